This design comes from an exercise in tuning for small area on the open sky130 flow, not from production work. Where RTL was checked, it was by simulation tests only, not by an equivalence proof against the original. Order is by start time. A run may have started before the one above it ended, and the first run may already hold edits. The series may have gaps, and a smaller design here may also do less where the tests do not look. Only the layout flow was run in runs 2, 4 and 5; the RTL was not checked for function there. In runs 5 to 24 the design's own scripts or RTL, not TritonCTS, make the clock network. The clock port is modelled as an ideal driver, which makes a skipped or thinned clock tree look cheaper than it is; a real chip needs a root buffer or a tree. No activity file was given, so power comes from the tool's default toggle rates.

==> design.v <==
`timescale 1ns / 1ps
module Vending_Machine_Controller(
input clk, input reset, input  conf_switch,input i_nickel, input i_dime, input i_quarter,
input sw0, input sw1, input sw2, input sw3,
output reg  oled_Soda, output reg  oled_Chips, output reg  oled_ProteinBar,
output reg  oled_Water,output reg oled_Error, 
 output reg [3:0] o_costMSB, output reg  [3:0] o_costLSB, 
 output reg [3:0] o_moneyMSB, output reg [3:0] o_moneyLSB,
 output reg [127:0] Page0, output reg [127:0] Page1, output reg [127:0] Page2, output reg [127:0] Page3
    );
    parameter init = 2'b00;
    parameter selection = 2'b01;
    parameter dispense = 2'b10;
    parameter change = 2'b11;
    reg [7:0] bit1;
    reg [7:0]bit2;
    reg [7:0]bit3;
    reg [7:0]bit4;
    reg [1:0] state;
    reg [1:0] next_state;
    integer money;
    integer cost;  
    localparam integer Water = 25;
    localparam integer Chips = 50;
    localparam integer ProteinBar = 65;
    localparam integer Soda= 80;
    localparam integer nickel= 5;
    localparam integer dime = 10;
    localparam integer quarter = 25;
    integer flag1;
    integer flag2;
    integer flag3;
    integer flag4;
    integer moneyCalculated;
    always @(posedge clk)
        begin 
        next_state = state;
        case (reset ? init : state)
            init: begin 
     Page0 <= {8'h45, 8'h4E, 8'h45, 8'h42, 8'h33, 8'h34, 8'h34, 8'h20, 8'h20, 8'h20, 8'h20, 8'h20, 8'h20, 8'h20, 8'h20, 8'h20};
     Page1 <= {8'h56, 8'h65, 8'h6E, 8'h64, 8'h69, 8'h6E, 8'h67, 8'h20, 8'h4D, 8'h61, 8'h63, 8'h68, 8'h69, 8'h6E, 8'h65, 8'h20};
     Page2 <= {8'h47, 8'h69, 8'h6F, 8'h76, 8'h61, 8'h6E, 8'h6E, 8'h69, 8'h20, 8'h41, 8'h72, 8'h67, 8'h75, 8'h65, 8'h74, 8'h61};
     Page3 <= {8'h20, 8'h20, 8'h20, 8'h20, 8'h20, 8'h20, 8'h20, 8'h20, 8'h20, 8'h20, 8'h20, 8'h20, 8'h20, 8'h20, 8'h20, 8'h20};
                oled_Soda =0;
                oled_Chips =0;
                oled_ProteinBar =0;
                oled_Water =0;
                oled_Error=0;
                cost = 0;
                o_costMSB = 4'b0000;
                o_costLSB= 4'b0000;
                o_moneyMSB= 4'b0000;
                o_moneyLSB= 4'b0000;
                money =0;
                flag1=0;
                flag2=0;
                flag3=0;
                flag4=0;
                moneyCalculated = 0;
                bit1=8'h30;
                bit2=8'h30;
                bit3=8'h30;
                bit4=8'h30;
      next_state= selection;
    end
        selection: begin
        oled_Error=0;
          if (sw0==1) begin
            if (flag1 ==0) begin
            cost = cost + Water;
            flag1 =1;
            bit1= 8'h31;
           end
           end
           else if (sw0 == 0) begin
           if (flag1 ==1) begin
           cost = cost - Water;
           flag1 = 0;
            bit1= 8'h30;
           end
           end
          if (sw1==1) begin
            if(flag2 ==0) begin
          cost = cost + Chips;
          flag2 = 1;
           bit2= 8'h31;
          end
          end
          else if(sw1 == 0) begin
          if (flag2 == 1) begin
          cost = cost- Chips;
          flag2 = 0;
           bit2= 8'h30;
          end 
          end
          if (sw2==1) begin
          if(flag3 ==0) begin
            cost = cost + ProteinBar;
            flag3= 1;
             bit3= 8'h31;
            end
            end
            else if (sw2 ==0) begin
            if(flag3 ==1) begin
            cost = cost - ProteinBar;
            flag3 =0;
             bit3= 8'h30;
            end 
            end
            if (sw3==1) begin
            if(flag4==0) begin
            cost = cost + Soda;
            flag4 =1;
             bit4= 8'h31;
            end
            end
            else if (sw3==0) begin
            if (flag4 ==1) begin
            cost = cost - Soda;
            flag4 =0;
             bit4= 8'h30;
            end
            end
      Page0 <= {8'h57, 8'h61, 8'h74, 8'h65, 8'h72, 8'h3A, 8'h53, 8'h57, 8'h33, 8'h3D, bit1, 8'h20, 8'h20, 8'h20, 8'h20, 8'h20};
    Page1 <= {8'h43, 8'h68, 8'h69, 8'h70, 8'h73, 8'h3A, 8'h53, 8'h57, 8'h32, 8'h3D, bit2, 8'h20, 8'h20, 8'h20, 8'h20, 8'h20};
     Page2 <= {8'h50, 8'h42, 8'h3A, 8'h53, 8'h57, 8'h31, 8'h3D, bit3, 8'h44, 8'h43, 8'h3A, 8'h53, 8'h57, 8'h30, 8'h3D, bit4};
     Page3 <= {8'h42, 8'h75, 8'h79, 8'h3A, 8'h20, 8'h53, 8'h57, 8'h34, 8'h3D, 8'h31, 8'h20, 8'h20, 8'h20, 8'h20, 8'h20, 8'h20};
    if( cost <= 96) begin
     case (cost / 10)
                    0: o_costMSB = 4'b0000;
                    1: o_costMSB = 4'b0001;
                    2: o_costMSB = 4'b0010;
                    3: o_costMSB = 4'b0011;
                    4: o_costMSB = 4'b0100;
                    5: o_costMSB = 4'b0101;
                    6: o_costMSB = 4'b0110;
                    7: o_costMSB = 4'b0111;
                    8: o_costMSB = 4'b1000;
                    9: o_costMSB = 4'b1001;
                    default: o_costMSB = 4'b0000;  
                endcase
             case (cost % 10)
                    0: o_costLSB = 4'b0000;
                    1: o_costLSB = 4'b0001;
                    2: o_costLSB = 4'b0010;
                    3: o_costLSB = 4'b0011;
                    4: o_costLSB = 4'b0100;
                    5: o_costLSB = 4'b0101;
                    6: o_costLSB = 4'b0110;
                    7: o_costLSB = 4'b0111;
                    8: o_costLSB = 4'b1000;
                    9: o_costLSB = 4'b1001;
                    default: o_costLSB = 4'b0000;  
                endcase
        end
          if (money <= 95) begin
          if (i_nickel ==1) begin money = money + nickel;
          end
          if (i_dime==1)begin money = money + dime;
         end
          if (i_quarter==1) begin money = money + quarter;
         end
         end
         if (money <=95) begin
          case (money / 10)
                    0: o_moneyMSB = 4'b0000;
                    1: o_moneyMSB = 4'b0001;
                    2: o_moneyMSB = 4'b0010;
                    3: o_moneyMSB = 4'b0011;
                    4: o_moneyMSB = 4'b0100;
                    5: o_moneyMSB = 4'b0101;
                    6: o_moneyMSB = 4'b0110;
                    7: o_moneyMSB = 4'b0111;
                    8: o_moneyMSB = 4'b1000;
                    9: o_moneyMSB = 4'b1001;
                    default: o_moneyMSB = 4'b0000;  
                endcase
        case (money % 10)
                    0: o_moneyLSB = 4'b0000;
                    1: o_moneyLSB = 4'b0001;
                    2: o_moneyLSB = 4'b0010;
                    3: o_moneyLSB = 4'b0011;
                    4: o_moneyLSB = 4'b0100;
                    5: o_moneyLSB = 4'b0101;
                    6: o_moneyLSB = 4'b0110;
                    7: o_moneyLSB = 4'b0111;
                    8: o_moneyLSB = 4'b1000;
                    9: o_moneyLSB = 4'b1001;
                    default: o_moneyLSB = 4'b0000; 
                endcase
         end
       if (money >=95)begin
        money = 95;
        end 
       if (conf_switch == 1) begin
            if((cost==0)) begin
                 next_state= selection;
                    oled_Error =1;
                     Page3 <= {8'h53, 8'h65, 8'h6c, 8'h65, 8'h63, 8'h74, 8'h20, 8'h61, 8'h20, 8'h70, 8'h72, 8'h6F, 8'h64, 8'h20, 8'h20, 8'h20};
                     end   
              if ( (money < cost) || (money==0)) begin
                    next_state = selection;
                     oled_Error = 1;
                    Page3 <= {8'h45, 8'h6E, 8'h74, 8'h65, 8'h72, 8'h20, 8'h6D, 8'h6F, 8'h72, 8'h65, 8'h20, 8'h6D, 8'h6F, 8'h6E, 8'h65, 8'h79};
                     end 
                  if( (money <cost) && (cost >95)) begin
                    next_state= selection;
                    oled_Error=1;
                    Page3 <= {8'h44, 8'h65, 8'h73, 8'h65, 8'h6C, 8'h65, 8'h63, 8'h74, 8'h20, 8'h70, 8'h72, 8'h6F, 8'h64, 8'h28, 8'h73, 8'h29};
                     end 
                      else if((money >=cost) && (money>0) &&  (cost >0) && (cost<=95))begin
                      next_state=dispense;
                    end
                   end
                    else next_state= selection;
                     end
          dispense: begin
     Page0 <= {8'h20, 8'h20, 8'h20, 8'h20, 8'h20, 8'h20, 8'h20, 8'h20, 8'h20, 8'h20, 8'h20, 8'h20, 8'h20, 8'h20, 8'h20, 8'h20};
     Page1 <= {8'h20, 8'h20, 8'h20, 8'h20, 8'h20, 8'h20, 8'h20, 8'h20, 8'h20, 8'h20, 8'h20, 8'h20, 8'h20, 8'h20, 8'h20, 8'h20};
     Page2 <= {8'h2E, 8'h2E, 8'h2E, 8'h2E, 8'h44, 8'h69, 8'h70, 8'h65, 8'h6E, 8'h73, 8'h69, 8'h6E, 8'h67, 8'h2E, 8'h2E, 8'h2E};
     Page3 <= {8'h20, 8'h20, 8'h20, 8'h20, 8'h20, 8'h20, 8'h20, 8'h20, 8'h20, 8'h20, 8'h20, 8'h20, 8'h20, 8'h20, 8'h20, 8'h20};
          oled_Error =0;
          if( sw0 && sw2) begin
          cost = cost - Water;
          cost = cost - ProteinBar;
          cost = cost + 80;
          Page3 <= {8'h44, 8'h69, 8'h73, 8'h63, 8'h6F, 8'h75, 8'h6E, 8'h74, 8'h21, 8'h32, 8'h30, 8'h63, 8'h20, 8'h6F, 8'h66, 8'h66};
          end
        if( cost<=96) begin
     case (cost / 10)
                    0: o_costMSB = 4'b0000;
                    1: o_costMSB = 4'b0001;
                    2: o_costMSB = 4'b0010;
                    3: o_costMSB = 4'b0011;
                    4: o_costMSB = 4'b0100;
                    5: o_costMSB = 4'b0101;
                    6: o_costMSB = 4'b0110;
                    7: o_costMSB = 4'b0111;
                    8: o_costMSB = 4'b1000;
                    9: o_costMSB = 4'b1001;
                    default: o_costMSB = 4'b0000;  
                endcase
             case (cost % 10)
                    0: o_costLSB = 4'b0000;
                    1: o_costLSB = 4'b0001;
                    2: o_costLSB = 4'b0010;
                    3: o_costLSB = 4'b0011;
                    4: o_costLSB = 4'b0100;
                    5: o_costLSB = 4'b0101;
                    6: o_costLSB = 4'b0110;
                    7: o_costLSB = 4'b0111;
                    8: o_costLSB = 4'b1000;
                    9: o_costLSB = 4'b1001;
                    default: o_costLSB = 4'b0000;  
                endcase
                end
            if(sw0) begin
            oled_Water = 1;
            end
            if (sw1) begin
            oled_Chips =1;
            end 
            if (sw2) begin
            oled_ProteinBar =1;
            end
            if (sw3) begin
            oled_Soda =1;
            end 
            if(money >= cost) begin
           next_state = change;
          end
          end
          change: begin
    Page0 <= {8'h48, 8'h65, 8'h72, 8'h65, 8'h27, 8'h73, 8'h20, 8'h79, 8'h6F, 8'h75, 8'h72, 8'h20, 8'h20, 8'h20, 8'h20, 8'h20};
     Page1 <= {8'h43, 8'h68, 8'h61, 8'h6E, 8'h67, 8'h65, 8'h20, 8'h20, 8'h20, 8'h20, 8'h20, 8'h20, 8'h20, 8'h20, 8'h20, 8'h20};
     Page2 <= {8'h54, 8'h75, 8'h72, 8'h6E, 8'h20, 8'h6F, 8'h66, 8'h66, 8'h20, 8'h61, 8'h6C, 8'h6C, 8'h20, 8'h73, 8'h77, 8'h73};
     Page3 <= {8'h74, 8'h6F, 8'h20, 8'h62, 8'h75, 8'h79, 8'h20, 8'h61, 8'h67, 8'h61, 8'h69, 8'h6E, 8'h20, 8'h20, 8'h20, 8'h20};
             if (!moneyCalculated && (money >= cost)) begin
            money = money - cost;
            moneyCalculated =1 ; 
        end  
        if(money <=95)begin
                case (money / 10)
                    0: o_moneyMSB = 4'b0000;
                    1: o_moneyMSB = 4'b0001;
                    2: o_moneyMSB = 4'b0010;
                    3: o_moneyMSB = 4'b0011;
                    4: o_moneyMSB = 4'b0100;
                    5: o_moneyMSB = 4'b0101;
                    6: o_moneyMSB = 4'b0110;
                    7: o_moneyMSB = 4'b0111;
                    8: o_moneyMSB = 4'b1000;
                    9: o_moneyMSB = 4'b1001;
                    default: o_moneyMSB = 4'b0000; 
                endcase
        case (money % 10)
                    0: o_moneyLSB = 4'b0000;
                    1: o_moneyLSB = 4'b0001;
                    2: o_moneyLSB = 4'b0010;
                    3: o_moneyLSB = 4'b0011;
                    4: o_moneyLSB = 4'b0100;
                    5: o_moneyLSB = 4'b0101;
                    6: o_moneyLSB = 4'b0110;
                    7: o_moneyLSB = 4'b0111;
                    8: o_moneyLSB = 4'b1000;
                    9: o_moneyLSB = 4'b1001;
                    default: o_moneyLSB = 4'b0000; 
                endcase
                end
               if ((sw0 == 0) && (sw1 == 0) && (sw2 ==0) && (sw3 ==0))
               next_state = init;
        end
       endcase
        if (reset == 1) state <= init;
        else state <= next_state;
       end
endmodule
==> run.sh <==
#!/bin/bash
# synth_recipe.tcl (not shown) runs the flow's synth.tcl, then flattens the netlist and writes it again
# the make line also repeats each setting of config.mk as NAME=value (left out here)
make -C /OpenROAD-flow-scripts/flow DESIGN_CONFIG=/design/flow/config.mk WORK_HOME=/design/flow/orfs CLKGATE_MAP_FILE= SYNTH_SCRIPT=/design/flow/synth_recipe.tcl finish
==> config.mk <==
export PLATFORM = sky130hd
export DESIGN_NAME = Vending_Machine_Controller
export DESIGN_NICKNAME = Vending_Machine_Controller
export VERILOG_FILES = /design/flow/design.v
export SDC_FILE = /design/flow/constraint.sdc
export NUM_CORES = 8
export LEC_CHECK = 0
export CAP_MARGIN = 20
export CORE_AREA = 5 5 355 355
export DIE_AREA = 0 0 360 360
export SLEW_MARGIN = 20
==> constraint.sdc <==
create_clock -name core_clock -period 30.0 [get_ports {clk}]
set_input_delay 6.0000 -clock core_clock [delete_from_list [all_inputs] [get_ports {clk}]]
set_output_delay 6.0000 -clock core_clock [all_outputs]
set_load 0.01 [all_outputs]
==> run notes, run 1 <==
outcome timing/DRC/antenna clean; total CTS buffers 25; CP Capture Type register; die area 130000 um2; count of flip-flops with a built-in enable after synthesis 122; Die Span Y 360 um; Hold WC Path Type reg2reg; vias in the first global route between 50000 and 60000; Port Buf Inserts 361; aggregate global-route resource usage 28.6%; Worst path max stage delay about 1.2 ns; worst clock skew on the final layout approximately 0.038 ns; cell with the largest stage delay on the worst path sky130_fd_sc_hd__clkdlybuf4s50_1; terminus of the critical flop-to-flop path o_moneyMSB[1]; number of clock sinks 212; slew margin rel. 17.3%; First-pass DRT Iterations 8; Synth top area share 7.25%; area of the mapped netlist 50600 um2; most common cell in the synthesized netlist sky130_fd_sc_hd__nor2_1; worst slew pin tran 1.24 ns; number of placed I/O pins 543; critical-path maximum fanout 39; TritonCTS clock tree built; most instantiated cells after synthesis 668 x sky130_fd_sc_hd__nor2_1, 608 x sky130_fd_sc_hd__nand2_1, 453 x sky130_fd_sc_hd__buf_4, 409 x sky130_fd_sc_hd__xnor2_1, 373 x sky130_fd_sc_hd__a21oi_1; Post-Syn Area per Cell 7.08 um2; initial core utilization 41.5%; worst hold start bit3[7]; Placement Rows 128; final net count 7234; cells after synthesis 7144; core area 122000 um2; first-pass GRT wire length 306000 um; endpoint arrival time on the critical path 29.10 ns; cell types occupying the most area after synthesis sky130_fd_sc_hd__edfxtp_1 7.2%, sky130_fd_sc_hd__xnor2_1 7.1%, sky130_fd_sc_hd__buf_4 6.7%; clock latency reported for the late side of the worst-skew pair 0.62 ns; number of endpoints failing setup at the final stage 0; setup repair after global routing missed its margin no; Max-cap violations 0; warning count from the yosys run 1; count of cells along the worst hold path 1; Post-synth ARST share 0%; shortest period the worst path allows 28.63 ns; Sum Neg Setup Slack 0 ns; placed wire-length estimate 157000 um; total number of vias around 57000; GR Overflow Total 0; layout overhead on the synthesized area 6.88%; maximum level of the CTS H-tree 1; reg2reg start money[0]; FF-to-FF setup slack a little over 6 ns; hold endpoint Page2[71]; clock-pin slew on the worst setup and hold paths about 0.06 ns; depth of the worst register-to-register path between 70 and 80; final wirelength 201000 um; final-layout fill cell count 12700; number of distinct library cells after synthesis 171; Final Cycle Share 95.4%; drt via density 6.52; Final Slew Violations 0; required time of the critical path 30.47 ns; Max Clk Rate 34.9 MHz; flip-flop and latch count after synthesis 212; Final ANT Viol Nets 0; Seq/Total Area, Yosys 10.8%; storage element area 5470 um2; primary flip-flop cell chosen by synthesis mapping sky130_fd_sc_hd__edfxtp_1; Die W 360 um; proportion of layout cells with a drive suffix above 1 7.42%; multi-input gate area in the final layout about 40000 um2; Avg WL per Cell between 20 and 25 um; total DRC errors in the routed layout 0; kind of start point of the critical path input port; Final Hold Fails 0; number of buffers on the longest clock path 3; RePlAce Congestion 0.986; critical path type in2reg; root buffer selected by CTS sky130_fd_sc_hd__clkbuf_16; maximum number of pins on one net before global-route repair 53; most area-hungry cell type in the Yosys netlist sky130_fd_sc_hd__edfxtp_1; Iter 0 DRT Violations 6480; antenna violations before repair 11; post-CTS setup buffer count 0
-- placed cells by master, fill, tap and decap left out, drive strengths merged, types with 78 or more instances in the layout --
cell,synthesis,routed
inv,195,199
o211ai,119,119
o31ai,89,89
dfxtp,90,90
clkdlybuf4s50,0,361
xor2,152,152
ha,136,136
and3,102,102
nand4,143,143
nor4,150,150
mux2i,78,78
or3,103,103
a21oi,379,379
xnor2,436,436
nor3,324,324
and2,111,111
nand3,268,268
o21ai,420,420
edfxtp,122,122
a31oi,112,112
nor2,681,681
buf,548,152
nand2,609,609
conb,2,181
a21o,84,84
a211oi,100,100
-- logic make-up (layout without fill, tap and decap cells) --
kind of cell    Yosys count  after routing  synth area share (%)
xor+xnor                589            589                  10.7
compound gates         2224           2224                  32.0
flops                   212            212                  10.8
mux                     104            104                  2.15
simple gates           2882           2882                  29.4
fa+ha+maj               152            152                  3.70
other cells               2            185                0.0149
buf+inv                 979            762                  11.2
-- metrics by stage --
| stage | cell area (um2) | hold slack, ns | cells | util [%] | worst slack (ns) |
|---|---|---|---|---|---|
| finish | 54000 | 0.492 | 8735 | 44.4 | 1.37 |
| global route | 54000 | 0.504 | 8731 | 44.4 | 0.0222 |
| CTS | 54000 | 0.491 | 8731 | 44.3 | 1.79 |
| detailed placement | 53200 | 0.473 | 8685 | 43.7 | 1.23 |
| global placement | 53100 | 0.470 | 8684 | 43.7 | 1.02 |
| floorplan | 51200 | 0.443 | 7323 | - | 7.26 |
-- flip-flops by register name, indices dropped and copies added, names as in the netlist, 2 cells and up --
| signal | cells |
|---|---|
| Page2 | 20 |
| o_costMSB | 4 |
| cost | 32 |
| o_moneyLSB | 4 |
| bit2 | 8 |
| bit4 | 8 |
| o_moneyMSB | 4 |
| money | 32 |
| o_costLSB | 4 |
| bit3 | 8 |
| bit1 | 8 |
| Page3 | 42 |
| state | 2 |
| Page0 | 18 |
| Page1 | 8 |
-- critical path, delay by kind of cell --
kind	cells	cell delay, ns
AO/OA/AOI/OAI	27	9.70
AND/OR/NAND/NOR	28	9.05
buffers and inverters	4	2.03
multiplexers	3	1.05
XOR/XNOR	2	0.69
adder cells (fa/ha/maj)	2	0.53
-- final cells by class --
class,count,share of cell area (%)
Inverter,203,1.41
Antenna cell,4,0.0185
Sequential cell,212,10.1
Clock inverter,6,0.0996
Timing Repair Buffer,513,8.79
Tap cell,1625,3.76
Clock buffer,40,1.42
Multi-Input combinational cell,6132,74.4
-- routing by layer --
| metal | GRT usage, % | vias to the layer above | wire length (um) |
|---|---|---|---|
| li1 | - | 26600 | - |
| met1 | 39.2 | 27300 | 86500 |
| met2 | 45.5 | 2744 | 88500 |
| met3 | 3.92 | 364 | 16700 |
| met4 | 11.1 | 0 | 9150 |
| met5 | 0 | - | 0 |
-- how the worst max path moves through the flow --
| stage | startpoint | cells past startpoint | end |
|---|---|---|---|
| detailed placement | sw0 | 66 | o_costMSB[1] |
| finish | sw0 | 66 | o_costMSB[1] |
| CTS | sw0 | 66 | o_costMSB[1] |
| global placement | sw0 | 65 | o_costMSB[1] |
| global route | sw0 | 67 | o_costMSB[1] |
| floorplan | i_nickel | 74 | o_moneyMSB[1] |
-- timing repair --
item                                    in CTS  in global routing
endpoints found under the setup margin       0                  3
hold buffers                                 0                  0
gates resized for setup                      0                  1
Power of run 1 is left out: the tool's default activity adds up to more than one toggle a clock period on the data nets, which glitch-free logic cannot reach.
==> inputs of run 2 (changes only) <==
==> design.v (replaced) <==
module Vending_Machine_Controller(
input clk, input reset, input  conf_switch,input i_nickel, input i_dime, input i_quarter,
input sw0, input sw1, input sw2, input sw3,
output reg  oled_Soda, output reg  oled_Chips, output reg  oled_ProteinBar,
output reg  oled_Water,output reg oled_Error,
 output [3:0] o_costMSB, output [3:0] o_costLSB,
 output [3:0] o_moneyMSB, output [3:0] o_moneyLSB,
 output reg [127:0] Page0, output reg [127:0] Page1, output reg [127:0] Page2, output reg [127:0] Page3
    );
    localparam [3:0] I0 = 4'd0,   
                     I1 = 4'd1,   
                     SB = 4'd2,   
                     SD = 4'd3,   
                     SS = 4'd4,   
                     SE = 4'd5,   
                     SX = 4'd6,   
                     DN = 4'd7,   
                     DD = 4'd8,   
                     C1 = 4'd9,   
                     C0 = 4'd10;  
    reg [3:0] f;
    reg [3:0] r;     
    reg [4:0] md;    
    reg ovf;         
    reg [4:0] cd;    
    assign o_costMSB = cd[4:1];
    assign o_costLSB = {1'b0, cd[0], 1'b0, cd[0]};
    assign o_moneyMSB = md[4:1];
    assign o_moneyLSB = {1'b0, md[0], 1'b0, md[0]};
    wire [5:0] c = (sw0 ? 6'd5 : 6'd0) + (sw1 ? 6'd10 : 6'd0) + (sw2 ? 6'd13 : 6'd0) + (sw3 ? 6'd16 : 6'd0);
    wire [4:0] base = ovf ? 5'd19 : md;
    wire [5:0] s = base + i_nickel + (i_dime ? 6'd2 : 6'd0) + (i_quarter ? 6'd5 : 6'd0);
    wire [5:0] m = (s > 6'd19) ? 6'd19 : s;
    wire [4:0] cr = (r[0] ? 5'd5 : 5'd0) + (r[1] ? 5'd10 : 5'd0) + (r[2] ? 5'd13 : 5'd0) + (r[3] ? 5'd16 : 5'd0)
                    - ((sw0 & sw2) ? 5'd2 : 5'd0);
    wire in_init = (f == I0) || (f == C0);
    wire in_sel = (f == I1) || (f == SB) || (f == SS) || (f == SE) || (f == SX);
    wire in_disp = (f == SD);
    always @(posedge clk) begin
        if (reset || in_init) begin
            f <= reset ? I0 : I1;
            r <= 4'd0;
            md <= 5'd0;
            ovf <= 1'b0;
            cd <= 5'd0;
        end else if (in_sel) begin
            r <= {sw3, sw2, sw1, sw0};
            if (c <= 6'd19) cd <= c[4:0];
            if (s <= 6'd19) begin
                md <= s[4:0];
                ovf <= 1'b0;
            end else
                ovf <= 1'b1;
            if (!conf_switch) f <= SB;
            else if (c > 6'd19) f <= SX;
            else if (m < c || m == 6'd0) f <= SE;
            else if (c == 6'd0) f <= SS;
            else f <= SD;
        end else if (in_disp) begin
            r <= {sw3, sw2, sw1, sw0};
            cd <= cr;
            f <= (sw0 & sw2) ? DD : DN;
        end else begin
            if (f != C1 && f != C0) begin
                md <= base - cd;
                ovf <= 1'b0;
            end
            f <= (sw0 | sw1 | sw2 | sw3) ? C1 : C0;
        end
    end
    localparam [127:0] T0 = "ENEB344         ",
                       T1 = "Vending Machine ",
                       T2 = "Giovanni Argueta",
                       BL = "                ",
                       M0 = "Water:SW3=0     ",
                       M1 = "Chips:SW2=0     ",
                       M2 = "PB:SW1=0DC:SW0=0",
                       BUY = "Buy: SW4=1      ",
                       SEL = "Select a prod   ",
                       ENT = "Enter more money",
                       DES = "Deselect prod(s)",
                       DSP = "....Dipensing...",
                       DIS = "Discount!20c off",
                       H0 = "Here's your     ",
                       H1 = "Change          ",
                       H2 = "Turn off all sws",
                       H3 = "to buy again    ";
    always @* begin
        oled_Water = 1'b0; oled_Chips = 1'b0; oled_ProteinBar = 1'b0; oled_Soda = 1'b0;
        oled_Error = 1'b0;
        case (f)
            I0, I1: begin
                Page0 = T0; Page1 = T1; Page2 = T2; Page3 = BL;
            end
            DN, DD: begin
                Page0 = BL; Page1 = BL; Page2 = DSP; Page3 = (f == DD) ? DIS : BL;
                {oled_Soda, oled_ProteinBar, oled_Chips, oled_Water} = r;
            end
            C1, C0: begin
                Page0 = H0; Page1 = H1; Page2 = H2; Page3 = H3;
                {oled_Soda, oled_ProteinBar, oled_Chips, oled_Water} = r;
            end
            default: begin
                Page0 = M0 | {80'd0, 7'd0, r[0], 40'd0};
                Page1 = M1 | {80'd0, 7'd0, r[1], 40'd0};
                Page2 = M2 | {56'd0, 7'd0, r[2], 56'd0, 7'd0, r[3]};
                case (f)
                    SS: Page3 = SEL;
                    SE: Page3 = ENT;
                    SX: Page3 = DES;
                    default: Page3 = BUY;
                endcase
                oled_Error = (f == SS) || (f == SE) || (f == SX);
            end
        endcase
    end
endmodule
==> flow/run.sh (new file) <==
#!/bin/bash
# Standard ORFS layout, with minimum-size port buffers.
set -euo pipefail
bash standard.sh finish "BUFFER_PORTS_ARGS=-buffer_cell sky130_fd_sc_hd__buf_1" > make_finish.log 2>&1
==> standard.sh (new file) <==
#!/bin/bash
# synth_recipe.tcl (not shown) runs the flow's synth.tcl, then flattens the netlist and writes it again
# the make line also repeats each setting of config.mk as NAME=value (left out here)
make -C /OpenROAD-flow-scripts/flow DESIGN_CONFIG=/design/flow/config.mk WORK_HOME=/design/flow/orfs CLKGATE_MAP_FILE= SYNTH_SCRIPT=/design/flow/synth_recipe.tcl "${@:-finish}"
--- a/config.mk
+++ b/config.mk
@@ -6,6 +6,6 @@
 export NUM_CORES = 8
 export LEC_CHECK = 0
 export CAP_MARGIN = 20
-export CORE_AREA = 5 5 355 355
-export DIE_AREA = 0 0 360 360
+export CORE_AREA = 5 5 105 105
+export DIE_AREA = 0 0 110 110
 export SLEW_MARGIN = 20
removed: run.sh
==> run 2 against run 1 <==
  * The flow now stops in I/O pin placement
  * Synthesized cell count decreased by 89%
  * Area after synthesis shrank 88%
==> run notes, run 2 <==
Placement Rows 36; cells after synthesis 811; area of the mapped netlist 5860 um2; count of flip-flops with a built-in enable after synthesis 0; number of distinct library cells after synthesis 52; warning count from the yosys run 1; outcome did not finish; Post-synth ARST share 0%; flip-flop and latch count after synthesis 19; Synth top area share 58.7%; most instantiated cells after synthesis 458 x sky130_fd_sc_hd__buf_4, 42 x sky130_fd_sc_hd__nand2_1, 41 x sky130_fd_sc_hd__nor2_1, 33 x sky130_fd_sc_hd__inv_1, 29 x sky130_fd_sc_hd__a21oi_1; primary flip-flop cell chosen by synthesis mapping sky130_fd_sc_hd__dfxtp_1; Post-Syn Area per Cell 7.22 um2; Stop Error [ERROR PPL-0024] Number of IO pins (543) exceeds maximum number of available positions (390). Increase the die perimeter from 440.00um to 738.48um.; Exit stage I/O pin placement; initial core utilization 59.9%; cell types occupying the most area after synthesis sky130_fd_sc_hd__buf_4 59%, sky130_fd_sc_hd__dfxtp_1 6.5%, sky130_fd_sc_hd__ha_1 4.7%; Die Span Y roughly 110 um; most common cell in the synthesized netlist sky130_fd_sc_hd__buf_4; Seq/Total Area, Yosys 6.49%; Die W approximately 110 um; most area-hungry cell type in the Yosys netlist sky130_fd_sc_hd__buf_4
[run 2: changes by cell type after synthesis, sizes merged, moves of 162 or more]
cell and delta:
o21ai -394, clkbuf -206, inv -162, a21oi -350, nor3 -312, nand2 -567
nor2 -640, xnor2 -427, nand3 -260
[run 2: logic make-up after synthesis]
group / share of synthesized area [%]
AND/OR/NAND/NOR: 10.8
other: 0.128
AO/OA/AOI/OAI: 10.9
multiplexers: 1.47
flip-flops: 6.49
buffers and inverters: 62.2
XOR/XNOR: 2.22
adder cells (fa/ha/maj): 5.73
==> inputs of run 3 (changes only) <==
==> design.v (replaced) <==
module Vending_Machine_Controller(
input clk, input reset, input  conf_switch,input i_nickel, input i_dime, input i_quarter,
input sw0, input sw1, input sw2, input sw3,
output reg  oled_Soda, output reg  oled_Chips, output reg  oled_ProteinBar,
output reg  oled_Water,output reg oled_Error,
 output [3:0] o_costMSB, output [3:0] o_costLSB,
 output [3:0] o_moneyMSB, output [3:0] o_moneyLSB,
 output reg [127:0] Page0, output reg [127:0] Page1, output reg [127:0] Page2, output reg [127:0] Page3
    );
    localparam [2:0] ZI = 3'd1,   
                     ZB = 3'd6,   
                     ZS = 3'd7,   
                     ZE = 3'd2,   
                     ZX = 3'd3,   
                     ZD = 3'd5,   
                     ZK = 3'd4,   
                     ZC = 3'd0;   
    reg [2:0] z;
    reg nx;
    reg [3:0] r;     
    reg [4:0] md;    
    reg ovf;         
    reg [4:0] cd;    
    assign o_costMSB = cd[4:1];
    assign o_costLSB = {1'b0, cd[0], 1'b0, cd[0]};
    assign o_moneyMSB = md[4:1];
    assign o_moneyLSB = {1'b0, md[0], 1'b0, md[0]};
    wire [3:0] sw = {sw3, sw2, sw1, sw0};
    wire too_much = (sw3 & (sw0 | sw1 | sw2)) | (sw1 & sw2);
    reg [4:0] c;
    always @* begin
        case (sw)
            4'b0001: c = 5'd5;
            4'b0010: c = 5'd10;
            4'b0100: c = 5'd13;
            4'b1000: c = 5'd16;
            4'b0011: c = 5'd15;
            4'b0101: c = 5'd18;
            default: c = 5'd0;
        endcase
    end
    wire [4:0] base = ovf ? 5'd19 : md;
    wire init_br = reset || ((z == ZI || z == ZC) && !nx);
    wire sel_br = (z == ZI && nx) || (z == ZB && !nx) || z == ZS || z == ZE || z == ZX;
    wire disp_br = z == ZB && nx;
    wire first_chg = z == ZD || z == ZK;
    wire [4:0] coin = {3'b000, i_dime, i_nickel} + (i_quarter ? 5'd5 : 5'd0);
    wire [4:0] opnd = sel_br ? coin : ~cd;
    wire [5:0] sum = {1'b0, base} + {1'b0, opnd} + {5'd0, !sel_br};
    wire s_ok = sum <= 6'd19;
    wire short = (sum == 6'd0) || (sum < {1'b0, c});
    wire disc = sw0 & sw2;
    always @(posedge clk) begin
        if (init_br) begin
            z <= ZI;
            nx <= !reset;
            r <= 4'd0;
            md <= 5'd0;
            ovf <= 1'b0;
            cd <= 5'd0;
        end else if (sel_br) begin
            r <= sw;
            if (!too_much) cd <= c;
            if (s_ok) begin
                md <= sum[4:0];
                ovf <= 1'b0;
            end else
                ovf <= 1'b1;
            nx <= 1'b0;
            if (!conf_switch) z <= ZB;
            else if (too_much) z <= ZX;
            else if (short) z <= ZE;
            else if (sw == 4'd0) z <= ZS;
            else begin
                z <= ZB;
                nx <= 1'b1;
            end
        end else if (disp_br) begin
            r <= sw;
            if (disc) cd <= cd - 5'd2;
            z <= disc ? ZK : ZD;
        end else begin
            if (first_chg) begin
                md <= sum[4:0];
                ovf <= 1'b0;
            end
            z <= ZC;
            nx <= |sw;
        end
    end
    localparam [127:0] T0 = "ENEB344         ",
                       T1 = "Vending Machine ",
                       T2 = "Giovanni Argueta",
                       BL = "                ",
                       M0 = "Water:SW3=0     ",
                       M1 = "Chips:SW2=0     ",
                       M2 = "PB:SW1=0DC:SW0=0",
                       BUY = "Buy: SW4=1      ",
                       SEL = "Select a prod   ",
                       ENT = "Enter more money",
                       DES = "Deselect prod(s)",
                       DSP = "....Dipensing...",
                       DIS = "Discount!20c off",
                       H0 = "Here's your     ",
                       H1 = "Change          ",
                       H2 = "Turn off all sws",
                       H3 = "to buy again    ";
    always @* begin
        oled_Water = 1'b0; oled_Chips = 1'b0; oled_ProteinBar = 1'b0; oled_Soda = 1'b0;
        oled_Error = 1'b0;
        case (z)
            ZI: begin
                Page0 = T0; Page1 = T1; Page2 = T2; Page3 = BL;
            end
            ZD, ZK: begin
                Page0 = BL; Page1 = BL; Page2 = DSP; Page3 = (z == ZK) ? DIS : BL;
                {oled_Soda, oled_ProteinBar, oled_Chips, oled_Water} = r;
            end
            ZC: begin
                Page0 = H0; Page1 = H1; Page2 = H2; Page3 = H3;
                {oled_Soda, oled_ProteinBar, oled_Chips, oled_Water} = r;
            end
            default: begin
                Page0 = M0 | {80'd0, 7'd0, r[0], 40'd0};
                Page1 = M1 | {80'd0, 7'd0, r[1], 40'd0};
                Page2 = M2 | {56'd0, 7'd0, r[2], 56'd0, 7'd0, r[3]};
                case (z)
                    ZS: Page3 = SEL;
                    ZE: Page3 = ENT;
                    ZX: Page3 = DES;
                    default: Page3 = BUY;
                endcase
                oled_Error = z != ZB;
            end
        endcase
    end
endmodule
==> flow/run.sh (replaced) <==
#!/bin/bash
# Layout flow: the standard flow (standard.sh) with these changes:
#  - after the standard synthesis, the combinational logic between the
#    registers is re-mapped for area (flow/resynth.tcl); registers untouched;
#  - minimum-size port buffers;
#  - the tie cells of constant outputs are paired so that no tie pin is left
#    unused (flow/ties_pair.tcl after floorplan, flow/ties_inv.tcl after
#    global placement).
# Each tool's output goes to a log file of its own in this folder.
set -euo pipefail
F=$(pwd)/flow
R=$(pwd)/orfs/results/$FLOW_PLATFORM/Vending_Machine_Controller/base
LIB=$FLOW_HOME/platforms/$FLOW_PLATFORM/lib/sky130_fd_sc_hd__tt_025C_1v80.lib

bash standard.sh synth > make_synth.log 2>&1
cp $R/1_2_yosys.v std_synth.v
python3 $F/cellmodels.py $LIB cells.v > cellmodels.log 2>&1
RS_LIB=$LIB RS_CELLS=cells.v RS_IN=std_synth.v RS_TOP=$FLOW_TOP \
RS_DONT_USE="sky130_fd_sc_hd__probe_p_8 sky130_fd_sc_hd__probec_p_8 sky130_fd_sc_hd__lpflow_*" \
RS_ABC=$F/area.abc RS_STAT=resynth_stat.txt RS_OUT=resynth.v \
  yosys -c $F/resynth.tcl > resynth.log 2>&1
cp resynth.v $R/1_2_yosys.v
bash standard.sh finish \
  "BUFFER_PORTS_ARGS=-buffer_cell sky130_fd_sc_hd__buf_1" \
  "CTS_ARGS=-sink_clustering_enable -repair_clock_nets -buf_list sky130_fd_sc_hd__clkbuf_4 -sink_clustering_size 50 -sink_clustering_max_diameter 400 -dont_use_dummy_load" \
  "POST_FLOORPLAN_TCL=$F/ties_pair.tcl" \
  "POST_GLOBAL_PLACE_TCL=$F/ties_inv.tcl" > make_finish.log 2>&1
==> flow/area.abc (new file) <==
strash
&get -n
&deepsyn -I 1 -J 50
&put
dch -f
amap
==> flow/cellmodels.py (new file) <==
#!/usr/bin/env python3
"""Write Verilog models of the liberty's cells: combinational cells as assigns
of their liberty functions, every other cell (flip-flops, ties, ...) as a
blackbox with its pins.  Usage: cellmodels.py LIB OUT.v"""
import re, sys

def cells(text):
    i = 0
    for m in re.finditer(r'\n\s*cell\s*\(\s*"?([A-Za-z0-9_]+)"?\s*\)\s*\{', text):
        start = m.end()
        depth = 1
        j = start
        while depth:
            c = text[j]
            if c == '{':
                depth += 1
            elif c == '}':
                depth -= 1
            j += 1
        yield m.group(1), text[start:j - 1]

def pins(body):
    for m in re.finditer(r'\n\s*pin\s*\(\s*"?([A-Za-z0-9_]+)"?\s*\)\s*\{', body):
        start = m.end()
        depth = 1
        j = start
        while depth:
            c = body[j]
            if c == '{':
                depth += 1
            elif c == '}':
                depth -= 1
            j += 1
        pb = body[start:j - 1]
        # only this pin's own attributes, not nested groups
        flat = re.sub(r'\{[^{}]*\}', '', pb)
        while re.search(r'\{[^{}]*\}', flat):
            flat = re.sub(r'\{[^{}]*\}', '', flat)
        d = re.search(r'direction\s*:\s*"?(\w+)"?', flat)
        f = re.search(r'function\s*:\s*"([^"]*)"', flat)
        yield m.group(1), d.group(1) if d else None, f.group(1) if f else None

def main():
    text = open(sys.argv[1]).read()
    out = []
    for name, body in cells(text):
        ps = list(pins(body))
        seq = re.search(r'\n\s*(ff|latch|statetable)\s*\(', body) is not None
        ins = [p for p, d, f in ps if d == 'input']
        outs = [(p, f) for p, d, f in ps if d == 'output']
        others = [p for p, d, f in ps if d not in ('input', 'output')]
        comb = (not seq and outs and not others and all(f for p, f in outs)
                and all(re.fullmatch(r'[A-Za-z0-9_!&|^() ]+', f) for p, f in outs)
                and all(set(re.findall(r'[A-Za-z_][A-Za-z0-9_]*', f)) <= set(ins) for p, f in outs))
        decl = ', '.join([f'input {p}' for p in ins] + [f'output {p}' for p, f in outs]
                         + [f'inout {p}' for p in others])
        if comb:
            out.append(f'module {name}({decl});')
            for p, f in outs:
                out.append(f'  assign {p} = {f.replace("!", "~")};')
            out.append('endmodule')
        else:
            out.append(f'(* blackbox *) module {name}({decl});')
            out.append('endmodule')
    open(sys.argv[2], 'w').write('\n'.join(out) + '\n')

main()
==> flow/resynth.tcl (new file) <==
# Re-map the combinational logic of the standard synthesis's netlist for area.
# The flip-flops are blackboxes here, so every register keeps its instance,
# name and cell type; only the logic between them is re-synthesised.
yosys -import
set lib $::env(RS_LIB)
read_verilog $::env(RS_CELLS)
read_verilog $::env(RS_IN)
hierarchy -top $::env(RS_TOP)
flatten
opt_clean -purge
hierarchy -top $::env(RS_TOP)
read_liberty -lib -ignore_redef $lib
techmap
opt -fast
set du {}
foreach c $::env(RS_DONT_USE) { lappend du -dont_use $c }
abc -liberty $lib {*}$du -script $::env(RS_ABC)
opt_clean -purge
setundef -zero
splitnets
opt_clean -purge
hilomap -singleton -hicell sky130_fd_sc_hd__conb_1 HI -locell sky130_fd_sc_hd__conb_1 LO
insbuf -buf sky130_fd_sc_hd__buf_4 A X
opt_clean -purge
check -assert -mapped
tee -o $::env(RS_STAT) stat -liberty $lib
write_verilog -noattr -nohex -nodec $::env(RS_OUT)
==> flow/ties_inv.tcl (new file) <==
# Ties left using only their LO pin: for each pair of them, keep one and drive
# the other's port from an inverter fed by the kept cell's HI pin, so no tie
# pin is left unconnected.  Runs after port buffering and global placement.
set block [ord::get_db_block]
set lo_only {}
foreach inst [$block getInsts] {
  if {[[$inst getMaster] getName] ne "sky130_fd_sc_hd__conb_1"} { continue }
  set hn [[$inst findITerm HI] getNet]
  set ln [[$inst findITerm LO] getNet]
  if {$ln ne "NULL" && $hn eq "NULL"} { lappend lo_only $inst }
}
# pair nearest neighbours greedily
set inv_master [[ord::get_db] findMaster sky130_fd_sc_hd__inv_1]
set left $lo_only
set k 0
while {[llength $left] >= 2} {
  set a [lindex $left 0]
  set left [lrange $left 1 end]
  lassign [$a getLocation] ax ay
  set best -1; set bd 1e18
  for {set j 0} {$j < [llength $left]} {incr j} {
    lassign [[lindex $left $j] getLocation] bx by
    set d [expr {abs($bx-$ax)+abs($by-$ay)}]
    if {$d < $bd} { set bd $d; set best $j }
  }
  set b [lindex $left $best]
  set left [lreplace $left $best $best]
  lassign [$b getLocation] bx by
  set bt [$b findITerm LO]
  set pnet [$bt getNet]
  $bt disconnect
  odb::dbInst_destroy $b
  set inv [odb::dbInst_create $block $inv_master "tie_inv_$k"]
  set hnet [odb::dbNet_create $block "tie_inv_net_$k"]
  [$a findITerm HI] connect $hnet
  [$inv findITerm A] connect $hnet
  [$inv findITerm Y] connect $pnet
  $inv setLocation $bx $by
  $inv setPlacementStatus PLACED
  incr k
}
puts "ties_inv: made $k inverters"
==> flow/ties_pair.tcl (new file) <==
# Pair tie cells: after repair_tie_fanout each constant output port has a
# conb_1 of its own, using only one of its two pins.  Give a port tied low the
# LO pin of a cell that already drives a port tied high, and delete its own
# cell, so both pins of the kept cell are used.
set block [ord::get_db_block]
set hi_only {}
set lo_only {}
foreach inst [$block getInsts] {
  if {[[$inst getMaster] getName] ne "sky130_fd_sc_hd__conb_1"} { continue }
  set hn [[$inst findITerm HI] getNet]
  set ln [[$inst findITerm LO] getNet]
  if {$hn ne "NULL" && $ln eq "NULL"} { lappend hi_only $inst }
  if {$ln ne "NULL" && $hn eq "NULL"} { lappend lo_only $inst }
}
set n [expr {min([llength $hi_only], [llength $lo_only])}]
puts "ties_pair: [llength $hi_only] high-only, [llength $lo_only] low-only ties; pairing $n"
for {set i 0} {$i < $n} {incr i} {
  set h [lindex $hi_only $i]
  set l [lindex $lo_only $i]
  set lt [$l findITerm LO]
  set net [$lt getNet]
  $lt disconnect
  [$h findITerm LO] connect $net
  odb::dbInst_destroy $l
}
--- a/config.mk
+++ b/config.mk
@@ -6,6 +6,6 @@
 export NUM_CORES = 8
 export LEC_CHECK = 0
 export CAP_MARGIN = 20
-export CORE_AREA = 5 5 105 105
-export DIE_AREA = 0 0 110 110
+export CORE_AREA = 5 5 151 151
+export DIE_AREA = 0 0 156 156
 export SLEW_MARGIN = 20
==> run 3 against run 2 <==
  * The run now finishes clean
  * Area after synthesis decreased by 9.5%
  * Synthesized cell count decreased by 6.4%
==> run notes, run 3 <==
aggregate global-route resource usage 9.72%; drt via density 3.59; TritonCTS clock tree built; depth of the worst register-to-register path 33; First-pass DRT Iterations 4; endpoint arrival time on the critical path 9.80 ns; M1 WL 5770 um; Max Clk Rate a little over 100 MHz; first-pass GRT wire length 18700 um; required time of the critical path 30.08 ns; worst setup path endpoint nx; clock-pin slew on the worst setup and hold paths about 0.12 ns; Port Buf Inserts 345; Hold WC Path Type reg2reg; number of endpoints failing setup at the final stage 0; terminus of the critical flop-to-flop path nx; total number of vias 3626; number of placed I/O pins between 500 and 600; Final ANT Viol Nets 0; # resized after CTS 0; maximum number of pins on one net before global-route repair 39; Final Slew Violations 0; Iter 0 DRT Violations 109; Max-cap violations 0; final-layout fill cell count ~2500; post-CTS setup buffer count 0; proportion of layout cells with a drive suffix above 1 1.77%; cells after synthesis 759; slew margin rel. 28.3%; worst slew pin tran 1.07 ns; largest registers ranked by flip-flop count cd x5, md x5, r x4; number of cells after detailed placement 1006; worst hold start md[2]; critical-path maximum fanout 5; shortest period the worst path allows roughly 9.7 ns; final wirelength 14400 um; warning count from the yosys run 1; root buffer selected by CTS sky130_fd_sc_hd__clkbuf_4; setup repair after global routing missed its margin no; core area around 21000 um2; die area between 20000 and 25000 um2; Final Cycle Share 32.4%; vias in the first global route 3025; length of routed met2 wiring 7380 um; Avg WL per Cell 14.3 um; kind of start point of the critical path input port; worst clock skew on the final layout 0.0188 ns; crit path buf inv count 2; Post-Syn Area per Cell between 6 and 7 um2; CTS Hold Bufs 0; maximum level of the CTS H-tree 1; Crit path top cell by count sky130_fd_sc_hd__nor2_1; clock latency reported for the late side of the worst-skew pair ~0.31 ns; antenna violations before repair 0; commonest non-fill, non-tap cell in the layout sky130_fd_sc_hd__buf_1; number of standard cells in the layout, taps in and fillers out 1010; Sum Neg Setup Slack 0 ns; Die W 156 um; number of buffers on the longest clock path 2; initial core utilization 25.2%; kind of cell adding the most delay to the critical path compound AO/OA/AOI/OAI gates; total CTS buffers 3; total DRC errors in the routed layout 0; most frequent cells in the layout 345 x sky130_fd_sc_hd__buf_1, 99 x sky130_fd_sc_hd__conb_1, 85 x sky130_fd_sc_hd__nor2_1; Placement Rows 53; placed wire-length estimate 12700 um; GR Overflow Total 0; Die Span Y 156 um; area of the mapped netlist 5300 um2; cell with the largest stage delay on the worst path sky130_fd_sc_hd__o31ai_1; WL met3 1230 um; uppermost signal routing layer after detailed routing met4; critical path type in2reg; reg2reg start z[1]; Crit. path cell count 26; Worst path max stage delay between 0.5 and 0.6 ns; FF-to-FF setup slack 22.81 ns; outcome timing/DRC/antenna clean; CP Capture Type register; final net count 844; layout overhead on the synthesized area -31.7%; worst setup path startpoint i_quarter; Final Hold Fails 0; number of clock sinks 19
==> run 3: worst min-delay path by stage <==
stage	slack [ns]	depth (start not counted)	endpoint
floorplan	0.45	2	md[2]
global placement	0.48	2	md[2]
detailed placement	0.48	2	md[2]
CTS	0.50	2	md[2]
global route	0.53	2	md[2]
finish	0.49	2	md[2]
==> run 3: through the flow <==
step / cell area [um2] / hold slack, ns / setup WS [ns] / util, %
final: 3620 / 0.494 / 20.28 / 17.2
after floorplan: 6030 / 0.449 / 20.44 / -
after CTS: 3610 / 0.501 / 20.33 / 17.2
after global placement: 3590 / 0.475 / 20.18 / 17.1
after detailed placement: 3590 / 0.477 / 20.00 / 17.1
after global routing: 3610 / 0.526 / 19.62 / 17.2
==> run 3: cell type report <==
cell class / instances / area, um2 / share of cell area [%]
inverters: 88 / 330 / 9.13
repair buffers: 354 / 1360 / 37.7
flip-flops and latches: 19 / 390 / 10.8
diodes: 1 / 2.50 / 0.0692
well taps: 275 / 344 / 9.52
clock buffers: 3 / 22.5 / 0.623
multi-input cells: 270 / 1160 / 32.2
==> run 3: per-layer routing <==
layer  vias up  GRT usage (%)
met1      1602           13.0
met5         -              0
met4         0          0.750
met3         6           1.22
met2       247           17.4
li1       1771              -
==> run 3: tightest hold or removal path: cells and delay by family, from the launching register on <==
kind	cells	cell delay, ns
AO/OA/AOI/OAI	1	0.06
buffers and inverters	1	0.05
flip-flops	1	0.34
Power of run 3 is not shown: the default activity estimate is doubtful for this run.
==> inputs of run 4 (changes only) <==
--- a/design.v
+++ b/design.v
@@ -9,12 +9,12 @@
     );
     localparam [2:0] ZI = 3'd1,   
                      ZB = 3'd6,   
-                     ZS = 3'd7,   
-                     ZE = 3'd2,   
-                     ZX = 3'd3,   
-                     ZD = 3'd5,   
-                     ZK = 3'd4,   
-                     ZC = 3'd0;   
+                     ZS = 3'd2,   
+                     ZE = 3'd0,   
+                     ZX = 3'd4,   
+                     ZD = 3'd7,   
+                     ZK = 3'd5,   
+                     ZC = 3'd3;   
     reg [2:0] z;
     reg nx;
     reg [3:0] r;     
--- a/flow/run.sh
+++ b/flow/run.sh
@@ -3,6 +3,8 @@
 #  - after the standard synthesis, the combinational logic between the
 #    registers is re-mapped for area (flow/resynth.tcl); registers untouched;
 #  - minimum-size port buffers;
+#  - global placement not timing-driven (flow/pre_gpl.tcl removes the
+#    synthesis buffers, as timing-driven placement would);
 #  - the tie cells of constant outputs are paired so that no tie pin is left
 #    unused (flow/ties_pair.tcl after floorplan, flow/ties_inv.tcl after
 #    global placement).
@@ -23,5 +25,6 @@
 bash standard.sh finish \
   "BUFFER_PORTS_ARGS=-buffer_cell sky130_fd_sc_hd__buf_1" \
   "CTS_ARGS=-sink_clustering_enable -repair_clock_nets -buf_list sky130_fd_sc_hd__clkbuf_4 -sink_clustering_size 50 -sink_clustering_max_diameter 400 -dont_use_dummy_load" \
+  "PRE_GLOBAL_PLACE_TCL=$F/pre_gpl.tcl" \
   "POST_FLOORPLAN_TCL=$F/ties_pair.tcl" \
   "POST_GLOBAL_PLACE_TCL=$F/ties_inv.tcl" > make_finish.log 2>&1
==> flow/pre_gpl.tcl (new file) <==
# Global placement runs without timing-driven mode (no buffering of
# high-fanout nets while placing); remove synthesis buffers here instead, as
# timing-driven mode would.
remove_buffers
--- a/config.mk
+++ b/config.mk
@@ -8,4 +8,5 @@
 export CAP_MARGIN = 20
 export CORE_AREA = 5 5 151 151
 export DIE_AREA = 0 0 156 156
+export GPL_TIMING_DRIVEN = 0
 export SLEW_MARGIN = 20
==> run 4 against run 3 <==
  * First-iteration DRC count is 16% higher
  * Worst hold slack lost 0.0010 ns
  * Global-route usage is 1.5 points higher
  * Synthesized cell count is 1.3% lower
  * Area after synthesis fell by 1.0%
  * Count of clock-buffer cells in the layout is the same
  * Wire length grew 13%
  * Non-clock buffer count is 6 lower
  * Critical path type is now reg2out
  * Largest cell class unchanged
  * Highest routed layer unchanged
==> run notes, run 4 <==
depth of the worst register-to-register path 25; internal power 186 uW; crit path cell chain clkinv_1 -> buf_16 -> nor2_2 -> clkinv_1 -> nor2_2 -> buf_8 -> clkinv_1 -> o21ai_0 -> buf_1; cell with the largest stage delay on the worst path sky130_fd_sc_hd__dfxtp_2; layout overhead on the synthesized area -32.2%; number of clock sinks 19; net switching power 426 uW; crit path buf inv count 6; GR Overflow Total 0; final wirelength 16300 um; Die W 156 um; maximum number of pins on one net before global-route repair 34; Die Span Y approximately 160 um; warning count from the yosys run 1; Iter 0 DRT Violations approximately 130; share of power burned in combinational logic 89.9%; Max-cap violations 0; antenna diode count 0; Final Hold Fails 0; core area 21000 um2; clock network fraction of design power about 2.1%; shortest period the worst path allows roughly 10 ns; total CTS buffers 3; Final Slew Violations 0; slew margin rel. 46.6%; clock-pin slew on the worst setup and hold paths 0.12 ns; number of placed I/O pins 543; Worst path max stage delay 0.76 ns; root buffer selected by CTS sky130_fd_sc_hd__clkbuf_4; clock latency reported for the late side of the worst-skew pair roughly 0.31 ns; kind of start point of the critical path register; endpoint arrival time on the critical path about 4.5 ns; terminus of the critical flop-to-flop path md[3]; aggregate global-route resource usage between 10 and 15%; number of buffers on the longest clock path 2; Final ANT Viol Nets 0; outcome timing/DRC/antenna clean; antenna violations before repair 0; cells after synthesis 749; kind of cell adding the most delay to the critical path buffers and inverters; critical-path maximum fanout 33; commonest non-fill, non-tap cell in the layout sky130_fd_sc_hd__buf_1; # resized after CTS 0; Post-Syn Area per Cell 7.00 um2; required time of the critical path 24.00 ns; Sum Neg Setup Slack 0 ns; worst clock skew on the final layout between 0.015 and 0.02 ns; power density normalized to cell area 172 nW/um2; leakage component of the power between 1.5 and 2 nW; largest registers ranked by flip-flop count cd x5, md x5, r x4; Port Buf Inserts about 350; critical path type reg2out; first-pass GRT wire length 20200 um; area of the mapped netlist 5240 um2; count of cells along the worst hold path 2; CP Capture Type output pin; worst slew pin tran 0.797 ns; number of standard cells in the layout, taps in and fillers out just under 1000; hold endpoint md[2]; TritonCTS clock tree built; part of the power in registers 8.0%; number of cells after detailed placement 990; drt via density about 3.6; switching part of the total 69.6%; Max Clk Rate 95.6 MHz; final net count 828; vias in the first global route between 2000 and 3000; die area 24300 um2; proportion of layout cells with a drive suffix above 1 under 10%; maximum vdd ir drop 0.0000455 V; Avg WL per Cell around 16 um; placed wire-length estimate ~15000 um; Placement Rows 53; First-pass DRT Iterations 4; total number of vias 3529; Final Cycle Share about a third; CTS Hold Bufs 0; number of endpoints failing setup at the final stage 0; FF-to-FF setup slack 23.06 ns; setup repair after global routing missed its margin no; Crit. path cell count 9; post-CTS setup buffer count 0; Crit path top cell by count sky130_fd_sc_hd__clkinv_1; reg2reg start z[2]; initial core utilization 24.9%; Hold WC Path Type reg2reg; total DRC errors in the routed layout 0; worst hold start md[2]; maximum level of the CTS H-tree 1; most frequent cells in the layout 345 x sky130_fd_sc_hd__buf_1, 99 x sky130_fd_sc_hd__conb_1, 62 x sky130_fd_sc_hd__nor2_1
-- run 4: cell count changes in the layout (fill, tap and decap cells not counted), sizes merged, moves of 2 or more --
cell | before | now
nand3 | 3 | 1
buf | 354 | 348
nor2 | 86 | 66
nor3 | 5 | 3
nand2 | 13 | 28
and2 | 2 | 0
o21ai | 19 | 22
-- run 4: power groups by stage --
| stage | clock, mW | sequential [mW] | combinational, mW |
|---|---|---|---|
| floorplan | 0 | 0.0440 | 0.661 |
| global placement | 0 | 0.0499 | 0.558 |
| detailed placement | 0 | 0.0505 | 0.565 |
| CTS | 0.0133 | 0.0499 | 0.566 |
| global route | 0.0146 | 0.0515 | 0.608 |
| finish | 0.0129 | 0.0491 | 0.550 |
-- run 4: per-stage QoR --
stage                     cell area (um2)  util, %  hold slack, ns  setup WS, ns  power (mW)
after detailed placement             3530     16.8           0.480         19.30       0.615
final                                3550     16.9           0.493         19.54       0.612
after global routing                 3550     16.9           0.518         19.03       0.674
after global placement               3470     16.5           0.480         17.29       0.608
after CTS                            3550     16.9           0.497         18.95       0.630
after floorplan                      5970        -           0.441         19.02       0.705
-- run 4: worst max path at each step --
stage	start	end	slack, ns
floorplan	z[0]	Page1[40]	19.02
detailed placement	z[0]	Page1[40]	19.30
global route	z[0]	Page1[40]	19.03
global placement	z[0]	Page1[40]	17.29
finish	z[0]	Page1[40]	19.54
CTS	z[0]	Page1[40]	18.95
-- run 4: final cells by class --
class / count / area (um2)
fill: 2456 / 17500
timing repair buffer: 348 / 1350
multi-input combinational: 260 / 1120
sequential: 19 / 392
tap: 275 / 344
inverter: 88 / 330
clock buffer: 3 / 22.5
-- run 4: worst register-to-register path: stages (launching register included) --
cell	delay (ns)
sky130_fd_sc_hd__dfxtp_1	0.65
sky130_fd_sc_hd__nor2_1	0.23
sky130_fd_sc_hd__nand2_1	0.35
sky130_fd_sc_hd__clkinv_1	0.68
sky130_fd_sc_hd__nor2_2	0.60
sky130_fd_sc_hd__buf_6	0.25
sky130_fd_sc_hd__clkinv_1	0.33
sky130_fd_sc_hd__nor2_1	0.63
sky130_fd_sc_hd__clkinv_1	0.35
sky130_fd_sc_hd__o22ai_1	0.28
sky130_fd_sc_hd__nand2_1	0.10
sky130_fd_sc_hd__o31ai_1	0.09
sky130_fd_sc_hd__nor2_1	0.11
sky130_fd_sc_hd__a21oi_1	0.20
sky130_fd_sc_hd__a21oi_1	0.11
sky130_fd_sc_hd__o21ai_0	0.28
sky130_fd_sc_hd__o21ai_0	0.16
sky130_fd_sc_hd__o21ai_0	0.28
sky130_fd_sc_hd__clkinv_1	0.17
sky130_fd_sc_hd__o211ai_1	0.19
sky130_fd_sc_hd__nand2_1	0.09
sky130_fd_sc_hd__nand2_1	0.07
sky130_fd_sc_hd__nand2_1	0.06
sky130_fd_sc_hd__nor2_1	0.24
sky130_fd_sc_hd__clkinv_1	0.18
sky130_fd_sc_hd__o22ai_1	0.18
-- run 4: per-layer routing --
metal | GRT usage, % | wire length, um
met1 | 13.8 | 6110
met2 | 22.3 | 9050
met3 | 0.610 | 1100
met4 | 0.667 | 34
met5 | 0 | 0
==> inputs of run 5 (changes only) <==
==> flow/run.sh (replaced) <==
#!/bin/bash
# Layout flow: the standard flow (standard.sh) with these changes:
#  - after the standard synthesis, the combinational logic between the
#    registers is re-mapped for area (flow/resynth.tcl, trying the ABC
#    scripts in flow/abc/ and keeping the smallest); registers untouched;
#  - minimum-size port buffers;
#  - global placement not timing-driven (flow/pre_gpl.tcl removes the
#    synthesis buffers, as timing-driven placement would);
#  - the tie cells of constant outputs are paired so that no tie pin is left
#    unused (flow/ties_pair.tcl after floorplan, flow/ties_inv.tcl after
#    global placement);
#  - after CTS the clock tree is replaced by two buffers on the clock port,
#    each driving the registers near it (flow/clock_groups.tcl).
# Each tool's output goes to a log file of its own in this folder.
set -euo pipefail
F=$(pwd)/flow
R=$(pwd)/orfs/results/$FLOW_PLATFORM/Vending_Machine_Controller/base
LIB=$FLOW_HOME/platforms/$FLOW_PLATFORM/lib/sky130_fd_sc_hd__tt_025C_1v80.lib

bash standard.sh synth > make_synth.log 2>&1
cp $R/1_2_yosys.v std_synth.v
python3 $F/cellmodels.py $LIB cells.v > cellmodels.log 2>&1
RS_LIB=$LIB RS_CELLS=cells.v RS_IN=std_synth.v RS_TOP=$FLOW_TOP \
RS_DONT_USE="sky130_fd_sc_hd__probe_p_8 sky130_fd_sc_hd__probec_p_8 sky130_fd_sc_hd__lpflow_*" \
RS_ABC="$(ls $F/abc/*.abc | tr '\n' ' ')" RS_STAT=resynth_stat.txt RS_OUT=resynth.v \
  yosys -c $F/resynth.tcl > resynth.log 2>&1
cp resynth.v $R/1_2_yosys.v
CLOCK_GROUPS=2 CLOCK_GROUP_BUF=sky130_fd_sc_hd__clkbuf_4 bash standard.sh finish \
  "BUFFER_PORTS_ARGS=-buffer_cell sky130_fd_sc_hd__buf_1" \
  "CTS_ARGS=-sink_clustering_enable -repair_clock_nets -buf_list sky130_fd_sc_hd__clkbuf_4 -sink_clustering_size 50 -sink_clustering_max_diameter 400 -dont_use_dummy_load" \
  "PRE_GLOBAL_PLACE_TCL=$F/pre_gpl.tcl" \
  "POST_FLOORPLAN_TCL=$F/ties_pair.tcl" \
  "POST_GLOBAL_PLACE_TCL=$F/ties_inv.tcl" \
  "POST_CTS_TCL=$F/clock_groups.tcl" > make_finish.log 2>&1
==> flow/abc/ds0.abc (new file) <==
strash
&get -n
&deepsyn -I 1 -J 50 -S 0
&put
dch -f
amap
==> flow/abc/ds1.abc (new file) <==
strash
&get -n
&deepsyn -I 1 -J 50 -S 1
&put
dch -f
amap
==> flow/abc/ds2.abc (new file) <==
strash
&get -n
&deepsyn -I 1 -J 50 -S 2
&put
dch -f
amap
==> flow/abc/ds3.abc (new file) <==
strash
&get -n
&deepsyn -I 1 -J 50 -S 3
&put
dch -f
amap
==> flow/abc/ds4.abc (new file) <==
strash
&get -n
&deepsyn -I 1 -J 50 -S 4
&put
dch -f
amap
==> flow/abc/ds5.abc (new file) <==
strash
&get -n
&deepsyn -I 1 -J 50 -S 5
&put
dch -f
amap
==> flow/abc/ds6.abc (new file) <==
strash
&get -n
&deepsyn -I 1 -J 50 -S 6
&put
dch -f
amap
==> flow/abc/ds7.abc (new file) <==
strash
&get -n
&deepsyn -I 1 -J 50 -S 7
&put
dch -f
amap
==> flow/clock_groups.tcl (new file) <==
# After CTS: replace the clock tree by CLOCK_GROUPS buffers (cell
# CLOCK_GROUP_BUF) fed by the clock port, each driving the flip-flops of one
# group; the flip-flops are grouped by position (k-means) and each buffer is
# placed at its group's centre.  The placement is legalised again.
set block [ord::get_db_block]
set k $::env(CLOCK_GROUPS)
set master [[ord::get_db] findMaster $::env(CLOCK_GROUP_BUF)]
set clk_net [[$block findBTerm clk] getNet]
# every clock buffer below the port, and every other clock pin (the sinks)
set bufs {}
set sinks {}
set todo [list $clk_net]
while {[llength $todo]} {
  set n [lindex $todo 0]
  set todo [lrange $todo 1 end]
  foreach it [$n getITerms] {
    if {![$it isInputSignal]} { continue }
    set inst [$it getInst]
    if {[string match "sky130_fd_sc_hd__clkbuf_*" [[$inst getMaster] getName]]} {
      lappend bufs $inst
      lappend todo [[$inst findITerm X] getNet]
    } else {
      lappend sinks $it
    }
  }
}
foreach b $bufs {
  set o [[$b findITerm X] getNet]
  foreach it [$o getITerms] { if {[$it getInst] ne $b} { $it disconnect } }
  odb::dbInst_destroy $b
  odb::dbNet_destroy $o
}
foreach it $sinks { $it disconnect }
# k-means on the sinks' positions, started from the sinks sorted along x
set pts {}
foreach it $sinks {
  set b [[$it getInst] getBBox]
  lappend pts [list [expr {([$b xMin] + [$b xMax]) / 2}] [expr {([$b yMin] + [$b yMax]) / 2}]]
}
set n [llength $pts]
set order [lsort -integer -indices -index 0 [lmap p $pts {lindex $p 0}]]
set cent {}
for {set g 0} {$g < $k} {incr g} {
  lappend cent [lindex $pts [lindex $order [expr {int(($g + 0.5) * $n / $k)}]]]
}
for {set iter 0} {$iter < 50} {incr iter} {
  set assign {}
  foreach p $pts {
    set best 0; set bd 1e30
    for {set g 0} {$g < $k} {incr g} {
      lassign [lindex $cent $g] cx cy
      set d [expr {abs([lindex $p 0] - $cx) + abs([lindex $p 1] - $cy)}]
      if {$d < $bd} { set bd $d; set best $g }
    }
    lappend assign $best
  }
  set new {}
  for {set g 0} {$g < $k} {incr g} {
    set sx 0; set sy 0; set c 0
    foreach p $pts a $assign { if {$a == $g} { set sx [expr {$sx + [lindex $p 0]}]; set sy [expr {$sy + [lindex $p 1]}]; incr c } }
    if {$c} { lappend new [list [expr {$sx / $c}] [expr {$sy / $c}]] } else { lappend new [lindex $cent $g] }
  }
  set cent $new
}
for {set g 0} {$g < $k} {incr g} {
  set buf [odb::dbInst_create $block $master "clkbuf_group_$g"]
  set net [odb::dbNet_create $block "clknet_group_$g"]
  $net setSigType CLOCK
  [$buf findITerm A] connect $clk_net
  [$buf findITerm X] connect $net
  set c 0
  foreach it $sinks a $assign { if {$a == $g} { $it connect $net; incr c } }
  lassign [lindex $cent $g] cx cy
  $buf setLocation [expr {int($cx)}] [expr {int($cy)}]
  $buf setPlacementStatus PLACED
  puts "clock_groups: $buf drives $c clock pins"
}
puts "clock_groups: [llength $bufs] tree buffers replaced by $k"
detailed_placement
check_placement -verbose
--- a/flow/resynth.tcl
+++ b/flow/resynth.tcl
@@ -1,6 +1,7 @@
 # Re-map the combinational logic of the standard synthesis's netlist for area.
 # The flip-flops are blackboxes here, so every register keeps its instance,
-# name and cell type; only the logic between them is re-synthesised.
+# name and cell type; only the logic between them is re-synthesised.  Each
+# ABC script in RS_ABC is tried in turn and the smallest result is kept.
 yosys -import
 set lib $::env(RS_LIB)
 read_verilog $::env(RS_CELLS)
@@ -12,10 +13,27 @@
 read_liberty -lib -ignore_redef $lib
 techmap
 opt -fast
+design -save base
 set du {}
 foreach c $::env(RS_DONT_USE) { lappend du -dont_use $c }
-abc -liberty $lib {*}$du -script $::env(RS_ABC)
-opt_clean -purge
+set best_area 1e30
+set best_script ""
+foreach script $::env(RS_ABC) {
+  design -load base
+  abc -liberty $lib {*}$du -script $script
+  opt_clean -purge
+  tee -q -o rs_try.txt stat -liberty $lib
+  set f [open rs_try.txt r]; set txt [read $f]; close $f
+  if {![regexp {Chip area for module [^:]*: ([0-9.]+)} $txt -> area]} { continue }
+  puts "RESYNTH $script area $area"
+  if {$area < $best_area} {
+    set best_area $area
+    set best_script $script
+    design -save best
+  }
+}
+puts "RESYNTH best $best_script area $best_area"
+design -load best
 setundef -zero
 splitnets
 opt_clean -purge
--- a/config.mk
+++ b/config.mk
@@ -5,8 +5,8 @@
 export SDC_FILE = /design/flow/constraint.sdc
 export NUM_CORES = 8
 export LEC_CHECK = 0
-export CAP_MARGIN = 20
+export CAP_MARGIN = 0
 export CORE_AREA = 5 5 151 151
 export DIE_AREA = 0 0 156 156
 export GPL_TIMING_DRIVEN = 0
-export SLEW_MARGIN = 20
+export SLEW_MARGIN = 0
removed: flow/area.abc
==> run 5 against run 4 <==
  * Still clean
  * Register-to-register slack worse by 0.56 ns
  * Synthesized cell count unchanged
  * Clock power down 21%
  * Cell count down 0.20%
  * Area after synthesis unchanged
  * Worst hold slack better by 0.0079 ns
  * Power down 0.99%
  * Flip-flop and latch count unchanged
  * First-iteration DRC count up 8.7%
  * Largest cell class unchanged
==> run notes, run 5 <==
outcome timing/DRC/antenna clean; power density normalized to cell area roughly 170 nW/um2; die area around 24000 um2; final net count 826; maximum vdd ir drop ~0.000036 V; Iter 0 DRT Violations roughly 140; share of power burned in combinational logic 90.2%; required time of the critical path approximately 24 ns; cells after synthesis roughly 750; setup repair after global routing missed its margin no; crit path buf inv count 5; antenna diode count 0; Max Clk Rate 85.4 MHz; part of the power in registers roughly 8%; CP Capture Type output pin; endpoint arrival time on the critical path 5.71 ns; core area between 20000 and 25000 um2; clock network fraction of design power 1.7%; first-pass GRT wire length 20100 um; Worst Hold Margin 0.501 ns; GR Overflow Total 0; worst clock skew on the final layout 0.00980 ns; kind of start point of the critical path register; vias in the first global route about 3000; leakage component of the power 1.78 nW; Die W 156 um; Sum Neg Setup Slack 0 ns; Placement Rows 53; internal power 184 uW; clock latency reported for the late side of the worst-skew pair 0.17 ns; kind of cell adding the most delay to the critical path buffers and inverters; slew margin rel. 18.8%; net switching power about 420 uW; number of placed I/O pins 543; clock-pin slew on the worst setup and hold paths around 0.11 ns; warning count from the yosys run 1; Hold WC Path Type reg2reg; cell with the largest stage delay on the worst path sky130_fd_sc_hd__clkinv_1; total DRC errors in the routed layout 0; initial core utilization 24.9%; final wirelength 16200 um; number of standard cells in the layout, taps in and fillers out 991; First-pass DRT Iterations 4; Max-cap violations 0; largest registers ranked by flip-flop count cd x5, md x5, r x4; Final Slew Violations 0; Post-Syn Area per Cell about 7 um2; Avg WL per Cell 16.3 um; shortest period the worst path allows 11.71 ns; layout overhead on the synthesized area -32.9%; switching part of the total between 60 and 70%; number of clock sinks 19; critical path type reg2out; Final ANT Viol Nets 0; aggregate global-route resource usage 11.3%; number of endpoints failing setup at the final stage 0; commonest non-fill, non-tap cell in the layout sky130_fd_sc_hd__buf_1; total number of vias 3547; drt via density around 3.6; worst slew pin tran 1.22 ns; post-placement cell area about 3500 um2; maximum number of pins on one net before global-route repair 43; Die Span Y 156 um; critical-path maximum fanout 42; storage element area 390 um2; area of the mapped netlist 5240 um2; multi-input gate area in the final layout between 1000 and 1500 um2; Crit path top cell by count sky130_fd_sc_hd__clkinv_1; placed wire-length estimate 14500 um; post-route cell area 3520 um2; Final Cycle Share 39.0%; most frequent cells in the layout 345 x sky130_fd_sc_hd__buf_1, 99 x sky130_fd_sc_hd__conb_1, 64 x sky130_fd_sc_hd__nor2_1; Final Hold Fails 0; antenna violations before repair 0; Port Buf Inserts 345; number of cells after detailed placement just under 1000; proportion of layout cells with a drive suffix above 1 less than 1%; crit path cell chain clkinv_1 -> nor2_1 -> clkinv_1 -> nor2_2 -> buf_8 -> clkinv_1 -> o21ai_0 -> buf_1; final-layout fill cell count 2465; Worst path max stage delay 1.26 ns
==> run 5: power groups by stage <==
stage | clock (mW) | sequential, mW | combinational (mW)
6_report | 0.0102 | 0.0492 | 0.547
3_5_place_dp | 0 | 0.0504 | 0.562
3_3_place_gp | 0 | 0.0499 | 0.558
5_1_grt | 0.0114 | 0.0513 | 0.607
2_1_floorplan | 0 | 0.0440 | 0.661
==> run 5: final timing paths <==
path	start	slack [ns]	cells past startpoint	to
worst max-delay path	z[0]	18.29	8	Page1[40]
worst min-delay path	md[2]	0.50	2	md[2]
worst max register to register	z[0]	22.50	24	nx
worst min register to register	md[2]	0.50	2	md[2]
==> run 5: metrics by stage <==
| stage | util, % | power, mW | worst slack, ns |
|---|---|---|---|
| 2_1_floorplan | - | 0.705 | 19.02 |
| 3_3_place_gp | 16.5 | 0.608 | 17.29 |
| 3_5_place_dp | 16.7 | 0.613 | 18.21 |
| 5_1_grt | 16.7 | 0.669 | 17.47 |
| 6_report | 16.7 | 0.606 | 18.29 |
==> run 5: cell type report <==
type                    instances  share of cell area, %
plain buffers                   2                  0.427
inverters                      88                   9.40
multi-input cells             260                   31.6
flip-flops and latches         19                   11.1
well taps                     275                   9.79
repair buffers                347                   37.7
==> run 5: tightest hold or removal path: stages, from the launching register on <==
cell and delay [ns]:
sky130_fd_sc_hd__dfxtp_1 0.34, sky130_fd_sc_hd__clkinv_1 0.06, sky130_fd_sc_hd__o22ai_1 0.07
==> run 5: routing by layer <==
layer	part of all wire [%]	vias to the layer above	track usage, %
met3	7.6	5	0.888
met4	0.70	0	1.29
met5	0	-	0
met2	56	256	22.4
met1	36	1566	13.3
li1	-	1720	-
==> inputs of run 6 (changes only) <==
--- a/design.v
+++ b/design.v
@@ -79,6 +79,7 @@
             r <= sw;
             if (disc) cd <= cd - 5'd2;
             z <= disc ? ZK : ZD;
+            nx <= 1'b0;
         end else begin
             if (first_chg) begin
                 md <= sum[4:0];
==> run 6 against run 5 <==
  * Still clean on timing, DRC and antenna
  * Global-route usage is 1.6 points lower
  * Maximum frequency increased by 9.3%
  * Worst hold slack worse by 0.0036 ns
  * Utilization rose by 0.10 points
  * Critical path depth stayed put
  * Die area is the same
  * Wire length down 11%
  * Clock skew shrank 0.0080 ns
  * Design area grew 0.60%
  * Critical path type unchanged
==> run notes, run 6 <==
crit path buf inv count 5; final net count 823; CP Capture Type output pin; cells after synthesis 745; First-pass DRT Iterations 4; multi-input gate area in the final layout 1120 um2; vias in the first global route between 2000 and 3000; slew margin rel. about 40%; die area ~24000 um2; initial core utilization around a quarter; total number of vias roughly 3500; aggregate global-route resource usage roughly 9.7%; warning count from the yosys run 1; number of clock sinks 19; required time of the critical path 24.00 ns; Final Slew Violations 0; number of placed I/O pins 543; Placement Rows 53; setup repair after global routing missed its margin no; crit path cell chain buf_16 -> clkinv_1 -> nor2_2 -> clkinv_1 -> nor2_2 -> clkinv_1 -> o21ai_0 -> buf_1; Hold WC Path Type reg2reg; Final Hold Fails 0; layout overhead on the synthesized area -32.4%; antenna violations before repair 1; drt via density 3.58; Max Clk Rate just over 90 MHz; shortest period the worst path allows 10.71 ns; Worst path max stage delay 0.96 ns; GR Overflow Total 0; Final ANT Viol Nets 0; outcome timing/DRC/antenna clean; proportion of layout cells with a drive suffix above 1 1.26%; antenna diode count 0; clock latency reported for the late side of the worst-skew pair ~0.17 ns; Die Span Y 156 um; Die W 156 um; commonest non-fill, non-tap cell in the layout sky130_fd_sc_hd__buf_1; kind of start point of the critical path register; Final Cycle Share 35.7%; Max-cap violations 0; Avg WL per Cell 14.6 um; final wirelength about 14000 um; core area around 21000 um2; Crit path top cell by count sky130_fd_sc_hd__clkinv_1; storage element area 380 um2; largest registers ranked by flip-flop count cd x5, md x5, r x4; Iter 0 DRT Violations 126; critical path type reg2out; most frequent cells in the layout 345 x sky130_fd_sc_hd__buf_1, 99 x sky130_fd_sc_hd__conb_1, 62 x sky130_fd_sc_hd__nor2_1; cell with the largest stage delay on the worst path sky130_fd_sc_hd__nor2_2; critical-path maximum fanout 38; final-layout fill cell count 2488; first-pass GRT wire length 18200 um; placed wire-length estimate 12700 um; worst slew pin tran 0.889 ns; endpoint arrival time on the critical path around 4.7 ns; Sum Neg Setup Slack 0 ns; clock-pin slew on the worst setup and hold paths between 0.1 and 0.15 ns; total DRC errors in the routed layout 0; Port Buf Inserts between 300 and 400; Post-Syn Area per Cell about 7.0 um2; number of endpoints failing setup at the final stage 0; kind of cell adding the most delay to the critical path buffers and inverters; worst clock skew on the final layout 0.00182 ns; area of the mapped netlist ~5200 um2; maximum number of pins on one net before global-route repair 39
==> run 6: final timing paths <==
| kind | from | endpoint | slack, ns | depth (start not counted) |
|---|---|---|---|---|
| worst min-delay path | md[4] | md[4] | 0.50 | 2 |
| worst min register to register | md[4] | md[4] | 0.50 | 2 |
| worst max register to register | z[0] | md[2] | 22.95 | 26 |
| worst max-delay path | z[0] | Page1[40] | 19.29 | 8 |
==> run 6: stage by stage <==
stage	cell area (um2)	instances	hold WS, ns	utilization, %	setup slack (ns)
after global placement	3450	983	0.472	16.4	17.06
after detailed placement	3520	986	0.477	16.7	18.78
after floorplan	5960	940	0.449	-	19.02
after global routing	3540	988	0.543	16.8	18.53
final	3540	988	0.498	16.8	19.29
==> run 6: cell type report <==
| class | instances | share of cell area, % |
|---|---|---|
| flip-flops and latches | 19 | 10.8 |
| repair buffers | 348 | 38.2 |
| plain buffers | 2 | 0.424 |
| inverters | 86 | 9.13 |
| well taps | 275 | 9.73 |
| multi-input cells | 258 | 31.7 |
==> run 6: worst reg2reg max path: stages (launching register included) <==
cell and delay [ns]:
sky130_fd_sc_hd__dfxtp_1 0.75, sky130_fd_sc_hd__buf_16 0.24, sky130_fd_sc_hd__clkinv_1 0.69, sky130_fd_sc_hd__nor2_2 0.99
sky130_fd_sc_hd__nor2_2 0.20, sky130_fd_sc_hd__buf_8 0.23, sky130_fd_sc_hd__clkinv_1 0.26, sky130_fd_sc_hd__nor2_1 0.27
sky130_fd_sc_hd__o21ai_0 0.21, sky130_fd_sc_hd__o21a_1 0.19, sky130_fd_sc_hd__nand2_1 0.06, sky130_fd_sc_hd__and2_0 0.19
sky130_fd_sc_hd__o21ai_0 0.23, sky130_fd_sc_hd__nor2_1 0.09, sky130_fd_sc_hd__a21oi_1 0.16, sky130_fd_sc_hd__o21a_1 0.14
sky130_fd_sc_hd__o21ai_0 0.11, sky130_fd_sc_hd__o21ai_0 0.26, sky130_fd_sc_hd__nand2_1 0.10, sky130_fd_sc_hd__o21ai_0 0.13
sky130_fd_sc_hd__o21ai_0 0.15, sky130_fd_sc_hd__o21ai_0 0.27, sky130_fd_sc_hd__nand3b_1 0.17, sky130_fd_sc_hd__a21oi_1 0.09
sky130_fd_sc_hd__nor3_1 0.43, sky130_fd_sc_hd__clkinv_1 0.21, sky130_fd_sc_hd__o22ai_1 0.17
==> run 6: per-layer routing <==
layer / wire (um) / track usage [%] / part of all wire [%] / vias to the layer above
met4: 163 / 1.92 / 1.1 / 0
met3: 1380 / 1.58 / 9.6 / 9
met5: 0 / 0 / 0 / -
met2: 7440 / 17.4 / 52 / 248
met1: 5440 / 12.2 / 38 / 1562
li1: - / - / - / 1714
Power of run 6 is not shown: the default activity estimate is doubtful for this run.
==> inputs of run 7 (changes only) <==
--- a/flow/run.sh
+++ b/flow/run.sh
@@ -9,6 +9,8 @@
 #  - the tie cells of constant outputs are paired so that no tie pin is left
 #    unused (flow/ties_pair.tcl after floorplan, flow/ties_inv.tcl after
 #    global placement);
+#  - after global placement, the driver of a net with more than SPLIT_FANOUT
+#    loads is duplicated per group of loads (flow/split_fanout.tcl);
 #  - after CTS the clock tree is replaced by two buffers on the clock port,
 #    each driving the registers near it (flow/clock_groups.tcl).
 # Each tool's output goes to a log file of its own in this folder.
@@ -25,10 +27,10 @@
 RS_ABC="$(ls $F/abc/*.abc | tr '\n' ' ')" RS_STAT=resynth_stat.txt RS_OUT=resynth.v \
   yosys -c $F/resynth.tcl > resynth.log 2>&1
 cp resynth.v $R/1_2_yosys.v
-CLOCK_GROUPS=2 CLOCK_GROUP_BUF=sky130_fd_sc_hd__clkbuf_4 bash standard.sh finish \
+SPLIT_FANOUT=16 CLOCK_GROUPS=2 CLOCK_GROUP_BUF=sky130_fd_sc_hd__clkbuf_4 bash standard.sh finish \
   "BUFFER_PORTS_ARGS=-buffer_cell sky130_fd_sc_hd__buf_1" \
   "CTS_ARGS=-sink_clustering_enable -repair_clock_nets -buf_list sky130_fd_sc_hd__clkbuf_4 -sink_clustering_size 50 -sink_clustering_max_diameter 400 -dont_use_dummy_load" \
   "PRE_GLOBAL_PLACE_TCL=$F/pre_gpl.tcl" \
   "POST_FLOORPLAN_TCL=$F/ties_pair.tcl" \
-  "POST_GLOBAL_PLACE_TCL=$F/ties_inv.tcl" \
+  "POST_GLOBAL_PLACE_TCL=$F/post_gpl.tcl" \
   "POST_CTS_TCL=$F/clock_groups.tcl" > make_finish.log 2>&1
==> flow/post_gpl.tcl (new file) <==
# After global placement: tie pins (ties_inv.tcl), then high-fanout nets
# (split_fanout.tcl).
set here [file dirname [info script]]
source $here/ties_inv.tcl
source $here/split_fanout.tcl
==> flow/split_fanout.tcl (new file) <==
# Nets of more than SPLIT_FANOUT loads (the decoded screen text drives up to
# 37 port buffers around the die): the loads are grouped by position and the
# driving gate is duplicated for each further group, each copy placed at its
# group's centre, instead of leaving the resizer to add large buffers.
set block [ord::get_db_block]
set maxfo $::env(SPLIT_FANOUT)
proc kmeans {pts k} {
  set n [llength $pts]
  set order [lsort -integer -indices [lmap p $pts {expr {[lindex $p 0] + [lindex $p 1]}}]]
  set cent {}
  for {set g 0} {$g < $k} {incr g} {
    lappend cent [lindex $pts [lindex $order [expr {int(($g + 0.5) * $n / $k)}]]]
  }
  set assign {}
  for {set iter 0} {$iter < 50} {incr iter} {
    set assign {}
    foreach p $pts {
      set best 0; set bd 1e30
      for {set g 0} {$g < $k} {incr g} {
        lassign [lindex $cent $g] cx cy
        set d [expr {abs([lindex $p 0] - $cx) + abs([lindex $p 1] - $cy)}]
        if {$d < $bd} { set bd $d; set best $g }
      }
      lappend assign $best
    }
    set new {}
    for {set g 0} {$g < $k} {incr g} {
      set sx 0; set sy 0; set c 0
      foreach p $pts a $assign { if {$a == $g} { set sx [expr {$sx + [lindex $p 0]}]; set sy [expr {$sy + [lindex $p 1]}]; incr c } }
      if {$c} { lappend new [list [expr {$sx / $c}] [expr {$sy / $c}]] } else { lappend new [lindex $cent $g] }
    }
    set cent $new
  }
  return [list $assign $cent]
}
set count 0
foreach net [$block getNets] {
  if {[$net getSigType] ne "SIGNAL"} { continue }
  if {[llength [$net getBTerms]]} { continue }
  set drv ""; set loads {}
  foreach it [$net getITerms] {
    if {[$it isOutputSignal]} { set drv $it } elseif {[$it isInputSignal]} { lappend loads $it }
  }
  set n [llength $loads]
  if {$drv eq "" || $n <= $maxfo} { continue }
  set inst [$drv getInst]
  set master [$inst getMaster]
  if {[llength [$inst getITerms]] > 8} { continue }
  set mname [$master getName]
  if {[string match "*conb*" $mname] || [string match "*df*" $mname]} { continue }
  set k [expr {int(ceil(double($n) / $maxfo))}]
  set pts {}
  foreach it $loads {
    set b [[$it getInst] getBBox]
    lappend pts [list [expr {([$b xMin] + [$b xMax]) / 2}] [expr {([$b yMin] + [$b yMax]) / 2}]]
  }
  lassign [kmeans $pts $k] assign cent
  for {set g 0} {$g < $k} {incr g} {
    lassign [lindex $cent $g] cx cy
    if {$g == 0} {
      set gi $inst
    } else {
      set gi [odb::dbInst_create $block $master "split_${count}_$g"]
      set gnet [odb::dbNet_create $block "split_net_${count}_$g"]
      foreach it [$inst getITerms] {
        if {[$it isInputSignal] && [$it getNet] ne "NULL"} {
          [$gi findITerm [[$it getMTerm] getName]] connect [$it getNet]
        }
      }
      [$gi findITerm [[$drv getMTerm] getName]] connect $gnet
      foreach it $loads a $assign {
        if {$a == $g} { $it disconnect; $it connect $gnet }
      }
    }
    $gi setLocation [expr {int($cx)}] [expr {int($cy)}]
    $gi setPlacementStatus PLACED
  }
  puts "split_fanout: [$net getName] ($n loads, [$master getName]) split in $k"
  incr count
}
puts "split_fanout: $count nets split"
==> run 7 against run 6 <==
  * Via count grew 0.34%
  * Sequential share of layout area grew 0.12 points
  * Wire length is 2.3% higher
  * Clock skew increased by 0.013 ns
  * Utilization decreased by 0.14 points
  * Largest cell class unchanged
  * Critical path type unchanged
  * First-iteration DRC count up 30%
  * Register-to-register slack lost 0.86 ns
  * Critical path depth fell by 1
  * Global-route usage rose by 0.28 points
  * Flip-flop and latch count unchanged
==> run notes, run 7 <==
commonest non-fill, non-tap cell in the layout sky130_fd_sc_hd__buf_1; worst slew pin tran 1.11 ns; area of the mapped netlist 5230 um2; crit path cell chain clkinv_1 -> nor2_1 -> nand2_1 -> clkinv_1 -> nor2_1 -> clkinv_1 -> buf_1; drt via density 3.56; warning count from the yosys run 1; final net count 830; aggregate global-route resource usage 9.95%; maximum number of pins on one net before global-route repair 36; Final Hold Fails 0; depth of the worst register-to-register path 27; Final Cycle Share 33.5%; cells after synthesis roughly 750; Worst path max stage delay 1.01 ns; required time of the critical path between 20 and 25 ns; number of endpoints failing setup at the final stage 0; endpoint arrival time on the critical path ~4.0 ns; smallest setup slack after layout ~20 ns; kind of cell adding the most delay to the critical path buffers and inverters; number of placed I/O pins between 500 and 600; CP Capture Type output pin; proportion of layout cells with a drive suffix above 1 0.417%; First-pass DRT Iterations 4; Hold WC Path Type reg2reg; Final Slew Violations 0; Max-cap violations 0; critical path type reg2out; final wirelength roughly 15000 um; clock-pin slew on the worst setup and hold paths 0.11 ns; largest registers ranked by flip-flop count cd x5, md x5, r x4; Final ANT Viol Nets 0; total number of vias roughly 3500; first-pass GRT wire length ~19000 um; Iter 0 DRT Violations ~160; total DRC errors in the routed layout 0; core area 21000 um2; count of cells along the worst hold path 2; cell with the largest stage delay on the worst path sky130_fd_sc_hd__nor2_1; setup repair after global routing missed its margin no; critical-path maximum fanout 23; layout overhead on the synthesized area -32.9%; Port Buf Inserts 345; Placement Rows 53; initial core utilization approximately 25%; vias in the first global route a little under 3000; kind of start point of the critical path register; outcome timing/DRC/antenna clean; most frequent cells in the layout 345 x sky130_fd_sc_hd__buf_1, 99 x sky130_fd_sc_hd__conb_1, 71 x sky130_fd_sc_hd__nor2_1; die area 24300 um2; placed wire-length estimate 13000 um; clock latency reported for the late side of the worst-skew pair 0.18 ns; antenna diode count 0; Sum Neg Setup Slack 0 ns; shortest period the worst path allows 10.04 ns; Die Span Y approximately 160 um; Max Clk Rate 99.6 MHz; slew margin rel. roughly a quarter; Post-Syn Area per Cell about 7.0 um2; crit path buf inv count 4; antenna violations before repair 0; Die W between 150 and 200 um; GR Overflow Total 0; Crit path top cell by count sky130_fd_sc_hd__clkinv_1; Avg WL per Cell between 10 and 15 um; pre-CTS setup slack 20.15 ns; Crit. path cell count 7; number of clock sinks 19; worst clock skew on the final layout approximately 0.015 ns
==> run 7: final cells by class <==
class | count | area, um2
fillers | 2481 | 17500
repair buffers | 345 | 1290
multi-input cells | 263 | 1130
flip-flops and latches | 19 | 382
well taps | 275 | 344
inverters | 91 | 342
plain buffers | 2 | 15.0
==> run 7: path summary, 6_finish.rpt <==
kind	start	end	slack, ns
hold / removal	md[3]	md[3]	0.49
setup / recovery	z[1]	Page2[35]	19.96
hold reg to reg	md[3]	md[3]	0.49
setup reg to reg	z[1]	md[3]	22.09
==> run 7: routing by layer <==
layer	vias to the layer above	GRT usage (%)	part of all wire (%)
met5	-	0	0
met4	0	1.46	0.67
met3	5	1.64	9.1
met2	225	17.8	52
met1	1581	12.8	38
li1	1734	-	-
==> run 7: worst reg2reg max path: cells and delay by family (launching register included) <==
kind                   cells  cell delay [ns]
AOI/OAI and AO/OA         12             1.97
buffers and inverters      4             1.67
DFF                        1             0.54
and+or+nand+nor           11             3.66
==> run 7: metrics by stage <==
step | hold slack [ns] | util, % | area, um2 | instances
2_1_floorplan | 0.449 | - | 5960 | 940
3_3_place_gp | 0.472 | 16.4 | 3450 | 983
3_5_place_dp | 0.477 | 16.6 | 3490 | 993
5_1_grt | 0.527 | 16.7 | 3510 | 995
6_report | 0.492 | 16.7 | 3510 | 995
Power of run 7 is not shown: the default activity estimate is doubtful for this run.
==> inputs of run 8 (changes only) <==
--- a/flow/run.sh
+++ b/flow/run.sh
@@ -27,7 +27,7 @@
 RS_ABC="$(ls $F/abc/*.abc | tr '\n' ' ')" RS_STAT=resynth_stat.txt RS_OUT=resynth.v \
   yosys -c $F/resynth.tcl > resynth.log 2>&1
 cp resynth.v $R/1_2_yosys.v
-SPLIT_FANOUT=16 CLOCK_GROUPS=2 CLOCK_GROUP_BUF=sky130_fd_sc_hd__clkbuf_4 bash standard.sh finish \
+SPLIT_FANOUT=25 CLOCK_GROUPS=2 CLOCK_GROUP_BUF=sky130_fd_sc_hd__clkbuf_4 bash standard.sh finish \
   "BUFFER_PORTS_ARGS=-buffer_cell sky130_fd_sc_hd__buf_1" \
   "CTS_ARGS=-sink_clustering_enable -repair_clock_nets -buf_list sky130_fd_sc_hd__clkbuf_4 -sink_clustering_size 50 -sink_clustering_max_diameter 400 -dont_use_dummy_load" \
   "PRE_GLOBAL_PLACE_TCL=$F/pre_gpl.tcl" \
==> run 8 against run 7 <==
  * Worst hold slack got worse by 0.0027 ns
  * Sequential share of layout area up 0.055 points
  * Die area is the same
  * Still clean
  * Global-route usage decreased by 0.40 points
  * Highest routed layer unchanged
  * First-iteration DRC count down 13%
==> run notes, run 8 <==
antenna diode count 0; antenna violations before repair 0; placed wire-length estimate 12700 um; core area 21000 um2; final net count approximately 820; final-layout fill cell count 2466; Sum Neg Setup Slack 0 ns; CP Capture Type output pin; Final ANT Viol Nets 0; Post-Syn Area per Cell 7.02 um2; Worst path max stage delay 0.88 ns; Hold WC Path Type reg2reg; Placement Rows 53; number of placed I/O pins 543; clock latency reported for the late side of the worst-skew pair 0.18 ns; worst slew pin tran 1.05 ns; vias in the first global route ~2900; kind of start point of the critical path register; total number of vias 3537; cells after synthesis 745; worst clock skew on the final layout 0.0200 ns; most frequent cells in the layout 345 x sky130_fd_sc_hd__buf_1, 99 x sky130_fd_sc_hd__conb_1, 66 x sky130_fd_sc_hd__nor2_1; final wirelength 14400 um; outcome timing/DRC/antenna clean; maximum number of pins on one net before global-route repair 35; number of endpoints failing setup at the final stage 0; largest registers ranked by flip-flop count cd x5, md x5, r x4; clock-pin slew on the worst setup and hold paths ~0.13 ns; crit path buf inv count 4; GR Overflow Total 0; reg2reg start z[1]; initial core utilization between 20% and 30%; number of standard cells in the layout, taps in and fillers out 989; area of the mapped netlist 5230 um2; slew margin rel. 29.9%; Die W 156 um; Iter 0 DRT Violations roughly 140; Final Cycle Share 35.8%; Final Hold Fails 0; required time of the critical path 24.00 ns; Crit path top cell by count sky130_fd_sc_hd__clkinv_1; Max Clk Rate slightly above 90 MHz; Avg WL per Cell between 10 and 15 um; die area 24300 um2; crit path cell chain clkinv_1 -> nor2_2 -> clkinv_1 -> nor2_1 -> clkinv_1 -> o21ai_0 -> buf_1; drt via density roughly 3.6; First-pass DRT Iterations 6; layout overhead on the synthesized area -33.3%; shortest period the worst path allows 10.74 ns; Die Span Y 156 um; Final Slew Violations 0; critical-path maximum fanout 34; setup repair after global routing missed its margin no; Port Buf Inserts 345; number of clock sinks 19; critical path type reg2out; worst setup path startpoint z[0]; commonest non-fill, non-tap cell in the layout sky130_fd_sc_hd__buf_1; aggregate global-route resource usage 9.55%; number of cells after detailed placement about 990; endpoint arrival time on the critical path 4.74 ns; total DRC errors in the routed layout 0; warning count from the yosys run 1; worst hold start md[3]; first-pass GRT wire length 17900 um; kind of cell adding the most delay to the critical path buffers and inverters; proportion of layout cells with a drive suffix above 1 0.700%; Max-cap violations 0; cell with the largest stage delay on the worst path sky130_fd_sc_hd__nor2_2
-- run 8: area by class of cell --
class	count	area (um2)	share of cell area (%)
Inverter	88	330	9.46
Tap cell	275	344	9.86
Timing Repair Buffer	345	1290	37.1
Sequential cell	19	382	10.9
Multi-Input combinational cell	260	1120	32.2
Buffer	2	15.0	0.430
-- run 8: final timing paths --
path / depth (start not counted) / endpoint / slack [ns]
worst max-delay path: 7 / Page1[40] / 19.26
worst min-delay path: 2 / md[3] / 0.49
worst min register to register: 2 / md[3] / 0.49
worst max register to register: 27 / md[2] / 22.24
-- run 8: metal layers --
layer	part of all wire, %	vias up	wire length, um	track usage [%]
li1	-	1728	-	-
met1	38	1555	5470	12.0
met2	51	244	7320	16.8
met3	9.5	10	1370	1.72
met4	1.7	0	240	2.42
met5	0	-	0	0
-- run 8: worst reg2reg max path: stages, from the launching register on --
cell and delay, ns:
sky130_fd_sc_hd__dfxtp_1 0.50, sky130_fd_sc_hd__clkinv_1 0.18, sky130_fd_sc_hd__nor2_1 0.17, sky130_fd_sc_hd__nand2_1 0.29, sky130_fd_sc_hd__clkinv_1 0.57, sky130_fd_sc_hd__nor2_1 1.01
sky130_fd_sc_hd__clkinv_1 0.68, sky130_fd_sc_hd__nor2_1 0.82, sky130_fd_sc_hd__o21ai_0 0.31, sky130_fd_sc_hd__o21a_1 0.19, sky130_fd_sc_hd__nand2_1 0.07, sky130_fd_sc_hd__and2_0 0.18
sky130_fd_sc_hd__o21ai_0 0.14, sky130_fd_sc_hd__nor2_1 0.14, sky130_fd_sc_hd__a21oi_1 0.07, sky130_fd_sc_hd__o21a_1 0.11, sky130_fd_sc_hd__o21ai_0 0.25, sky130_fd_sc_hd__o21ai_0 0.16
sky130_fd_sc_hd__nand2_1 0.10, sky130_fd_sc_hd__o21ai_0 0.12, sky130_fd_sc_hd__o21ai_0 0.22, sky130_fd_sc_hd__nand2_1 0.12, sky130_fd_sc_hd__o21ai_0 0.14, sky130_fd_sc_hd__nand3b_1 0.17
sky130_fd_sc_hd__a21oi_1 0.09, sky130_fd_sc_hd__nor3_1 0.48, sky130_fd_sc_hd__clkinv_1 0.23, sky130_fd_sc_hd__o22ai_1 0.16
-- run 8: through the flow --
| step | hold slack [ns] | utilization (%) | worst slack [ns] | instance area (um2) |
|---|---|---|---|---|
| detailed placement | 0.472 | 16.5 | 18.80 | 3470 |
| floorplan | 0.449 | - | 19.02 | 5960 |
| global route | 0.547 | 16.6 | 18.52 | 3490 |
| finish | 0.490 | 16.6 | 19.26 | 3490 |
| global placement | 0.472 | 16.4 | 17.06 | 3450 |
Power of run 8 is not shown: the default activity estimate is doubtful for this run.
==> inputs of run 9 (changes only) <==
--- a/flow/run.sh
+++ b/flow/run.sh
@@ -27,7 +27,7 @@
 RS_ABC="$(ls $F/abc/*.abc | tr '\n' ' ')" RS_STAT=resynth_stat.txt RS_OUT=resynth.v \
   yosys -c $F/resynth.tcl > resynth.log 2>&1
 cp resynth.v $R/1_2_yosys.v
-SPLIT_FANOUT=25 CLOCK_GROUPS=2 CLOCK_GROUP_BUF=sky130_fd_sc_hd__clkbuf_4 bash standard.sh finish \
+SPLIT_FANOUT=25 CLOCK_GROUPS=3 CLOCK_GROUP_BUF=sky130_fd_sc_hd__clkbuf_4 bash standard.sh finish \
   "BUFFER_PORTS_ARGS=-buffer_cell sky130_fd_sc_hd__buf_1" \
   "CTS_ARGS=-sink_clustering_enable -repair_clock_nets -buf_list sky130_fd_sc_hd__clkbuf_4 -sink_clustering_size 50 -sink_clustering_max_diameter 400 -dont_use_dummy_load" \
   "PRE_GLOBAL_PLACE_TCL=$F/pre_gpl.tcl" \
==> flow/abc/ds10.abc (new file) <==
strash
&get -n
&deepsyn -I 1 -J 50 -S 10
&put
dch -f
amap
==> flow/abc/ds11.abc (new file) <==
strash
&get -n
&deepsyn -I 1 -J 50 -S 11
&put
dch -f
amap
==> flow/abc/ds12.abc (new file) <==
strash
&get -n
&deepsyn -I 1 -J 50 -S 12
&put
dch -f
amap
==> flow/abc/ds13.abc (new file) <==
strash
&get -n
&deepsyn -I 1 -J 50 -S 13
&put
dch -f
amap
==> flow/abc/ds14.abc (new file) <==
strash
&get -n
&deepsyn -I 1 -J 50 -S 14
&put
dch -f
amap
==> flow/abc/ds15.abc (new file) <==
strash
&get -n
&deepsyn -I 1 -J 50 -S 15
&put
dch -f
amap
==> flow/abc/ds8.abc (new file) <==
strash
&get -n
&deepsyn -I 1 -J 50 -S 8
&put
dch -f
amap
==> flow/abc/ds9.abc (new file) <==
strash
&get -n
&deepsyn -I 1 -J 50 -S 9
&put
dch -f
amap
==> run 9 against run 8 <==
  * Maximum frequency is essentially flat
  * Worst setup slack gained 0.0067 ns
  * Global-route usage grew 0.052 points
  * First-iteration DRC count grew 30%
  * Critical path depth is the same
  * Die area is the same
  * Via count grew 0.17%
==> run notes, run 9 <==
proportion of layout cells with a drive suffix above 1 0.839%; clock-pin slew on the worst setup and hold paths around 0.08 ns; die area between 20000 and 25000 um2; total DRC errors in the routed layout 0; slew margin rel. 27.8%; Post-Syn Area per Cell approximately 7 um2; Avg WL per Cell 14.5 um; Hold WC Path Type reg2reg; endpoint arrival time on the critical path 4.74 ns; most frequent cells in the layout 345 x sky130_fd_sc_hd__buf_1, 99 x sky130_fd_sc_hd__conb_1, 66 x sky130_fd_sc_hd__nor2_1; critical path type reg2out; aggregate global-route resource usage 9.60%; storage element area 382 um2; CP Capture Type output pin; setup repair after global routing missed its margin no; commonest non-fill, non-tap cell in the layout sky130_fd_sc_hd__buf_1; final net count 825; length of routed met2 wiring between 7000 and 8000 um; Final ANT Viol Nets 0; Sum Neg Setup Slack 0 ns; Die W 156 um; post-placement cell area 3470 um2; drt via density 3.58; clock latency reported for the late side of the worst-skew pair 0.15 ns; final wirelength 14400 um; number of endpoints failing setup at the final stage 0; placed wire-length estimate 12700 um; shortest period the worst path allows between 10 and 15 ns; cells after synthesis between 700 and 800; kind of start point of the critical path register; maximum number of pins on one net before global-route repair 35; Iter 0 DRT Violations 185; total number of vias 3543; required time of the critical path about 24 ns; Worst Hold Margin about 0.48 ns; Final Hold Fails 0; Die Span Y 156 um; critical-path maximum fanout 34; Final Slew Violations 0; Placement Rows 53; final design utilization 16.6%; number of placed I/O pins 543; uppermost signal routing layer after detailed routing met4; warning count from the yosys run 1; outcome timing/DRC/antenna clean; final-layout fill cell count 2463; antenna diode count 0; multi-input gate area in the final layout around 1100 um2; antenna violations before repair 0; number of clock sinks 19; Max-cap violations 0; First-pass DRT Iterations 4; largest registers ranked by flip-flop count cd x5, md x5, r x4; vias in the first global route 2855; post-route cell area 3500 um2; GR Overflow Total 0; M1 WL 5430 um; Max Clk Rate slightly above 90 MHz; core area 21000 um2; area of the mapped netlist ~5200 um2; first-pass GRT wire length ~18000 um; worst clock skew on the final layout 0.00984 ns; initial core utilization 24.9%; Final Cycle Share 35.8%; Port Buf Inserts 345; worst slew pin tran approximately 1.1 ns; layout overhead on the synthesized area -33.1%; WL met3 1420 um
==> run 9: path summary, 6_finish.rpt <==
check	from	endpoint	slack (ns)	depth (start not counted)
max	z[0]	Page1[40]	19.26	7
min	md[3]	md[3]	0.48	2
max reg2reg	z[1]	md[2]	22.33	27
min reg2reg	md[3]	md[3]	0.48	2
==> run 9: worst max-delay path: stages (launching register included) <==
cell and delay (ns):
sky130_fd_sc_hd__dfxtp_2 0.84, sky130_fd_sc_hd__clkinv_1 0.72, sky130_fd_sc_hd__nor2_2 0.90, sky130_fd_sc_hd__clkinv_1 0.61, sky130_fd_sc_hd__nor2_1 0.81, sky130_fd_sc_hd__clkinv_1 0.36, sky130_fd_sc_hd__o21ai_0 0.15, sky130_fd_sc_hd__buf_1 0.18
==> run 9: final cells by class <==
class	count	area share [%]
timing repair buffer	345	37.0
inverter	88	9.44
sequential	19	10.9
buffer	3	0.644
multi-input combinational	260	32.2
tap	275	9.84
==> run 9: layer usage <==
metal  vias to the layer above  track usage, %
li1                       1734               -
met1                      1560            12.0
met2                       239            16.8
met3                        10            1.97
met4                         0            2.58
met5                         -               0
==> run 9: metrics by stage <==
stage	std cells	setup WS, ns
2_1_floorplan	940	19.02
5_1_grt	990	18.58
3_5_place_dp	987	18.80
6_report	990	19.26
3_3_place_gp	983	17.06
Power of run 9 is not shown: the default activity estimate is doubtful for this run.
==> inputs of run 10 (changes only) <==
--- a/flow/run.sh
+++ b/flow/run.sh
@@ -27,7 +27,7 @@
 RS_ABC="$(ls $F/abc/*.abc | tr '\n' ' ')" RS_STAT=resynth_stat.txt RS_OUT=resynth.v \
   yosys -c $F/resynth.tcl > resynth.log 2>&1
 cp resynth.v $R/1_2_yosys.v
-SPLIT_FANOUT=25 CLOCK_GROUPS=3 CLOCK_GROUP_BUF=sky130_fd_sc_hd__clkbuf_4 bash standard.sh finish \
+SPLIT_FANOUT=25 CLOCK_GROUPS=2 CLOCK_PULL=0.5 CLOCK_GROUP_BUF=sky130_fd_sc_hd__clkbuf_4 bash standard.sh finish \
   "BUFFER_PORTS_ARGS=-buffer_cell sky130_fd_sc_hd__buf_1" \
   "CTS_ARGS=-sink_clustering_enable -repair_clock_nets -buf_list sky130_fd_sc_hd__clkbuf_4 -sink_clustering_size 50 -sink_clustering_max_diameter 400 -dont_use_dummy_load" \
   "PRE_GLOBAL_PLACE_TCL=$F/pre_gpl.tcl" \
--- a/flow/clock_groups.tcl
+++ b/flow/clock_groups.tcl
@@ -1,7 +1,8 @@
 # After CTS: replace the clock tree by CLOCK_GROUPS buffers (cell
 # CLOCK_GROUP_BUF) fed by the clock port, each driving the flip-flops of one
 # group; the flip-flops are grouped by position (k-means) and each buffer is
-# placed at its group's centre.  The placement is legalised again.
+# placed at its group's centre; the group's flip-flops are moved towards it
+# by the fraction CLOCK_PULL.  The placement is legalised again.
 set block [ord::get_db_block]
 set k $::env(CLOCK_GROUPS)
 set master [[ord::get_db] findMaster $::env(CLOCK_GROUP_BUF)]
@@ -71,6 +72,14 @@
   set c 0
   foreach it $sinks a $assign { if {$a == $g} { $it connect $net; incr c } }
   lassign [lindex $cent $g] cx cy
+  # pull the group's flip-flops towards its buffer by CLOCK_PULL (0..1)
+  foreach it $sinks a $assign {
+    if {$a != $g} { continue }
+    set inst [$it getInst]
+    lassign [$inst getLocation] ix iy
+    set f $::env(CLOCK_PULL)
+    $inst setLocation [expr {int($ix + $f * ($cx - $ix))}] [expr {int($iy + $f * ($cy - $iy))}]
+  }
   $buf setLocation [expr {int($cx)}] [expr {int($cy)}]
   $buf setPlacementStatus PLACED
   puts "clock_groups: $buf drives $c clock pins"
==> run 10 against run 9 <==
  * Global-route usage grew 0.078 points
  * Critical path depth unchanged
  * Wire length grew 1.2%
  * Utilization hardly changed
  * Via count barely moved
  * Cell count fell by 0.10%
  * Die area unchanged
  * Worst hold slack better by 0.011 ns
  * Critical path type unchanged
  * Still clean on timing, DRC and antenna
==> run notes, run 10 <==
Final ANT Viol Nets 0; Port Buf Inserts 345; Final Hold Fails 0; Avg WL per Cell between 10 and 15 um; layout overhead on the synthesized area -33.3%; clock latency reported for the late side of the worst-skew pair 0.17 ns; critical path type reg2out; antenna diode count 0; total DRC errors in the routed layout 0; total number of vias 3546; clock-pin slew on the worst setup and hold paths between 0.1 and 0.15 ns; outcome timing/DRC/antenna clean; final wirelength 14500 um; Post-Syn Area per Cell approximately 7.0 um2; crit path cell chain clkinv_1 -> nor2_2 -> clkinv_1 -> nor2_1 -> clkinv_1 -> o21ai_0 -> buf_1; First-pass DRT Iterations 4; cell with the largest stage delay on the worst path sky130_fd_sc_hd__nor2_2; required time of the critical path 24.00 ns; number of placed I/O pins 543; placed wire-length estimate between 10000 and 15000 um; Die Span Y 156 um; initial core utilization 24.9%; slew margin rel. 27.2%; most frequent cells in the layout 345 x sky130_fd_sc_hd__buf_1, 99 x sky130_fd_sc_hd__conb_1, 66 x sky130_fd_sc_hd__nor2_1; setup repair after global routing missed its margin no; Placement Rows 53; Die W 156 um; endpoint arrival time on the critical path 4.80 ns; final-layout fill cell count around 2500; Hold WC Path Type reg2reg; critical-path maximum fanout 34; vias in the first global route 2885; number of clock sinks 19; Final Cycle Share a little over a third; die area around 24000 um2; antenna violations before repair 0; proportion of layout cells with a drive suffix above 1 0.700%; final net count ~820; cells after synthesis 745; GR Overflow Total 0; drt via density 3.59; Final Slew Violations 0; Max-cap violations 0; worst clock skew on the final layout 0.0181 ns; number of endpoints failing setup at the final stage 0; largest registers ranked by flip-flop count cd x5, md x5, r x4; aggregate global-route resource usage 9.68%; first-pass GRT wire length 18100 um; Max Clk Rate 92.6 MHz; worst slew pin tran 1.09 ns; area of the mapped netlist 5230 um2; maximum number of pins on one net before global-route repair 35; commonest non-fill, non-tap cell in the layout sky130_fd_sc_hd__buf_1; warning count from the yosys run 1; Sum Neg Setup Slack 0 ns; core area ~21000 um2; shortest period the worst path allows about 11 ns; Worst path max stage delay between 0.8 and 0.9 ns; Iter 0 DRT Violations 165; CP Capture Type output pin; kind of start point of the critical path register; Crit path top cell by count sky130_fd_sc_hd__clkinv_1
==> run 10: cell type report <==
class                           instances  area, um2  share of cell area [%]
Buffer                                  2       15.0                   0.430
Inverter                               88        330                    9.46
Multi-Input combinational cell        260       1120                    32.2
Tap cell                              275        344                    9.86
Timing Repair Buffer                  345       1290                    37.1
Sequential cell                        19        382                    10.9
==> run 10: worst paths after layout <==
| check | startpoint | to | slack [ns] | depth (start not counted) |
|---|---|---|---|---|
| worst max-delay path | z[0] | Page1[40] | 19.20 | 7 |
| worst min-delay path | md[3] | md[3] | 0.49 | 2 |
| worst max register to register | z[1] | md[2] | 22.22 | 27 |
| worst min register to register | md[3] | md[3] | 0.49 | 2 |
==> run 10: per-stage QoR <==
| stage | util [%] | hold slack (ns) | std cells | worst slack (ns) | area, um2 |
|---|---|---|---|---|---|
| 6_report | 16.6 | 0.495 | 989 | 19.20 | 3490 |
| 3_5_place_dp | 16.5 | 0.472 | 987 | 18.80 | 3470 |
| 2_1_floorplan | - | 0.449 | 940 | 19.02 | 5960 |
| 5_1_grt | 16.6 | 0.546 | 989 | 18.50 | 3490 |
| 3_3_place_gp | 16.4 | 0.472 | 983 | 17.06 | 3450 |
==> run 10: routing by layer <==
layer  track usage (%)  part of all wire, %
met1              12.1                   38
met2              17.0                   51
met3              1.72                  9.4
met5                 0                    0
met4              2.63                  1.7
==> run 10: critical path, delay by kind of cell (launching register included) <==
| kind | cells | cell delay, ns |
|---|---|---|
| and+or+nand+nor | 2 | 1.70 |
| buffers and inverters | 4 | 1.87 |
| DFF | 1 | 0.88 |
| AOI/OAI and AO/OA | 1 | 0.15 |
Power of run 10 is not shown: the default activity estimate is doubtful for this run.
==> inputs of run 11 (changes only) <==
--- a/design.v
+++ b/design.v
@@ -7,25 +7,25 @@
  output [3:0] o_moneyMSB, output [3:0] o_moneyLSB,
  output reg [127:0] Page0, output reg [127:0] Page1, output reg [127:0] Page2, output reg [127:0] Page3
     );
-    localparam [2:0] ZI = 3'd1,   
-                     ZB = 3'd6,   
-                     ZS = 3'd2,   
-                     ZE = 3'd0,   
-                     ZX = 3'd4,   
-                     ZD = 3'd7,   
-                     ZK = 3'd5,   
-                     ZC = 3'd3;   
+    localparam [2:0] ZI = 3'd3,   
+                     ZB = 3'd5,   
+                     ZP = 3'd4,   
+                     ZS = 3'd7,   
+                     ZE = 3'd6,   
+                     ZX = 3'd2,   
+                     ZD = 3'd1,   
+                     ZC = 3'd0;   
     reg [2:0] z;
-    reg nx;
     reg [3:0] r;     
     reg [4:0] md;    
-    reg ovf;         
+    reg ovf;
     reg [4:0] cd;    
     assign o_costMSB = cd[4:1];
     assign o_costLSB = {1'b0, cd[0], 1'b0, cd[0]};
     assign o_moneyMSB = md[4:1];
     assign o_moneyLSB = {1'b0, md[0], 1'b0, md[0]};
     wire [3:0] sw = {sw3, sw2, sw1, sw0};
+    wire disc = sw0 & sw2;
     wire too_much = (sw3 & (sw0 | sw1 | sw2)) | (sw1 & sw2);
     reg [4:0] c;
     always @* begin
@@ -40,23 +40,27 @@
         endcase
     end
     wire [4:0] base = ovf ? 5'd19 : md;
-    wire init_br = reset || ((z == ZI || z == ZC) && !nx);
-    wire sel_br = (z == ZI && nx) || (z == ZB && !nx) || z == ZS || z == ZE || z == ZX;
-    wire disp_br = z == ZB && nx;
-    wire first_chg = z == ZD || z == ZK;
+    wire init_br = (z == ZI && ovf) || (z == ZC && !ovf);
+    wire sel_br = (z == ZI && !ovf) || z == ZB || z == ZS || z == ZE || z == ZX;
+    wire disp_br = z == ZP;
+    wire first_chg = z == ZD;
     wire [4:0] coin = {3'b000, i_dime, i_nickel} + (i_quarter ? 5'd5 : 5'd0);
     wire [4:0] opnd = sel_br ? coin : ~cd;
     wire [5:0] sum = {1'b0, base} + {1'b0, opnd} + {5'd0, !sel_br};
     wire s_ok = sum <= 6'd19;
     wire short = (sum == 6'd0) || (sum < {1'b0, c});
-    wire disc = sw0 & sw2;
     always @(posedge clk) begin
-        if (init_br) begin
+        if (reset) begin
             z <= ZI;
-            nx <= !reset;
+            ovf <= 1'b1;
             r <= 4'd0;
             md <= 5'd0;
+            cd <= 5'd0;
+        end else if (init_br) begin
+            z <= ZI;
             ovf <= 1'b0;
+            r <= 4'd0;
+            md <= 5'd0;
             cd <= 5'd0;
         end else if (sel_br) begin
             r <= sw;
@@ -66,27 +70,19 @@
                 ovf <= 1'b0;
             end else
                 ovf <= 1'b1;
-            nx <= 1'b0;
             if (!conf_switch) z <= ZB;
             else if (too_much) z <= ZX;
             else if (short) z <= ZE;
             else if (sw == 4'd0) z <= ZS;
-            else begin
-                z <= ZB;
-                nx <= 1'b1;
-            end
+            else z <= ZP;
         end else if (disp_br) begin
             r <= sw;
             if (disc) cd <= cd - 5'd2;
-            z <= disc ? ZK : ZD;
-            nx <= 1'b0;
+            z <= ZD;
         end else begin
-            if (first_chg) begin
-                md <= sum[4:0];
-                ovf <= 1'b0;
-            end
+            if (first_chg) md <= sum[4:0];
             z <= ZC;
-            nx <= |sw;
+            ovf <= |sw;
         end
     end
     localparam [127:0] T0 = "ENEB344         ",
@@ -113,8 +109,8 @@
             ZI: begin
                 Page0 = T0; Page1 = T1; Page2 = T2; Page3 = BL;
             end
-            ZD, ZK: begin
-                Page0 = BL; Page1 = BL; Page2 = DSP; Page3 = (z == ZK) ? DIS : BL;
+            ZD: begin
+                Page0 = BL; Page1 = BL; Page2 = DSP; Page3 = (r[0] & r[2]) ? DIS : BL;
                 {oled_Soda, oled_ProteinBar, oled_Chips, oled_Water} = r;
             end
             ZC: begin
@@ -131,7 +127,7 @@
                     ZX: Page3 = DES;
                     default: Page3 = BUY;
                 endcase
-                oled_Error = z != ZB;
+                oled_Error = z == ZS || z == ZE || z == ZX;
             end
         endcase
     end
==> run 11 against run 10 <==
  * Design area fell by 0.25%
  * Area after synthesis down 0.29%
  * Die area stayed put
  * Largest cell class unchanged
  * Critical path type unchanged
  * Worst setup slack better by 0.41 ns
  * Register-to-register slack gained 2.7 ns
==> run notes, run 11 <==
outcome timing/DRC/antenna clean; depth of the worst register-to-register path 18; most frequent cells in the layout 345 x sky130_fd_sc_hd__buf_1, 99 x sky130_fd_sc_hd__conb_1, 70 x sky130_fd_sc_hd__nor2_1; first-pass GRT wire length 19100 um; Final Cycle Share 34.6%; count of cells along the worst hold path 2; Tot Pwr 573 uW; Final Hold Fails 0; GR Overflow Total 0; Iter 0 DRT Violations approximately 230; warning count from the yosys run 1; leakage component of the power 1.75 nW; largest registers ranked by flip-flop count cd x5, md x5, r x4; setup repair after global routing missed its margin no; kind of start point of the critical path register; Final Slew Violations 0; internal power 171 uW; area of the mapped netlist 5220 um2; drt via density 3.56; aggregate global-route resource usage 10.2%; proportion of layout cells with a drive suffix above 1 0.849%; shortest period the worst path allows about 10 ns; maximum vdd ir drop 0.000108 V; number of endpoints failing setup at the final stage 0; maximum number of pins on one net before global-route repair 30; clock-pin slew on the worst setup and hold paths 0.10 ns; switching part of the total 70.2%; number of placed I/O pins between 500 and 600; Placement Rows 53; final design utilization 16.6%; endpoint arrival time on the critical path 4.39 ns; part of the power in registers ~7.7%; cells after synthesis 738; initial core utilization 24.8%; number of clock sinks 18; net switching power 402 uW; worst slew pin tran 1.24 ns; Final ANT Viol Nets 0; power density normalized to cell area roughly 160 nW/um2; Post-Syn Area per Cell 7.07 um2; antenna violations before repair 0; slew margin rel. 17.2%; antenna diode count 0; worst clock skew on the final layout about 0.016 ns; Die Span Y 156 um; share of power burned in combinational logic 90.8%; CP Capture Type output pin; required time of the critical path 24.00 ns; critical path type reg2out; Max Clk Rate around 96 MHz; clock latency reported for the late side of the worst-skew pair 0.16 ns; First-pass DRT Iterations 4; core area between 20000 and 25000 um2; Avg WL per Cell 15.4 um; final net count 817; layout overhead on the synthesized area -33.2%; clock network fraction of design power 1.5%; total DRC errors in the routed layout 0; commonest non-fill, non-tap cell in the layout sky130_fd_sc_hd__buf_1; die area 24300 um2; Port Buf Inserts 345; final wirelength 15100 um; Die W roughly 160 um; critical-path maximum fanout 19; total number of vias about 3500; Max-cap violations 0; Hold WC Path Type reg2reg; vias in the first global route 2847; placed wire-length estimate 13400 um; Sum Neg Setup Slack 0 ns
run 11: path summary, 6_finish.rpt:
kind	startpoint	endpoint	slack, ns
worst max-delay path	z[2]	Page3[73]	19.61
worst min-delay path	md[3]	md[3]	0.49
worst max register to register	z[2]	md[4]	24.87
worst min register to register	md[3]	md[3]	0.49
run 11: layout make-up:
cell class,count,area [um2]
Inverter,80,300
Buffer,2,15.0
Tap cell,275,344
Multi-Input combinational cell,262,1170
Timing Repair Buffer,345,1290
Sequential cell,18,360
Fill cell,2468,17500
run 11: power groups by stage:
stage	clock [mW]	sequential [mW]	combinational (mW)
2_1_floorplan	0	0.0383	0.646
6_report	0.00888	0.0440	0.520
3_3_place_gp	0	0.0433	0.527
5_1_grt	0.0104	0.0457	0.578
3_5_place_dp	0	0.0445	0.529
run 11: metrics by stage:
stage          instance area (um2)  cells  worst slack [ns]  hold slack (ns)
2_1_floorplan                 5950    933             20.14            0.450
3_5_place_dp                  3450    980             19.07            0.472
6_report                      3480    982             19.61            0.493
5_1_grt                       3480    982             19.03            0.522
3_3_place_gp                  3440    976             18.66            0.480
run 11: critical path: stages (launching register included):
cell,delay (ns)
sky130_fd_sc_hd__dfxtp_1,0.48
sky130_fd_sc_hd__clkinv_1,0.28
sky130_fd_sc_hd__nand2_1,0.28
sky130_fd_sc_hd__nor2_1,0.85
sky130_fd_sc_hd__clkinv_1,0.71
sky130_fd_sc_hd__nor3_2,0.76
sky130_fd_sc_hd__or2_0,0.28
sky130_fd_sc_hd__nor2_1,0.11
sky130_fd_sc_hd__nor2_1,0.20
sky130_fd_sc_hd__buf_1,0.25
run 11: layer usage:
layer | global-route usage (%) | wire (um)
met1 | 12.8 | 5690
met2 | 17.5 | 7560
met3 | 3.41 | 1780
met4 | 1.17 | 80
met5 | 0 | 0
==> inputs of run 12 (changes only) <==
--- a/design.v
+++ b/design.v
@@ -46,9 +46,9 @@
     wire first_chg = z == ZD;
     wire [4:0] coin = {3'b000, i_dime, i_nickel} + (i_quarter ? 5'd5 : 5'd0);
     wire [4:0] opnd = sel_br ? coin : ~cd;
-    wire [5:0] sum = {1'b0, base} + {1'b0, opnd} + {5'd0, !sel_br};
-    wire s_ok = sum <= 6'd19;
-    wire short = (sum == 6'd0) || (sum < {1'b0, c});
+    wire [4:0] sum = base + opnd + {4'd0, !sel_br};
+    wire s_ok = !(sum[4] & (sum[3] | sum[2]));
+    wire short = (sum == 5'd0) || (sum < c);
     always @(posedge clk) begin
         if (reset) begin
             z <= ZI;
@@ -59,7 +59,7 @@
         end else if (init_br) begin
             z <= ZI;
             ovf <= 1'b0;
-            r <= 4'd0;
+            r <= sw;
             md <= 5'd0;
             cd <= 5'd0;
         end else if (sel_br) begin
@@ -77,7 +77,7 @@
             else z <= ZP;
         end else if (disp_br) begin
             r <= sw;
-            if (disc) cd <= cd - 5'd2;
+            if (disc) cd[4:1] <= {cd[4] & cd[1], cd[3] | (cd[4] & ~cd[1]), (cd[3] & cd[2] & cd[1]) | (cd[4] & ~cd[1]), ~cd[1]};
             z <= ZD;
         end else begin
             if (first_chg) md <= sum[4:0];
==> run 12 against run 11 <==
  * Design area down 0.90%
  * Flip-flop and latch count is the same
  * First-iteration DRC count shrank 12%
  * Critical path depth did not move
  * Worst setup slack lost 1.1 ns
  * Worst hold slack lost 0.0026 ns
  * Largest power group unchanged
  * Critical path type unchanged
  * Wire length decreased by 1.5%
  * Power grew 3.9%
  * Utilization is 0.15 points lower
  * Clock skew decreased by 0.015 ns
==> run notes, run 12 <==
clock network fraction of design power 1.6%; endpoint arrival time on the critical path 5.49 ns; layout overhead on the synthesized area -33.6%; aggregate global-route resource usage 10.0%; Sum Neg Setup Slack 0 ns; worst clock skew on the final layout about 0.0012 ns; most frequent cells in the layout 345 x sky130_fd_sc_hd__buf_1, 99 x sky130_fd_sc_hd__conb_1, 59 x sky130_fd_sc_hd__nor2_1; clock latency reported for the late side of the worst-skew pair 0.16 ns; proportion of layout cells with a drive suffix above 1 less than 1%; share of power burned in combinational logic between 90% and 100%; cells after synthesis 743; leakage component of the power around 1.8 nW; largest registers ranked by flip-flop count cd x5, md x5, r x4; Placement Rows 53; Worst path max stage delay 0.93 ns; power density normalized to cell area 173 nW/um2; initial core utilization 24.7%; final-layout fill cell count between 2000 and 2500; shortest period the worst path allows roughly 11 ns; maximum vdd ir drop 0.0000985 V; number of placed I/O pins between 500 and 600; die area roughly 24000 um2; number of endpoints failing setup at the final stage 0; commonest non-fill, non-tap cell in the layout sky130_fd_sc_hd__buf_1; number of clock sinks 18; antenna diode count 0; setup repair after global routing missed its margin no; Avg WL per Cell 15.1 um; First-pass DRT Iterations 5; first-pass GRT wire length around 19000 um; final wirelength 14900 um; placed wire-length estimate approximately 13000 um; critical-path maximum fanout 25; internal power 175 uW; clock-pin slew on the worst setup and hold paths 0.10 ns; part of the power in registers under 10%; cell with the largest stage delay on the worst path sky130_fd_sc_hd__nor2_1; warning count from the yosys run 1; Port Buf Inserts between 300 and 400; antenna violations before repair 0; Die Span Y around 160 um; Final Slew Violations 0; kind of start point of the critical path register; Die W 156 um; required time of the critical path 24.00 ns; final net count 822; post-placement cell area around 3400 um2; Post-Syn Area per Cell between 6 and 7 um2; GR Overflow Total 0; worst slew pin tran 1.19 ns; total number of vias 3595; Final Hold Fails 0; Iter 0 DRT Violations just under 200; area of the mapped netlist 5190 um2; critical path type reg2out; total DRC errors in the routed layout 0; CP Capture Type output pin; Max Clk Rate between 80 and 90 MHz; post-route cell area between 3000 and 4000 um2; crit path cell chain nor2_1 -> clkinv_1 -> nor2_2 -> clkinv_1 -> nand3_1 -> clkinv_1 -> nor2_1 -> nor2_1 -> buf_1; Final Cycle Share 38.3%; Max-cap violations 0; core area roughly 21000 um2; slew margin rel. 20.6%; switching part of the total 70.6%; vias in the first global route 2802; net switching power 420 uW; Final ANT Viol Nets 0; Hold WC Path Type reg2reg; maximum number of pins on one net before global-route repair 26; drt via density 3.64; outcome timing/DRC/antenna clean
[run 12: routing by layer]
layer | share of wire, % | vias up | track usage [%]
met5 | 0 | - | 0
met4 | 0.80 | 0 | 1.00
met3 | 8.8 | 2 | 1.36
met2 | 52 | 252 | 18.4
met1 | 39 | 1619 | 12.9
li1 | - | 1722 | -
[run 12: worst paths after layout]
kind | cells past startpoint | slack (ns) | end | start
worst max-delay path | 9 | 18.51 | Page3[70] | z[1]
worst min-delay path | 2 | 0.49 | md[3] | md[3]
worst max register to register | 17 | 24.00 | md[4] | z[2]
worst min register to register | 2 | 0.49 | md[3] | md[3]
[run 12: power groups by stage]
| stage | Sequential, mW | Combinational, mW | Clock (mW) |
|---|---|---|---|
| final | 0.0425 | 0.544 | 0.00935 |
| after global routing | 0.0445 | 0.597 | 0.0100 |
| after detailed placement | 0.0431 | 0.551 | 0 |
| after global placement | 0.0419 | 0.550 | 0 |
| after floorplan | 0.0381 | 0.690 | 0 |
[run 12: stage by stage]
| stage | util [%] | instances | worst slack [ns] | hold WS, ns | total power [mW] |
|---|---|---|---|---|---|
| 6_report | 16.4 | 987 | 18.51 | 0.491 | 0.595 |
| 3_5_place_dp | 16.3 | 985 | 18.45 | 0.474 | 0.594 |
| 2_1_floorplan | - | 938 | 19.95 | 0.452 | 0.728 |
| 5_1_grt | 16.4 | 987 | 17.82 | 0.530 | 0.652 |
| 3_3_place_gp | 16.3 | 981 | 17.92 | 0.473 | 0.592 |
[run 12: critical path: cells and delay by family, from the launching register on]
family,cells,cell delay (ns)
buffers and inverters,4,1.66
flip-flops,1,0.42
AND/OR/NAND/NOR,5,3.22
[run 12: final cells by class]
cell class | instances | area, um2 | share of cell area, %
inverter | 90 | 338 | 9.79
buffer | 2 | 15.0 | 0.435
timing repair buffer | 345 | 1290 | 37.5
sequential | 18 | 360 | 10.4
multi-input combinational | 257 | 1100 | 31.8
tap | 275 | 344 | 9.97
==> inputs of run 13 (changes only) <==
--- a/flow/run.sh
+++ b/flow/run.sh
@@ -29,6 +29,7 @@
 cp resynth.v $R/1_2_yosys.v
 SPLIT_FANOUT=25 CLOCK_GROUPS=2 CLOCK_PULL=0.5 CLOCK_GROUP_BUF=sky130_fd_sc_hd__clkbuf_4 bash standard.sh finish \
   "BUFFER_PORTS_ARGS=-buffer_cell sky130_fd_sc_hd__buf_1" \
+  "IO_PLACER_V=met2 met4" \
   "CTS_ARGS=-sink_clustering_enable -repair_clock_nets -buf_list sky130_fd_sc_hd__clkbuf_4 -sink_clustering_size 50 -sink_clustering_max_diameter 400 -dont_use_dummy_load" \
   "PRE_GLOBAL_PLACE_TCL=$F/pre_gpl.tcl" \
   "POST_FLOORPLAN_TCL=$F/ties_pair.tcl" \
--- a/flow/resynth.tcl
+++ b/flow/resynth.tcl
@@ -25,6 +25,9 @@
   tee -q -o rs_try.txt stat -liberty $lib
   set f [open rs_try.txt r]; set txt [read $f]; close $f
   if {![regexp {Chip area for module [^:]*: ([0-9.]+)} $txt -> area]} { continue }
+  # keep only a fully mapped result
+  set unmapped [string trim [tee -q -s result.string select -list t:\$*]]
+  if {$unmapped ne ""} { puts "RESYNTH $script not fully mapped"; continue }
   puts "RESYNTH $script area $area"
   if {$area < $best_area} {
     set best_area $area
--- a/config.mk
+++ b/config.mk
@@ -6,7 +6,7 @@
 export NUM_CORES = 8
 export LEC_CHECK = 0
 export CAP_MARGIN = 0
-export CORE_AREA = 5 5 151 151
-export DIE_AREA = 0 0 156 156
+export CORE_AREA = 5 5 115 115
+export DIE_AREA = 0 0 120 120
 export GPL_TIMING_DRIVEN = 0
 export SLEW_MARGIN = 0
==> run 13 against run 12 <==
  * Register-to-register slack gained 0.11 ns
  * Critical endpoint is now Page3[94]
  * Maximum frequency grew 8.3%
  * Via count grew 7.0%
  * Die area fell by 41%
  * Clock skew is essentially flat
  * Flip-flop and latch count stayed put
  * Area after synthesis stayed put
  * Utilization rose by 11 points
  * Worst hold slack gained 0.011 ns
  * First-iteration DRC count grew 22%
  * Cell count decreased by 13%
==> run notes, run 13 <==
Final Slew Violations 0; Final ANT Viol Nets 0; proportion of layout cells with a drive suffix above 1 0.980%; vias in the first global route 3146; Port Buf Inserts 345; total DRC errors in the routed layout 0; core area 12000 um2; Max-cap violations 0; largest registers ranked by flip-flop count cd x5, md x5, r x4; clock latency reported for the late side of the worst-skew pair roughly 0.16 ns; clock-pin slew on the worst setup and hold paths approximately 0.1 ns; multi-input gate area in the final layout approximately 1100 um2; initial core utilization 43.4%; drt via density 4.47; number of clock sinks 18; shortest period the worst path allows around 11 ns; GR Overflow Total 0; final-layout fill cell count 1391; antenna diode count 0; Worst Hold Margin between 0.5 and 0.6 ns; Final Cycle Share 35.4%; First-pass DRT Iterations 4; endpoint arrival time on the critical path 4.61 ns; most frequent cells in the layout 345 x sky130_fd_sc_hd__buf_1, 99 x sky130_fd_sc_hd__conb_1, 57 x sky130_fd_sc_hd__nor2_1; placed wire-length estimate 12700 um; setup repair after global routing missed its margin no; slew margin rel. approximately 30%; cells after synthesis 743; warning count from the yosys run 1; number of placed I/O pins between 500 and 600; layout overhead on the synthesized area -36.1%; Avg WL per Cell 17.0 um; number of endpoints failing setup at the final stage 0; Hold WC Path Type reg2reg; aggregate global-route resource usage between 15 and 20%; final net count 824; Placement Rows 40; antenna violations before repair 0; first-pass GRT wire length 19300 um; critical-path maximum fanout 22; required time of the critical path approximately 24 ns; kind of start point of the critical path register; Iter 0 DRT Violations 242; Final Hold Fails 0; Post-Syn Area per Cell 6.99 um2; maximum number of pins on one net before global-route repair 29; area of the mapped netlist roughly 5200 um2; Die W 120 um; worst slew pin tran around 1.0 ns; Die Span Y 120 um; storage element area around 360 um2; Sum Neg Setup Slack 0 ns; commonest non-fill, non-tap cell in the layout sky130_fd_sc_hd__buf_1; final wirelength 14600 um; worst clock skew on the final layout between 0.001 and 0.0015 ns; Max Clk Rate ~94 MHz; CP Capture Type output pin; outcome timing/DRC/antenna clean; total number of vias 3846; critical path type reg2out; die area 14400 um2
## run 13: cell count changes in the layout (fill, tap and decap cells not counted)
cell                     delta
sky130_fd_sc_hd__buf_8      +1
sky130_fd_sc_hd__buf_6      +1
sky130_fd_sc_hd__nor2_2     +2
sky130_fd_sc_hd__nor2_1     -2
## run 13: area by class of cell
class | instances | area share, %
timing repair buffer | 347 | 39.8
inverter | 90 | 10.2
sequential | 18 | 10.8
multi-input combinational | 257 | 33.2
buffer | 2 | 0.452
tap | 147 | 5.54
## run 13: path summary, 6_finish.rpt
path	startpoint	endpoint	slack [ns]	cells past startpoint
setup reg to reg	z[2]	md[1]	24.11	17
hold / removal	r[1]	r[1]	0.50	2
hold reg to reg	r[1]	r[1]	0.50	2
setup / recovery	z[1]	Page3[94]	19.39	10
## run 13: metal layers
metal	vias to the layer above	part of all wire [%]	global-route usage [%]	wire length, um
met3	134	9.3	3.82	1360
met4	0	3.8	4.58	558
met1	1630	37	20.9	5460
li1	1722	-	-	-
met2	360	50	29.6	7260
met5	-	0	0	0
## run 13: critical path, stage by stage, from the launching register on
cell	delay, ns
sky130_fd_sc_hd__dfxtp_1	0.39
sky130_fd_sc_hd__nor2_1	0.57
sky130_fd_sc_hd__clkinv_1	0.42
sky130_fd_sc_hd__nor2_2	0.33
sky130_fd_sc_hd__buf_8	0.22
sky130_fd_sc_hd__clkinv_1	0.33
sky130_fd_sc_hd__nand3_1	0.50
sky130_fd_sc_hd__clkinv_1	0.30
sky130_fd_sc_hd__nor2_1	0.84
sky130_fd_sc_hd__nor2_1	0.30
sky130_fd_sc_hd__buf_1	0.22
## run 13: metrics by stage
step / utilization [%] / instances / area [um2] / setup slack (ns)
3_5_place_dp: 27.5 / 858 / 3290 / 18.82
5_1_grt: 27.8 / 861 / 3320 / 18.76
3_3_place_gp: 27.2 / 853 / 3260 / 17.26
6_report: 27.8 / 861 / 3320 / 19.39
2_1_floorplan: - / 938 / 5930 / 19.95
Power of run 13 is not shown: the default activity estimate is doubtful for this run.
==> inputs of run 14 (changes only) <==
--- a/design.v
+++ b/design.v
@@ -16,7 +16,8 @@
                      ZD = 3'd1,   
                      ZC = 3'd0;   
     reg [2:0] z;
-    reg [3:0] r;     
+    reg [3:0] nr;
+    wire [3:0] r = ~nr;
     reg [4:0] md;    
     reg ovf;
     reg [4:0] cd;    
@@ -27,43 +28,32 @@
     wire [3:0] sw = {sw3, sw2, sw1, sw0};
     wire disc = sw0 & sw2;
     wire too_much = (sw3 & (sw0 | sw1 | sw2)) | (sw1 & sw2);
-    reg [4:0] c;
-    always @* begin
-        case (sw)
-            4'b0001: c = 5'd5;
-            4'b0010: c = 5'd10;
-            4'b0100: c = 5'd13;
-            4'b1000: c = 5'd16;
-            4'b0011: c = 5'd15;
-            4'b0101: c = 5'd18;
-            default: c = 5'd0;
-        endcase
-    end
+    wire [4:0] c = {sw3 | disc, sw1 | (sw2 & ~sw0), sw0 ^ sw2, sw1 | disc, sw0 ^ sw2};
     wire [4:0] base = ovf ? 5'd19 : md;
     wire init_br = (z == ZI && ovf) || (z == ZC && !ovf);
     wire sel_br = (z == ZI && !ovf) || z == ZB || z == ZS || z == ZE || z == ZX;
     wire disp_br = z == ZP;
     wire first_chg = z == ZD;
-    wire [4:0] coin = {3'b000, i_dime, i_nickel} + (i_quarter ? 5'd5 : 5'd0);
+    wire [4:0] coin = {1'b0, i_quarter & i_dime & i_nickel, i_quarter & ~(i_dime & i_nickel), i_dime ^ (i_nickel & i_quarter), i_nickel ^ i_quarter};
     wire [4:0] opnd = sel_br ? coin : ~cd;
     wire [4:0] sum = base + opnd + {4'd0, !sel_br};
     wire s_ok = !(sum[4] & (sum[3] | sum[2]));
-    wire short = (sum == 5'd0) || (sum < c);
+    wire short = sum < {c[4:1], c[0] | (sw == 4'd0)};
     always @(posedge clk) begin
         if (reset) begin
             z <= ZI;
             ovf <= 1'b1;
-            r <= 4'd0;
+            nr <= 4'b1111;
             md <= 5'd0;
             cd <= 5'd0;
         end else if (init_br) begin
             z <= ZI;
             ovf <= 1'b0;
-            r <= sw;
+            nr <= 4'b1111;
             md <= 5'd0;
             cd <= 5'd0;
         end else if (sel_br) begin
-            r <= sw;
+            nr <= ~sw;
             if (!too_much) cd <= c;
             if (s_ok) begin
                 md <= sum[4:0];
@@ -76,7 +66,7 @@
             else if (sw == 4'd0) z <= ZS;
             else z <= ZP;
         end else if (disp_br) begin
-            r <= sw;
+            nr <= ~sw;
             if (disc) cd[4:1] <= {cd[4] & cd[1], cd[3] | (cd[4] & ~cd[1]), (cd[3] & cd[2] & cd[1]) | (cd[4] & ~cd[1]), ~cd[1]};
             z <= ZD;
         end else begin
--- a/flow/run.sh
+++ b/flow/run.sh
@@ -29,7 +29,6 @@
 cp resynth.v $R/1_2_yosys.v
 SPLIT_FANOUT=25 CLOCK_GROUPS=2 CLOCK_PULL=0.5 CLOCK_GROUP_BUF=sky130_fd_sc_hd__clkbuf_4 bash standard.sh finish \
   "BUFFER_PORTS_ARGS=-buffer_cell sky130_fd_sc_hd__buf_1" \
-  "IO_PLACER_V=met2 met4" \
   "CTS_ARGS=-sink_clustering_enable -repair_clock_nets -buf_list sky130_fd_sc_hd__clkbuf_4 -sink_clustering_size 50 -sink_clustering_max_diameter 400 -dont_use_dummy_load" \
   "PRE_GLOBAL_PLACE_TCL=$F/pre_gpl.tcl" \
   "POST_FLOORPLAN_TCL=$F/ties_pair.tcl" \
--- a/config.mk
+++ b/config.mk
@@ -6,7 +6,7 @@
 export NUM_CORES = 8
 export LEC_CHECK = 0
 export CAP_MARGIN = 0
-export CORE_AREA = 5 5 115 115
-export DIE_AREA = 0 0 120 120
+export CORE_AREA = 5 5 151 151
+export DIE_AREA = 0 0 156 156
 export GPL_TIMING_DRIVEN = 0
 export SLEW_MARGIN = 0
==> run 14 against run 13 <==
  * Critical path type unchanged
  * Cell count up 14%
  * Wire length up 12%
  * Design area up 4.1%
  * Via count down 7.2%
  * Register-to-register slack better by 1.0 ns
  * Clock skew up 0.019 ns
  * Sequential share of layout area down 0.43 points
  * Worst hold slack worse by 0.0064 ns
  * Critical path depth unchanged
  * Global-route usage down 5.7 points
  * Largest cell class unchanged
  * Synthesized cell count down 1.3%
==> run notes, run 14 <==
endpoint arrival time on the critical path 4.67 ns; final net count between 800 and 900; power density normalized to cell area 175 nW/um2; clock latency reported for the late side of the worst-skew pair around 0.16 ns; maximum vdd ir drop 0.0000608 V; Final Cycle Share between 30% and 40%; placed wire-length estimate 14600 um; maximum number of pins on one net before global-route repair 25; area of the mapped netlist between 5000 and 6000 um2; commonest non-fill, non-tap cell in the layout sky130_fd_sc_hd__buf_1; Worst path max stage delay 0.77 ns; crit path cell chain clkinv_1 -> nand2_1 -> nor2_1 -> buf_6 -> clkinv_1 -> nor3_2 -> buf_8 -> clkinv_1 -> o21ai_0 -> buf_1; kind of cell adding the most delay to the critical path simple AND/OR/NAND/NOR gates; FF-to-FF setup slack approximately 25 ns; pre-CTS setup slack 18.45 ns; worst clock skew on the final layout 0.0203 ns; Final ANT Viol Nets 0; Worst Hold Margin 0.495 ns; total DRC errors in the routed layout 0; number of placed I/O pins 543; Final Hold Fails 0; Avg WL per Cell about 17 um; final wirelength 16500 um; Crit path top cell by count sky130_fd_sc_hd__clkinv_1; aggregate global-route resource usage 11.2%; First-pass DRT Iterations 4; Final Slew Violations 0; antenna diode count 0; proportion of layout cells with a drive suffix above 1 0.711%; critical path type reg2out; total number of vias 3570; kind of start point of the critical path register; warning count from the yosys run 1; required time of the critical path 24.00 ns; shortest period the worst path allows 10.67 ns; number of clock sinks 18; initial core utilization between 20% and 30%; Sum Neg Setup Slack 0 ns; CP Capture Type output pin; crit path buf inv count 6; number of endpoints failing setup at the final stage 0; GR Overflow Total 0; first-pass GRT wire length 20500 um; outcome timing/DRC/antenna clean; Hold WC Path Type reg2reg; worst slew pin tran 1.40 ns; Port Buf Inserts between 300 and 400; post-route cell area 3460 um2; Die Span Y around 160 um; Placement Rows 53; Max Clk Rate 93.7 MHz; die area 24300 um2; layout overhead on the synthesized area -33.2%; cells after synthesis 733; largest registers ranked by flip-flop count cd x5, md x5, nr x4; slew margin rel. 6.56%; most frequent cells in the layout 345 x sky130_fd_sc_hd__buf_1, 99 x sky130_fd_sc_hd__conb_1, 62 x sky130_fd_sc_hd__nor2_1; core area 21000 um2; vias in the first global route slightly below 3000; clock-pin slew on the worst setup and hold paths 0.10 ns; smallest setup slack after layout approximately 19 ns; number of standard cells in the layout, taps in and fillers out 978; leakage component of the power 1.76 nW; Die W 156 um; setup repair after global routing missed its margin no; Iter 0 DRT Violations 144; Max-cap violations 0; number of cells after detailed placement around 980; cell with the largest stage delay on the worst path sky130_fd_sc_hd__nor2_1; critical-path maximum fanout 24; Post-Syn Area per Cell 7.07 um2; post-placement cell area between 3000 and 4000 um2; drt via density 3.65; antenna violations before repair 0
-- run 14: per-layer routing --
| metal | global-route usage (%) | vias up | routed length (um) |
|---|---|---|---|
| li1 | - | 1690 | - |
| met1 | 14.0 | 1598 | 6210 |
| met2 | 19.4 | 268 | 8140 |
| met3 | 3.33 | 14 | 1880 |
| met4 | 2.04 | 0 | 226 |
| met5 | 0 | - | 0 |
-- run 14: worst register-to-register path, delay by kind of cell, from the launching register on --
| kind | cells | cell delay [ns] |
|---|---|---|
| buffers and inverters | 1 | 0.26 |
| AOI/OAI and AO/OA | 9 | 2.08 |
| DFF | 1 | 0.48 |
| and+or+nand+nor | 6 | 1.91 |
-- run 14: worst paths after layout --
kind,depth (start not counted),end,startpoint
worst max register to register,16,md[0],z[2]
worst min register to register,2,md[1],md[1]
worst min-delay path,2,md[1],md[1]
worst max-delay path,10,Page3[96],z[2]
-- run 14: per-stage QoR --
stage                     total power [mW]  utilization, %
after global routing                 0.668            16.5
after floorplan                      0.718               -
final                                0.607            16.5
after detailed placement             0.608            16.3
after global placement               0.603            16.2
-- run 14: report_power, final --
part,internal (mW),total (mW),switching [mW]
sequential,0.0322,0.0457,0.0134
clock,0.00319,0.00862,0.00543
combinational,0.141,0.553,0.411
-- run 14: area by class of cell --
type                    count  area (um2)
plain buffers               2        15.0
fillers                  2464       17600
inverters                  80         300
multi-input cells         256        1120
flip-flops and latches     18         360
well taps                 275         344
repair buffers            347        1320
==> inputs of run 15 (changes only) <==
--- a/flow/run.sh
+++ b/flow/run.sh
@@ -10,7 +10,8 @@
 #    unused (flow/ties_pair.tcl after floorplan, flow/ties_inv.tcl after
 #    global placement);
 #  - after global placement, the driver of a net with more than SPLIT_FANOUT
-#    loads is duplicated per group of loads (flow/split_fanout.tcl);
+#    loads, or whose slowest load sees a slew above SPLIT_SLEW_NS, is
+#    duplicated per group of loads (flow/split_fanout.tcl, split_slew.tcl);
 #  - after CTS the clock tree is replaced by two buffers on the clock port,
 #    each driving the registers near it (flow/clock_groups.tcl).
 # Each tool's output goes to a log file of its own in this folder.
@@ -27,7 +28,7 @@
 RS_ABC="$(ls $F/abc/*.abc | tr '\n' ' ')" RS_STAT=resynth_stat.txt RS_OUT=resynth.v \
   yosys -c $F/resynth.tcl > resynth.log 2>&1
 cp resynth.v $R/1_2_yosys.v
-SPLIT_FANOUT=25 CLOCK_GROUPS=2 CLOCK_PULL=0.5 CLOCK_GROUP_BUF=sky130_fd_sc_hd__clkbuf_4 bash standard.sh finish \
+SPLIT_FANOUT=25 SPLIT_SLEW_NS=1.2 CLOCK_GROUPS=2 CLOCK_PULL=0.5 CLOCK_GROUP_BUF=sky130_fd_sc_hd__clkbuf_4 bash standard.sh finish \
   "BUFFER_PORTS_ARGS=-buffer_cell sky130_fd_sc_hd__buf_1" \
   "CTS_ARGS=-sink_clustering_enable -repair_clock_nets -buf_list sky130_fd_sc_hd__clkbuf_4 -sink_clustering_size 50 -sink_clustering_max_diameter 400 -dont_use_dummy_load" \
   "PRE_GLOBAL_PLACE_TCL=$F/pre_gpl.tcl" \
==> flow/post_gpl.tcl (replaced) <==
# After global placement: tie pins (ties_inv.tcl), then high-fanout nets
# (split_fanout.tcl) and nets with slow slews (split_slew.tcl).
set here [file dirname [info script]]
source $here/ties_inv.tcl
source $here/split_fanout.tcl
source $here/split_slew.tcl
--- a/flow/split_fanout.tcl
+++ b/flow/split_fanout.tcl
@@ -33,6 +33,37 @@
   }
   return [list $assign $cent]
 }
+proc split_net {net drv loads k tag} {
+  set block [ord::get_db_block]
+  set inst [$drv getInst]
+  set master [$inst getMaster]
+  set pts {}
+  foreach it $loads {
+    set b [[$it getInst] getBBox]
+    lappend pts [list [expr {([$b xMin] + [$b xMax]) / 2}] [expr {([$b yMin] + [$b yMax]) / 2}]]
+  }
+  lassign [kmeans $pts $k] assign cent
+  for {set g 0} {$g < $k} {incr g} {
+    lassign [lindex $cent $g] cx cy
+    if {$g == 0} {
+      set gi $inst
+    } else {
+      set gi [odb::dbInst_create $block $master "split_${tag}_$g"]
+      set gnet [odb::dbNet_create $block "split_net_${tag}_$g"]
+      foreach it [$inst getITerms] {
+        if {[$it isInputSignal] && [$it getNet] ne "NULL"} {
+          [$gi findITerm [[$it getMTerm] getName]] connect [$it getNet]
+        }
+      }
+      [$gi findITerm [[$drv getMTerm] getName]] connect $gnet
+      foreach it $loads a $assign {
+        if {$a == $g} { $it disconnect; $it connect $gnet }
+      }
+    }
+    $gi setLocation [expr {int($cx)}] [expr {int($cy)}]
+    $gi setPlacementStatus PLACED
+  }
+}
 set count 0
 foreach net [$block getNets] {
   if {[$net getSigType] ne "SIGNAL"} { continue }
@@ -49,33 +80,8 @@
   set mname [$master getName]
   if {[string match "*conb*" $mname] || [string match "*df*" $mname]} { continue }
   set k [expr {int(ceil(double($n) / $maxfo))}]
-  set pts {}
-  foreach it $loads {
-    set b [[$it getInst] getBBox]
-    lappend pts [list [expr {([$b xMin] + [$b xMax]) / 2}] [expr {([$b yMin] + [$b yMax]) / 2}]]
-  }
-  lassign [kmeans $pts $k] assign cent
-  for {set g 0} {$g < $k} {incr g} {
-    lassign [lindex $cent $g] cx cy
-    if {$g == 0} {
-      set gi $inst
-    } else {
-      set gi [odb::dbInst_create $block $master "split_${count}_$g"]
-      set gnet [odb::dbNet_create $block "split_net_${count}_$g"]
-      foreach it [$inst getITerms] {
-        if {[$it isInputSignal] && [$it getNet] ne "NULL"} {
-          [$gi findITerm [[$it getMTerm] getName]] connect [$it getNet]
-        }
-      }
-      [$gi findITerm [[$drv getMTerm] getName]] connect $gnet
-      foreach it $loads a $assign {
-        if {$a == $g} { $it disconnect; $it connect $gnet }
-      }
-    }
-    $gi setLocation [expr {int($cx)}] [expr {int($cy)}]
-    $gi setPlacementStatus PLACED
-  }
-  puts "split_fanout: [$net getName] ($n loads, [$master getName]) split in $k"
+  split_net $net $drv $loads $k $count
+  puts "split_fanout: [$net getName] ($n loads, $mname) split in $k"
   incr count
 }
 puts "split_fanout: $count nets split"
==> flow/split_slew.tcl (new file) <==
# After splitting by fanout: estimate the wires and split again, in two, any
# net whose slowest load sees a slew above SPLIT_SLEW_NS (the library limit is
# 1.5 ns), so the resizer has no reason to add large buffers.
estimate_parasitics -placement
set block [ord::get_db_block]
set limit $::env(SPLIT_SLEW_NS)
proc net_worst_slew {net} {
  set worst 0.0
  foreach it [$net getITerms] {
    if {![$it isInputSignal]} { continue }
    set pn "[[$it getInst] getName]/[[$it getMTerm] getName]"
    foreach e {rise fall} {
      set s [get_property [get_pins $pn] slew_max_$e]
      if {[string is double -strict $s]} {
        set s [sta::time_sta_ui $s]
        if {$s > $worst} { set worst $s }
      }
    }
  }
  return $worst
}
set done 0
foreach net [$block getNets] {
  if {[$net getSigType] ne "SIGNAL" || [llength [$net getBTerms]]} { continue }
  set drv ""; set loads {}
  foreach it [$net getITerms] {
    if {[$it isOutputSignal]} { set drv $it } elseif {[$it isInputSignal]} { lappend loads $it }
  }
  if {$drv eq "" || [llength $loads] < 4} { continue }
  set inst [$drv getInst]
  set mname [[$inst getMaster] getName]
  if {[string match "*conb*" $mname] || [string match "*df*" $mname] || [string match "*clkbuf*" $mname]} { continue }
  set w [net_worst_slew $net]
  if {$w <= $limit} { continue }
  puts "split_slew: [$net getName] ([llength $loads] loads, $mname) worst slew $w ns"
  split_net $net $drv $loads 2 "slew$done"
  incr done
}
puts "split_slew: $done nets split"
==> run 15 against run 14 <==
  * Still clean
  * Global-route usage up 0.63 points
  * Via count rose by 5.8%
  * Combinational power is 2% higher
  * Clock skew is 0.010 ns higher
  * Clock power up 4.1%
  * Die area stayed put
  * Register-to-register slack better by 0.63 ns
  * Worst hold slack got worse by 0.010 ns
==> run notes, run 15 <==
setup repair after global routing missed its margin no; number of endpoints failing setup at the final stage 0; Final ANT Viol Nets 0; number of clock sinks 18; Die W 156 um; Avg WL per Cell ~17 um; vias in the first global route between 3000 and 4000; Worst Hold Margin about 0.48 ns; FF-to-FF setup slack 25.74 ns; Crit path top cell by count sky130_fd_sc_hd__clkinv_1; kind of cell adding the most delay to the critical path simple AND/OR/NAND/NOR gates; Die Span Y approximately 160 um; Max Clk Rate 92.6 MHz; Sum Neg Setup Slack 0 ns; worst slew pin tran about 1.1 ns; clock latency reported for the late side of the worst-skew pair between 0.15 and 0.2 ns; proportion of layout cells with a drive suffix above 1 less than 1%; layout overhead on the synthesized area -30.1%; leakage component of the power 1.82 nW; Worst path max stage delay 1.00 ns; placed wire-length estimate roughly 15000 um; hold endpoint md[1]; part of the power in registers a little over 8%; Final Cycle Share 36.0%; crit path buf inv count 3; critical path type reg2out; shortest period the worst path allows roughly 11 ns; clock-pin slew on the worst setup and hold paths ~0.11 ns; area of the mapped netlist between 5000 and 6000 um2; power density normalized to cell area 173 nW/um2; cell with the largest stage delay on the worst path sky130_fd_sc_hd__nor3_1; final wirelength ~17000 um; cells after synthesis 733; final design utilization between 15 and 20%; Post-Syn Area per Cell 7.07 um2; worst clock skew on the final layout 0.0305 ns; core area around 21000 um2; depth of the worst register-to-register path 16; endpoint arrival time on the critical path between 4 and 5 ns; largest registers ranked by flip-flop count cd x5, md x5, nr x4; outcome timing/DRC/antenna clean; total DRC errors in the routed layout 0; Final Slew Violations 0; count of cells along the worst hold path 2; number of placed I/O pins around 540; antenna violations before repair 0; maximum number of pins on one net before global-route repair 19; final-layout fill cell count 2470; slew margin rel. about 28%; maximum vdd ir drop 0.0000706 V; most frequent cells in the layout 348 x sky130_fd_sc_hd__buf_1, 99 x sky130_fd_sc_hd__conb_1, 78 x sky130_fd_sc_hd__nor2_1; commonest non-fill, non-tap cell in the layout sky130_fd_sc_hd__buf_1; required time of the critical path 24.00 ns; first-pass GRT wire length 21800 um; Port Buf Inserts ~350; terminus of the critical flop-to-flop path md[0]; internal power between 150 and 200 uW; GR Overflow Total 0; warning count from the yosys run 1; switching part of the total 71.3%; Placement Rows 53; drt via density 3.69; Iter 0 DRT Violations approximately 130; die area 24300 um2; clock network fraction of design power 1.4%; antenna diode count 0; initial core utilization between 20 and 25%; kind of start point of the critical path register; worst hold start md[1]; CP Capture Type output pin; First-pass DRT Iterations 4; Final Hold Fails 0; total number of vias 3777; crit path cell chain nand2_1 -> nor2_1 -> clkinv_1 -> nor3_1 -> clkinv_1 -> o21ai_0 -> buf_1; final net count 858; aggregate global-route resource usage between 10% and 20%; worst setup path startpoint z[0]; Max-cap violations 0; net switching power 446 uW; reg2reg start z[2]; critical-path maximum fanout 18; Hold WC Path Type reg2reg; share of power burned in combinational logic 90.2%
## run 15: how the worst max path moves through the flow
stage	slack, ns	endpoint	cells after the start
final	19.20	Page3[96]	7
after floorplan	20.52	Page3[10]	8
after global routing	18.51	Page3[78]	7
after detailed placement	19.14	Page3[56]	7
after global placement	16.65	Page3[94]	8
## run 15: tightest hold or removal path, delay by kind of cell, from the launching register on
| family | cells | cell delay [ns] |
|---|---|---|
| AO/OA/AOI/OAI | 1 | 0.06 |
| buffers and inverters | 1 | 0.05 |
| flip-flops | 1 | 0.33 |
## run 15: layer usage
layer | share of wire (%) | track usage [%] | vias up
li1 | - | - | 1821
met1 | 39 | 14.8 | 1675
met2 | 50 | 20.9 | 270
met3 | 10 | 3.22 | 11
met4 | 0.97 | 1.67 | 0
met5 | 0 | 0 | -
## run 15: layout make-up
| type | instances | area, um2 | share of cell area [%] |
|---|---|---|---|
| buffer | 5 | 26.3 | 0.726 |
| inverter | 97 | 364 | 10.1 |
| multi-input combinational | 283 | 1230 | 34.0 |
| sequential | 18 | 360 | 9.96 |
| tap | 275 | 344 | 9.51 |
| timing repair buffer | 345 | 1290 | 35.8 |
## run 15: metrics by stage
stage / cell area [um2] / std cells / worst slack, ns / power (mW)
after floorplan: 5910 / 928 / 20.52 / 0.718
after global placement: 3400 / 971 / 16.65 / 0.603
after detailed placement: 3600 / 1021 / 19.14 / 0.627
after global routing: 3620 / 1023 / 18.51 / 0.688
final: 3620 / 1023 / 19.20 / 0.625
## run 15: power by group through the flow
stage	clock network (mW)	logic, mW	registers [mW]
2_1_floorplan	0	0.679	0.0390
3_5_place_dp	0	0.572	0.0551
5_1_grt	0.0102	0.623	0.0552
3_3_place_gp	0	0.559	0.0445
6_report	0.00897	0.564	0.0520
==> inputs of run 16 (changes only) <==
--- a/flow/split_slew.tcl
+++ b/flow/split_slew.tcl
@@ -12,7 +12,6 @@
     foreach e {rise fall} {
       set s [get_property [get_pins $pn] slew_max_$e]
       if {[string is double -strict $s]} {
-        set s [sta::time_sta_ui $s]
         if {$s > $worst} { set worst $s }
       }
     }
==> run 16 against run 15 <==
  * Register-to-register slack worse by 0.51 ns
  * Area after synthesis unchanged
  * Power is 2.7% lower
  * Worst hold slack gained 0.0024 ns
  * Synthesized cell count did not move
  * Utilization down 0.85 points
  * Design area is 4.9% lower
  * Wire length shrank 2.7%
  * Critical path depth increased by 1
  * Largest cell class unchanged
==> run notes, run 16 <==
kind of start point of the critical path register; Max-cap violations 0; pre-CTS setup slack 18.91 ns; number of clock sinks 18; crit path cell chain clkinv_1 -> nand2_1 -> nor2_1 -> clkinv_1 -> nor3_1 -> clkinv_1 -> o21ai_0 -> buf_1; Die W approximately 160 um; required time of the critical path 24.00 ns; placed wire-length estimate 14900 um; Placement Rows 53; Die Span Y 156 um; Sum Neg Setup Slack 0 ns; total DRC errors in the routed layout 0; First-pass DRT Iterations 4; core area about 21000 um2; cell with the largest stage delay on the worst path sky130_fd_sc_hd__nor3_1; Final Slew Violations 0; layout overhead on the synthesized area -33.6%; setup repair after global routing missed its margin no; outcome timing/DRC/antenna clean; Post-Syn Area per Cell about 7 um2; largest registers ranked by flip-flop count cd x5, md x5, nr x4; aggregate global-route resource usage 11.6%; endpoint arrival time on the critical path 4.95 ns; warning count from the yosys run 1; commonest non-fill, non-tap cell in the layout sky130_fd_sc_hd__buf_1; Worst path max stage delay 0.86 ns; maximum vdd ir drop approximately 0.000066 V; initial core utilization about a quarter; antenna diode count 0; number of endpoints failing setup at the final stage 0; Port Buf Inserts 345; die area 24300 um2; number of placed I/O pins between 500 and 600; final design utilization 16.4%; cells after synthesis 733; clock-pin slew on the worst setup and hold paths 0.11 ns; Max Clk Rate around 91 MHz; smallest setup slack after layout between 15 and 20 ns; power density normalized to cell area roughly 180 nW/um2; antenna violations before repair 0; critical-path maximum fanout 25; area of the mapped netlist 5180 um2; GR Overflow Total 0; CP Capture Type output pin; worst clock skew on the final layout 0.0302 ns; Hold WC Path Type reg2reg; shortest period the worst path allows 10.95 ns; leakage component of the power approximately 1.7 nW; Final Cycle Share 36.5%; Avg WL per Cell 17.0 um; final wirelength 16600 um; Iter 0 DRT Violations 149; final net count 814; clock latency reported for the late side of the worst-skew pair 0.17 ns; most frequent cells in the layout 345 x sky130_fd_sc_hd__buf_1, 99 x sky130_fd_sc_hd__conb_1, 64 x sky130_fd_sc_hd__nor2_1; drt via density 3.63; critical path type reg2out; Final ANT Viol Nets 0; proportion of layout cells with a drive suffix above 1 0.284%; Final Hold Fails 0; vias in the first global route 2989; total number of vias about 3600; first-pass GRT wire length 21000 um; maximum number of pins on one net before global-route repair 26; Crit path top cell by count sky130_fd_sc_hd__clkinv_1; worst slew pin tran 1.21 ns; slew margin rel. 19.2%
run 16: where the power goes:
part	switching [mW]	total (mW)	internal, mW
clock	0.00553	0.00872	0.00319
combinational	0.411	0.551	0.140
sequential	0.0159	0.0481	0.0322
total	0.432	0.608	0.176
run 16: worst max-delay path: cells and delay by family, from the launching register on:
family	cells	cell delay [ns]
buf+inv	4	1.82
simple gates	3	2.17
compound gates	1	0.27
flops	1	0.49
run 16: routing by layer:
metal  vias to the layer above  track usage (%)  part of all wire, %  wire length, um
met5                         -                0                    0                0
met4                         0             1.42                 0.73              121
met3                         8             3.58                   11             1890
met2                       261             19.9                   50             8240
met1                      1579             14.6                   38             6400
li1                       1702                -                    -                -
run 16: stage by stage:
step                area (um2)  power [mW]  std cells  hold WS [ns]
floorplan                 5910       0.718        928         0.449
detailed placement        3430       0.612        977         0.474
global placement          3400       0.603        971         0.472
finish                    3440       0.608        979         0.487
global route              3440       0.669        979         0.508
run 16: final timing paths:
check	startpoint	to	slack [ns]	cells past startpoint
max	z[2]	Page3[96]	19.05	8
min	md[1]	md[1]	0.49	2
max reg2reg	z[1]	md[0]	25.23	9
min reg2reg	md[1]	md[1]	0.49	2
run 16: cell type report:
type,count,area [um2]
multi-input cells,259,1130
plain buffers,2,15.0
inverters,80,300
repair buffers,345,1290
flip-flops and latches,18,360
well taps,275,344
fillers,2513,17600
==> inputs of run 17 (changes only) <==
--- a/flow/run.sh
+++ b/flow/run.sh
@@ -28,7 +28,7 @@
 RS_ABC="$(ls $F/abc/*.abc | tr '\n' ' ')" RS_STAT=resynth_stat.txt RS_OUT=resynth.v \
   yosys -c $F/resynth.tcl > resynth.log 2>&1
 cp resynth.v $R/1_2_yosys.v
-SPLIT_FANOUT=25 SPLIT_SLEW_NS=1.2 CLOCK_GROUPS=2 CLOCK_PULL=0.5 CLOCK_GROUP_BUF=sky130_fd_sc_hd__clkbuf_4 bash standard.sh finish \
+SPLIT_FANOUT=1000 SPLIT_SLEW_NS=1.2 CLOCK_GROUPS=2 CLOCK_PULL=0.5 CLOCK_GROUP_BUF=sky130_fd_sc_hd__clkbuf_4 bash standard.sh finish \
   "BUFFER_PORTS_ARGS=-buffer_cell sky130_fd_sc_hd__buf_1" \
   "CTS_ARGS=-sink_clustering_enable -repair_clock_nets -buf_list sky130_fd_sc_hd__clkbuf_4 -sink_clustering_size 50 -sink_clustering_max_diameter 400 -dont_use_dummy_load" \
   "PRE_GLOBAL_PLACE_TCL=$F/pre_gpl.tcl" \
==> run 17 against run 16 <==
  * Register-to-register slack lost 0.02 ns
  * Sequential power barely moved
  * Highest routed layer unchanged
  * Critical path type unchanged
  * Via count is 0.23% lower
  * Sequential share of layout area is essentially flat
  * Flip-flop and latch count is the same
==> run notes, run 17 <==
final net count 813; number of endpoints failing setup at the final stage 0; worst hold start md[4]; required time of the critical path approximately 24 ns; maximum vdd ir drop 0.0000649 V; placed wire-length estimate 14900 um; Hold WC Path Type reg2reg; number of clock sinks 18; kind of start point of the critical path register; GR Overflow Total 0; Die Span Y 156 um; Final Hold Fails 0; crit path buf inv count 3; Max-cap violations 0; die area 24300 um2; first-pass GRT wire length ~21000 um; cells after synthesis 733; total DRC errors in the routed layout 0; largest registers ranked by flip-flop count cd x5, md x5, nr x4; shortest period the worst path allows 11.09 ns; kind of cell adding the most delay to the critical path simple AND/OR/NAND/NOR gates; total number of vias 3542; antenna diode count 0; Iter 0 DRT Violations 118; endpoint arrival time on the critical path approximately 5.1 ns; Port Buf Inserts around 350; Post-Syn Area per Cell roughly 7.1 um2; power density normalized to cell area 176 nW/um2; clock-pin slew on the worst setup and hold paths 0.11 ns; antenna violations before repair 0; leakage component of the power 1.75 nW; drt via density 3.62; worst setup path startpoint z[2]; Sum Neg Setup Slack 0 ns; CP Capture Type output pin; proportion of layout cells with a drive suffix above 1 0.284%; Avg WL per Cell 17.1 um; maximum number of pins on one net before global-route repair 35; clock latency reported for the late side of the worst-skew pair 0.16 ns; aggregate global-route resource usage 11.5%; cell with the largest stage delay on the worst path sky130_fd_sc_hd__nor3_1; First-pass DRT Iterations 4; Crit path top cell by count sky130_fd_sc_hd__nor2_1; Final Cycle Share 37.0%; reg2reg start z[1]; number of placed I/O pins 543; pre-CTS setup slack 18.93 ns; commonest non-fill, non-tap cell in the layout sky130_fd_sc_hd__buf_1; slew margin rel. 24.9%; core area 21000 um2; worst clock skew on the final layout 0.0289 ns; Worst path max stage delay 0.90 ns; Tot Pwr 606 uW; worst slew pin tran 1.11 ns; Max Clk Rate ~90 MHz; critical path type reg2out; vias in the first global route ~3000; area of the mapped netlist 5180 um2; Placement Rows 53; Final ANT Viol Nets 0; Final Slew Violations 0; crit path cell chain clkinv_1 -> nand2_1 -> nor2_1 -> clkinv_1 -> nor3_1 -> nor2_1 -> nor2_1 -> buf_1; Die W between 150 and 200 um; initial core utilization 24.6%; layout overhead on the synthesized area -33.6%; warning count from the yosys run 1; final wirelength approximately 17000 um; critical-path maximum fanout 25; setup repair after global routing missed its margin no; smallest setup slack after layout 18.91 ns; most frequent cells in the layout 345 x sky130_fd_sc_hd__buf_1, 99 x sky130_fd_sc_hd__conb_1, 64 x sky130_fd_sc_hd__nor2_1; outcome timing/DRC/antenna clean
run 17: final timing paths:
kind	to	slack, ns	cells after the start
setup reg to reg	md[0]	25.21	9
setup / recovery	Page3[38]	18.91	8
hold reg to reg	md[4]	0.49	2
hold / removal	md[4]	0.49	2
run 17: where the power goes:
part           internal, mW  switching [mW]
clock network       0.00319         0.00546
logic                 0.140           0.408
registers            0.0322          0.0161
run 17: final cells by class:
| class | instances | area, um2 |
|---|---|---|
| Inverter | 79 | 297 |
| Buffer | 2 | 15.0 |
| Sequential cell | 18 | 360 |
| Tap cell | 275 | 344 |
| Timing Repair Buffer | 345 | 1290 |
| Multi-Input combinational cell | 259 | 1130 |
| Fill cell | 2494 | 17600 |
run 17: worst register-to-register path, cell delays in order, from the launching register on:
cell	delay [ns]
sky130_fd_sc_hd__dfxtp_1	0.69
sky130_fd_sc_hd__clkinv_1	0.46
sky130_fd_sc_hd__nor2_1	0.79
sky130_fd_sc_hd__clkinv_1	0.56
sky130_fd_sc_hd__nand2_1	0.18
sky130_fd_sc_hd__o21ai_0	0.11
sky130_fd_sc_hd__o21ai_0	0.89
sky130_fd_sc_hd__clkinv_1	0.43
sky130_fd_sc_hd__o21ai_0	0.33
sky130_fd_sc_hd__o22ai_1	0.18
run 17: routing by layer:
metal	track usage, %	vias to the layer above	wire [um]	share of wire [%]
met2	20.4	238	8370	50
met4	1.04	0	64	0.38
li1	-	1697	-	-
met3	3.41	5	1760	11
met5	0	-	0	0
met1	14.2	1602	6500	39
run 17: stage by stage:
step,hold WS (ns),util (%),area [um2],cells
floorplan,0.449,-,5910,928
global placement,0.472,16.2,3400,971
detailed placement,0.475,16.3,3420,976
global route,0.521,16.4,3440,978
finish,0.490,16.4,3440,978
==> inputs of run 18 (changes only) <==
--- a/flow/run.sh
+++ b/flow/run.sh
@@ -28,7 +28,7 @@
 RS_ABC="$(ls $F/abc/*.abc | tr '\n' ' ')" RS_STAT=resynth_stat.txt RS_OUT=resynth.v \
   yosys -c $F/resynth.tcl > resynth.log 2>&1
 cp resynth.v $R/1_2_yosys.v
-SPLIT_FANOUT=1000 SPLIT_SLEW_NS=1.2 CLOCK_GROUPS=2 CLOCK_PULL=0.5 CLOCK_GROUP_BUF=sky130_fd_sc_hd__clkbuf_4 bash standard.sh finish \
+SPLIT_FANOUT=25 SPLIT_SLEW_NS=1.35 CLOCK_GROUPS=2 CLOCK_PULL=0.5 CLOCK_GROUP_BUF=sky130_fd_sc_hd__clkbuf_4 bash standard.sh finish \
   "BUFFER_PORTS_ARGS=-buffer_cell sky130_fd_sc_hd__buf_1" \
   "CTS_ARGS=-sink_clustering_enable -repair_clock_nets -buf_list sky130_fd_sc_hd__clkbuf_4 -sink_clustering_size 50 -sink_clustering_max_diameter 400 -dont_use_dummy_load" \
   "PRE_GLOBAL_PLACE_TCL=$F/pre_gpl.tcl" \
==> run 18 against run 17 <==
  * Worst hold slack got worse by 0.0028 ns
  * Maximum frequency grew 1.3%
  * Global-route usage up 0.082 points
  * First-iteration DRC count increased by 26%
  * Flip-flop and latch count unchanged
  * Design area increased by 0.11%
  * Via count increased by 0.23%
  * Die area unchanged
==> run notes, run 18 <==
outcome timing/DRC/antenna clean; worst hold start md[1]; total number of vias 3550; layout overhead on the synthesized area -33.6%; most frequent cells in the layout 345 x sky130_fd_sc_hd__buf_1, 99 x sky130_fd_sc_hd__conb_1, 64 x sky130_fd_sc_hd__nor2_1; number of standard cells in the layout, taps in and fillers out 979; die area 24300 um2; clock latency reported for the late side of the worst-skew pair 0.17 ns; total DRC errors in the routed layout 0; crit path cell chain clkinv_1 -> nand2_1 -> nor2_1 -> clkinv_1 -> nor3_1 -> clkinv_1 -> o21ai_0 -> buf_1; final wirelength 16600 um; largest registers ranked by flip-flop count cd x5, md x5, nr x4; post-placement cell area 3430 um2; Final Cycle Share about 36%; required time of the critical path 24.00 ns; Sum Neg Setup Slack 0 ns; count of cells along the worst hold path 2; shortest period the worst path allows approximately 11 ns; power density normalized to cell area 177 nW/um2; antenna diode count 0; commonest non-fill, non-tap cell in the layout sky130_fd_sc_hd__buf_1; Final Slew Violations 0; number of endpoints failing setup at the final stage 0; post-route cell area between 3000 and 4000 um2; first-pass GRT wire length 21000 um; maximum vdd ir drop roughly 0.000066 V; worst slew pin tran between 1 and 1.5 ns; final-layout fill cell count 2513; reg2reg start z[1]; drt via density 3.63; final net count between 800 and 900; CP Capture Type output pin; worst clock skew on the final layout 0.0302 ns; crit path buf inv count 4; warning count from the yosys run 1; hold endpoint md[1]; Crit path top cell by count sky130_fd_sc_hd__clkinv_1; multi-input gate area in the final layout 1130 um2; initial core utilization 24.6%; Post-Syn Area per Cell 7.07 um2; Placement Rows 53; setup repair after global routing missed its margin no; Max Clk Rate between 90 and 100 MHz; core area 21000 um2; leakage component of the power between 1.5 and 2 nW; proportion of layout cells with a drive suffix above 1 less than 1%; aggregate global-route resource usage 11.6%; final design utilization 16.4%; Port Buf Inserts approximately 350; Worst path max stage delay 0.86 ns; Max-cap violations 0; slew margin rel. 19.2%; Hold WC Path Type reg2reg; terminus of the critical flop-to-flop path md[0]; clock-pin slew on the worst setup and hold paths 0.11 ns; endpoint arrival time on the critical path 4.95 ns; Avg WL per Cell 17.0 um; Die W 156 um; antenna violations before repair 0; First-pass DRT Iterations 4; depth of the worst register-to-register path 9; cells after synthesis 733; number of placed I/O pins 543; Final Hold Fails 0; critical-path maximum fanout 25; Die Span Y 156 um; number of clock sinks 18; Final ANT Viol Nets 0; placed wire-length estimate between 10000 and 15000 um; maximum number of pins on one net before global-route repair 26; FF-to-FF setup slack 25.23 ns; number of cells after detailed placement about 1000; kind of start point of the critical path register; Iter 0 DRT Violations 149; cell with the largest stage delay on the worst path sky130_fd_sc_hd__nor3_1; critical path type reg2out; storage element area between 300 and 400 um2; GR Overflow Total 0; kind of cell adding the most delay to the critical path simple AND/OR/NAND/NOR gates; area of the mapped netlist slightly above 5000 um2; vias in the first global route approximately 3000
## run 18: how the worst max path moves through the flow
stage | startpoint | slack [ns] | depth (start not counted) | end
2_1_floorplan | z[2] | 20.52 | 8 | Page3[10]
3_3_place_gp | z[2] | 16.65 | 8 | Page3[94]
3_5_place_dp | z[2] | 18.91 | 8 | Page3[94]
5_1_grt | z[2] | 18.27 | 8 | Page3[70]
6_report | z[2] | 19.05 | 8 | Page3[96]
## run 18: through the flow
stage / power (mW) / setup WS, ns / hold WS, ns
finish: 0.608 / 19.05 / 0.487
floorplan: 0.718 / 20.52 / 0.449
global placement: 0.603 / 16.65 / 0.472
detailed placement: 0.612 / 18.91 / 0.474
global route: 0.669 / 18.27 / 0.508
## run 18: layout make-up
class / count / area share, %
Buffer: 2 / 0.436
Inverter: 80 / 8.73
Tap cell: 275 / 10.0
Timing Repair Buffer: 345 / 37.6
Sequential cell: 18 / 10.5
Multi-Input combinational cell: 259 / 32.7
## run 18: where the power goes
part           total, mW  internal (mW)  switching, mW
clock network    0.00872        0.00319        0.00553
registers         0.0481         0.0322         0.0159
logic              0.551          0.140          0.411
total              0.608          0.176          0.432
## run 18: metal layers
layer	GRT usage, %	vias to the layer above	wire [um]
met5	0	-	0
met4	1.42	0	121
met3	3.58	8	1890
met2	19.9	261	8240
met1	14.6	1579	6400
li1	-	1702	-
## run 18: tightest hold or removal path: stages, from the launching register on
cell and delay (ns):
sky130_fd_sc_hd__dfxtp_1 0.33, sky130_fd_sc_hd__clkinv_1 0.05, sky130_fd_sc_hd__o22ai_1 0.06
==> inputs of run 19 (changes only) <==
--- a/flow/run.sh
+++ b/flow/run.sh
@@ -28,7 +28,7 @@
 RS_ABC="$(ls $F/abc/*.abc | tr '\n' ' ')" RS_STAT=resynth_stat.txt RS_OUT=resynth.v \
   yosys -c $F/resynth.tcl > resynth.log 2>&1
 cp resynth.v $R/1_2_yosys.v
-SPLIT_FANOUT=25 SPLIT_SLEW_NS=1.35 CLOCK_GROUPS=2 CLOCK_PULL=0.5 CLOCK_GROUP_BUF=sky130_fd_sc_hd__clkbuf_4 bash standard.sh finish \
+SPLIT_FANOUT=1000 SPLIT_SLEW_NS=1.2 CLOCK_GROUPS=2 CLOCK_PULL=0.5 CLOCK_GROUP_BUF=sky130_fd_sc_hd__clkbuf_4 bash standard.sh finish \
   "BUFFER_PORTS_ARGS=-buffer_cell sky130_fd_sc_hd__buf_1" \
   "CTS_ARGS=-sink_clustering_enable -repair_clock_nets -buf_list sky130_fd_sc_hd__clkbuf_4 -sink_clustering_size 50 -sink_clustering_max_diameter 400 -dont_use_dummy_load" \
   "PRE_GLOBAL_PLACE_TCL=$F/pre_gpl.tcl" \
--- a/config.mk
+++ b/config.mk
@@ -9,4 +9,5 @@
 export CORE_AREA = 5 5 151 151
 export DIE_AREA = 0 0 156 156
 export GPL_TIMING_DRIVEN = 0
+export PLACE_DENSITY = 0.35
 export SLEW_MARGIN = 0
==> run 19 against run 18 <==
  * Still clean on timing, DRC and antenna
  * Die area unchanged
  * Clock skew shrank 0.029 ns
  * Design area down 0.33%
  * Maximum frequency is 0.63% higher
  * Global-route usage down 0.81 points
  * Register-to-register slack worse by 0.44 ns
==> run notes, run 19 <==
number of cells after detailed placement 974; critical path type reg2out; commonest non-fill, non-tap cell in the layout sky130_fd_sc_hd__buf_1; layout overhead on the synthesized area -33.8%; aggregate global-route resource usage approximately 11%; number of clock sinks 18; number of standard cells in the layout, taps in and fillers out just under 1000; clock network fraction of design power 1.6%; Avg WL per Cell 15.9 um; vias in the first global route 3012; Port Buf Inserts 345; final design utilization 16.3%; required time of the critical path 24.00 ns; maximum number of pins on one net before global-route repair 35; initial core utilization 24.6%; maximum vdd ir drop a little under 0.00006 V; cell with the largest stage delay on the worst path sky130_fd_sc_hd__nor2_1; antenna diode count 0; First-pass DRT Iterations 4; die area between 20000 and 25000 um2; number of placed I/O pins 543; total DRC errors in the routed layout 0; post-route cell area 3430 um2; GR Overflow Total 0; multi-input gate area in the final layout 1120 um2; final wirelength approximately 16000 um; clock latency reported for the late side of the worst-skew pair 0.16 ns; Iter 0 DRT Violations between 100 and 150; endpoint arrival time on the critical path 4.88 ns; switching part of the total 70.5%; Max-cap violations 0; Placement Rows 53; net switching power around 420 uW; critical-path maximum fanout 32; CP Capture Type output pin; shortest period the worst path allows ~11 ns; part of the power in registers 7.6%; kind of start point of the critical path register; Crit path top cell by count sky130_fd_sc_hd__nor2_1; worst clock skew on the final layout 0.000838 ns; core area approximately 21000 um2; Hold WC Path Type reg2reg; Tot Pwr ~600 uW; area of the mapped netlist between 5000 and 6000 um2; storage element area 360 um2; proportion of layout cells with a drive suffix above 1 less than 1%; crit path cell chain clkinv_1 -> nand2_1 -> nor2_1 -> clkinv_1 -> nor3_1 -> nor2_1 -> nor2_1 -> buf_1; pre-CTS setup slack ~19 ns; Die W 156 um; number of endpoints failing setup at the final stage 0; warning count from the yosys run 1; share of power burned in combinational logic 90.9%; antenna violations before repair 0; setup repair after global routing missed its margin no; largest registers ranked by flip-flop count cd x5, md x5, nr x4; Die Span Y ~160 um; slew margin rel. 21.2%; Final Hold Fails 0; first-pass GRT wire length 20100 um; Post-Syn Area per Cell slightly above 7 um2; placed wire-length estimate 13700 um; Max Clk Rate slightly above 90 MHz; most frequent cells in the layout 345 x sky130_fd_sc_hd__buf_1, 99 x sky130_fd_sc_hd__conb_1, 63 x sky130_fd_sc_hd__nor2_1; Final Slew Violations 0; Worst Hold Margin about 0.5 ns; internal power 177 uW; kind of cell adding the most delay to the critical path simple AND/OR/NAND/NOR gates; leakage component of the power 1.74 nW; post-placement cell area 3410 um2; cells after synthesis around 730; Final ANT Viol Nets 0; Final Cycle Share between 30% and 40%; drt via density about 3.5; outcome timing/DRC/antenna clean; Sum Neg Setup Slack 0 ns; smallest setup slack after layout 19.12 ns; Worst path max stage delay 0.83 ns; crit path buf inv count 3; final net count 811; worst slew pin tran 1.18 ns; final-layout fill cell count 2508; total number of vias 3421; power density normalized to cell area 175 nW/um2; clock-pin slew on the worst setup and hold paths 0.10 ns
-- run 19: cell count changes in the layout (fill, tap and decap cells not counted), sizes merged --
cell / change
clkinv: -1
nand2: -1
nor2: -1
-- run 19: path summary, 6_finish.rpt --
path	startpoint	to	slack, ns	depth (start not counted)
setup / recovery	z[2]	Page3[94]	19.12	8
hold reg to reg	md[2]	md[2]	0.51	2
hold / removal	md[2]	md[2]	0.51	2
setup reg to reg	z[2]	md[1]	24.79	10
-- run 19: per-layer routing --
layer | part of all wire (%) | global-route usage [%] | wire [um] | vias to the layer above
li1 | - | - | - | 1684
met1 | 38 | 13.6 | 5940 | 1510
met2 | 50 | 18.2 | 7720 | 224
met3 | 12 | 4.30 | 1860 | 3
met4 | 0.19 | 0.625 | 29 | 0
met5 | 0 | 0 | 0 | -
-- run 19: cell type report --
cell class / count / share of cell area (%)
repair buffers: 345 / 37.8
multi-input cells: 257 / 32.6
flip-flops and latches: 18 / 10.5
well taps: 275 / 10.0
inverters: 79 / 8.65
plain buffers: 2 / 0.438
-- run 19: worst reg2reg max path, cell delays in order, from the launching register on --
cell	delay [ns]
sky130_fd_sc_hd__dfxtp_1	0.46
sky130_fd_sc_hd__clkinv_1	0.28
sky130_fd_sc_hd__nand2_1	0.74
sky130_fd_sc_hd__nor2_1	1.09
sky130_fd_sc_hd__clkinv_1	0.51
sky130_fd_sc_hd__nand2_1	0.16
sky130_fd_sc_hd__o21ai_0	0.11
sky130_fd_sc_hd__o21ai_0	0.77
sky130_fd_sc_hd__clkinv_1	0.41
sky130_fd_sc_hd__o21ai_0	0.34
sky130_fd_sc_hd__o22ai_1	0.19
-- run 19: power by group through the flow --
stage	logic (mW)	registers [mW]	clock network [mW]
after floorplan	0.679	0.0390	0
after detailed placement	0.563	0.0470	0
final	0.546	0.0456	0.00934
after global placement	0.568	0.0452	0
after global routing	0.609	0.0481	0.0100
==> inputs of run 20 (changes only) <==
--- a/config.mk
+++ b/config.mk
@@ -9,5 +9,5 @@
 export CORE_AREA = 5 5 151 151
 export DIE_AREA = 0 0 156 156
 export GPL_TIMING_DRIVEN = 0
-export PLACE_DENSITY = 0.35
+export PLACE_DENSITY = 0.9
 export SLEW_MARGIN = 0
==> run 20 against run 19 <==
  * Via count up 5.1%
  * Maximum frequency down 5.5%
  * Flip-flop and latch count unchanged
  * Largest cell class unchanged
  * Sequential share of layout area unchanged
  * First-iteration DRC count up 28%
  * Utilization unchanged
  * Clock power down 1%
  * Worst setup slack worse by 0.63 ns
  * Area after synthesis unchanged
  * Global-route usage down 0.070 points
  * Power about the same
  * Critical path depth unchanged
==> run notes, run 20 <==
outcome timing/DRC/antenna clean; Iter 0 DRT Violations 151; number of placed I/O pins 543; Final Cycle Share 38.4%; Die Span Y 156 um; part of the power in registers a little under 8%; worst hold start md[1]; final net count 811; Final Slew Violations 0; layout overhead on the synthesized area -33.8%; maximum number of pins on one net before global-route repair 35; Max Clk Rate ~87 MHz; worst slew pin tran 1.22 ns; vias in the first global route 3040; Final ANT Viol Nets 0; placed wire-length estimate 13800 um; cells after synthesis 733; final wirelength approximately 16000 um; setup repair after global routing missed its margin no; Max-cap violations 0; antenna diode count 0; critical path type reg2out; total DRC errors in the routed layout 0; critical-path maximum fanout 31; final design utilization 16.3%; core area 21000 um2; post-placement cell area 3410 um2; Post-Syn Area per Cell about 7.1 um2; endpoint arrival time on the critical path 5.51 ns; depth of the worst register-to-register path 10; post-route cell area 3430 um2; internal power 177 uW; clock network fraction of design power around 1.5%; proportion of layout cells with a drive suffix above 1 0.285%; most frequent cells in the layout 345 x sky130_fd_sc_hd__buf_1, 99 x sky130_fd_sc_hd__conb_1, 63 x sky130_fd_sc_hd__nor2_1; Final Hold Fails 0; area of the mapped netlist 5180 um2; commonest non-fill, non-tap cell in the layout sky130_fd_sc_hd__buf_1; CP Capture Type output pin; number of standard cells in the layout, taps in and fillers out 976; reg2reg start z[2]; terminus of the critical flop-to-flop path md[0]; leakage component of the power 1.74 nW; switching part of the total 70.6%; Hold WC Path Type reg2reg; worst clock skew on the final layout 0.0147 ns; slew margin rel. 18.7%; maximum vdd ir drop 0.0000870 V; Avg WL per Cell approximately 16 um; FF-to-FF setup slack 24.43 ns; clock-pin slew on the worst setup and hold paths 0.10 ns; hold endpoint md[1]; count of cells along the worst hold path 2; die area 24300 um2; aggregate global-route resource usage 10.7%; Die W 156 um; power density normalized to cell area 176 nW/um2; shortest period the worst path allows 11.51 ns; total number of vias 3596; number of endpoints failing setup at the final stage 0; first-pass GRT wire length 19900 um; initial core utilization 24.6%; antenna violations before repair 0; required time of the critical path 24.00 ns; number of cells after detailed placement ~970; drt via density 3.68; warning count from the yosys run 1; clock latency reported for the late side of the worst-skew pair 0.16 ns; First-pass DRT Iterations 4; Sum Neg Setup Slack 0 ns; Port Buf Inserts 345; net switching power 425 uW; GR Overflow Total 0; number of clock sinks 18; kind of start point of the critical path register; largest registers ranked by flip-flop count cd x5, md x5, nr x4; share of power burned in combinational logic 90.6%; Placement Rows 53
run 20: routing by layer:
metal	global-route usage [%]	wire [um]
met5	0	0
met4	1.13	142
met3	3.19	1750
met2	19.4	8020
met1	12.8	5710
run 20: how the worst max path moves through the flow:
stage | from | to | slack (ns) | cells after the start
after floorplan | z[2] | Page3[10] | 20.52 | 8
after global placement | z[2] | Page3[94] | 17.86 | 8
after detailed placement | z[2] | Page3[94] | 18.38 | 8
after global routing | z[2] | Page3[94] | 17.48 | 8
final | z[2] | Page3[94] | 18.49 | 8
run 20: worst max-delay path: stages (launching register included):
cell and delay (ns):
sky130_fd_sc_hd__dfxtp_1 0.53, sky130_fd_sc_hd__clkinv_1 0.33, sky130_fd_sc_hd__nand2_1 0.72, sky130_fd_sc_hd__nor2_1 1.02
sky130_fd_sc_hd__clkinv_1 0.82, sky130_fd_sc_hd__nor3_1 0.77, sky130_fd_sc_hd__nor2_1 0.39, sky130_fd_sc_hd__nor2_1 0.41
sky130_fd_sc_hd__buf_1 0.31
run 20: per-stage QoR:
step           setup WS (ns)  hold slack [ns]  power [mW]
6_report               18.49            0.497       0.602
5_1_grt                17.48            0.526       0.666
3_5_place_dp           18.38            0.482       0.603
3_3_place_gp           17.86            0.466       0.592
2_1_floorplan          20.52            0.449       0.718
run 20: final cells by class:
type / instances / area, um2
Fill cell: 2464 / 17600
Multi-Input combinational cell: 257 / 1120
Tap cell: 275 / 344
Buffer: 2 / 15.0
Sequential cell: 18 / 360
Timing Repair Buffer: 345 / 1290
Inverter: 79 / 297
run 20: power groups by stage:
stage | clock [mW] | combinational (mW) | sequential [mW]
after floorplan | 0 | 0.679 | 0.0390
after global placement | 0 | 0.547 | 0.0450
after detailed placement | 0 | 0.555 | 0.0484
after global routing | 0.0102 | 0.606 | 0.0497
final | 0.00924 | 0.545 | 0.0476
==> inputs of run 21 (changes only) <==
--- a/flow/run.sh
+++ b/flow/run.sh
@@ -28,7 +28,7 @@
 RS_ABC="$(ls $F/abc/*.abc | tr '\n' ' ')" RS_STAT=resynth_stat.txt RS_OUT=resynth.v \
   yosys -c $F/resynth.tcl > resynth.log 2>&1
 cp resynth.v $R/1_2_yosys.v
-SPLIT_FANOUT=1000 SPLIT_SLEW_NS=1.2 CLOCK_GROUPS=2 CLOCK_PULL=0.5 CLOCK_GROUP_BUF=sky130_fd_sc_hd__clkbuf_4 bash standard.sh finish \
+SPLIT_FANOUT=1000 SPLIT_SLEW_NS=1.2 CLOCK_GROUPS=1 CLOCK_PULL=0.5 CLOCK_GROUP_BUF=sky130_fd_sc_hd__clkbuf_8 bash standard.sh finish \
   "BUFFER_PORTS_ARGS=-buffer_cell sky130_fd_sc_hd__buf_1" \
   "CTS_ARGS=-sink_clustering_enable -repair_clock_nets -buf_list sky130_fd_sc_hd__clkbuf_4 -sink_clustering_size 50 -sink_clustering_max_diameter 400 -dont_use_dummy_load" \
   "PRE_GLOBAL_PLACE_TCL=$F/pre_gpl.tcl" \
==> run 21 against run 20 <==
  * Worst setup slack got worse by 0.059 ns
  * Synthesized cell count did not move
  * Design area barely moved
  * Sequential power barely moved
  * Register-to-register slack got worse by 0.18 ns
  * Die area did not move
  * Combinational power rose by 0.7%
  * Worst hold slack got worse by 0.0015 ns
  * Global-route usage rose by 0.29 points
  * Wire length rose by 2.1%
  * Sequential share of layout area barely moved
==> run notes, run 21 <==
drt via density 3.74; total number of vias 3651; critical-path maximum fanout 31; Post-Syn Area per Cell 7.07 um2; CP Capture Type output pin; storage element area 360 um2; share of power burned in combinational logic between 90% and 100%; Placement Rows between 50 and 60; Sum Neg Setup Slack 0 ns; placed wire-length estimate 13800 um; die area around 24000 um2; number of standard cells in the layout, taps in and fillers out 975; First-pass DRT Iterations 5; endpoint arrival time on the critical path 5.57 ns; Final ANT Viol Nets 0; final-layout fill cell count 2457; internal power approximately 180 uW; critical path type reg2out; area of the mapped netlist 5180 um2; number of placed I/O pins 543; maximum vdd ir drop 0.0000871 V; number of endpoints failing setup at the final stage 0; multi-input gate area in the final layout 1120 um2; warning count from the yosys run 1; Die W 156 um; largest registers ranked by flip-flop count cd x5, md x5, nr x4; cells after synthesis approximately 730; Avg WL per Cell approximately 16 um; antenna diode count 0; outcome timing/DRC/antenna clean; kind of start point of the critical path register; worst clock skew on the final layout 0.00308 ns; Final Hold Fails 0; Max Clk Rate 86.5 MHz; initial core utilization 24.6%; depth of the worst register-to-register path 10; count of cells along the worst hold path 2; slew margin rel. between 10% and 20%; Iter 0 DRT Violations 233; aggregate global-route resource usage around 11%; Final Slew Violations 0; shortest period the worst path allows 11.57 ns; Die Span Y 156 um; setup repair after global routing missed its margin no; final wirelength about 16000 um; clock network fraction of design power 1.6%; leakage component of the power approximately 1.7 nW; switching part of the total 70.8%; antenna violations before repair 0; net switching power between 400 and 500 uW; required time of the critical path 24.00 ns; proportion of layout cells with a drive suffix above 1 0.143%; number of clock sinks 18; Max-cap violations 0; vias in the first global route 3089; first-pass GRT wire length slightly above 20000 um; number of cells after detailed placement 974; power density normalized to cell area 177 nW/um2; part of the power in registers 7.9%; GR Overflow Total 0; Hold WC Path Type reg2reg; worst slew pin tran 1.21 ns; layout overhead on the synthesized area -33.8%; clock latency reported for the late side of the worst-skew pair 0.17 ns; final net count 810; core area 21000 um2; Port Buf Inserts 345; pre-CTS setup slack between 15 and 20 ns; total DRC errors in the routed layout 0; most frequent cells in the layout 345 x sky130_fd_sc_hd__buf_1, 99 x sky130_fd_sc_hd__conb_1, 63 x sky130_fd_sc_hd__nor2_1; Final Cycle Share about 39%; commonest non-fill, non-tap cell in the layout sky130_fd_sc_hd__buf_1; clock-pin slew on the worst setup and hold paths 0.11 ns; smallest setup slack after layout 18.44 ns; maximum number of pins on one net before global-route repair 35
## run 21: area by class of cell
| type | instances | area share [%] |
|---|---|---|
| Timing Repair Buffer | 345 | 37.8 |
| Sequential cell | 18 | 10.5 |
| Multi-Input combinational cell | 257 | 32.6 |
| Buffer | 1 | 0.401 |
| Inverter | 79 | 8.65 |
| Tap cell | 275 | 10.0 |
## run 21: final timing paths
check        start   endpoint  slack (ns)
min reg2reg  md[3]      md[3]        0.50
max           z[2]  Page3[94]       18.44
max reg2reg   z[2]      md[1]       24.25
min          md[3]      md[3]        0.50
## run 21: critical path, cell delays in order, from the launching register on
cell and delay, ns:
sky130_fd_sc_hd__dfxtp_1 0.53, sky130_fd_sc_hd__clkinv_1 0.32, sky130_fd_sc_hd__nand2_1 0.74, sky130_fd_sc_hd__nor2_1 1.06, sky130_fd_sc_hd__clkinv_1 0.82, sky130_fd_sc_hd__nor3_1 0.77
sky130_fd_sc_hd__nor2_1 0.39, sky130_fd_sc_hd__nor2_1 0.41, sky130_fd_sc_hd__buf_1 0.31
## run 21: layer usage
| metal | routed length [um] | track usage (%) | vias up |
|---|---|---|---|
| met4 | 214 | 1.58 | 0 |
| met1 | 5710 | 13.2 | 1617 |
| met2 | 8170 | 19.7 | 323 |
| met5 | 0 | 0 | - |
| met3 | 1850 | 3.19 | 24 |
| li1 | - | - | 1687 |
## run 21: per-stage QoR
step	util (%)	area, um2	hold slack [ns]	power (mW)
after floorplan	-	5910	0.449	0.718
after global placement	16.2	3400	0.466	0.592
after detailed placement	16.2	3410	0.482	0.603
after global routing	16.3	3430	0.518	0.667
final	16.3	3430	0.495	0.606
## run 21: power groups by stage
stage	sequential, mW	clock, mW	combinational (mW)
5_1_grt	0.0499	0.00955	0.608
2_1_floorplan	0.0390	0	0.679
6_report	0.0477	0.00943	0.549
3_5_place_dp	0.0484	0	0.555
3_3_place_gp	0.0450	0	0.547
==> inputs of run 22 (changes only) <==
--- a/flow/run.sh
+++ b/flow/run.sh
@@ -28,7 +28,7 @@
 RS_ABC="$(ls $F/abc/*.abc | tr '\n' ' ')" RS_STAT=resynth_stat.txt RS_OUT=resynth.v \
   yosys -c $F/resynth.tcl > resynth.log 2>&1
 cp resynth.v $R/1_2_yosys.v
-SPLIT_FANOUT=1000 SPLIT_SLEW_NS=1.2 CLOCK_GROUPS=1 CLOCK_PULL=0.5 CLOCK_GROUP_BUF=sky130_fd_sc_hd__clkbuf_8 bash standard.sh finish \
+SPLIT_FANOUT=1000 SPLIT_SLEW_NS=1.2 CLOCK_GROUPS=2 CLOCK_PULL=0.5 CLOCK_GROUP_BUF=sky130_fd_sc_hd__clkbuf_4 bash standard.sh finish \
   "BUFFER_PORTS_ARGS=-buffer_cell sky130_fd_sc_hd__buf_1" \
   "CTS_ARGS=-sink_clustering_enable -repair_clock_nets -buf_list sky130_fd_sc_hd__clkbuf_4 -sink_clustering_size 50 -sink_clustering_max_diameter 400 -dont_use_dummy_load" \
   "PRE_GLOBAL_PLACE_TCL=$F/pre_gpl.tcl" \
--- a/flow/split_slew.tcl
+++ b/flow/split_slew.tcl
@@ -1,6 +1,7 @@
 # After splitting by fanout: estimate the wires and split again, in two, any
 # net whose slowest load sees a slew above SPLIT_SLEW_NS (the library limit is
-# 1.5 ns), so the resizer has no reason to add large buffers.
+# 1.5 ns): its driver is sized up one step if that is enough, otherwise
+# duplicated, so the resizer has no reason to add large buffers.
 estimate_parasitics -placement
 set block [ord::get_db_block]
 set limit $::env(SPLIT_SLEW_NS)
@@ -18,6 +19,10 @@
   }
   return $worst
 }
+proc dont_use_master {m} {
+  foreach pat $::env(DONT_USE_CELLS) { if {[string match $pat [$m getName]]} { return 1 } }
+  return 0
+}
 set done 0
 foreach net [$block getNets] {
   if {[$net getSigType] ne "SIGNAL" || [llength [$net getBTerms]]} { continue }
@@ -31,8 +36,27 @@
   if {[string match "*conb*" $mname] || [string match "*df*" $mname] || [string match "*clkbuf*" $mname]} { continue }
   set w [net_worst_slew $net]
   if {$w <= $limit} { continue }
-  puts "split_slew: [$net getName] ([llength $loads] loads, $mname) worst slew $w ns"
-  split_net $net $drv $loads 2 "slew$done"
+  # first try the next drive strength of the same cell, if it is enough
+  set fixed 0
+  if {[regexp {^(.*_)([0-9]+)$} $mname -> stem size] && $size == 1} {
+    set up [[ord::get_db] findMaster "${stem}2"]
+    if {$up ne "NULL" && ![dont_use_master $up]} {
+      $inst swapMaster $up
+      estimate_parasitics -placement
+      set w2 [net_worst_slew $net]
+      if {$w2 <= $limit} {
+        puts "split_slew: [$net getName] ([llength $loads] loads) $mname sized up, slew $w ns -> $w2 ns"
+        set fixed 1
+      } else {
+        $inst swapMaster [[ord::get_db] findMaster $mname]
+        estimate_parasitics -placement
+      }
+    }
+  }
+  if {!$fixed} {
+    puts "split_slew: [$net getName] ([llength $loads] loads, $mname) worst slew $w ns, split"
+    split_net $net $drv $loads 2 "slew$done"
+  }
   incr done
 }
 puts "split_slew: $done nets split"
==> run 22 against run 21 <==
  * Power shrank 1.0%
  * Global-route usage decreased by 0.58 points
  * Wire length down 3.5%
  * First-iteration DRC count shrank 4.3%
  * Register-to-register slack improved by 0.17 ns
  * Area after synthesis unchanged
  * Clock skew increased by 0.033 ns
  * Clock power shrank 1%
  * Sequential power decreased by 4.6%
  * Largest power group unchanged
==> run notes, run 22 <==
most frequent cells in the layout 345 x sky130_fd_sc_hd__buf_1, 99 x sky130_fd_sc_hd__conb_1, 59 x sky130_fd_sc_hd__nor2_1; number of clock sinks 18; maximum number of pins on one net before global-route repair 39; clock-pin slew on the worst setup and hold paths 0.12 ns; shortest period the worst path allows 11.62 ns; GR Layer Usage met3 2.77%; Max Clk Rate 86.0 MHz; layer with the highest usage after global routing met2; Worst path max stage delay 1.07 ns; part of the power in registers roughly 7.6%; pre-CTS setup slack 18.28 ns; Final ANT Viol Nets 0; Sum Neg Setup Slack 0 ns; drt via density 3.64; cell with the largest stage delay on the worst path sky130_fd_sc_hd__nor2_1; Die Span Y 156 um; final wirelength 15400 um; antenna violations before repair 0; final-layout fill cell count ~2400; crit path cell chain clkinv_1 -> nand2_1 -> nor2_1 -> clkinv_1 -> nor3_2 -> nor2_1 -> nor2_1 -> buf_1; aggregate global-route resource usage 10.4%; Placement Rows 53; largest registers ranked by flip-flop count cd x5, md x5, nr x4; maximum vdd ir drop 0.0000951 V; Post-Syn Area per Cell between 7 and 8 um2; number of placed I/O pins between 500 and 600; power density normalized to cell area approximately 180 nW/um2; final net count 808; Final Cycle Share just under 40%; clock latency reported for the late side of the worst-skew pair 0.18 ns; warning count from the yosys run 1; GR Util met2 18.8%; crit path buf inv count 3; cells after synthesis 733; Worst Hold Margin 0.497 ns; worst slew pin tran 1.17 ns; smallest setup slack after layout roughly 18 ns; vias in the first global route 2981; share of power burned in combinational logic 90.9%; Port Buf Inserts 345; CP Capture Type output pin; Final Hold Fails 0; kind of start point of the critical path register; switching part of the total 70.4%; initial core utilization 24.6%; outcome timing/DRC/antenna clean; Final Slew Violations 0; net switching power 423 uW; First-pass DRT Iterations 4; setup repair after global routing missed its margin no; placed wire-length estimate 13500 um; number of endpoints failing setup at the final stage 0; required time of the critical path roughly 24 ns; Hold WC Path Type reg2reg; endpoint arrival time on the critical path 5.62 ns; first-pass GRT wire length 19400 um; Iter 0 DRT Violations 223; total number of vias 3540; die area between 20000 and 25000 um2; internal power 177 uW; worst clock skew on the final layout 0.0361 ns; kind of cell adding the most delay to the critical path simple AND/OR/NAND/NOR gates; Max-cap violations 0; area of the mapped netlist around 5200 um2; total DRC errors in the routed layout 0; proportion of layout cells with a drive suffix above 1 less than 1%; critical-path maximum fanout 30; layout overhead on the synthesized area -33.8%; commonest non-fill, non-tap cell in the layout sky130_fd_sc_hd__buf_1; clock network fraction of design power 1.6%; Crit path top cell by count sky130_fd_sc_hd__nor2_1; slew margin rel. 22.1%; leakage component of the power 1.74 nW; Avg WL per Cell 15.8 um; critical path type reg2out; antenna diode count 0; Die W roughly 160 um; GR Overflow Total 0; Global Route met1 Usage 12.7%; core area 21000 um2
==> run 22: cell types whose count changed in the layout (fill, tap and decap cells not counted), sizes merged <==
cell	previous run	this run
nor3	4	3
nor2	63	61
clkbuf	1	2
==> run 22: worst register-to-register path, stage by stage, from the launching register on <==
cell and delay (ns):
sky130_fd_sc_hd__dfxtp_1 0.51, sky130_fd_sc_hd__clkinv_1 0.31, sky130_fd_sc_hd__nand2_1 0.72, sky130_fd_sc_hd__nor2_2 1.20, sky130_fd_sc_hd__clkinv_1 0.62, sky130_fd_sc_hd__nand2_1 0.18, sky130_fd_sc_hd__o21ai_0 0.12, sky130_fd_sc_hd__o21ai_0 0.79
sky130_fd_sc_hd__clkinv_1 0.40, sky130_fd_sc_hd__o21ai_0 0.35, sky130_fd_sc_hd__o22ai_1 0.19
==> run 22: power groups by stage <==
| stage | Clock (mW) | Combinational (mW) | Sequential [mW] |
|---|---|---|---|
| floorplan | 0 | 0.679 | 0.0390 |
| global placement | 0 | 0.547 | 0.0450 |
| detailed placement | 0 | 0.555 | 0.0458 |
| global route | 0.00971 | 0.603 | 0.0469 |
| finish | 0.00934 | 0.545 | 0.0455 |
==> run 22: cell type report <==
class | count | area [um2] | share of cell area, %
Buffer | 2 | 15.0 | 0.438
Inverter | 79 | 297 | 8.65
Multi-Input combinational cell | 254 | 1120 | 32.6
Sequential cell | 18 | 360 | 10.5
Tap cell | 275 | 344 | 10.0
Timing Repair Buffer | 345 | 1290 | 37.8
==> run 22: path summary, 6_finish.rpt <==
check	startpoint	endpoint	slack, ns	depth (start not counted)
hold reg to reg	md[1]	md[1]	0.50	2
setup / recovery	z[2]	Page3[94]	18.38	8
hold / removal	md[1]	md[1]	0.50	2
setup reg to reg	z[2]	md[0]	24.42	10
==> run 22: metal layers <==
metal | wire length [um] | part of all wire (%) | up-vias
met5 | 0 | 0 | -
met4 | 127 | 0.83 | 0
met3 | 1680 | 11 | 15
met2 | 7870 | 51 | 267
met1 | 5720 | 37 | 1583
li1 | - | - | 1675
==> run 22: metrics by stage <==
| step | utilization [%] | cells | instance area (um2) | power, mW |
|---|---|---|---|---|
| after floorplan | - | 928 | 5910 | 0.718 |
| after global placement | 16.2 | 971 | 3400 | 0.592 |
| after detailed placement | 16.2 | 971 | 3410 | 0.600 |
| after global routing | 16.3 | 973 | 3430 | 0.659 |
| final | 16.3 | 973 | 3430 | 0.600 |
==> inputs of run 23 (changes only) <==
--- a/flow/run.sh
+++ b/flow/run.sh
@@ -12,7 +12,7 @@
 #  - after global placement, the driver of a net with more than SPLIT_FANOUT
 #    loads, or whose slowest load sees a slew above SPLIT_SLEW_NS, is
 #    duplicated per group of loads (flow/split_fanout.tcl, split_slew.tcl);
-#  - after CTS the clock tree is replaced by two buffers on the clock port,
+#  - after CTS the clock tree is replaced by CLOCK_GROUPS buffers on the clock port,
 #    each driving the registers near it (flow/clock_groups.tcl).
 # Each tool's output goes to a log file of its own in this folder.
 set -euo pipefail
@@ -28,7 +28,7 @@
 RS_ABC="$(ls $F/abc/*.abc | tr '\n' ' ')" RS_STAT=resynth_stat.txt RS_OUT=resynth.v \
   yosys -c $F/resynth.tcl > resynth.log 2>&1
 cp resynth.v $R/1_2_yosys.v
-SPLIT_FANOUT=1000 SPLIT_SLEW_NS=1.2 CLOCK_GROUPS=2 CLOCK_PULL=0.5 CLOCK_GROUP_BUF=sky130_fd_sc_hd__clkbuf_4 bash standard.sh finish \
+SPLIT_FANOUT=1000 SPLIT_SLEW_NS=1.2 CLOCK_GROUPS=1 CLOCK_PULL=0.5 CLOCK_GROUP_BUF=sky130_fd_sc_hd__clkbuf_8 bash standard.sh finish \
   "BUFFER_PORTS_ARGS=-buffer_cell sky130_fd_sc_hd__buf_1" \
   "CTS_ARGS=-sink_clustering_enable -repair_clock_nets -buf_list sky130_fd_sc_hd__clkbuf_4 -sink_clustering_size 50 -sink_clustering_max_diameter 400 -dont_use_dummy_load" \
   "PRE_GLOBAL_PLACE_TCL=$F/pre_gpl.tcl" \
==> run 23 against run 22 <==
  * Still clean on timing, DRC and antenna
  * First-iteration DRC count is 1.8% higher
  * Worst setup slack better by 0.023 ns
  * Utilization hardly changed
  * Design area hardly changed
  * Clock skew is 0.034 ns lower
  * Global-route usage hardly changed
  * Critical path type unchanged
  * Via count is 1.2% higher
==> run notes, run 23 <==
most frequent cells in the layout 345 x sky130_fd_sc_hd__buf_1, 99 x sky130_fd_sc_hd__conb_1, 59 x sky130_fd_sc_hd__nor2_1; Post-Syn Area per Cell 7.07 um2; net switching power 424 uW; required time of the critical path between 20 and 25 ns; number of endpoints failing setup at the final stage 0; cells after synthesis 733; final wirelength 15500 um; Final ANT Viol Nets 0; drt via density 3.69; endpoint arrival time on the critical path 5.60 ns; total DRC errors in the routed layout 0; aggregate global-route resource usage around a tenth; Placement Rows 53; crit path buf inv count 3; Sum Neg Setup Slack 0 ns; leakage component of the power 1.73 nW; die area 24300 um2; post-route cell area 3430 um2; cell with the largest stage delay on the worst path sky130_fd_sc_hd__nor2_1; Final Cycle Share around two fifths; critical path type reg2out; clock latency reported for the late side of the worst-skew pair 0.17 ns; maximum vdd ir drop between 0.00009 and 0.0001 V; commonest non-fill, non-tap cell in the layout sky130_fd_sc_hd__buf_1; Crit path top cell by count sky130_fd_sc_hd__nor2_1; initial core utilization 24.6%; first-pass GRT wire length 19400 um; worst slew pin tran ~1.2 ns; critical-path maximum fanout 30; maximum number of pins on one net before global-route repair 39; switching part of the total 70.5%; Worst path max stage delay between 1 and 1.5 ns; power density normalized to cell area 176 nW/um2; Die Span Y 156 um; Max Clk Rate 86.2 MHz; Max-cap violations 0; warning count from the yosys run 1; area of the mapped netlist just over 5000 um2; setup repair after global routing missed its margin no; proportion of layout cells with a drive suffix above 1 less than 1%; number of placed I/O pins 543; clock network fraction of design power 1.6%; crit path cell chain clkinv_1 -> nand2_1 -> nor2_1 -> clkinv_1 -> nor3_2 -> nor2_1 -> nor2_1 -> buf_1; outcome timing/DRC/antenna clean; number of clock sinks 18; layout overhead on the synthesized area -33.8%; antenna violations before repair 0; total number of vias 3583; Die W 156 um; Avg WL per Cell 16.0 um; part of the power in registers approximately 7.6%; Hold WC Path Type reg2reg; clock-pin slew on the worst setup and hold paths between 0.1 and 0.15 ns; worst clock skew on the final layout 0.00177 ns; share of power burned in combinational logic around nine tenths; First-pass DRT Iterations 4; GR Overflow Total 0; kind of cell adding the most delay to the critical path simple AND/OR/NAND/NOR gates; largest registers ranked by flip-flop count cd x5, md x5, nr x4; kind of start point of the critical path register; placed wire-length estimate 13500 um; core area 21000 um2; slew margin rel. between 20% and 30%; Iter 0 DRT Violations 227; shortest period the worst path allows 11.60 ns; post-placement cell area 3410 um2; final net count 807; Port Buf Inserts 345; antenna diode count 0; CP Capture Type output pin; Tot Pwr 602 uW; vias in the first global route 2975; Final Slew Violations 0; Final Hold Fails 0; internal power 177 uW
-- run 23: final cells by class --
cell class / count / area [um2]
inverter: 79 / 297
buffer: 1 / 13.8
multi-input combinational: 254 / 1120
fill: 2426 / 17600
timing repair buffer: 345 / 1290
tap: 275 / 344
sequential: 18 / 360
-- run 23: metrics by stage --
| step | util (%) | std cells | worst slack (ns) | hold slack [ns] |
|---|---|---|---|---|
| after floorplan | - | 928 | 20.52 | 0.449 |
| after global placement | 16.2 | 971 | 17.86 | 0.466 |
| after detailed placement | 16.2 | 971 | 18.28 | 0.482 |
| after global routing | 16.3 | 972 | 17.45 | 0.511 |
| final | 16.3 | 972 | 18.40 | 0.501 |
-- run 23: power by group through the flow --
stage                     Clock, mW  Combinational, mW  Sequential, mW
after floorplan                   0              0.679          0.0390
after global placement            0              0.547          0.0450
after detailed placement          0              0.555          0.0458
after global routing        0.00977              0.604          0.0467
final                       0.00971              0.546          0.0455
-- run 23: layer usage --
| layer | vias to the layer above | wire length [um] | global-route usage (%) |
|---|---|---|---|
| met5 | - | 0 | 0 |
| met4 | 0 | 160 | 1.08 |
| met3 | 21 | 1870 | 3.36 |
| met2 | 287 | 7900 | 18.8 |
| met1 | 1596 | 5580 | 12.5 |
| li1 | 1679 | - | - |
-- run 23: final timing paths --
check / cells after the start / slack [ns] / endpoint / start
setup / recovery: 8 / 18.40 / Page3[94] / z[2]
hold reg to reg: 2 / 0.50 / md[3] / md[3]
setup reg to reg: 10 / 24.39 / md[0] / z[2]
hold / removal: 2 / 0.50 / md[3] / md[3]
-- run 23: worst min-delay path, cell delays in order, from the launching register on --
cell and delay [ns]:
sky130_fd_sc_hd__dfxtp_1 0.33, sky130_fd_sc_hd__clkinv_1 0.06, sky130_fd_sc_hd__o22ai_1 0.07
==> inputs of run 24 (changes only) <==
--- a/flow/run.sh
+++ b/flow/run.sh
@@ -9,11 +9,13 @@
 #  - the tie cells of constant outputs are paired so that no tie pin is left
 #    unused (flow/ties_pair.tcl after floorplan, flow/ties_inv.tcl after
 #    global placement);
-#  - after global placement, the driver of a net with more than SPLIT_FANOUT
-#    loads, or whose slowest load sees a slew above SPLIT_SLEW_NS, is
-#    duplicated per group of loads (flow/split_fanout.tcl, split_slew.tcl);
-#  - after CTS the clock tree is replaced by CLOCK_GROUPS buffers on the clock port,
-#    each driving the registers near it (flow/clock_groups.tcl).
+#  - after global placement, a net whose slowest load sees a slew above
+#    SPLIT_SLEW_NS gets a stronger driver or a copy of its driver for half of
+#    its loads (flow/split_slew.tcl; flow/split_fanout.tcl does the same by
+#    fanout above SPLIT_FANOUT, here not used);
+#  - after CTS the clock tree is replaced by CLOCK_GROUPS buffers (here one
+#    clkbuf_8) on the clock port, each driving the registers near it
+#    (flow/clock_groups.tcl).
 # Each tool's output goes to a log file of its own in this folder.
 set -euo pipefail
 F=$(pwd)/flow
==> run 24 against run 23 <==
  * Utilization unchanged
  * Flip-flop and latch count unchanged
  * Cell count unchanged
  * Critical path depth unchanged
  * Clock power about the same
  * Combinational power about the same
  * Sequential share of layout area unchanged
  * Global-route usage unchanged
  * Via count unchanged
  * First-iteration DRC count unchanged
  * Critical endpoint unchanged
  * Largest cell class unchanged
  * Largest power group unchanged
==> run notes, run 24 <==
number of endpoints failing setup at the final stage 0; number of clock sinks 18; largest registers ranked by flip-flop count cd x5, md x5, nr x4; warning count from the yosys run 1; layout overhead on the synthesized area -33.8%; Worst path max stage delay between 1 and 1.5 ns; vias in the first global route 2975; GR Overflow Total 0; aggregate global-route resource usage 10.4%; internal power roughly 180 uW; slew margin rel. 22.1%; First-pass DRT Iterations 4; most frequent cells in the layout 345 x sky130_fd_sc_hd__buf_1, 99 x sky130_fd_sc_hd__conb_1, 59 x sky130_fd_sc_hd__nor2_1; Final Hold Fails 0; endpoint arrival time on the critical path 5.60 ns; shortest period the worst path allows 11.60 ns; placed wire-length estimate 13500 um; Sum Neg Setup Slack 0 ns; worst clock skew on the final layout 0.00177 ns; clock latency reported for the late side of the worst-skew pair 0.17 ns; setup repair after global routing missed its margin no; final net count 807; die area ~24000 um2; worst slew pin tran 1.17 ns; part of the power in registers under 10%; final design utilization 16.3%; Max-cap violations 0; Die Span Y 156 um; drt via density 3.69; commonest non-fill, non-tap cell in the layout sky130_fd_sc_hd__buf_1; core area 21000 um2; CP Capture Type output pin; Max Clk Rate 86.2 MHz; Final Slew Violations 0; Final ANT Viol Nets 0; Avg WL per Cell ~16 um; required time of the critical path between 20 and 25 ns; number of placed I/O pins 543; first-pass GRT wire length between 15000 and 20000 um; initial core utilization 24.6%; Crit path top cell by count sky130_fd_sc_hd__nor2_1; Final Cycle Share 38.7%; outcome timing/DRC/antenna clean; Post-Syn Area per Cell 7.07 um2; maximum vdd ir drop 0.0000952 V; critical-path maximum fanout 30; maximum number of pins on one net before global-route repair 39; final wirelength between 15000 and 20000 um; net switching power ~420 uW; leakage component of the power 1.73 nW; kind of start point of the critical path register; Die W around 160 um; cells after synthesis 733; area of the mapped netlist 5180 um2; Iter 0 DRT Violations 227; share of power burned in combinational logic 90.8%; critical path type reg2out; switching part of the total 70.5%; proportion of layout cells with a drive suffix above 1 0.574%; Port Buf Inserts 345; antenna violations before repair 0; Hold WC Path Type reg2reg; crit path cell chain clkinv_1 -> nand2_1 -> nor2_1 -> clkinv_1 -> nor3_2 -> nor2_1 -> nor2_1 -> buf_1; total DRC errors in the routed layout 0; total number of vias 3583; cell with the largest stage delay on the worst path sky130_fd_sc_hd__nor2_1; clock-pin slew on the worst setup and hold paths 0.12 ns; Placement Rows 53; power density normalized to cell area 176 nW/um2; antenna diode count 0; clock network fraction of design power 1.6%
[run 24: cell counts in the layout (fill, tap and decap cells not counted)]
Identical to the previous run, type by type.
[run 24: worst paths after layout]
kind | start | end | slack, ns | cells past startpoint
setup / recovery | z[2] | Page3[94] | 18.40 | 8
hold / removal | md[3] | md[3] | 0.50 | 2
setup reg to reg | z[2] | md[0] | 24.39 | 10
hold reg to reg | md[3] | md[3] | 0.50 | 2
[run 24: final cells by class]
class,instances,area (um2)
buffer,1,13.8
fill,2426,17600
inverter,79,297
multi-input combinational,254,1120
sequential,18,360
tap,275,344
timing repair buffer,345,1290
[run 24: layer usage]
metal,wire length (um),vias to the layer above,GRT usage [%]
li1,-,1679,-
met1,5580,1596,12.5
met2,7900,287,18.8
met3,1870,21,3.36
met4,160,0,1.08
met5,0,-,0
[run 24: critical path: cells and delay by family (launching register included)]
kind | cells | cell delay [ns]
AND/OR/NAND/NOR | 5 | 3.50
buffers and inverters | 3 | 1.39
flip-flops | 1 | 0.51
[run 24: power by group through the flow]
stage,registers (mW),clock network [mW],logic [mW]
2_1_floorplan,0.0390,0,0.679
3_3_place_gp,0.0450,0,0.547
3_5_place_dp,0.0458,0,0.555
5_1_grt,0.0467,0.00977,0.604
6_report,0.0455,0.00971,0.546
[run 24: through the flow]
step | total power, mW | instances | cell area (um2) | worst slack, ns | hold WS, ns
floorplan | 0.718 | 928 | 5910 | 20.52 | 0.449
global route | 0.660 | 972 | 3430 | 17.45 | 0.511
detailed placement | 0.600 | 971 | 3410 | 18.28 | 0.482
finish | 0.602 | 972 | 3430 | 18.40 | 0.501
global placement | 0.592 | 971 | 3400 | 17.86 | 0.466

## separate check: timing with driven ports
Ports are ideal in the flow. The routed layouts listed here were re-timed in OpenROAD.
Step 1 (the two cells are an assumption about what drives the block):
set clk [get_ports {clk}]
set_driving_cell -lib_cell sky130_fd_sc_hd__clkbuf_16 $clk
set_driving_cell -lib_cell sky130_fd_sc_hd__buf_2 [delete_from_list [all_inputs] $clk]
Step 2, shift: input delay + t, output delay - t, t = (earliest + latest rising clock arrival at the registers) / 2. This alone moves slack from input paths to output paths.
a / b / c = no drivers / after step 1 / after step 2; a / b = the first two.
run	t, ns	setup slack, ns	worst slew at a driven data input, ns
run 1	0.661	1.374 / 1.405 / 0.744	0.05
run 3	0.320	20.278 / 20.280 / 19.960	0.03
run 4	0.321	19.541 / 19.517 / 19.838	0.07
run 5	0.200	18.291 / 18.256 / 18.456	0.07
run 6	0.207	19.288 / 19.248 / 19.455	0.04
run 7	0.211	19.960 / 19.920 / 20.131	0.04
run 8	0.205	19.255 / 19.219 / 19.424	0.04
run 9	0.184	19.262 / 19.220 / 19.404	0.04
run 10	0.197	19.200 / 19.163 / 19.360	0.04
run 11	0.188	19.607 / 19.572 / 19.760	0.05
run 12	0.186	18.509 / 18.479 / 18.666	0.08
run 13	0.192	19.385 / 19.355 / 19.546	0.05
run 14	0.181	19.331 / 19.300 / 19.481	0.08
run 15	0.188	19.196 / 19.161 / 19.349	0.08
run 16	0.183	19.053 / 19.022 / 19.205	0.07
run 17	0.183	18.912 / 18.879 / 19.063	0.07
run 18	0.183	19.053 / 19.022 / 19.205	0.07
run 19	0.192	19.122 / 19.088 / 19.279	0.04
run 20	0.185	18.494 / 18.465 / 18.650	0.05
run 21	0.194	18.435 / 18.406 / 18.600	0.05
run 22	0.186	18.377 / 18.347 / 18.534	0.05
run 23	0.195	18.399 / 18.372 / 18.567	0.05
run 24	0.195	18.399 / 18.372 / 18.567	0.05
After both steps setup and hold are still met in every run listed. For run 1, which loses most, drivers alone change the setup slack by +0.031 ns; drivers and shift together by -0.630 ns.
